What follows belongs to an exercise in optimizing a design on an open flow for small area and a short achievable clock period; a production flow would make more cautious choices.
Where RTL was checked, it was by simulation tests only, not by an equivalence proof against the original.
Order is by start time. A run may have started before the one above it ended, and the first run may already hold edits.
Some runs may be left out. An edit can pass the tests and still lose a function that they never use.
Function not checked in runs 2, 3, 5 and 8: the RTL went through the layout flow alone.
No activity file was given, so power comes from the tool's default toggle rates.

`design/flow/constraint.sdc`:
```
create_clock -name core_clock -period 5.5 [get_ports {clk}]
set_input_delay 1.1000 -clock core_clock [delete_from_list [all_inputs] [get_ports {clk}]]
set_output_delay 1.1000 -clock core_clock [all_outputs]
set_load 0.01 [all_outputs]
```
`design/flow/config.mk`:
```
export PLATFORM = sky130hd
export DESIGN_NAME = mul_signed_64
export DESIGN_NICKNAME = mul_signed_64
export VERILOG_FILES = /design/flow/design.v
export SDC_FILE = /design/flow/constraint.sdc
export NUM_CORES = 4
export LEC_CHECK = 0
export CAP_MARGIN = 20
export CORE_MARGIN = 2
export CORE_UTILIZATION = 40
export SLEW_MARGIN = 20
```
`design/flow/design.v`:
```
`timescale 100ps/100ps
module booth(
    input[2:0] a,
    input[63:0] b,
    output x,
    output[127:0] y  
);
wire s;
assign s = a[2];  
wire[1:0] ai;
assign ai = s ? ~a : a;
wire[2:0] z;
assign z[0] = ~(ai[0]|ai[1]);  
assign z[1] = ai[0]^ai[1];  
assign z[2] = ai[0]&ai[1];  
reg[127:0] res;
always @(*)
begin
    case(z)
    3'b001:
        res = 128'b0;
    3'b010:
        res = {{64{b[63]}},b};  
    3'b100:
        res = {{63{b[63]}},b,1'b0};  
    default: res = 128'b0;
    endcase
end
assign x = s;
assign y = s ? ~res : res;
endmodule
module adder(
    input[127:0] a,
    input[127:0] b,
    input[127:0] c,
    output[127:0] x,
    output[127:0] y
);
assign y = a ^ b ^ c;
assign x = (a & b) | (a & c) | (b & c);
endmodule
module DFF
#(
    parameter WIDTH = 32
)(
    input clk,
    input rst_n,
    input vld_in,
    input[WIDTH-1:0] a,
    output reg vld_out,
    output reg[WIDTH-1:0] x
);
always @(posedge clk or negedge rst_n)
begin
    if(!rst_n)
    begin
        vld_out <= 0;
    end else
    begin
        vld_out <= vld_in;
        if(vld_in) x <= a;
    end
end
endmodule
module mul_signed_64(
    input clk,
    input rst_n,
    input stb,  
    input[63:0] din1,
    input[63:0] din2,
    output valid_out,
    output[127:0] dout
);
wire[2:0] vld;
wire[63:0] a, b;
DFF #(128) latch0(
    .clk(clk),
    .rst_n(rst_n),
    .vld_in(stb),
    .a({din1, din2}),
    .vld_out(vld[0]),
    .x({a, b})
);
wire[64:0] ai;
assign ai = {a,1'b0};
wire[127:0] p[32:0];
wire[127:0] cin;
genvar i;
generate
for(i = 0; i < 32; i = i + 1)
begin
booth enc(
    .a(ai[i*2+2:i*2]),
    .b(b),
    .x(cin[i*2]),
    .y(p[i])
);
assign cin[i*2+1] = 0;
end
endgenerate
assign cin[127:64] = 0;
wire[127:0] c0[11:0];
wire[127:0] s0[11:0];
genvar j;
generate
for(j = 0; j < 11; j = j + 1)
begin
adder csa_s0(.a(p[j*3]<<(j*6)), .b(p[j*3+1]<<(j*6+2)), .c(j==10?cin:(p[j*3+2]<<(j*6+4))), .x(c0[j]), .y(s0[j]));
end
endgenerate
wire[127:0] c1[8:0];
wire[127:0] s1[8:0];
generate
for(j = 0; j < 4; j = j + 1)
begin
adder csa_s1_0(.a(c0[j*3]<<1), .b(s0[j*3+1]), .c(j==3?0:(c0[j*3+2]<<1)), .x(c1[j*2]), .y(s1[j*2]));
adder csa_s1_1(.a(s0[j*3]), .b(c0[j*3+1]<<1), .c(j==3?0:s0[j*3+2]), .x(c1[j*2+1]), .y(s1[j*2+1]));
end
endgenerate
wire[127:0] c2[5:0];
wire[127:0] s2[5:0];
generate
for(j = 0; j < 3; j = j + 1)
begin
adder csa_s2_0(.a(c1[j*3]<<1), .b(s1[j*3+1]), .c(j==2?0:(c1[j*3+2]<<1)), .x(c2[j*2]), .y(s2[j*2]));
adder csa_s2_1(.a(s1[j*3]), .b(c1[j*3+1]<<1), .c(j==2?0:s1[j*3+2]), .x(c2[j*2+1]), .y(s2[j*2+1]));
end
endgenerate
wire[127:0] c3[5:0];
wire[127:0] s3[5:0];
DFF #(1536) latch1(
    .clk(clk),
    .rst_n(rst_n),
    .vld_in(vld[0]),
    .a({c2[0],c2[1],c2[2],c2[3],c2[4],c2[5],s2[0],s2[1],s2[2],s2[3],s2[4],s2[5]}),
    .vld_out(vld[1]),
    .x({c3[0],c3[1],c3[2],c3[3],c3[4],c3[5],s3[0],s3[1],s3[2],s3[3],s3[4],s3[5]})
);
wire[127:0] c4[3:0];
wire[127:0] s4[3:0];
generate
for(j = 0; j < 2; j = j + 1)
begin
adder csa_s3_0(.a(c3[j*3]<<1), .b(s3[j*3+1]), .c(c3[j*3+2]<<1), .x(c4[j*2]), .y(s4[j*2]));
adder csa_s3_1(.a(s3[j*3]), .b(c3[j*3+1]<<1), .c(s3[j*3+2]), .x(c4[j*2+1]), .y(s4[j*2+1]));
end
endgenerate
wire[127:0] c5[2:0];
wire[127:0] s5[2:0];
adder csa_s4_0(.a(c4[0]<<1), .b(c4[1]<<1), .c(s4[1]), .x(c5[0]), .y(s5[0]));
adder csa_s4_1(.a(c4[2]<<1), .b(c4[3]<<1), .c(s4[3]), .x(c5[1]), .y(s5[1]));
adder csa_s4_2(.a(s4[0]), .b(s4[2]), .c(128'b0), .x(c5[2]), .y(s5[2]));
wire[127:0] c6[1:0];
wire[127:0] s6[1:0];
adder csa_s5_0(.a(s5[0]), .b(s5[1]), .c(c5[2]<<1), .x(c6[0]), .y(s6[0]));
adder csa_s5_1(.a(c5[0]<<1), .b(c5[1]<<1), .c(s5[2]), .x(c6[1]), .y(s6[1]));
wire[127:0] c7[1:0];
wire[127:0] s7[1:0];
adder csa_s6_0(.a(c6[0]<<1), .b(c6[1]<<1), .c(s6[1]), .x(c7[0]), .y(s7[0]));
adder csa_s6_1(.a(c7[0]<<1), .b(s7[0]), .c(s6[0]), .x(c7[1]), .y(s7[1]));
wire[127:0] x,y;
DFF #(256) latch2(
    .clk(clk),
    .rst_n(rst_n),
    .vld_in(vld[1]),
    .a({c7[1]<<1, s7[1]}),
    .vld_out(vld[2]),
    .x({x, y})
);
wire[127:0] product;
add_128 cla(
    .a(x),
    .b(y),
    .sum(product)
);
DFF #(128) latch3(
    .clk(clk),
    .rst_n(rst_n),
    .vld_in(vld[2]),
    .a(product),
    .vld_out(valid_out),
    .x(dout)
);
endmodule
`timescale 100ps/100ps
module carry4(
    input[3:0] p,
    input[3:0] g,
    input cin,
    output bp,
    output bg,
    output[2:0] cout
);
assign bp = &p;
assign bg = g[3]|(p[3]&g[2])|(p[3]&p[2]&g[1])|(p[3]&p[2]&p[1]&g[0]);
assign cout[0] = g[0]|(p[0]&cin);
assign cout[1] = g[1]|(p[1]&g[0])|(p[1]&p[0]&cin);
assign cout[2] = g[2]|(p[2]&g[1])|(p[2]&p[1]&g[0])|(p[2]&p[1]&p[0]&cin);
endmodule
module add_128(
    input[127:0] a,
    input[127:0] b,
    output[127:0] sum
);
wire cin;
assign cin = 0;
wire[127:0] c;
wire[127:0] p,g;
assign p = a|b;
assign g = a&b;
wire[31:0] bp,bg;
genvar i;
generate
for(i = 0; i < 32; i = i + 1)
begin
carry4 cgen_s0(
    .p(p[i*4+3:i*4]),
    .g(g[i*4+3:i*4]),
    .cin(c[i*4]),
    .bp(bp[i]),
    .bg(bg[i]),
    .cout(c[i*4+3:i*4+1])
);
end
endgenerate
wire[7:0] bbp,bbg;
generate
for(i = 0; i < 8; i = i + 1)
begin
carry4 cgen_s1(
    .p(bp[i*4+3:i*4]),
    .g(bg[i*4+3:i*4]),
    .cin(c[i*16]),
    .bp(bbp[i]),
    .bg(bbg[i]),
    .cout({c[i*16+12],c[i*16+8],c[i*16+4]})
);
end
endgenerate
wire[1:0] bbbp,bbbg;
generate
for(i = 0; i < 2; i = i + 1)
begin
carry4 cgen_s2(
    .p(bbp[i*4+3:i*4]),
    .g(bbg[i*4+3:i*4]),
    .cin(c[i*64]),
    .bp(bbbp[i]),
    .bg(bbbg[i]),
    .cout({c[i*64+48],c[i*64+32],c[i*64+16]})
);
end
endgenerate
assign c[0] = cin;
assign c[64] = bbbg[0]|(bbbp[0]&cin);
wire[127:0] y;
assign y = (~a&~b&c)|(~a&b&~c)|(a&~b&~c)|(a&b&c);
assign sum = y;
endmodule
```
`design/flow/run.sh`:
```
#!/bin/bash
# synth_recipe.tcl (not shown) runs the flow's synth.tcl, then flattens the netlist and writes it again
# the make line also repeats each setting of config.mk as NAME=value (left out here)
make -C /OpenROAD-flow-scripts/flow DESIGN_CONFIG=/design/flow/config.mk WORK_HOME=/design/flow/orfs CLKGATE_MAP_FILE= SYNTH_SCRIPT=/design/flow/synth_recipe.tcl finish
```
==> results by group, run 1 <==
Outcome
  – Status: timing/DRC/antenna clean

Route
  – Routed Antenna Nets: 0
  – Vias per inst: between 5 and 6
  – Vias: 121036
  – Post-Route WL: 612000 um
  – WL/cell: about 30 um
  – Drc violations: 0
  – 1st-iter DRT viols: about 17000
  – DRT Pass-1 Iters: 8

Critical path
  – Worst path required time: approximately 6.2 ns
  – WP data arrival: ~6.1 ns
  – WS Path Type: reg2reg
  – Startpoint Class: flip-flop
  – Max Fanout on Critical Path: 3
  – CP Capture Type: flip-flop

Clock tree
  – CTS tree: done
  – Skew-Pair Late Insertion Delay: 1.00 ns
  – Clk buf depth: 4
  – Clk sink count: roughly 1600
  – H-tree levels: 4
  – CTS root buffer: clkbuf_16
  – Post-CTS Hold Buffers: 0
  – Clock transition at path regs: ~0.070 ns
  – CTS Buf Count: just under 200

Logic synthesis
  – Mapped Cells: about 15000
  – Synth unique cells: 63
  – Ys Warns: 5
  – Area of the mapped netlist: about 160000 um^2
  – Number of synthesized flops with an enable pin: between 1500 and 2000
  – Dominant synthesized flop cell: edfxtp_1
  – Async SR Flop Fraction: 0.258%
  – Mean Syn Cell Area: between 10 and 15 um^2
  – Seq cells post-synth: 1553
  – Syn_nets: 18585
  – Register area share after synthesis: about 29%

Timing
  – Final worst slack: approximately 0.14 ns
  – Final Hold Fails: 0
  – Worst slew margin: 16.8%
  – Worst slew pin tran: around 1.2 ns
  – Tcrit/Tclk final: 97.5%
  – Clock Skew: a little under 0.09 ns
  – FMAX: between 0.15 and 0.2 GHz
  – Final-report setup violation count: 0
  – Final Max Tran Viols: 0
  – Crit path time final: between 5 and 6 ns

Die
  – Core Region: around 410000 um^2
  – Io pins: between 200 and 300
  – Site Rows: around 230
  – Initial Util: around two fifths
  – Die height: roughly 640 um
  – DIE WIDTH: between 600 and 700 um
  – DIE AREA: approximately 410000 um^2

Final layout
  – Final core occ: about 44%
  – Area Growth Syn to Fin: 10.4%
  – Finished Layout Cells: 20638
  – Nets: 18204
  – Final instance area: 180000 um^2
  – Share of post-route cells with drive strength above 1: 6.21%

Global route
  – Initial antenna violation count: 27
  – Pin count of the biggest net entering global routing: 97
  – First-pass GRT wire length: around 890000 um
  – Global route total overflow: 0
  – Vias in the first global route: about 130k
  – GRT Util Overall: between 20% and 30%

Place
  – Post-Place Setup Slack: -0.267 ns
  – Area after DPL: around 170000 um^2
  – Final HPWL DP: around 410000 um
  – RD Place Congestion: 0.948
  – Placed insts: just over 20000
  – # port buffers: between 200 and 300

Run
  – Max_cap viols: 0

Hold path
  – Min-delay worst type: in2async
## worst max-delay path, stage by stage (launching register included)
cell and delay (ns):
edfxtp_1 0.37, ha_1 0.21, ha_1 0.19, maj3_2 0.33, o221a_1 0.27, a221oi_4 0.29, o311ai_4 0.21, a221oi_2 0.33
buf_4 0.22, o31ai_4 0.22, buf_4 0.22, a31oi_4 0.33, buf_12 0.17, o21bai_2 0.21, a21o_1 0.26, maj3_1 0.36
maj3_2 0.33, maj3_1 0.37, xnor2_1 0.13
## cell usage after synthesis (64+ instances only)
library cell | number | area, um^2
edfxtp_1 | 1549 | 46500
nand2_1 | 64 | 240
ha_1 | 760 | 9510
inv_1 | 2546 | 9560
a22oi_1 | 2057 | 15400
fa_1 | 2278 | 45600
clkbuf_1 | 866 | 3250
xnor2_1 | 1598 | 14000
xor2_1 | 682 | 5970
buf_1 | 514 | 1930
nor2_1 | 1953 | 7330
o21ai_0 | 80 | 400
## metal layers
metal  part of all wire, %  up-vias  global-route usage (%)
met5                 0.090        -                    1.03
met4                   6.8       26                    15.6
met3                    14     2378                    10.9
met2                    42     9222                    43.4
met1                    37    60376                    37.4
li1                      -    49034                       -
## registers in the layout, indices dropped and copies added, names as in the netlist
register,cells
latch1.vld_out,1
latch2.vld_out,1
latch3.x,128
latch1.x,1040
latch0.vld_out,1
latch3.vld_out,1
latch0.x,128
latch2.x,253
## through the flow
stage	hold slack (ns)	TNS, ns
floorplan	0.346	-3321.84
global placement	0.362	-1.45
detailed placement	0.365	-1.05
CTS	0.342	0
global route	0.365	-0.0135
finish	0.375	0
## cells by family after synthesis
group / count (synthesis) / synth area share [%]
compound gates: 2409 / 10.9
xor+xnor: 2280 / 12.2
fa+ha+maj: 3112 / 34.2
simple gates: 2135 / 5.06
buf+inv: 3927 / 9.03
flops: 1553 / 28.5
## path summary, 6_finish.rpt
check,from,end,slack (ns),cells after the start
max,latch2.x[2],latch3.x[79],0.14,18
min,rst_n,latch3.vld_out,0.38,1
max reg2reg,latch2.x[2],latch3.x[79],0.14,18
min reg2reg,latch1.vld_out,latch2.vld_out,0.38,0
max in group asynchronous,rst_n,latch1.vld_out,4.89,1
min in group core_clock,latch1.vld_out,latch2.vld_out,0.38,0
## placed cells by master (no fill, tap or decap), drive strengths merged, types with 10 or more instances in the layout
master / netlist / routed
nand2: 64 / 64
clkbuf: 866 / 231
o31ai: 54 / 54
nor2b: 10 / 10
a21o: 13 / 13
xnor2: 1598 / 1598
edfxtp: 1549 / 1549
nor2: 1953 / 1953
buf: 514 / 542
clkinvlp: 0 / 11
and2: 12 / 12
inv: 2547 / 2559
a221oi: 18 / 18
clkinv: 0 / 80
bufinv: 0 / 20
o22ai: 27 / 27
a22oi: 2057 / 2057
xor2: 682 / 682
maj3: 74 / 74
a21oi: 58 / 58
ha: 760 / 760
o211ai: 12 / 12
diode: 0 / 19
a211oi: 15 / 15
nor3: 35 / 35
clkdlybuf4s50: 0 / 259
fa: 2278 / 2278
a31oi: 23 / 23
nand3: 12 / 12
o21ai: 80 / 80
## layout make-up
| class | instances | area [um^2] |
|---|---|---|
| Antenna cell | 19 | 47.5 |
| Clock buffer | 231 | 5060 |
| Clock inverter | 123 | 1280 |
| Fill cell | 37885 | 226000 |
| Inverter | 2547 | 9560 |
| Multi-Input combinational cell | 9936 | 102000 |
| Sequential cell | 1553 | 46600 |
| Tap cell | 5428 | 6790 |
| Timing Repair Buffer | 801 | 8680 |
## timing repair
| action | in CTS | in global routing |
|---|---|---|
| pin swaps | 1 | 5 |
| gates resized for setup | 2 | 10 |
| cloned | 0 | 0 |
| buffers inserted | 0 | 4 |
| setup endpoints to repair | 7 | 7 |
Power of run 1 is not shown: default switching activity piles up to over one toggle a cycle in this logic, so the estimate is an artifact.
==> run 2: too many edits to list; what changed since run 1 <==
design/flow/design.v: 259 -> 4855 lines; modules unchanged: 0
  mul_signed_64: edited, 120 -> 4075 lines, shown in part
  add_128: edited, 60 -> 780 lines, not shown
  removed: booth, adder, DFF, carry4
  code outside the modules changed too, not shown
==> module mul_signed_64, changes in run 2, first 73 of 4187 lines <==
@@ -3,118 +3,4073 @@
     input rst_n,
-    input stb,  
-    input[63:0] din1,
-    input[63:0] din2,
+    input stb,
+    input [63:0] din1,
+    input [63:0] din2,
     output valid_out,
-    output[127:0] dout
+    output [127:0] dout
 );
-wire[2:0] vld;
-wire[63:0] a, b;
-DFF #(128) latch0(
-    .clk(clk),
-    .rst_n(rst_n),
-    .vld_in(stb),
-    .a({din1, din2}),
-    .vld_out(vld[0]),
-    .x({a, b})
-);
-wire[64:0] ai;
-assign ai = {a,1'b0};
-wire[127:0] p[32:0];
-wire[127:0] cin;
-genvar i;
-generate
-for(i = 0; i < 32; i = i + 1)
-begin
-booth enc(
-    .a(ai[i*2+2:i*2]),
-    .b(b),
-    .x(cin[i*2]),
-    .y(p[i])
-);
-assign cin[i*2+1] = 0;
-end
-endgenerate
-assign cin[127:64] = 0;
-wire[127:0] c0[11:0];
-wire[127:0] s0[11:0];
-genvar j;
-generate
-for(j = 0; j < 11; j = j + 1)
-begin
-adder csa_s0(.a(p[j*3]<<(j*6)), .b(p[j*3+1]<<(j*6+2)), .c(j==10?cin:(p[j*3+2]<<(j*6+4))), .x(c0[j]), .y(s0[j]));
-end
-endgenerate
-wire[127:0] c1[8:0];
-wire[127:0] s1[8:0];
-generate
-for(j = 0; j < 4; j = j + 1)
-begin
-adder csa_s1_0(.a(c0[j*3]<<1), .b(s0[j*3+1]), .c(j==3?0:(c0[j*3+2]<<1)), .x(c1[j*2]), .y(s1[j*2]));
-adder csa_s1_1(.a(s0[j*3]), .b(c0[j*3+1]<<1), .c(j==3?0:s0[j*3+2]), .x(c1[j*2+1]), .y(s1[j*2+1]));
-end
-endgenerate
-wire[127:0] c2[5:0];
-wire[127:0] s2[5:0];
-generate
-for(j = 0; j < 3; j = j + 1)
-begin
-adder csa_s2_0(.a(c1[j*3]<<1), .b(s1[j*3+1]), .c(j==2?0:(c1[j*3+2]<<1)), .x(c2[j*2]), .y(s2[j*2]));
-adder csa_s2_1(.a(s1[j*3]), .b(c1[j*3+1]<<1), .c(j==2?0:s1[j*3+2]), .x(c2[j*2+1]), .y(s2[j*2+1]));
+reg [3:0] vld;
+always @(posedge clk or negedge rst_n)
+    if (!rst_n) vld <= 0;
+    else vld <= {vld[2:0], stb};
+assign valid_out = vld[3];
+wire [31:0] e_one_d, e_two_d, e_neg_d;
+wire [64:0] a_ext = {din1, 1'b0};
+genvar gi;
--- a/design/flow/config.mk
+++ b/design/flow/config.mk
@@ -7,2 +7,3 @@
 export LEC_CHECK = 0
+export ABC_AREA = 1
 export CAP_MARGIN = 20
@@ -10,2 +11,3 @@
 export CORE_UTILIZATION = 40
+export SETUP_SLACK_MARGIN = 2.7
 export SLEW_MARGIN = 20
==> results by group, run 2 <==
Outcome
  – Status: did not finish
  – Failed at: 5_1_grt
  – Err: [ERROR GRT-0116] Global routing finished with congestion. Check the congestion regions in the DRC Viewer.

Logic synthesis
  – Synth unique cells: 46
  – Synth cell count leaders: inv_1 (2183), xor2_1 (2107), o22ai_1 (2017), fa_1 (1869), dfxtp_1 (1043)
  – Mapped Cells: approximately 12000
  – Most frequent cell after synthesis: inv_1
  – Async SR Flop Fraction: less than 1%
  – Register area share after synthesis: a little under a fifth
  – Dominant synthesized flop cell: dfxtp_1
  – Ys Warns: 1
  – Post-synth top area share: between 30% and 40%
  – Area of the mapped netlist: 111000 um^2
  – Syn_nets: 14118
  – Seq cells post-synth: 1047
  – Cell taking the most area after synthesis: fa_1
  – Mean Syn Cell Area: 9.31 um^2
  – Ranking of synthesized cells by area: fa_1 (34%), dfxtp_1 (19%), xor2_1 (17%)
  – Number of synthesized flops with an enable pin: 0

Place
  – RD Place Congestion: roughly 1.0
  – # port buffers: about 260
  – Final HPWL DP: between 300000 and 400000 um
  – Placed insts: 15171
  – Post-Place Setup Slack: between 1 and 1.5 ns

Clock tree
  – Post-CTS Hold Buffers: 0
  – CTS Buf Count: between 100 and 150
  – H-tree levels: 4
  – Clk buf depth: 4
  – Clk sink count: approximately 1000
  – CTS root buffer: clkbuf_16

Die
  – Initial Util: between 40% and 50%
  – Die height: approximately 530 um
  – Site Rows: 193
  – Io pins: between 200 and 300
  – DIE WIDTH: 530 um

Global route
  – Pin count of the biggest net entering global routing: 51
[run 2: cell count changes after synthesis, moves of 1043 or more]
cell and delta:
nor2_1 -1738, edfxtp_1 -1549, a22oi_1 -2057, o22ai_1 +1990, xnor2_1 -1584, xor2_1 +1425, dfxtp_1 +1043
[run 2: how the worst min path moves through the flow]
stage / from / endpoint / slack [ns]
floorplan: r4[0] / rcs[0] / 0.31
global placement: r4[517] / rcs[216] / 0.31
detailed placement: r4[4] / rcs[4] / 0.32
CTS: r4[2] / rcs[2] / 0.33
[run 2: kinds of logic after synthesis]
family | synth area share (%)
and+or+nand+nor | 3.93
DFF | 18.9
xor gates and xnor gates | 16.8
AOI/OAI and AO/OA | 12.5
buffers and inverters | 11.6
adders and majority gates | 36.0
muxes | 0.325
[run 2: what timing repair did]
| action | 4_1_cts |
|---|---|
| buffers inserted | 715 |
| pin swaps | 630 |
| resized for setup | 3497 |
| endpoints found under the setup margin | 715 |
| cloned | 458 |
[run 2: metrics by stage]
step / instance area, um^2 / util (%)
after floorplan: 122000 / -
after global placement: 122000 / 44.1
after detailed placement: 122000 / 44.1
after CTS: 158000 / 57.4
--- run 3: outline of the changes from run 2 ---
design/flow/design.v: 4855 -> 5493 lines; modules unchanged: 0
  mul_signed_64: edited, 4075 -> 4071 lines, shown in part
  add_128: edited, 780 -> 1422 lines, not shown
==> module mul_signed_64, changes in run 3, first 44 of 2022 lines <==
@@ -9,20 +9,16 @@
 );
-reg [3:0] vld;
+reg [2:0] vld;
 always @(posedge clk or negedge rst_n)
     if (!rst_n) vld <= 0;
-    else vld <= {vld[2:0], stb};
-assign valid_out = vld[3];
-wire [31:0] e_one_d, e_two_d, e_neg_d;
-wire [64:0] a_ext = {din1, 1'b0};
+    else vld <= {vld[1:0], stb};
+assign valid_out = vld[2];
+wire [63:0] ma = din1, mb = din2;
+wire [31:0] e_one, e_two, e_neg;
+wire [64:0] a_ext = {ma, 1'b0};
 genvar gi;
 generate for (gi = 0; gi < 32; gi = gi + 1) begin : enc
-  assign e_one_d[gi] = a_ext[2*gi+1] ^ a_ext[2*gi];
-  assign e_two_d[gi] = (a_ext[2*gi+2] & ~a_ext[2*gi+1] & ~a_ext[2*gi]) | (~a_ext[2*gi+2] & a_ext[2*gi+1] & a_ext[2*gi]);
-  assign e_neg_d[gi] = a_ext[2*gi+2];
+  assign e_one[gi] = a_ext[2*gi+1] ^ a_ext[2*gi];
+  assign e_two[gi] = (a_ext[2*gi+2] & ~a_ext[2*gi+1] & ~a_ext[2*gi]) | (~a_ext[2*gi+2] & a_ext[2*gi+1] & a_ext[2*gi]);
+  assign e_neg[gi] = a_ext[2*gi+2];
 end endgenerate
-reg [31:0] e_one, e_two, e_neg;
-reg [63:0] mb;
-always @(posedge clk) begin
-  e_one <= e_one_d; e_two <= e_two_d; e_neg <= e_neg_d; mb <= din2;
-end
 wire [64:0] bx = {mb[63], mb};
@@ -2929,706 +2925,706 @@
 wire c2868 = pp31[63] | c2270;
-wire s2869 = s37 ^ c36 ^ c2272;
-wire c2870 = (s37 & c36) | (s37 & c2272) | (c36 & c2272);
-wire s2871 = s2281 ^ c1390 ^ c1392;
-wire c2872 = (s2281 & c1390) | (s2281 & c1392) | (c1390 & c1392);
-wire s2873 = s2283 ^ c1394 ^ c2282;
-wire c2874 = (s2283 & c1394) | (s2283 & c2282) | (c1394 & c2282);
-wire s2875 = s2285 ^ c1396 ^ c2284;
-wire c2876 = (s2285 & c1396) | (s2285 & c2284) | (c1396 & c2284);
-wire s2877 = s2287 ^ c1400 ^ c2286;
-wire c2878 = (s2287 & c1400) | (s2287 & c2286) | (c1400 & c2286);
-wire s2879 = s2289 ^ c1404 ^ c2288;
-wire c2880 = (s2289 & c1404) | (s2289 & c2288) | (c1404 & c2288);
--- a/design/flow/config.mk
+++ b/design/flow/config.mk
@@ -10,4 +10,4 @@
 export CORE_MARGIN = 2
-export CORE_UTILIZATION = 40
-export SETUP_SLACK_MARGIN = 2.7
+export CORE_UTILIZATION = 30
+export SETUP_SLACK_MARGIN = 2.5
 export SLEW_MARGIN = 20
==> results by group, run 3 <==
Outcome
  – Status: did not finish
  – Failed at: 5_1_grt
  – Err: [ERROR GRT-0232] Routing congestion too high. Check the congestion heatmap in the GUI.

Logic synthesis
  – Mean Syn Cell Area: approximately 9.0 um^2
  – Ys Warns: 1
  – Mapped Cells: approximately 13000
  – Dominant synthesized flop cell: dfxtp_1
  – Mux contribution to synthesized area: less than 1%
  – Adder-Cell Fraction of Synth Area: 34.4%
  – Post-synth top area share: between 30% and 40%
  – Synth unique cells: between 40 and 50
  – Syn_nets: between 15000 and 20000
  – Ranking of synthesized cells by area: fa_1 (32%), dfxtp_1 (19%), xor2_1 (16%)
  – Most frequent cell after synthesis: inv_1
  – Number of synthesized flops with an enable pin: 0
  – Seq cells post-synth: 1111
  – Area of the mapped netlist: 116000 um^2
  – Synth Area in Compound Gates: 12.0%
  – Async SR Flop Fraction: less than 1%
  – Cell taking the most area after synthesis: fa_1
  – Synth cell count leaders: inv_1 (2282), xor2_1 (2104), o22ai_1 (2016), fa_1 (1869), nand2_1 (1414)
  – XOR/XNOR Fraction of Synth Area: 16.0%
  – Synth Area in Simple Gates: ~7.0%
  – Largest family of logic cells by synthesized area: adder cells
  – Register area share after synthesis: about a fifth

Clock tree
  – H-tree levels: 4
  – CTS Buf Count: around 150
  – Clk sink count: roughly 1100
  – Clk buf depth: 4
  – CTS root buffer: clkbuf_16

Die
  – Initial Util: between 30% and 40%
  – Site Rows: 228
  – DIE WIDTH: around 630 um
  – Io pins: between 200 and 300
  – Die height: 626 um

Place
  – Post-Place Setup Slack: approximately 0.36 ns
  – RD Place Congestion: between 0.9 and 1
  – Placed insts: approximately 18000
  – # port buffers: approximately 260
  – Final HPWL DP: 404000 um

Global route
  – Pin count of the biggest net entering global routing: 52
==> run 3: changes by cell type after synthesis, moves of 22 or more <==
| cell | previous run | this run |
|---|---|---|
| nor2_1 | 215 | 290 |
| inv_1 | 2183 | 2282 |
| o21ai_2 | 0 | 22 |
| clkbuf_1 | 812 | 379 |
| a21oi_1 | 119 | 95 |
| inv_2 | 156 | 96 |
| nand4_1 | 5 | 32 |
| dfxtp_1 | 1043 | 1108 |
| buf_2 | 137 | 352 |
| nand2_1 | 645 | 1414 |
| buf_1 | 49 | 267 |
| mux2_2 | 32 | 0 |
==> run 3: metrics by stage <==
stage / hold WS (ns) / area [um^2]
CTS: 0.323 / 160000
detailed placement: 0.312 / 130000
global placement: 0.312 / 130000
floorplan: 0.310 / 121000
==> run 3: cell families after synthesis <==
| kind of cell | Yosys count |
|---|---|
| multiplexers | 2 |
| XOR/XNOR | 2116 |
| buffers and inverters | 3386 |
| flip-flops | 1111 |
| AO/OA/AOI/OAI | 2242 |
| adder cells (fa/ha/maj) | 2068 |
| AND/OR/NAND/NOR | 1974 |
==> run 3: how the worst max path moves through the flow <==
stage | from | end | slack (ns) | depth (start not counted)
after floorplan | din1[43] | r3[444] | 1.86 | 12
after global placement | din1[14] | r3[120] | 0.39 | 10
after detailed placement | din1[14] | r3[33] | 0.36 | 10
after CTS | din1[47] | r3[512] | 2.13 | 14
==> run 3: what timing repair did <==
| action | in CTS |
|---|---|
| buffers inserted | 635 |
| hold buffers | 0 |
| pin swaps | 432 |
| setup endpoints to repair | 762 |
| resized for setup | 2375 |
| gates cloned | 386 |
==> run 4: too many edits to list; what changed since run 3 <==
design/flow/design.v: 5493 -> 5493 lines; modules unchanged: 1
  mul_signed_64: edited, 4071 -> 4071 lines, shown in part
==> module mul_signed_64, changes in run 4, first 36 of 2416 lines <==
@@ -2327,1026 +2327,1026 @@
 wire c2270 = (sx31 & pp31[62]) | (sx31 & c1374) | (pp31[62] & c1374);
-wire s2271 = s35 ^ e_neg[2] ^ c1376;
-wire c2272 = (s35 & e_neg[2]) | (s35 & c1376) | (e_neg[2] & c1376);
-wire s2273 = s1383 ^ c44 ^ c46;
-wire c2274 = (s1383 & c44) | (s1383 & c46) | (c44 & c46);
-wire s2275 = s1385 ^ c48 ^ c1384;
-wire c2276 = (s1385 & c48) | (s1385 & c1384) | (c48 & c1384);
-wire s2277 = s1387 ^ c52 ^ c1386;
-wire c2278 = (s1387 & c52) | (s1387 & c1386) | (c52 & c1386);
-wire s2279 = s1389 ^ s1391 ^ c1388;
-wire c2280 = (s1389 & s1391) | (s1389 & c1388) | (s1391 & c1388);
-wire s2281 = s1393 ^ c58 ^ c60;
-wire c2282 = (s1393 & c58) | (s1393 & c60) | (c58 & c60);
-wire s2283 = s1395 ^ c62 ^ c64;
-wire c2284 = (s1395 & c62) | (s1395 & c64) | (c62 & c64);
-wire s2285 = s1397 ^ s1399 ^ c70;
-wire c2286 = (s1397 & s1399) | (s1397 & c70) | (s1399 & c70);
-wire s2287 = s1401 ^ s1403 ^ c1398;
-wire c2288 = (s1401 & s1403) | (s1401 & c1398) | (s1403 & c1398);
-wire s2289 = s1405 ^ s1407 ^ c1402;
-wire c2290 = (s1405 & s1407) | (s1405 & c1402) | (s1407 & c1402);
-wire s2291 = s1409 ^ s1411 ^ c84;
-wire c2292 = (s1409 & s1411) | (s1409 & c84) | (s1411 & c84);
-wire s2293 = c86 ^ c1406 ^ c1408;
-wire c2294 = (c86 & c1406) | (c86 & c1408) | (c1406 & c1408);
-wire s2295 = s1413 ^ s1415 ^ c92;
-wire c2296 = (s1413 & s1415) | (s1413 & c92) | (s1415 & c92);
-wire s2297 = s1417 ^ s1419 ^ c98;
-wire c2298 = (s1417 & s1419) | (s1417 & c98) | (s1419 & c98);
-wire s2299 = s1421 ^ s1423 ^ s1425;
-wire c2300 = (s1421 & s1423) | (s1421 & s1425) | (s1423 & s1425);
-wire s2301 = s1427 ^ s1429 ^ c110;
-wire c2302 = (s1427 & s1429) | (s1427 & c110) | (s1429 & c110);
-wire s2303 = c112 ^ c1422 ^ c1424;
-wire c2304 = (c112 & c1422) | (c112 & c1424) | (c1422 & c1424);
removed: design/flow/run.sh
==> design/flow/flow/run.sh (new file) <==
#!/bin/bash
set -euo pipefail
here=$(pwd)
orfs=$(grep -o 'WORK_HOME=[^ ]*' standard.sh | head -1 | cut -d= -f2 | tr -d "'")
res=$orfs/results/$FLOW_PLATFORM/mul_signed_64/base
bash standard.sh "$res/1_2_yosys.v" > "$here/synth.log" 2>&1
python3 flow/fa_polarity.py "$res/1_2_yosys.v" "$res/1_2_yosys.pol.v" > "$here/fa_polarity.log" 2>&1
mv "$res/1_2_yosys.pol.v" "$res/1_2_yosys.v"
bash standard.sh > "$here/layout.log" 2>&1
==> design/flow/flow/fa_polarity.py (new file) <==
#!/usr/bin/env python3
"""Remove inverters around full adders in a Yosys netlist.

A full adder is self-dual: FA(~a,~b,~c) = (~sum, ~carry). Yosys's extract_fa
leaves many inverters between full adders where ABC picked the other polarity.
This picks, for every full adder, whether to build it in true or complemented
form so that as few nets as possible need an inverter, then rewrites the netlist.
Registers and ports are untouched.

usage: fa_polarity.py IN.v OUT.v
"""
import re, sys
from collections import defaultdict

src = open(sys.argv[1]).read()
m = re.search(r'\bmodule\b.*?;\n', src, re.S)
mod_end = src.rindex('endmodule')
body = src[m.end():mod_end]

NET = r'(?:\\\S+ |[A-Za-z_][\w$]*(?:\[\d+\])?|\d+\'[bhd][0-9a-fA-FxXzZ]+)'
cell_re = re.compile(r'^\s*(sky130_fd_sc_hd__\w+)\s+(\S+(?: )?)\s*\((.*?)\);\n', re.S | re.M)
pin_re = re.compile(r'\.(\w+)\(\s*(' + NET + r')\s*\)')

# split body into cell statements and everything else
items = []   # ('text', str) or ('cell', type, name, [(pin, net)])
pos = 0
for cm in cell_re.finditer(body):
    if cm.start() > pos:
        items.append(('text', body[pos:cm.start()]))
    pins = pin_re.findall(cm.group(3))
    items.append(('cell', cm.group(1), cm.group(2), pins))
    pos = cm.end()
items.append(('text', body[pos:]))

ports = set()
for pm in re.finditer(r'^\s*(?:input|output)\s+(?:\[(\d+):(\d+)\]\s+)?(\S+);', body, re.M):
    name = pm.group(3)
    if pm.group(1):
        hi, lo = int(pm.group(1)), int(pm.group(2))
        for i in range(min(hi, lo), max(hi, lo) + 1):
            ports.add(f'{name}[{i}]')
    ports.add(name)
# assigns would hide loads: refuse to run on them
if re.search(r'^\s*assign\b', body, re.M):
    print('netlist has assign statements; leaving it unchanged', file=sys.stderr)
    open(sys.argv[2], 'w').write(src)
    sys.exit(0)

OUTPINS = {'X', 'Y', 'Q', 'Q_N', 'SUM', 'COUT', 'HI', 'LO'}
def is_inv(t): return re.match(r'sky130_fd_sc_hd__(inv|clkinv)_\d+$', t) is not None
def is_fa(t): return re.match(r'sky130_fd_sc_hd__(fa|xor2|xnor2)_\d+$', t) is not None
def is_x(t): return re.match(r'sky130_fd_sc_hd__(xor2|xnor2)_\d+$', t) is not None
XSWAP = {'xor2': 'xnor2', 'xnor2': 'xor2'}
def key(n): return n.strip()

inv_of = {}      # inverter output net -> input net
removable = []   # indexes of inverter items
for idx, it in enumerate(items):
    if it[0] == 'cell' and is_inv(it[1]):
        d = dict(it[3])
        y, a = key(d['Y']), key(d['A'])
        if y in ports:
            continue
        inv_of[y] = a
        removable.append(idx)

def lit(n):
    n = key(n); p = 0
    while n in inv_of:
        n = inv_of[n]; p ^= 1
    return n, p

fas = [idx for idx, it in enumerate(items) if it[0] == 'cell' and is_fa(it[1])]
fa_out = {}  # net -> fa index
for idx in fas:
    d = dict(items[idx][3])
    if is_x(items[idx][1]):
        fa_out[key(d.get('Y', d.get('X')))] = idx
    else:
        fa_out[key(d['SUM'])] = idx
        fa_out[key(d['COUT'])] = idx

# loads: list of (base, parity, owner_fa or None)
loads = defaultdict(list)  # base -> list of [parity, owner]
ltype = {}
removable_set = set(removable)
for idx, it in enumerate(items):
    if it[0] != 'cell' or idx in removable_set:
        continue
    for pin, net in it[3]:
        if pin in OUTPINS:
            continue
        b, p = lit(net)
        loads[b].append((p, idx if is_fa(it[1]) and not is_x(it[1]) else None))
        ltype[(b, len(loads[b])-1)] = it[1]
# port outputs driven by removable inverters? ports are loads too
for pnet in ports:
    pass  # outputs driven by inverters were excluded above; outputs driven directly need no change

flip = defaultdict(int)
def need_inv(b):
    # does base net b need an inverter given the flips?
    fb = flip[fa_out[b]] if b in fa_out else 0
    for p, owner in loads[b]:
        fo = flip[owner] if owner is not None else 0
        if p ^ fb ^ fo:
            return 1
    return 0

def nets_of(idx):
    d = dict(items[idx][3])
    s = set()
    if is_x(items[idx][1]):
        s.add(key(d.get('Y', d.get('X'))))
        return s
    for pin in ('A', 'B', 'CIN'):
        s.add(lit(d[pin])[0])
    s.add(key(d['SUM'])); s.add(key(d['COUT']))
    return s

fa_nets = {idx: nets_of(idx) for idx in fas}
before = sum(need_inv(b) for b in list(loads))
improved = True
rounds = 0
while improved and rounds < 50:
    improved = False; rounds += 1
    for idx in fas:
        ns = fa_nets[idx]
        c0 = sum(need_inv(b) for b in ns)
        flip[idx] ^= 1
        c1 = sum(need_inv(b) for b in ns)
        if c1 < c0:
            improved = True
        else:
            flip[idx] ^= 1
# simulated annealing on top of the greedy result
import random, math
rng = random.Random(1)
cur = sum(need_inv(b) for b in list(loads))
best = cur; best_flip = dict(flip)
T = 1.0
nmoves = 400000
for k in range(nmoves):
    T = 1.5 * (1 - k / nmoves) + 0.02
    idx = fas[rng.randrange(len(fas))]
    ns = fa_nets[idx]
    c0 = sum(need_inv(b) for b in ns)
    flip[idx] ^= 1
    c1 = sum(need_inv(b) for b in ns)
    d = c1 - c0
    if d <= 0 or rng.random() < math.exp(-d / T):
        cur += d
        if cur < best:
            best = cur; best_flip = dict(flip)
    else:
        flip[idx] ^= 1
flip.clear(); flip.update(best_flip)
after = sum(need_inv(b) for b in list(loads))
print(f'inverters: {len(removable)} removable, nets needing one {before} -> {after}, '
      f'{sum(flip.values())} of {len(fas)} full adders flipped', file=sys.stderr)

# rewrite
invnet = {}
new_cells = []
def get_net(b, want):
    # net carrying value (base b) ^ want, where base already accounts for flips
    if not want:
        return b
    if b not in invnet:
        n = f'fapol_n{len(invnet)}'
        invnet[b] = n
        new_cells.append(n)
    return invnet[b]

out = []
for idx, it in enumerate(items):
    if it[0] == 'text':
        out.append(it[1]); continue
    if idx in removable_set:
        continue
    t, name, pins = it[1], it[2], it[3]
    fo = flip[idx] if is_fa(t) and not is_x(t) else 0
    if is_x(t) and flip[idx]:
        mm = re.match(r'sky130_fd_sc_hd__(xor2|xnor2)_(\d+)$', t)
        t = f'sky130_fd_sc_hd__{XSWAP[mm.group(1)]}_{mm.group(2)}'
        pins = [({'X': 'Y', 'Y': 'X'}[p] if p in ('X', 'Y') else p, n) for p, n in pins]
    conns = []
    for pin, net in pins:
        if pin in OUTPINS:
            conns.append((pin, net.strip() if not net.startswith('\\') else net))
            continue
        b, p = lit(net)
        fb = flip[fa_out[b]] if b in fa_out else 0
        n = get_net(b, p ^ fb ^ fo)
        conns.append((pin, n))
    def fmt(n):
        return n if not n.startswith('\\') else (n if n.endswith(' ') else n + ' ')
    out.append(f'  {t} {name.strip()}{" " if name.strip().startswith(chr(92)) else ""} (\n' +
               ',\n'.join(f'    .{p}({fmt(n)})' for p, n in conns) + '\n  );\n')
decls = ''.join(f'  wire {n};\n' for n in invnet.values())
cells = ''.join(f'  sky130_fd_sc_hd__inv_1 fapol_i{i} (\n    .A({b if not b.startswith(chr(92)) else b + " "}),\n    .Y({n})\n  );\n'
                for i, (b, n) in enumerate(invnet.items()))
res = src[:m.end()] + decls + ''.join(out) + cells + src[mod_end:]
open(sys.argv[2], 'w').write(res)
print(f'wrote {len(invnet)} inverters', file=sys.stderr)
if len(sys.argv) > 3:
    from collections import Counter
    drv = {}
    for idx, it in enumerate(items):
        if it[0] == 'cell':
            for pin, net in it[3]:
                if pin in OUTPINS: drv[key(net)] = it[1].replace('sky130_fd_sc_hd__', '')
    c = Counter(); cl = Counter()
    for b in invnet:
        c[drv.get(b, 'port')] += 1
        fb = flip[fa_out[b]] if b in fa_out else 0
        for j, (p, owner) in enumerate(loads[b]):
            fo = flip[owner] if owner is not None else 0
            if p ^ fb ^ fo:
                cl[drv.get(b, 'port') + '->' + ltype[(b, j)].replace('sky130_fd_sc_hd__', '')] += 1
    print(c.most_common(10), cl, file=sys.stderr)
==> design/flow/standard.sh (new file) <==
#!/bin/bash
# synth_recipe.tcl (not shown) runs the flow's synth.tcl, then flattens the netlist and writes it again
# the make line also repeats each setting of config.mk as NAME=value (left out here)
make -C /OpenROAD-flow-scripts/flow DESIGN_CONFIG=/design/flow/config.mk WORK_HOME=/design/flow/orfs CLKGATE_MAP_FILE= SYNTH_SCRIPT=/design/flow/synth_recipe.tcl "${@:-finish}"
--- a/design/flow/config.mk
+++ b/design/flow/config.mk
@@ -10,4 +10,4 @@
 export CORE_MARGIN = 2
-export CORE_UTILIZATION = 30
-export SETUP_SLACK_MARGIN = 2.5
+export CORE_UTILIZATION = 40
+export SETUP_SLACK_MARGIN = 2.3
 export SLEW_MARGIN = 20
==> results by group, run 4 <==
Critical path
  – Crit-path most repeated cell: fa_1
  – Critical-path top delay cell: buf_4
  – WS Path Type: in2reg
  – Worst-path cell chain: buf_2, buf_4, nand2_4, nand2_8, buf_12, o22ai_1, xnor2_1, fa_1, fa_1
  – Startpoint Class: primary input
  – Worst path required time: 6.20 ns
  – CP Capture Type: flip-flop
  – Reg-to-reg setup timing slack: ~2.2 ns
  – Max Fanout on Critical Path: 35
  – CP max stage delay: 0.54 ns
  – WP data arrival: about 4.1 ns

Final layout
  – Share of post-route cells with drive strength above 1: 9.61%
  – Commonest non-fill, non-tap cell in the layout: o22ai_1
  – Fill cells: approximately 27000
  – Nets: 13831
  – Most frequent cells in the layout: o22ai_1 (1998), fa_1 (1837), dfxtp_1 (1400)
  – Final core occ: a little under half
  – Biggest regs: r2: 1024 flops, r7: 254 flops, dout_r: 128 flops
  – Max reg flops: 1024
  – Most flops, register: r2
  – Area Growth Syn to Fin: 14.2%

Die
  – Core Region: around 290000 um^2
  – DIE AREA: around 300000 um^2
  – Initial Util: 40.1%
  – Io pins: between 200 and 300
  – Site Rows: 198
  – Die height: roughly 540 um
  – DIE WIDTH: between 500 and 600 um

Route
  – Post-Route WL: 597000 um
  – Routed Antenna Nets: 0
  – Vias: between 100k and 150k
  – 1st-iter DRT viols: ~17000
  – Drc violations: 0
  – Vias per inst: 6.58
  – WL/cell: between 30 and 40 um
  – DRT Pass-1 Iters: 15

Global route
  – Initial antenna violation count: 68
  – Vias in the first global route: around 110k
  – First-pass GRT wire length: ~800000 um
  – Pin count of the biggest net entering global routing: 65
  – Global route total overflow: 0
  – GRT Util Overall: between 30% and 40%

Timing
  – Final Hold Fails: 0
  – Crit path time final: around 3.4 ns
  – Tcrit/Tclk final: between 60% and 70%
  – Setup_tns: 0 ns
  – Final Max Tran Viols: 0
  – Clock Skew: between 0.07 and 0.08 ns
  – Final-report setup violation count: 0
  – Worst slew margin: 13.2%
  – Worst slew pin tran: roughly 1.3 ns
  – Fin Hold WS: 0.324 ns
  – FMAX: between 0.2 and 0.3 GHz
  – RSZ-0062 raised after global routing: true

Clock tree
  – Clock transition at path regs: 0.06 ns
  – H-tree levels: 4
  – CTS Buf Count: about 170
  – Clk buf depth: 4
  – CTS tree: done
  – CTS root buffer: clkbuf_16
  – Post-CTS Hold Buffers: 0
  – Skew-Pair Late Insertion Delay: ~0.9 ns
  – Clk sink count: 1409

Logic synthesis
  – Ys Warns: 1
  – Mapped Cells: roughly 12000
  – Area of the mapped netlist: about 120000 um^2
  – Mean Syn Cell Area: around 9.9 um^2
  – Syn_nets: about 14000

Place
  – # port buffers: roughly 260
  – RD Place Congestion: roughly 1.0
  – Final HPWL DP: between 300000 and 400000 um

Run
  – Max_cap viols: 0

Hold path
  – Min-delay worst type: reg2reg

Outcome
  – Status: timing/DRC/antenna clean
-- run 4: routing by layer --
metal  global-route usage [%]  wire (um)  share of wire (%)  up-vias
li1                         -          -                  -    38310
met1                     43.2     194000                 33    50127
met2                     54.1     233000                 39    10883
met3                     22.5     108000                 18     3909
met4                     28.1      60800                 10       95
met5                     1.17       1460               0.24        -
-- run 4: worst max-delay path, delay by kind of cell --
kind,cells,cell delay (ns)
AO/OA/AOI/OAI,1,0.16
XOR/XNOR,1,0.37
adder cells (fa/ha/maj),2,1.01
buffers and inverters,3,0.93
AND/OR/NAND/NOR,2,0.41
-- run 4: metrics by stage --
step / area [um^2] / std cells / worst slack [ns]
4_1_cts: 131000 / 15626 / 2.24
3_5_place_dp: 124000 / 15270 / 0.978
2_1_floorplan: 118000 / 11759 / 2.25
3_3_place_gp: 124000 / 15269 / 0.980
5_1_grt: 133000 / 15675 / 2.20
6_report: 133000 / 15701 / 2.10
-- run 4: final timing paths --
| path | start | end | cells after the start |
|---|---|---|---|
| max | din1[27] | r2[500] | 9 |
| min | r2[1] | r7[1] | 0 |
| max reg2reg | r2[237] | r7[77] | 5 |
| min reg2reg | r2[1] | r7[1] | 0 |
| max in group asynchronous | rst_n | vld[0] | 1 |
| min in group asynchronous | rst_n | vld[2] | 1 |
-- run 4: layout make-up --
| type | count | area (um^2) | area share (%) |
|---|---|---|---|
| Sequential cell | 1409 | 28200 | 21.2 |
| Inverter | 948 | 3720 | 2.80 |
| Clock buffer | 247 | 5050 | 3.80 |
| Antenna cell | 37 | 92.6 | 0.0697 |
| Tap cell | 3900 | 4880 | 3.67 |
| Multi-Input combinational cell | 8404 | 81600 | 61.4 |
| Timing Repair Buffer | 696 | 8570 | 6.45 |
| Clock inverter | 60 | 758 | 0.570 |
-- run 4: what timing repair did --
action | 4_1_cts | 5_1_grt
endpoints found under the setup margin | 847 | 662
cloned | 14 | 25
hold endpoints to repair | 0 | 0
pin swaps | 18 | 20
resized for setup | 140 | 239
setup buffers | 35 | 13
Power of run 4 is not shown: the default activity estimate is doubtful for this run.
==> run 5: too many edits to list; what changed since run 4 <==
design/flow/design.v: 5493 -> 5491 lines; modules unchanged: 0
  mul_signed_64: edited, 4071 -> 4070 lines, shown in part
  add_128: edited, 1422 -> 1421 lines
==> module mul_signed_64, changes in run 5, first 28 of 8040 lines <==
@@ -14,45 +14,44 @@
 assign valid_out = vld[2];
-wire [63:0] ma = din1, mb = din2;
+wire [64:0] a_ext = {din1, 1'b0};
 wire [31:0] e_one, e_two, e_neg;
-wire [64:0] a_ext = {ma, 1'b0};
 genvar gi;
 generate for (gi = 0; gi < 32; gi = gi + 1) begin : enc
-  assign e_one[gi] = a_ext[2*gi+1] ^ a_ext[2*gi];
-  assign e_two[gi] = (a_ext[2*gi+2] & ~a_ext[2*gi+1] & ~a_ext[2*gi]) | (~a_ext[2*gi+2] & a_ext[2*gi+1] & a_ext[2*gi]);
-  assign e_neg[gi] = a_ext[2*gi+2];
+    assign e_one[gi] = a_ext[2*gi+1] ^ a_ext[2*gi];
+    assign e_two[gi] = (a_ext[2*gi+2] & ~a_ext[2*gi+1] & ~a_ext[2*gi]) | (~a_ext[2*gi+2] & a_ext[2*gi+1] & a_ext[2*gi]);
+    assign e_neg[gi] = a_ext[2*gi+2];
 end endgenerate
-wire [64:0] bx = {mb[63], mb};
-wire [65:0] bs = {mb[63], mb, 1'b0};
-wire [64:0] pp0 = (({65{e_one[0]}} & bx) | ({65{e_two[0]}} & bs[64:0])) ^ {65{e_neg[0]}};
-wire [64:0] pp1 = (({65{e_one[1]}} & bx) | ({65{e_two[1]}} & bs[64:0])) ^ {65{e_neg[1]}};
-wire [64:0] pp2 = (({65{e_one[2]}} & bx) | ({65{e_two[2]}} & bs[64:0])) ^ {65{e_neg[2]}};
-wire [64:0] pp3 = (({65{e_one[3]}} & bx) | ({65{e_two[3]}} & bs[64:0])) ^ {65{e_neg[3]}};
-wire [64:0] pp4 = (({65{e_one[4]}} & bx) | ({65{e_two[4]}} & bs[64:0])) ^ {65{e_neg[4]}};
-wire [64:0] pp5 = (({65{e_one[5]}} & bx) | ({65{e_two[5]}} & bs[64:0])) ^ {65{e_neg[5]}};
-wire [64:0] pp6 = (({65{e_one[6]}} & bx) | ({65{e_two[6]}} & bs[64:0])) ^ {65{e_neg[6]}};
-wire [64:0] pp7 = (({65{e_one[7]}} & bx) | ({65{e_two[7]}} & bs[64:0])) ^ {65{e_neg[7]}};
-wire [64:0] pp8 = (({65{e_one[8]}} & bx) | ({65{e_two[8]}} & bs[64:0])) ^ {65{e_neg[8]}};
-wire [64:0] pp9 = (({65{e_one[9]}} & bx) | ({65{e_two[9]}} & bs[64:0])) ^ {65{e_neg[9]}};
-wire [64:0] pp10 = (({65{e_one[10]}} & bx) | ({65{e_two[10]}} & bs[64:0])) ^ {65{e_neg[10]}};
==> module add_128, changes in run 5 <==
@@ -1,3 +1,2 @@
 module add_128(
-    input clk,
     input [127:0] a,
--- a/design/flow/flow/run.sh
+++ b/design/flow/flow/run.sh
@@ -2,2 +2,4 @@
 set -euo pipefail
+# port buffers: a plain buffer instead of the delay cell buffer_ports picks by default
+export BUFFER_PORTS_ARGS="-buffer_cell sky130_fd_sc_hd__buf_2"
 here=$(pwd)
--- a/design/flow/config.mk
+++ b/design/flow/config.mk
@@ -10,4 +10,4 @@
 export CORE_MARGIN = 2
-export CORE_UTILIZATION = 40
-export SETUP_SLACK_MARGIN = 2.3
+export CORE_UTILIZATION = 45
+export SETUP_SLACK_MARGIN = 2.4
 export SLEW_MARGIN = 20
==> results by group, run 5 <==
Logic synthesis
  – Area of the mapped netlist: 111000 um^2
  – Ys Warns: 1
  – Syn_nets: around 14000
  – Mean Syn Cell Area: between 9 and 10 um^2
  – Mapped Cells: ~11000

Outcome
  – Err: [ERROR GRT-0232] Routing congestion too high. Check the congestion heatmap in the GUI.
  – Status: did not finish
  – Failed at: 5_1_grt

Global route
  – Pin count of the biggest net entering global routing: 65

Die
  – DIE WIDTH: roughly 500 um
  – Die height: 500 um
  – Io pins: 260
  – Site Rows: approximately 180
  – Initial Util: 45.1%

Clock tree
  – CTS Buf Count: between 100 and 150
  – CTS root buffer: clkbuf_16
  – Clk buf depth: 3
  – H-tree levels: 4

Place
  – RD Place Congestion: 1.04
  – # port buffers: about 260
  – Final HPWL DP: around 370000 um
-- run 5: worst max-delay path by stage --
stage / from / to / slack (ns) / depth (start not counted)
3_5_place_dp: din1[19] / r1[222] / 0.56 / 9
3_3_place_gp: din1[19] / r1[222] / 0.57 / 9
4_1_cts: din1[21] / r1[87] / 2.28 / 13
2_1_floorplan: din1[5] / r1[364] / 1.77 / 9
-- run 5: repair_timing --
action	in CTS
hold endpoints to repair	3
gates cloned	197
hold buffers	1
buffers inserted	350
endpoints found under the setup margin	729
gates resized for setup	1035
pin swaps	422
-- run 5: stage by stage --
step / worst slack [ns] / cell area (um^2) / cells / utilization (%) / hold WS [ns]
floorplan: 1.77 / 115000 / 11471 / - / 0.310
global placement: 0.566 / 119000 / 14351 / 48.6 / 0.312
detailed placement: 0.558 / 119000 / 14351 / 48.6 / 0.312
CTS: 2.28 / 138000 / 15141 / 56.1 / 0.313
==> run 6: changes to the inputs <==
==> design/flow/design.v: back to that of run 4 <==
==> results by group, run 6 <==
Logic synthesis
  – Mapped Cells: 11759
  – Syn_nets: about 14000
  – Ys Warns: 1
  – Mean Syn Cell Area: 9.90 um^2
  – Area of the mapped netlist: 116000 um^2

Critical path
  – Critical Path Start: r2[254]
  – Worst path required time: about 6.3 ns
  – CP Capture Type: flip-flop
  – WS Path Type: reg2reg
  – Max Fanout on Critical Path: 1
  – WP data arrival: 4.08 ns
  – RR Startpoint: r2[254]
  – Startpoint Class: flip-flop

Die
  – Io pins: 260
  – Site Rows: ~190
  – DIE WIDTH: a little over 500 um
  – Core Region: approximately 260000 um^2
  – Die height: between 500 and 600 um
  – Initial Util: 45.3%
  – DIE AREA: 263000 um^2

Final layout
  – Final core occ: between 50% and 60%
  – Biggest regs: r2: 1024 flops, r7: 254 flops, dout_r: 128 flops
  – Final instance area: between 100000 and 150000 um^2
  – Max reg flops: roughly 1000
  – Most frequent cells in the layout: o22ai_1 (1883), fa_1 (1693), nand2_1 (1374)
  – Share of post-route cells with drive strength above 1: ~14%
  – Nets: 13842
  – Commonest non-fill, non-tap cell in the layout: o22ai_1
  – Most flops, register: r2
  – Area Growth Syn to Fin: 13.0%

Global route
  – Vias in the first global route: between 100k and 150k
  – Met2 Use GR: approximately three fifths
  – GRT Util Overall: between 40% and 50%
  – First-pass GRT wire length: 784000 um
  – Global route total overflow: 0
  – Pin count of the biggest net entering global routing: 65
  – M3 GR Usage: 23.1%
  – Initial antenna violation count: 63
  – GRT met1 Usage: about half
  – Gr busiest metal: met2

Clock tree
  – Skew-Pair Late Insertion Delay: 0.90 ns
  – H-tree levels: 4
  – Clk buf depth: 4
  – Clk sink count: between 1000 and 1500
  – CTS Buf Count: approximately 170
  – Clock transition at path regs: approximately 0.060 ns
  – CTS root buffer: clkbuf_16
  – CTS tree: done

Route
  – Vias per inst: about 6.7
  – DRT Pass-1 Iters: 9
  – WL/cell: ~38 um
  – Vias: between 100k and 150k
  – Post-Route WL: 579000 um
  – Routed Antenna Nets: 0
  – 1st-iter DRT viols: between 15000 and 20000
  – Drc violations: 0

Timing
  – Final Max Tran Viols: 0
  – Worst slew pin tran: ~1.3 ns
  – Final Hold Fails: 0
  – Worst slew margin: 11.5%
  – RSZ-0062 raised after global routing: true
  – Crit path time final: about 3.3 ns
  – Tcrit/Tclk final: roughly 60%
  – FMAX: around 0.3 GHz
  – Clock Skew: 0.0588 ns
  – Setup_tns: 0 ns
  – Final-report setup violation count: 0
  – Fin Hold WS: approximately 0.31 ns

Hold path
  – Hold Crit Start: stb
  – Min-delay worst type: in2reg

Run
  – Max_cap viols: 0

Place
  – # port buffers: 259
  – RD Place Congestion: between 1 and 1.5
  – Final HPWL DP: 379000 um
  – Area after DPL: 123000 um^2

Outcome
  – Status: timing/DRC/antenna clean
run 6: final timing paths:
check / slack [ns] / depth (start not counted) / endpoint
worst max register to register: 2.18 / 5 / r7[81]
worst max-delay path: 2.18 / 5 / r7[81]
min in group asynchronous: 0.52 / 2 / vld[1]
worst min-delay path: 0.31 / 1 / vld[0]
worst min register to register: 0.32 / 0 / r7[0]
max in group asynchronous: 4.87 / 2 / vld[0]
run 6: layout make-up:
type                            instances  area [um^2]
Antenna cell                           61          153
Clock inverter                         83          955
Inverter                              948         3640
Multi-Input combinational cell       8405        82700
Clock buffer                          215         4770
Timing Repair Buffer                  706         6780
Sequential cell                      1409        28300
Tap cell                             3384         4230
Fill cell                           23192       125000
run 6: metal layers:
layer | up-vias | part of all wire, %
met2 | 10350 | 39
li1 | 38308 | -
met4 | 68 | 9.2
met1 | 49742 | 34
met3 | 3246 | 18
met5 | - | 0.17
run 6: what timing repair did:
item / CTS / global route
hold endpoints to repair: 3 / 0
hold buffers: 1 / 0
resized for setup: 162 / 154
gates cloned: 8 / 13
pin swaps: 28 / 27
setup endpoints to repair: 921 / 442
setup buffers: 44 / 22
run 6: metrics by stage:
step | worst slack [ns] | cells
finish | 2.18 | 15211
global route | 2.15 | 15186
CTS | 2.30 | 15115
detailed placement | 0.776 | 14764
global placement | 0.802 | 14764
floorplan | 2.28 | 11759
run 6: critical path: stages (launching register included):
cell and delay (ns):
dfxtp_1 0.43, fa_1 0.48, fa_1 0.52, fa_1 0.53, fa_2 0.45, fa_2 0.79
Power of run 6 is not shown: default switching activity piles up to over one toggle a cycle in this logic, so the estimate is an artifact.
==> run 7: changes to the inputs <==
--- a/design/flow/config.mk
+++ b/design/flow/config.mk
@@ -11,3 +11,3 @@
 export CORE_UTILIZATION = 45
-export SETUP_SLACK_MARGIN = 2.4
+export SETUP_SLACK_MARGIN = 2.8
 export SLEW_MARGIN = 20
==> results by group, run 7 <==
Die
  – Initial Util: between 40% and 50%
  – Die height: 513 um
  – Site Rows: ~190
  – DIE WIDTH: roughly 510 um
  – Io pins: 260

Outcome
  – Failed at: 5_1_grt
  – Status: did not finish
  – Err: [ERROR GRT-0232] Routing congestion too high. Check the congestion heatmap in the GUI.

Clock tree
  – H-tree levels: 4
  – Clk buf depth: 3
  – CTS root buffer: clkbuf_16
  – CTS Buf Count: about 160

Logic synthesis
  – Mapped Cells: between 10000 and 15000
  – Syn_nets: ~14000
  – Area of the mapped netlist: about 120000 um^2
  – Mean Syn Cell Area: around 10 um^2
  – Ys Warns: 1

Place
  – Final HPWL DP: ~380000 um
  – RD Place Congestion: slightly above 1
  – # port buffers: 259
  – Placed insts: roughly 15000
  – Area after DPL: between 100000 and 150000 um^2

Global route
  – Pin count of the biggest net entering global routing: 65
==> run 7: timing repair <==
| item | in CTS |
|---|---|
| hold buffers | 1 |
| gates cloned | 126 |
| endpoints found under the hold margin | 3 |
| pin swaps | 333 |
| resized for setup | 1121 |
| setup buffers | 241 |
| endpoints found under the setup margin | 1184 |
==> run 7: how the worst max path moves through the flow <==
stage / endpoint / startpoint / slack [ns] / depth (start not counted)
after floorplan: r2[871] / din1[45] / 2.28 / 9
after global placement: r2[111] / din1[23] / 0.65 / 10
after detailed placement: r2[156] / din1[3] / 0.91 / 8
after CTS: r7[192] / r2[834] / 2.21 / 5
==> run 7: metrics by stage <==
| step | worst slack (ns) | utilization, % |
|---|---|---|
| floorplan | 2.28 | - |
| global placement | 0.650 | 48.9 |
| detailed placement | 0.908 | 48.9 |
| CTS | 2.21 | 55.1 |
==> run 8: changes to the inputs <==
--- a/design/flow/design.v
+++ b/design/flow/design.v
@@ -9,16 +9,20 @@
 );
-reg [2:0] vld;
+reg [4:0] vld;
 always @(posedge clk or negedge rst_n)
     if (!rst_n) vld <= 0;
-    else vld <= {vld[1:0], stb};
-assign valid_out = vld[2];
-wire [63:0] ma = din1, mb = din2;
-wire [31:0] e_one, e_two, e_neg;
-wire [64:0] a_ext = {ma, 1'b0};
+    else vld <= {vld[3:0], stb};
+assign valid_out = vld[4];
+wire [31:0] e_one_d, e_two_d, e_neg_d;
+wire [64:0] a_ext = {din1, 1'b0};
 genvar gi;
 generate for (gi = 0; gi < 32; gi = gi + 1) begin : enc
-  assign e_one[gi] = a_ext[2*gi+1] ^ a_ext[2*gi];
-  assign e_two[gi] = (a_ext[2*gi+2] & ~a_ext[2*gi+1] & ~a_ext[2*gi]) | (~a_ext[2*gi+2] & a_ext[2*gi+1] & a_ext[2*gi]);
-  assign e_neg[gi] = a_ext[2*gi+2];
+  assign e_one_d[gi] = a_ext[2*gi+1] ^ a_ext[2*gi];
+  assign e_two_d[gi] = (a_ext[2*gi+2] & ~a_ext[2*gi+1] & ~a_ext[2*gi]) | (~a_ext[2*gi+2] & a_ext[2*gi+1] & a_ext[2*gi]);
+  assign e_neg_d[gi] = a_ext[2*gi+2];
 end endgenerate
+reg [31:0] e_one, e_two, e_neg;
+reg [63:0] mb;
+always @(posedge clk) begin
+  e_one <= e_one_d; e_two <= e_two_d; e_neg <= e_neg_d; mb <= din2;
+end
 wire [64:0] bx = {mb[63], mb};
@@ -3769,298 +3773,300 @@
 wire c3712 = (s2859 & c2858) | (s2859 & c3526) | (c2858 & c3526);
-wire s3713 = r2[14] ^ r2[15] ^ c3532;
-wire c3714 = (r2[14] & r2[15]) | (r2[14] & c3532) | (r2[15] & c3532);
-wire s3715 = s3559 ^ c3310 ^ c3312;
-wire c3716 = (s3559 & c3310) | (s3559 & c3312) | (c3310 & c3312);
-wire s3717 = s3561 ^ c3314 ^ c3560;
-wire c3718 = (s3561 & c3314) | (s3561 & c3560) | (c3314 & c3560);
-wire s3719 = s3563 ^ c3316 ^ c3562;
-wire c3720 = (s3563 & c3316) | (s3563 & c3562) | (c3316 & c3562);
-wire s3721 = s3565 ^ c3318 ^ c3564;
-wire c3722 = (s3565 & c3318) | (s3565 & c3564) | (c3318 & c3564);
-wire s3723 = s3567 ^ c3320 ^ c3566;
-wire c3724 = (s3567 & c3320) | (s3567 & c3566) | (c3320 & c3566);
-wire s3725 = s3569 ^ c3322 ^ c3568;
-wire c3726 = (s3569 & c3322) | (s3569 & c3568) | (c3322 & c3568);
-wire s3727 = s3571 ^ c3324 ^ c3570;
-wire c3728 = (s3571 & c3324) | (s3571 & c3570) | (c3324 & c3570);
-wire s3729 = s3573 ^ c3328 ^ c3572;
-wire c3730 = (s3573 & c3328) | (s3573 & c3572) | (c3328 & c3572);
-wire s3731 = s3575 ^ c3332 ^ c3574;
-wire c3732 = (s3575 & c3332) | (s3575 & c3574) | (c3332 & c3574);
-wire s3733 = s3577 ^ c3336 ^ c3576;
-wire c3734 = (s3577 & c3336) | (s3577 & c3576) | (c3336 & c3576);
-wire s3735 = s3579 ^ c3340 ^ c3578;
-wire c3736 = (s3579 & c3340) | (s3579 & c3578) | (c3340 & c3578);
-wire s3737 = s3581 ^ c3344 ^ c3580;
-wire c3738 = (s3581 & c3344) | (s3581 & c3580) | (c3344 & c3580);
-wire s3739 = s3583 ^ c3348 ^ c3582;
-wire c3740 = (s3583 & c3348) | (s3583 & c3582) | (c3348 & c3582);
-wire s3741 = s3585 ^ c3352 ^ c3584;
-wire c3742 = (s3585 & c3352) | (s3585 & c3584) | (c3352 & c3584);
-wire s3743 = s3587 ^ c3356 ^ c3586;
-wire c3744 = (s3587 & c3356) | (s3587 & c3586) | (c3356 & c3586);
-wire s3745 = s3589 ^ c3360 ^ c3588;
-wire c3746 = (s3589 & c3360) | (s3589 & c3588) | (c3360 & c3588);
-wire s3747 = s3591 ^ c3364 ^ c3590;
-wire c3748 = (s3591 & c3364) | (s3591 & c3590) | (c3364 & c3590);
-wire s3749 = s3593 ^ c3368 ^ c3592;
-wire c3750 = (s3593 & c3368) | (s3593 & c3592) | (c3368 & c3592);
-wire s3751 = s3595 ^ s3597 ^ c3594;
-wire c3752 = (s3595 & s3597) | (s3595 & c3594) | (s3597 & c3594);
-wire s3753 = s3599 ^ s3601 ^ c3596;
-wire c3754 = (s3599 & s3601) | (s3599 & c3596) | (s3601 & c3596);
-wire s3755 = s3603 ^ s3605 ^ c3600;
-wire c3756 = (s3603 & s3605) | (s3603 & c3600) | (s3605 & c3600);
-wire s3757 = s3607 ^ s3609 ^ c3604;
-wire c3758 = (s3607 & s3609) | (s3607 & c3604) | (s3609 & c3604);
-wire s3759 = s3611 ^ s3613 ^ c3608;
-wire c3760 = (s3611 & s3613) | (s3611 & c3608) | (s3613 & c3608);
-wire s3761 = s3615 ^ s3617 ^ c3612;
-wire c3762 = (s3615 & s3617) | (s3615 & c3612) | (s3617 & c3612);
-wire s3763 = s3619 ^ s3621 ^ c3616;
-wire c3764 = (s3619 & s3621) | (s3619 & c3616) | (s3621 & c3616);
-wire s3765 = s3623 ^ s3625 ^ c3620;
-wire c3766 = (s3623 & s3625) | (s3623 & c3620) | (s3625 & c3620);
-wire s3767 = s3627 ^ s3629 ^ c3624;
-wire c3768 = (s3627 & s3629) | (s3627 & c3624) | (s3629 & c3624);
-wire s3769 = s3631 ^ c3408 ^ c3628;
-wire c3770 = (s3631 & c3408) | (s3631 & c3628) | (c3408 & c3628);
-wire s3771 = s3633 ^ s3635 ^ c3632;
-wire c3772 = (s3633 & s3635) | (s3633 & c3632) | (s3635 & c3632);
-wire s3773 = s3637 ^ c3416 ^ c3634;
-wire c3774 = (s3637 & c3416) | (s3637 & c3634) | (c3416 & c3634);
-wire s3775 = s3639 ^ c3420 ^ c3638;
-wire c3776 = (s3639 & c3420) | (s3639 & c3638) | (c3420 & c3638);
-wire s3777 = s3641 ^ c3422 ^ c3424;
-wire c3778 = (s3641 & c3422) | (s3641 & c3424) | (c3422 & c3424);
-wire s3779 = s3643 ^ c3428 ^ c3642;
-wire c3780 = (s3643 & c3428) | (s3643 & c3642) | (c3428 & c3642);
-wire s3781 = s3645 ^ c3430 ^ c3432;
-wire c3782 = (s3645 & c3430) | (s3645 & c3432) | (c3430 & c3432);
-wire s3783 = s3647 ^ c3436 ^ c3646;
-wire c3784 = (s3647 & c3436) | (s3647 & c3646) | (c3436 & c3646);
-wire s3785 = s3649 ^ c3438 ^ c3440;
-wire c3786 = (s3649 & c3438) | (s3649 & c3440) | (c3438 & c3440);
-wire s3787 = s3651 ^ c3442 ^ c3650;
-wire c3788 = (s3651 & c3442) | (s3651 & c3650) | (c3442 & c3650);
-wire s3789 = s3653 ^ c3444 ^ c3446;
-wire c3790 = (s3653 & c3444) | (s3653 & c3446) | (c3444 & c3446);
-wire s3791 = s3655 ^ c3448 ^ c3654;
-wire c3792 = (s3655 & c3448) | (s3655 & c3654) | (c3448 & c3654);
-wire s3793 = s3657 ^ c3450 ^ c3452;
-wire c3794 = (s3657 & c3450) | (s3657 & c3452) | (c3450 & c3452);
-wire s3795 = s3659 ^ c3454 ^ c3658;
-wire c3796 = (s3659 & c3454) | (s3659 & c3658) | (c3454 & c3658);
-wire s3797 = s3661 ^ c3456 ^ c3458;
-wire c3798 = (s3661 & c3456) | (s3661 & c3458) | (c3456 & c3458);
-wire s3799 = s3663 ^ c3460 ^ c3662;
-wire c3800 = (s3663 & c3460) | (s3663 & c3662) | (c3460 & c3662);
-wire s3801 = s3667 ^ c3464 ^ c3466;
-wire c3802 = (s3667 & c3464) | (s3667 & c3466) | (c3464 & c3466);
-wire s3803 = s3671 ^ c3470 ^ c3472;
-wire c3804 = (s3671 & c3470) | (s3671 & c3472) | (c3470 & c3472);
-wire s3805 = s3677 ^ c3480 ^ c3676;
-wire c3806 = (s3677 & c3480) | (s3677 & c3676) | (c3480 & c3676);
-wire s3807 = s3681 ^ c3484 ^ c3680;
-wire c3808 = (s3681 & c3484) | (s3681 & c3680) | (c3484 & c3680);
-wire s3809 = s3685 ^ c3488 ^ c3684;
-wire c3810 = (s3685 & c3488) | (s3685 & c3684) | (c3488 & c3684);
-wire s3811 = s3689 ^ c3492 ^ c3688;
-wire c3812 = (s3689 & c3492) | (s3689 & c3688) | (c3492 & c3688);
-wire s3813 = s3693 ^ c3496 ^ c3692;
-wire c3814 = (s3693 & c3496) | (s3693 & c3692) | (c3496 & c3692);
-wire s3815 = s3501 ^ c3500 ^ c3696;
-wire c3816 = (s3501 & c3500) | (s3501 & c3696) | (c3500 & c3696);
-wire s3817 = s3505 ^ c3504 ^ c3698;
-wire c3818 = (s3505 & c3504) | (s3505 & c3698) | (c3504 & c3698);
-wire s3819 = s3511 ^ c3510 ^ c3700;
-wire c3820 = (s3511 & c3510) | (s3511 & c3700) | (c3510 & c3700);
-wire s3821 = s3515 ^ c3514 ^ c3702;
-wire c3822 = (s3515 & c3514) | (s3515 & c3702) | (c3514 & c3702);
-wire s3823 = s3519 ^ c3518 ^ c3704;
-wire c3824 = (s3519 & c3518) | (s3519 & c3704) | (c3518 & c3704);
-wire s3825 = s3249 ^ c3248 ^ c3706;
-wire c3826 = (s3249 & c3248) | (s3249 & c3706) | (c3248 & c3706);
-wire s3827 = r7[10] ^ r7[11] ^ r7[12];
-wire c3828 = (r7[10] & r7[11]) | (r7[10] & r7[12]) | (r7[11] & r7[12]);
-wire s3829 = r7[13] ^ r7[14];
-wire c3830 = r7[13] & r7[14];
-wire s3831 = r7[15] ^ r7[16];
-wire c3832 = r7[15] & r7[16];
-wire s3833 = r7[17] ^ r7[18];
-wire c3834 = r7[17] & r7[18];
-wire s3835 = r7[19] ^ r7[20];
-wire c3836 = r7[19] & r7[20];
-wire s3837 = r7[21] ^ r7[22];
-wire c3838 = r7[21] & r7[22];
-wire s3839 = r7[23] ^ r7[24];
-wire c3840 = r7[23] & r7[24];
-wire s3841 = r7[25] ^ r7[26];
-wire c3842 = r7[25] & r7[26];
-wire s3843 = r7[27] ^ r7[28];
-wire c3844 = r7[27] & r7[28];
-wire s3845 = r7[29] ^ r7[30];
-wire c3846 = r7[29] & r7[30];
-wire s3847 = r7[31] ^ r7[32];
-wire c3848 = r7[31] & r7[32];
-wire s3849 = r7[33] ^ r7[34];
-wire c3850 = r7[33] & r7[34];
-wire s3851 = r7[35] ^ r7[36];
-wire c3852 = r7[35] & r7[36];
-wire s3853 = r7[37] ^ r7[38];
-wire c3854 = r7[37] & r7[38];
-wire s3855 = r7[39] ^ r7[40];
-wire c3856 = r7[39] & r7[40];
-wire s3857 = r7[41] ^ r7[42];
-wire c3858 = r7[41] & r7[42];
-wire s3859 = r7[43] ^ r7[44];
-wire c3860 = r7[43] & r7[44];
-wire s3861 = r7[45] ^ r7[46];
-wire c3862 = r7[45] & r7[46];
-wire s3863 = r7[47] ^ r7[48];
-wire c3864 = r7[47] & r7[48];
-wire s3865 = r7[49] ^ r7[50];
-wire c3866 = r7[49] & r7[50];
-wire s3867 = r7[51] ^ r7[52];
-wire c3868 = r7[51] & r7[52];
-wire s3869 = r7[53] ^ r7[54];
-wire c3870 = r7[53] & r7[54];
-wire s3871 = r7[55] ^ r7[56];
-wire c3872 = r7[55] & r7[56];
-wire s3873 = r7[57] ^ r7[58];
-wire c3874 = r7[57] & r7[58];
-wire s3875 = r7[59] ^ r7[60];
-wire c3876 = r7[59] & r7[60];
-wire s3877 = r7[61] ^ r7[62];
-wire c3878 = r7[61] & r7[62];
-wire s3879 = r7[63] ^ r7[64];
-wire c3880 = r7[63] & r7[64];
-wire s3881 = r7[65] ^ r7[66];
-wire c3882 = r7[65] & r7[66];
-wire s3883 = r7[67] ^ r7[68];
-wire c3884 = r7[67] & r7[68];
-wire s3885 = r7[69] ^ r7[70];
-wire c3886 = r7[69] & r7[70];
-wire s3887 = r7[71] ^ r7[72];
-wire c3888 = r7[71] & r7[72];
-wire s3889 = r7[73] ^ r7[74];
-wire c3890 = r7[73] & r7[74];
-wire s3891 = r7[75] ^ r7[76];
-wire c3892 = r7[75] & r7[76];
-wire s3893 = r7[77] ^ r7[78];
-wire c3894 = r7[77] & r7[78];
-wire s3895 = r7[79] ^ r7[80];
-wire c3896 = r7[79] & r7[80];
-wire s3897 = r7[81] ^ r7[82];
-wire c3898 = r7[81] & r7[82];
-wire s3899 = r7[83] ^ r7[84];
-wire c3900 = r7[83] & r7[84];
-wire s3901 = r7[85] ^ r7[86];
-wire c3902 = r7[85] & r7[86];
-wire s3903 = r7[87] ^ r7[88];
-wire c3904 = r7[87] & r7[88];
-wire s3905 = r7[89] ^ r7[90];
-wire c3906 = r7[89] & r7[90];
-wire s3907 = r7[91] ^ r7[92];
-wire c3908 = r7[91] & r7[92];
-wire s3909 = r7[93] ^ r7[94];
-wire c3910 = r7[93] & r7[94];
-wire s3911 = r7[95] ^ r7[96];
-wire c3912 = r7[95] & r7[96];
-wire s3913 = r7[97] ^ r7[98];
-wire c3914 = r7[97] & r7[98];
-wire s3915 = r7[99] ^ r7[100];
-wire c3916 = r7[99] & r7[100];
-wire s3917 = r7[101] ^ r7[102];
-wire c3918 = r7[101] & r7[102];
-wire s3919 = r7[103] ^ r7[104];
-wire c3920 = r7[103] & r7[104];
-wire s3921 = r7[105] ^ r7[106];
-wire c3922 = r7[105] & r7[106];
-wire s3923 = r7[107] ^ r7[108];
-wire c3924 = r7[107] & r7[108];
-wire s3925 = r7[109] ^ r7[110];
-wire c3926 = r7[109] & r7[110];
-wire s3927 = r7[111] ^ r7[112];
-wire c3928 = r7[111] & r7[112];
-wire s3929 = r7[113] ^ r7[114] ^ r7[115];
-wire c3930 = (r7[113] & r7[114]) | (r7[113] & r7[115]) | (r7[114] & r7[115]);
-wire s3931 = r7[116] ^ r7[117] ^ r7[118];
-wire c3932 = (r7[116] & r7[117]) | (r7[116] & r7[118]) | (r7[117] & r7[118]);
-wire s3933 = r7[119] ^ r7[120] ^ r7[121];
-wire c3934 = (r7[119] & r7[120]) | (r7[119] & r7[121]) | (r7[120] & r7[121]);
-wire s3935 = r7[122] ^ r7[123] ^ r7[124];
-wire c3936 = (r7[122] & r7[123]) | (r7[122] & r7[124]) | (r7[123] & r7[124]);
-wire s3937 = r7[125] ^ r7[126] ^ r7[127];
-wire c3938 = (r7[125] & r7[126]) | (r7[125] & r7[127]) | (r7[126] & r7[127]);
-wire s3939 = r7[128] ^ r7[129] ^ r7[130];
-wire c3940 = (r7[128] & r7[129]) | (r7[128] & r7[130]) | (r7[129] & r7[130]);
-wire s3941 = r7[131] ^ r7[132] ^ r7[133];
-wire c3942 = (r7[131] & r7[132]) | (r7[131] & r7[133]) | (r7[132] & r7[133]);
-wire s3943 = r7[134] ^ r7[135] ^ r7[136];
-wire c3944 = (r7[134] & r7[135]) | (r7[134] & r7[136]) | (r7[135] & r7[136]);
-wire s3945 = r7[137] ^ r7[138] ^ r7[139];
-wire c3946 = (r7[137] & r7[138]) | (r7[137] & r7[139]) | (r7[138] & r7[139]);
-wire s3947 = r7[140] ^ r7[141];
-wire c3948 = r7[140] & r7[141];
-wire s3949 = r7[142] ^ r7[143] ^ r7[144];
-wire c3950 = (r7[142] & r7[143]) | (r7[142] & r7[144]) | (r7[143] & r7[144]);
-wire s3951 = r7[145] ^ r7[146];
-wire c3952 = r7[145] & r7[146];
-wire s3953 = r7[147] ^ r7[148] ^ r7[149];
-wire c3954 = (r7[147] & r7[148]) | (r7[147] & r7[149]) | (r7[148] & r7[149]);
-wire s3955 = r7[150] ^ r7[151];
-wire c3956 = r7[150] & r7[151];
-wire s3957 = r7[152] ^ r7[153] ^ r7[154];
-wire c3958 = (r7[152] & r7[153]) | (r7[152] & r7[154]) | (r7[153] & r7[154]);
-wire s3959 = r7[155] ^ r7[156];
-wire c3960 = r7[155] & r7[156];
-wire s3961 = r7[157] ^ r7[158] ^ r7[159];
-wire c3962 = (r7[157] & r7[158]) | (r7[157] & r7[159]) | (r7[158] & r7[159]);
-wire s3963 = r7[160] ^ r7[161];
-wire c3964 = r7[160] & r7[161];
-wire s3965 = r7[162] ^ r7[163] ^ r7[164];
-wire c3966 = (r7[162] & r7[163]) | (r7[162] & r7[164]) | (r7[163] & r7[164]);
-wire s3967 = r7[165] ^ r7[166];
-wire c3968 = r7[165] & r7[166];
-wire s3969 = r7[167] ^ r7[168] ^ r7[169];
-wire c3970 = (r7[167] & r7[168]) | (r7[167] & r7[169]) | (r7[168] & r7[169]);
-wire s3971 = r7[170] ^ r7[171];
-wire c3972 = r7[170] & r7[171];
-wire s3973 = r7[172] ^ r7[173] ^ r7[174];
-wire c3974 = (r7[172] & r7[173]) | (r7[172] & r7[174]) | (r7[173] & r7[174]);
-wire s3975 = r7[175] ^ r7[176];
-wire c3976 = r7[175] & r7[176];
-wire s3977 = r7[177] ^ r7[178] ^ r7[179];
-wire c3978 = (r7[177] & r7[178]) | (r7[177] & r7[179]) | (r7[178] & r7[179]);
-wire s3979 = r7[180] ^ r7[181];
-wire c3980 = r7[180] & r7[181];
-wire s3981 = r7[182] ^ r7[183] ^ r7[184];
-wire c3982 = (r7[182] & r7[183]) | (r7[182] & r7[184]) | (r7[183] & r7[184]);
-wire s3983 = r7[185] ^ r7[186];
-wire c3984 = r7[185] & r7[186];
-wire s3985 = r7[187] ^ r7[188] ^ r7[189];
-wire c3986 = (r7[187] & r7[188]) | (r7[187] & r7[189]) | (r7[188] & r7[189]);
-wire s3987 = r7[190] ^ r7[191];
-wire c3988 = r7[190] & r7[191];
-wire s3989 = r7[193] ^ r7[194] ^ r7[195];
-wire c3990 = (r7[193] & r7[194]) | (r7[193] & r7[195]) | (r7[194] & r7[195]);
-wire s3991 = r7[197] ^ r7[198] ^ r7[199];
-wire c3992 = (r7[197] & r7[198]) | (r7[197] & r7[199]) | (r7[198] & r7[199]);
-wire s3993 = r7[201] ^ r7[202] ^ r7[203];
-wire c3994 = (r7[201] & r7[202]) | (r7[201] & r7[203]) | (r7[202] & r7[203]);
-wire s3995 = r7[205] ^ r7[206] ^ r7[207];
-wire c3996 = (r7[205] & r7[206]) | (r7[205] & r7[207]) | (r7[206] & r7[207]);
-wire s3997 = r7[209] ^ r7[210] ^ r7[211];
-wire c3998 = (r7[209] & r7[210]) | (r7[209] & r7[211]) | (r7[210] & r7[211]);
-wire s3999 = r7[213] ^ r7[214] ^ r7[215];
-wire c4000 = (r7[213] & r7[214]) | (r7[213] & r7[215]) | (r7[214] & r7[215]);
-wire s4001 = r7[217] ^ r7[218] ^ r7[219];
-wire c4002 = (r7[217] & r7[218]) | (r7[217] & r7[219]) | (r7[218] & r7[219]);
+wire s3713 = r6[9] ^ r6[10] ^ r6[11];
+wire c3714 = (r6[9] & r6[10]) | (r6[9] & r6[11]) | (r6[10] & r6[11]);
+wire s3715 = r6[76] ^ r6[77] ^ r6[78];
+wire c3716 = (r6[76] & r6[77]) | (r6[76] & r6[78]) | (r6[77] & r6[78]);
+wire s3717 = r6[80] ^ r6[81] ^ r6[82];
+wire c3718 = (r6[80] & r6[81]) | (r6[80] & r6[82]) | (r6[81] & r6[82]);
+wire s3719 = r6[83] ^ r6[84] ^ r6[85];
+wire c3720 = (r6[83] & r6[84]) | (r6[83] & r6[85]) | (r6[84] & r6[85]);
+wire s3721 = r6[86] ^ r6[87] ^ r6[88];
+wire c3722 = (r6[86] & r6[87]) | (r6[86] & r6[88]) | (r6[87] & r6[88]);
+wire s3723 = r6[89] ^ r6[90] ^ r6[91];
+wire c3724 = (r6[89] & r6[90]) | (r6[89] & r6[91]) | (r6[90] & r6[91]);
+wire s3725 = r6[92] ^ r6[93] ^ r6[94];
+wire c3726 = (r6[92] & r6[93]) | (r6[92] & r6[94]) | (r6[93] & r6[94]);
+wire s3727 = r6[95] ^ r6[96] ^ r6[97];
+wire c3728 = (r6[95] & r6[96]) | (r6[95] & r6[97]) | (r6[96] & r6[97]);
+wire s3729 = r6[98] ^ r6[99] ^ r6[100];
+wire c3730 = (r6[98] & r6[99]) | (r6[98] & r6[100]) | (r6[99] & r6[100]);
+wire s3731 = r6[101] ^ r6[102] ^ r6[103];
+wire c3732 = (r6[101] & r6[102]) | (r6[101] & r6[103]) | (r6[102] & r6[103]);
+wire s3733 = r6[104] ^ r6[105] ^ r6[106];
+wire c3734 = (r6[104] & r6[105]) | (r6[104] & r6[106]) | (r6[105] & r6[106]);
+wire s3735 = r6[107] ^ r6[108] ^ r6[109];
+wire c3736 = (r6[107] & r6[108]) | (r6[107] & r6[109]) | (r6[108] & r6[109]);
+wire s3737 = r6[110] ^ r6[111] ^ r6[112];
+wire c3738 = (r6[110] & r6[111]) | (r6[110] & r6[112]) | (r6[111] & r6[112]);
+wire s3739 = r6[113] ^ r6[114] ^ r6[115];
+wire c3740 = (r6[113] & r6[114]) | (r6[113] & r6[115]) | (r6[114] & r6[115]);
+wire s3741 = r6[116] ^ r6[117] ^ r6[118];
+wire c3742 = (r6[116] & r6[117]) | (r6[116] & r6[118]) | (r6[117] & r6[118]);
+wire s3743 = r6[119] ^ r6[120] ^ r6[121];
+wire c3744 = (r6[119] & r6[120]) | (r6[119] & r6[121]) | (r6[120] & r6[121]);
+wire s3745 = r6[122] ^ r6[123] ^ r6[124];
+wire c3746 = (r6[122] & r6[123]) | (r6[122] & r6[124]) | (r6[123] & r6[124]);
+wire s3747 = r6[125] ^ r6[126] ^ r6[127];
+wire c3748 = (r6[125] & r6[126]) | (r6[125] & r6[127]) | (r6[126] & r6[127]);
+wire s3749 = r6[128] ^ r6[129] ^ r6[130];
+wire c3750 = (r6[128] & r6[129]) | (r6[128] & r6[130]) | (r6[129] & r6[130]);
+wire s3751 = r6[131] ^ r6[132] ^ r6[133];
+wire c3752 = (r6[131] & r6[132]) | (r6[131] & r6[133]) | (r6[132] & r6[133]);
+wire s3753 = r6[134] ^ r6[135] ^ r6[136];
+wire c3754 = (r6[134] & r6[135]) | (r6[134] & r6[136]) | (r6[135] & r6[136]);
+wire s3755 = r6[138] ^ r6[139] ^ r6[140];
+wire c3756 = (r6[138] & r6[139]) | (r6[138] & r6[140]) | (r6[139] & r6[140]);
+wire s3757 = r6[142] ^ r6[143] ^ r6[144];
+wire c3758 = (r6[142] & r6[143]) | (r6[142] & r6[144]) | (r6[143] & r6[144]);
+wire s3759 = r6[146] ^ r6[147] ^ r6[148];
+wire c3760 = (r6[146] & r6[147]) | (r6[146] & r6[148]) | (r6[147] & r6[148]);
+wire s3761 = r6[150] ^ r6[151] ^ r6[152];
+wire c3762 = (r6[150] & r6[151]) | (r6[150] & r6[152]) | (r6[151] & r6[152]);
+wire s3763 = r6[154] ^ r6[155] ^ r6[156];
+wire c3764 = (r6[154] & r6[155]) | (r6[154] & r6[156]) | (r6[155] & r6[156]);
+wire s3765 = r6[158] ^ r6[159] ^ r6[160];
+wire c3766 = (r6[158] & r6[159]) | (r6[158] & r6[160]) | (r6[159] & r6[160]);
+wire s3767 = r6[162] ^ r6[163] ^ r6[164];
+wire c3768 = (r6[162] & r6[163]) | (r6[162] & r6[164]) | (r6[163] & r6[164]);
+wire s3769 = r6[166] ^ r6[167] ^ r6[168];
+wire c3770 = (r6[166] & r6[167]) | (r6[166] & r6[168]) | (r6[167] & r6[168]);
+wire s3771 = r6[170] ^ r6[171] ^ r6[172];
+wire c3772 = (r6[170] & r6[171]) | (r6[170] & r6[172]) | (r6[171] & r6[172]);
+wire s3773 = r6[173] ^ r6[174] ^ r6[175];
+wire c3774 = (r6[173] & r6[174]) | (r6[173] & r6[175]) | (r6[174] & r6[175]);
+wire s3775 = r6[177] ^ r6[178] ^ r6[179];
+wire c3776 = (r6[177] & r6[178]) | (r6[177] & r6[179]) | (r6[178] & r6[179]);
+wire s3777 = r6[180] ^ r6[181] ^ r6[182];
+wire c3778 = (r6[180] & r6[181]) | (r6[180] & r6[182]) | (r6[181] & r6[182]);
+wire s3779 = r6[184] ^ r6[185] ^ r6[186];
+wire c3780 = (r6[184] & r6[185]) | (r6[184] & r6[186]) | (r6[185] & r6[186]);
+wire s3781 = r6[187] ^ r6[188] ^ r6[189];
+wire c3782 = (r6[187] & r6[188]) | (r6[187] & r6[189]) | (r6[188] & r6[189]);
+wire s3783 = r6[191] ^ r6[192] ^ r6[193];
+wire c3784 = (r6[191] & r6[192]) | (r6[191] & r6[193]) | (r6[192] & r6[193]);
+wire s3785 = r6[194] ^ r6[195] ^ r6[196];
+wire c3786 = (r6[194] & r6[195]) | (r6[194] & r6[196]) | (r6[195] & r6[196]);
+wire s3787 = r6[198] ^ r6[199] ^ r6[200];
+wire c3788 = (r6[198] & r6[199]) | (r6[198] & r6[200]) | (r6[199] & r6[200]);
+wire s3789 = r6[201] ^ r6[202] ^ r6[203];
+wire c3790 = (r6[201] & r6[202]) | (r6[201] & r6[203]) | (r6[202] & r6[203]);
+wire s3791 = r6[205] ^ r6[206] ^ r6[207];
+wire c3792 = (r6[205] & r6[206]) | (r6[205] & r6[207]) | (r6[206] & r6[207]);
+wire s3793 = r6[208] ^ r6[209] ^ r6[210];
+wire c3794 = (r6[208] & r6[209]) | (r6[208] & r6[210]) | (r6[209] & r6[210]);
+wire s3795 = r6[212] ^ r6[213] ^ r6[214];
+wire c3796 = (r6[212] & r6[213]) | (r6[212] & r6[214]) | (r6[213] & r6[214]);
+wire s3797 = r6[215] ^ r6[216] ^ r6[217];
+wire c3798 = (r6[215] & r6[216]) | (r6[215] & r6[217]) | (r6[216] & r6[217]);
+wire s3799 = r6[219] ^ r6[220] ^ r6[221];
+wire c3800 = (r6[219] & r6[220]) | (r6[219] & r6[221]) | (r6[220] & r6[221]);
+wire s3801 = r6[224] ^ r6[225] ^ r6[226];
+wire c3802 = (r6[224] & r6[225]) | (r6[224] & r6[226]) | (r6[225] & r6[226]);
+wire s3803 = r6[230] ^ r6[231] ^ r6[232];
+wire c3804 = (r6[230] & r6[231]) | (r6[230] & r6[232]) | (r6[231] & r6[232]);
+wire s3805 = r6[238] ^ r6[239] ^ r6[240];
+wire c3806 = (r6[238] & r6[239]) | (r6[238] & r6[240]) | (r6[239] & r6[240]);
+wire s3807 = r6[243] ^ r6[244] ^ r6[245];
+wire c3808 = (r6[243] & r6[244]) | (r6[243] & r6[245]) | (r6[244] & r6[245]);
+wire s3809 = r6[248] ^ r6[249] ^ r6[250];
+wire c3810 = (r6[248] & r6[249]) | (r6[248] & r6[250]) | (r6[249] & r6[250]);
+wire s3811 = r6[253] ^ r6[254] ^ r6[255];
+wire c3812 = (r6[253] & r6[254]) | (r6[253] & r6[255]) | (r6[254] & r6[255]);
+wire s3813 = r6[258] ^ r6[259] ^ r6[260];
+wire c3814 = (r6[258] & r6[259]) | (r6[258] & r6[260]) | (r6[259] & r6[260]);
+wire s3815 = r6[263] ^ r6[264] ^ r6[265];
+wire c3816 = (r6[263] & r6[264]) | (r6[263] & r6[265]) | (r6[264] & r6[265]);
+wire s3817 = r6[268] ^ r6[269] ^ r6[270];
+wire c3818 = (r6[268] & r6[269]) | (r6[268] & r6[270]) | (r6[269] & r6[270]);
+wire s3819 = r6[274] ^ r6[275] ^ r6[276];
+wire c3820 = (r6[274] & r6[275]) | (r6[274] & r6[276]) | (r6[275] & r6[276]);
+wire s3821 = r6[278] ^ r6[279] ^ r6[280];
+wire c3822 = (r6[278] & r6[279]) | (r6[278] & r6[280]) | (r6[279] & r6[280]);
+wire s3823 = r6[282] ^ r6[283] ^ r6[284];
+wire c3824 = (r6[282] & r6[283]) | (r6[282] & r6[284]) | (r6[283] & r6[284]);
+wire s3825 = r6[286] ^ r6[287] ^ r6[288];
+wire c3826 = (r6[286] & r6[287]) | (r6[286] & r6[288]) | (r6[287] & r6[288]);
+wire s3827 = r6[12] ^ r6[13] ^ c3714;
+wire c3828 = (r6[12] & r6[13]) | (r6[12] & c3714) | (r6[13] & c3714);
+wire s3829 = r6[14] ^ r6[15];
+wire c3830 = r6[14] & r6[15];
+wire s3831 = r6[16] ^ r6[17];
+wire c3832 = r6[16] & r6[17];
+wire s3833 = r6[18] ^ r6[19];
+wire c3834 = r6[18] & r6[19];
+wire s3835 = r6[20] ^ r6[21];
+wire c3836 = r6[20] & r6[21];
+wire s3837 = r6[22] ^ r6[23];
+wire c3838 = r6[22] & r6[23];
+wire s3839 = r6[24] ^ r6[25];
+wire c3840 = r6[24] & r6[25];
+wire s3841 = r6[26] ^ r6[27];
+wire c3842 = r6[26] & r6[27];
+wire s3843 = r6[28] ^ r6[29];
+wire c3844 = r6[28] & r6[29];
+wire s3845 = r6[30] ^ r6[31];
+wire c3846 = r6[30] & r6[31];
+wire s3847 = r6[32] ^ r6[33];
+wire c3848 = r6[32] & r6[33];
+wire s3849 = r6[34] ^ r6[35];
+wire c3850 = r6[34] & r6[35];
+wire s3851 = r6[36] ^ r6[37];
+wire c3852 = r6[36] & r6[37];
+wire s3853 = r6[38] ^ r6[39];
+wire c3854 = r6[38] & r6[39];
+wire s3855 = r6[40] ^ r6[41];
+wire c3856 = r6[40] & r6[41];
+wire s3857 = r6[42] ^ r6[43];
+wire c3858 = r6[42] & r6[43];
+wire s3859 = r6[44] ^ r6[45];
+wire c3860 = r6[44] & r6[45];
+wire s3861 = r6[46] ^ r6[47];
+wire c3862 = r6[46] & r6[47];
+wire s3863 = r6[48] ^ r6[49];
+wire c3864 = r6[48] & r6[49];
+wire s3865 = r6[50] ^ r6[51];
+wire c3866 = r6[50] & r6[51];
+wire s3867 = r6[52] ^ r6[53];
+wire c3868 = r6[52] & r6[53];
+wire s3869 = r6[54] ^ r6[55];
+wire c3870 = r6[54] & r6[55];
+wire s3871 = r6[56] ^ r6[57];
+wire c3872 = r6[56] & r6[57];
+wire s3873 = r6[58] ^ r6[59];
+wire c3874 = r6[58] & r6[59];
+wire s3875 = r6[60] ^ r6[61];
+wire c3876 = r6[60] & r6[61];
+wire s3877 = r6[62] ^ r6[63];
+wire c3878 = r6[62] & r6[63];
+wire s3879 = r6[64] ^ r6[65];
+wire c3880 = r6[64] & r6[65];
+wire s3881 = r6[66] ^ r6[67];
+wire c3882 = r6[66] & r6[67];
+wire s3883 = r6[68] ^ r6[69];
+wire c3884 = r6[68] & r6[69];
+wire s3885 = r6[70] ^ r6[71];
+wire c3886 = r6[70] & r6[71];
+wire s3887 = r6[72] ^ r6[73];
+wire c3888 = r6[72] & r6[73];
+wire s3889 = r6[74] ^ r6[75];
+wire c3890 = r6[74] & r6[75];
+wire s3891 = s3715 ^ r6[79];
+wire c3892 = s3715 & r6[79];
+wire s3893 = s3717 ^ c3716;
+wire c3894 = s3717 & c3716;
+wire s3895 = s3719 ^ c3718;
+wire c3896 = s3719 & c3718;
+wire s3897 = s3721 ^ c3720;
+wire c3898 = s3721 & c3720;
+wire s3899 = s3723 ^ c3722;
+wire c3900 = s3723 & c3722;
+wire s3901 = s3725 ^ c3724;
+wire c3902 = s3725 & c3724;
+wire s3903 = s3727 ^ c3726;
+wire c3904 = s3727 & c3726;
+wire s3905 = s3729 ^ c3728;
+wire c3906 = s3729 & c3728;
+wire s3907 = s3731 ^ c3730;
+wire c3908 = s3731 & c3730;
+wire s3909 = s3733 ^ c3732;
+wire c3910 = s3733 & c3732;
+wire s3911 = s3735 ^ c3734;
+wire c3912 = s3735 & c3734;
+wire s3913 = s3737 ^ c3736;
+wire c3914 = s3737 & c3736;
+wire s3915 = s3739 ^ c3738;
+wire c3916 = s3739 & c3738;
+wire s3917 = s3741 ^ c3740;
+wire c3918 = s3741 & c3740;
+wire s3919 = s3743 ^ c3742;
+wire c3920 = s3743 & c3742;
+wire s3921 = s3745 ^ c3744;
+wire c3922 = s3745 & c3744;
+wire s3923 = s3747 ^ c3746;
+wire c3924 = s3747 & c3746;
+wire s3925 = s3749 ^ c3748;
+wire c3926 = s3749 & c3748;
+wire s3927 = s3751 ^ c3750;
+wire c3928 = s3751 & c3750;
+wire s3929 = s3753 ^ r6[137] ^ c3752;
+wire c3930 = (s3753 & r6[137]) | (s3753 & c3752) | (r6[137] & c3752);
+wire s3931 = s3755 ^ r6[141] ^ c3754;
+wire c3932 = (s3755 & r6[141]) | (s3755 & c3754) | (r6[141] & c3754);
+wire s3933 = s3757 ^ r6[145] ^ c3756;
+wire c3934 = (s3757 & r6[145]) | (s3757 & c3756) | (r6[145] & c3756);
+wire s3935 = s3759 ^ r6[149] ^ c3758;
+wire c3936 = (s3759 & r6[149]) | (s3759 & c3758) | (r6[149] & c3758);
+wire s3937 = s3761 ^ r6[153] ^ c3760;
+wire c3938 = (s3761 & r6[153]) | (s3761 & c3760) | (r6[153] & c3760);
+wire s3939 = s3763 ^ r6[157] ^ c3762;
+wire c3940 = (s3763 & r6[157]) | (s3763 & c3762) | (r6[157] & c3762);
+wire s3941 = s3765 ^ r6[161] ^ c3764;
+wire c3942 = (s3765 & r6[161]) | (s3765 & c3764) | (r6[161] & c3764);
+wire s3943 = s3767 ^ r6[165] ^ c3766;
+wire c3944 = (s3767 & r6[165]) | (s3767 & c3766) | (r6[165] & c3766);
+wire s3945 = s3769 ^ r6[169] ^ c3768;
+wire c3946 = (s3769 & r6[169]) | (s3769 & c3768) | (r6[169] & c3768);
+wire s3947 = s3771 ^ c3770;
+wire c3948 = s3771 & c3770;
+wire s3949 = s3773 ^ r6[176] ^ c3772;
+wire c3950 = (s3773 & r6[176]) | (s3773 & c3772) | (r6[176] & c3772);
+wire s3951 = s3775 ^ c3774;
+wire c3952 = s3775 & c3774;
+wire s3953 = s3777 ^ r6[183] ^ c3776;
+wire c3954 = (s3777 & r6[183]) | (s3777 & c3776) | (r6[183] & c3776);
+wire s3955 = s3779 ^ c3778;
+wire c3956 = s3779 & c3778;
+wire s3957 = s3781 ^ r6[190] ^ c3780;
+wire c3958 = (s3781 & r6[190]) | (s3781 & c3780) | (r6[190] & c3780);
+wire s3959 = s3783 ^ c3782;
+wire c3960 = s3783 & c3782;
+wire s3961 = s3785 ^ r6[197] ^ c3784;
+wire c3962 = (s3785 & r6[197]) | (s3785 & c3784) | (r6[197] & c3784);
+wire s3963 = s3787 ^ c3786;
+wire c3964 = s3787 & c3786;
+wire s3965 = s3789 ^ r6[204] ^ c3788;
+wire c3966 = (s3789 & r6[204]) | (s3789 & c3788) | (r6[204] & c3788);
+wire s3967 = s3791 ^ c3790;
+wire c3968 = s3791 & c3790;
+wire s3969 = s3793 ^ r6[211] ^ c3792;
+wire c3970 = (s3793 & r6[211]) | (s3793 & c3792) | (r6[211] & c3792);
+wire s3971 = s3795 ^ c3794;
+wire c3972 = s3795 & c3794;
+wire s3973 = s3797 ^ r6[218] ^ c3796;
+wire c3974 = (s3797 & r6[218]) | (s3797 & c3796) | (r6[218] & c3796);
+wire s3975 = s3799 ^ c3798;
+wire c3976 = s3799 & c3798;
+wire s3977 = r6[222] ^ r6[223] ^ c3800;
+wire c3978 = (r6[222] & r6[223]) | (r6[222] & c3800) | (r6[223] & c3800);
+wire s3979 = s3801 ^ r6[227];
+wire c3980 = s3801 & r6[227];
+wire s3981 = r6[228] ^ r6[229] ^ c3802;
+wire c3982 = (r6[228] & r6[229]) | (r6[228] & c3802) | (r6[229] & c3802);
+wire s3983 = s3803 ^ r6[233];
+wire c3984 = s3803 & r6[233];
+wire s3985 = r6[234] ^ r6[235] ^ c3804;
+wire c3986 = (r6[234] & r6[235]) | (r6[234] & c3804) | (r6[235] & c3804);
+wire s3987 = r6[236] ^ r6[237];
+wire c3988 = r6[236] & r6[237];
+wire s3989 = r6[241] ^ r6[242] ^ c3806;
+wire c3990 = (r6[241] & r6[242]) | (r6[241] & c3806) | (r6[242] & c3806);
+wire s3991 = r6[246] ^ r6[247] ^ c3808;
+wire c3992 = (r6[246] & r6[247]) | (r6[246] & c3808) | (r6[247] & c3808);
+wire s3993 = r6[251] ^ r6[252] ^ c3810;
+wire c3994 = (r6[251] & r6[252]) | (r6[251] & c3810) | (r6[252] & c3810);
+wire s3995 = r6[256] ^ r6[257] ^ c3812;
+wire c3996 = (r6[256] & r6[257]) | (r6[256] & c3812) | (r6[257] & c3812);
+wire s3997 = r6[261] ^ r6[262] ^ c3814;
+wire c3998 = (r6[261] & r6[262]) | (r6[261] & c3814) | (r6[262] & c3814);
+wire s3999 = r6[266] ^ r6[267] ^ c3816;
+wire c4000 = (r6[266] & r6[267]) | (r6[266] & c3816) | (r6[267] & c3816);
+wire s4001 = r6[271] ^ r6[272] ^ c3818;
+wire c4002 = (r6[271] & r6[272]) | (r6[271] & c3818) | (r6[272] & c3818);
 reg [1023:0] r2;
 always @(posedge clk) r2 <= {sx32, c2270, pp31[63], s2269, c1372, s1373, c2268, c1370, s1371, c2266, s2267, c2264, s2265, c2262, c1364, s2263, c2260, c1362, c1360, s2261, c2258, c1358, s2259, c2256, c1354, s2257, c2254, c1350, c1348, s2255, c2252, c2250, c1346, c1344, s2253, c2248, c2246, s2251, s2249, c2244, c2242, c1338, s2247, s2245, c2240, c2238, s2243, s2241, c2236, c2234, s2239, s2237, c2232, c2230, c1320, s2235, s2233, c2228, c2226, c1314, s2231, s2229, c2224, c2222, c2220, c1308, c1306, s2227, s2225, c2218, c2216, s2223, s2221, s2219, c2214, c2212, c1294, c1292, s2217, s2215, c2210, c2208, c2206, c1286, c1284, s2213, s2211, c2204, c2202, c2200, s2209, s2207, s2205, c2198, c2196, c2194, s2203, s2201, s2199, c2192, c2190, c2188, c1262, s2197, s2195, s2193, c2186, c2184, c2182, c1254, c1252, s2191, s2189, s2187, c2180, c2178, c2176, c1244, s2185, s2183, s2181, c2174, c2172, c2170, c1234, s2179, s2177, s2175, c2168, c2166, c2164, c1224, c1222, s2173, s2171, s2169, c2162, c2160, c2158, c2156, c1214, c1212, s2167, s2165, s2163, c2154, c2152, c2150, c2148, s2161, s2159, s2157, s2155, c2146, c2144, c2142, c2140, c1194, s2153, s2151, s2149, s2147, c2138, c2136, c2134, c2132, s2145, s2143, s2141, s2139, c2130, c2128, c2126, c2124, s2137, s2135, s2133, s2131, c2122, c2120, c2118, c2116, c1158, s2129, s2127, s2125, s2123, c2114, c2112, c2110, c2108, c1146, s2121, s2119, s2117, s2115, c2106, c2104, c2102, c2100, c2098, c1134, c1132, s2113, s2111, s2109, s2107, c2096, c2094, c2092, c2090, s2105, s2103, s2101, s2099, s2097, c2088, c2086, c2084, c2082, c1108, c1106, s2095, s2093, s2091, s2089, c2080, c2078, c2076, c2074, c2072, c1094, c1092, s2087, s2085, s2083, s2081, c2070, c2068, c2066, c2064, c2062, s2079, s2077, s2075, s2073, s2071, c2060, c2058, c2056, c2054, c2052, s2069, s2067, s2065, s2063, s2061, c2050, c2048, c2046, c2044, c2042, c1052, s2059, s2057, s2055, s2053, s2051, c2040, c2038, c2036, c2034, c2032, c1038, c1036, s2049, s2047, s2045, s2043, s2041, c2030, c2028, c2026, c2024, c2022, c1022, s2039, s2037, s2035, s2033, s2031, c2020, c2018, c2016, c2014, c2012, c1006, s2029, s2027, s2025, s2023, s2021, c2010, c2008, c2006, c2004, c2002, c990, c988, s2019, s2017, s2015, s2013, s2011, c2000, c1998, c1996, c1994, c1992, c1990, c974, c972, s2009, s2007, s2005, s2003, s2001, c1988, c1986, c1984, c1982, c1980, c1978, s1999, s1997, s1995, s1993, s1991, s1989, c1976, c1974, c1972, c1970, c1968, c1966, c942, s1987, s1985, s1983, s1981, s1979, s1977, c1964, c1962, c1960, c1958, c1956, c1954, s1975, s1973, s1971, s1969, s1967, s1965, c1952, c1950, c1948, c1946, c1944, c1942, s1963, s1961, s1959, s1957, s1955, s1953, c1940, c1938, c1936, c1934, c1932, c1930, c888, s1951, s1949, s1947, s1945, s1943, s1941, c1928, c1926, c1924, c1922, c1920, c1918, c870, s1939, s1937, s1935, s1933, s1931, s1929, c1916, c1914, c1912, c1910, c1908, c1906, c1904, c852, c850, s1927, s1925, s1923, s1921, s1919, s1917, c1902, c1900, c1898, c1896, c1894, c1892, s1915, s1913, s1911, s1909, s1907, s1905, s1903, c1890, c1888, c1886, c1884, c1882, c1880, c814, c812, s1901, s1899, s1897, s1895, s1893, s1891, c1878, c1876, c1874, c1872, c1870, c1868, c1866, c794, c792, s1889, s1887, s1885, s1883, s1881, s1879, c1864, c1862, c1860, c1858, c1856, c1854, c1852, s1877, s1875, s1873, s1871, s1869, s1867, s1865, c1850, c1848, c1846, c1844, c1842, c1840, c1838, c754, s1863, s1861, s1859, s1857, s1855, s1853, s1851, c1836, c1834, c1832, c1830, c1828, c1826, c1824, c734, s1849, s1847, s1845, s1843, s1841, s1839, s1837, c1822, c1820, c1818, c1816, c1814, c1812, c1810, c714, s1835, s1833, s1831, s1829, s1827, s1825, s1823, c1808, c1806, c1804, c1802, c1800, c1798, c1796, c694, c692, s1821, s1819, s1817, s1815, s1813, s1811, s1809, c1794, c1792, c1790, c1788, c1786, c1784, c1782, s1807, s1805, s1803, s1801, s1799, s1797, s1795, c1780, c1778, c1776, c1774, c1772, c1770, c1768, s1793, s1791, s1789, s1787, s1785, s1783, s1781, c1766, c1764, c1762, c1760, c1758, c1756, c632, s1779, s1777, s1775, s1773, s1771, s1769, s1767, c1754, c1752, c1750, c1748, c1746, c1744, c612, c610, s1765, s1763, s1761, s1759, s1757, s1755, c1742, c1740, c1738, c1736, c1734, c1732, c1730, c592, c590, s1753, s1751, s1749, s1747, s1745, s1743, c1728, c1726, c1724, c1722, c1720, c1718, s1741, s1739, s1737, s1735, s1733, s1731, s1729, c1716, c1714, c1712, c1710, c1708, c1706, c554, s1727, s1725, s1723, s1721, s1719, s1717, c1704, c1702, c1700, c1698, c1696, c1694, c536, s1715, s1713, s1711, s1709, s1707, s1705, c1692, c1690, c1688, c1686, c1684, c1682, c518, c516, s1703, s1701, s1699, s1697, s1695, s1693, c1680, c1678, c1676, c1674, c1672, c1670, s1691, s1689, s1687, s1685, s1683, s1681, c1668, c1666, c1664, c1662, c1660, c1658, s1679, s1677, s1675, s1673, s1671, s1669, c1656, c1654, c1652, c1650, c1648, c466, s1667, s1665, s1663, s1661, s1659, s1657, c1646, c1644, c1642, c1640, c1638, c448, c446, s1655, s1653, s1651, s1649, s1647, c1636, c1634, c1632, c1630, c1628, c1626, c432, c430, s1645, s1643, s1641, s1639, s1637, c1624, c1622, c1620, c1618, c1616, s1635, s1633, s1631, s1629, s1627, s1625, c1614, c1612, c1610, c1608, c1606, c400, s1623, s1621, s1619, s1617, s1615, c1604, c1602, c1600, c1598, c1596, c384, s1613, s1611, s1609, s1607, s1605, c1594, c1592, c1590, c1588, c1586, c370, c368, s1603, s1601, s1599, s1597, s1595, c1584, c1582, c1580, c1578, c1576, s1593, s1591, s1589, s1587, s1585, c1574, c1572, c1570, c1568, c1566, s1583, s1581, s1579, s1577, s1575, c1564, c1562, c1560, c1558, c326, s1573, s1571, s1569, s1567, s1565, c1556, c1554, c1552, c1550, c312, c310, s1563, s1561, s1559, s1557, c1548, c1546, c1544, c1542, c1540, c298, c296, s1555, s1553, s1551, s1549, c1538, c1536, c1534, c1532, s1547, s1545, s1543, s1541, s1539, c1530, c1528, c1526, c1524, c272, s1537, s1535, s1533, s1531, c1522, c1520, c1518, c1516, c260, s1529, s1527, s1525, s1523, c1514, c1512, c1510, c1508, c248, c246, s1521, s1519, s1517, s1515, c1506, c1504, c1502, c1500, s1513, s1511, s1509, s1507, c1498, c1496, c1494, c1492, s1505, s1503, s1501, s1499, c1490, c1488, c1486, c214, s1497, s1495, s1493, s1491, c1484, c1482, c1480, c202, c200, s1489, s1487, s1485, c1478, c1476, c1474, c1472, c192, c190, s1483, s1481, s1479, c1470, c1468, c1466, s1477, s1475, s1473, s1471, c1464, c1462, c1460, c172, s1469, s1467, s1465, c1458, c1456, c1454, c162, s1463, s1461, s1459, c1452, c1450, c1448, c154, c152, s1457, s1455, s1453, c1446, c1444, c1442, s1451, s1449, s1447, c1440, c1438, c1436, s1445, s1443, s1441, c1434, c1432, c128, s1439, s1437, s1435, c1430, c1428, c120, c118, s1433, s1431, c1426, c1424, c1422, c112, c110, s1429, s1427, c1420, c1418, s1425, s1423, s1421, c1416, c1414, c98, s1419, s1417, c1412, c1410, c92, s1415, s1413, c1408, c1406, c86, c84, s1411, s1409, c1404, c1402, s1407, s1405, c1400, c1398, s1403, s1401, c1396, c70, s1399, s1397, c1394, c64, c62, s1395, c1392, c1390, c60, c58, s1393, c1388, s1391, s1389, c1386, c52, s1387, c1384, c48, s1385, c1382, c46, c44, s1383, c1380, s1381, c1378, s1379, c38, s1377, c36, s37, c1376, e_neg[2], s35, s1375, s33, pp0[1], e_neg[0], pp0[0]};
-reg [253:0] r7;
-always @(posedge clk) r7 <= {c2868, r2[1023], s2867, c3264, r2[1020], s3263, c3530, s2865, s3529, c3528, s3261, s3527, c3712, s3259, s3711, c3710, s3525, s3709, c3708, s3523, s3707, c3826, s3521, s3825, c3824, s3705, s3823, c3822, s3703, s3821, c3820, s3701, s3819, s3699, c3818, c3506, s3507, s3817, c3816, c3502, s3697, s3815, c3814, c3694, s3695, s3813, c3812, c3690, s3691, s3811, c3810, c3686, s3687, s3809, c3808, c3682, s3683, s3807, c3806, c3678, s3679, s3805, c3674, s3675, c3804, c3672, s3673, c3670, s3803, c3802, c3668, s3669, c3666, s3801, c3800, c3664, s3665, c3798, s3799, c3796, c3660, s3797, c3794, s3795, c3792, c3656, s3793, c3790, s3791, c3788, c3652, s3789, c3786, s3787, c3784, c3648, s3785, c3782, s3783, c3780, c3644, s3781, c3778, s3779, c3776, c3640, s3777, c3774, s3775, c3772, c3636, s3773, c3770, s3771, c3768, c3630, s3769, c3766, c3626, s3767, c3764, c3622, s3765, c3762, c3618, s3763, c3760, c3614, s3761, c3758, c3610, s3759, c3756, c3606, s3757, c3754, c3602, s3755, c3752, c3598, s3753, c3750, s3751, c3748, s3749, c3746, s3747, c3744, s3745, c3742, s3743, c3740, s3741, c3738, s3739, c3736, s3737, c3734, s3735, c3732, s3733, c3730, s3731, c3728, s3729, c3726, s3727, c3724, s3725, c3722, s3723, c3720, s3721, c3718, s3719, c3716, s3717, c3558, s3715, c3556, s3557, c3554, s3555, c3552, s3553, c3550, s3551, c3548, s3549, c3546, s3547, c3544, s3545, c3542, s3543, c3540, s3541, c3538, s3539, c3536, s3537, c3534, s3535, c3284, s3533, c3282, s3283, c3280, s3281, c3278, s3279, c3276, s3277, c3274, s3275, c3272, s3273, c3270, s3271, c3268, s3269, c2882, s3267, c2880, s2881, c2878, s2879, c2876, s2877, c2874, s2875, c2872, s2873, c2280, s2871, c2278, s2279, c2276, s2277, c2274, s2275, c3714, r2[19], s2273, s3713, s3531, s3265, s2869, s2271, r2[4], r2[3], r2[2], r2[1], r2[0]};
-wire [127:0] fx = {1'b1, r7[252], r7[251], r7[249], r7[248], r7[246], r7[245], r7[243], r7[242], r7[240], r7[239], r7[237], r7[236], r7[234], r7[233], r7[231], r7[230], r7[228], r7[227], r7[225], r7[224], r7[222], r7[221], r7[220], s4001, r7[216], s3999, r7[212], s3997, r7[208], s3995, r7[204], s3993, r7[200], s3991, r7[196], s3989, r7[192], s3987, s3985, s3983, s3981, s3979, s3977, s3975, s3973, s3971, s3969, s3967, s3965, s3963, s3961, s3959, s3957, s3955, s3953, s3951, s3949, s3947, s3945, s3943, s3941, s3939, s3937, s3935, s3933, s3931, s3929, s3927, s3925, s3923, s3921, s3919, s3917, s3915, s3913, s3911, s3909, s3907, s3905, s3903, s3901, s3899, s3897, s3895, s3893, s3891, s3889, s3887, s3885, s3883, s3881, s3879, s3877, s3875, s3873, s3871, s3869, s3867, s3865, s3863, s3861, s3859, s3857, s3855, s3853, s3851, s3849, s3847, s3845, s3843, s3841, s3839, s3837, s3835, s3833, s3831, s3829, s3827, r7[9], r7[8], r7[7], r7[6], r7[5], r7[4], r7[3], r7[2], r7[0]};
-wire [127:0] fy = {1'b0, r7[253], 1'b0, r7[250], 1'b0, r7[247], 1'b0, r7[244], 1'b0, r7[241], 1'b0, r7[238], 1'b0, r7[235], 1'b0, r7[232], 1'b0, r7[229], 1'b0, r7[226], 1'b0, r7[223], 1'b0, c4002, 1'b0, c4000, 1'b0, c3998, 1'b0, c3996, 1'b0, c3994, 1'b0, c3992, 1'b0, c3990, 1'b0, c3988, c3986, c3984, c3982, c3980, c3978, c3976, c3974, c3972, c3970, c3968, c3966, c3964, c3962, c3960, c3958, c3956, c3954, c3952, c3950, c3948, c3946, c3944, c3942, c3940, c3938, c3936, c3934, c3932, c3930, c3928, c3926, c3924, c3922, c3920, c3918, c3916, c3914, c3912, c3910, c3908, c3906, c3904, c3902, c3900, c3898, c3896, c3894, c3892, c3890, c3888, c3886, c3884, c3882, c3880, c3878, c3876, c3874, c3872, c3870, c3868, c3866, c3864, c3862, c3860, c3858, c3856, c3854, c3852, c3850, c3848, c3846, c3844, c3842, c3840, c3838, c3836, c3834, c3832, c3830, c3828, 1'b0, 1'b0, 1'b0, 1'b0, 1'b0, 1'b0, 1'b0, 1'b0, 1'b0, r7[1]};
+reg [310:0] r6;
+always @(posedge clk) r6 <= {c2868, r2[1023], s2867, c3264, r2[1020], s3263, c3530, s2865, s3529, c3528, s3261, s3527, c3712, s3259, s3711, c3710, s3525, s3709, c3708, s3523, s3707, s3521, c3706, c3248, s3249, s3705, c3704, c3518, s3519, s3703, c3702, c3514, s3515, s3701, c3700, c3510, s3511, s3699, c3506, s3507, c3698, c3504, s3505, c3502, s3697, c3696, c3500, s3501, c3694, s3695, c3692, c3496, s3693, c3690, s3691, c3688, c3492, s3689, c3686, s3687, c3684, c3488, s3685, c3682, s3683, c3680, c3484, s3681, c3678, s3679, c3676, c3480, s3677, c3674, s3675, c3672, s3673, c3670, c3472, c3470, s3671, c3668, s3669, c3666, c3466, c3464, s3667, c3664, s3665, c3662, c3460, s3663, c3660, c3458, c3456, s3661, c3658, c3454, s3659, c3656, c3452, c3450, s3657, c3654, c3448, s3655, c3652, c3446, c3444, s3653, c3650, c3442, s3651, c3648, c3440, c3438, s3649, c3646, c3436, s3647, c3644, c3432, c3430, s3645, c3642, c3428, s3643, c3640, c3424, c3422, s3641, c3638, c3420, s3639, c3636, c3634, c3416, s3637, c3632, s3635, s3633, c3630, c3628, c3408, s3631, c3626, c3624, s3629, s3627, c3622, c3620, s3625, s3623, c3618, c3616, s3621, s3619, c3614, c3612, s3617, s3615, c3610, c3608, s3613, s3611, c3606, c3604, s3609, s3607, c3602, c3600, s3605, s3603, c3598, c3596, s3601, s3599, c3594, s3597, s3595, c3592, c3368, s3593, c3590, c3364, s3591, c3588, c3360, s3589, c3586, c3356, s3587, c3584, c3352, s3585, c3582, c3348, s3583, c3580, c3344, s3581, c3578, c3340, s3579, c3576, c3336, s3577, c3574, c3332, s3575, c3572, c3328, s3573, c3570, c3324, s3571, c3568, c3322, s3569, c3566, c3320, s3567, c3564, c3318, s3565, c3562, c3316, s3563, c3560, c3314, s3561, c3558, c3312, c3310, s3559, c3556, s3557, c3554, s3555, c3552, s3553, c3550, s3551, c3548, s3549, c3546, s3547, c3544, s3545, c3542, s3543, c3540, s3541, c3538, s3539, c3536, s3537, c3534, s3535, c3284, s3533, c3282, s3283, c3280, s3281, c3278, s3279, c3276, s3277, c3274, s3275, c3272, s3273, c3270, s3271, c3268, s3269, c2882, s3267, c2880, s2881, c2878, s2879, c2876, s2877, c2874, s2875, c2872, s2873, c2280, s2871, c2278, s2279, c2276, s2277, c2274, s2275, r2[19], s2273, c3532, r2[15], r2[14], s3531, s3265, s2869, s2271, r2[4], r2[3], r2[2], r2[1], r2[0]};
+reg [226:0] rcs;
+always @(posedge clk) rcs <= {r6[310], r6[309], r6[308], r6[307], r6[306], r6[305], r6[304], r6[303], r6[302], r6[301], r6[300], r6[299], r6[298], r6[297], r6[296], r6[295], r6[294], r6[293], r6[292], r6[291], r6[290], c3826, r6[289], s3825, c3824, r6[285], s3823, c3822, r6[281], s3821, c3820, r6[277], s3819, c4002, r6[273], s4001, c4000, s3817, s3999, c3998, s3815, s3997, c3996, s3813, s3995, c3994, s3811, s3993, c3992, s3809, s3991, c3990, s3807, s3989, c3988, s3805, c3986, s3987, c3984, s3985, c3982, s3983, c3980, s3981, c3978, s3979, c3976, s3977, c3974, s3975, c3972, s3973, c3970, s3971, c3968, s3969, c3966, s3967, c3964, s3965, c3962, s3963, c3960, s3961, c3958, s3959, c3956, s3957, c3954, s3955, c3952, s3953, c3950, s3951, c3948, s3949, c3946, s3947, c3944, s3945, c3942, s3943, c3940, s3941, c3938, s3939, c3936, s3937, c3934, s3935, c3932, s3933, c3930, s3931, c3928, s3929, c3926, s3927, c3924, s3925, c3922, s3923, c3920, s3921, c3918, s3919, c3916, s3917, c3914, s3915, c3912, s3913, c3910, s3911, c3908, s3909, c3906, s3907, c3904, s3905, c3902, s3903, c3900, s3901, c3898, s3899, c3896, s3897, c3894, s3895, c3892, s3893, c3890, s3891, c3888, s3889, c3886, s3887, c3884, s3885, c3882, s3883, c3880, s3881, c3878, s3879, c3876, s3877, c3874, s3875, c3872, s3873, c3870, s3871, c3868, s3869, c3866, s3867, c3864, s3865, c3862, s3863, c3860, s3861, c3858, s3859, c3856, s3857, c3854, s3855, c3852, s3853, c3850, s3851, c3848, s3849, c3846, s3847, c3844, s3845, c3842, s3843, c3840, s3841, c3838, s3839, c3836, s3837, c3834, s3835, c3832, s3833, c3830, s3831, c3828, s3829, s3827, s3713, r6[8], r6[7], r6[6], r6[5], r6[4], r6[3], r6[2], r6[1], r6[0]};
+wire [127:0] fx = {1'b1, rcs[225], rcs[224], rcs[222], rcs[221], rcs[219], rcs[218], rcs[216], rcs[215], rcs[213], rcs[212], rcs[210], rcs[209], rcs[207], rcs[206], rcs[204], rcs[203], rcs[201], rcs[200], rcs[198], rcs[197], rcs[195], rcs[194], rcs[192], rcs[191], rcs[189], rcs[188], rcs[186], rcs[185], rcs[183], rcs[182], rcs[180], rcs[179], rcs[177], rcs[176], rcs[174], rcs[173], rcs[171], rcs[169], rcs[167], rcs[165], rcs[163], rcs[161], rcs[159], rcs[157], rcs[155], rcs[153], rcs[151], rcs[149], rcs[147], rcs[145], rcs[143], rcs[141], rcs[139], rcs[137], rcs[135], rcs[133], rcs[131], rcs[129], rcs[127], rcs[125], rcs[123], rcs[121], rcs[119], rcs[117], rcs[115], rcs[113], rcs[111], rcs[109], rcs[107], rcs[105], rcs[103], rcs[101], rcs[99], rcs[97], rcs[95], rcs[93], rcs[91], rcs[89], rcs[87], rcs[85], rcs[83], rcs[81], rcs[79], rcs[77], rcs[75], rcs[73], rcs[71], rcs[69], rcs[67], rcs[65], rcs[63], rcs[61], rcs[59], rcs[57], rcs[55], rcs[53], rcs[51], rcs[49], rcs[47], rcs[45], rcs[43], rcs[41], rcs[39], rcs[37], rcs[35], rcs[33], rcs[31], rcs[29], rcs[27], rcs[25], rcs[23], rcs[21], rcs[19], rcs[17], rcs[15], rcs[13], rcs[11], rcs[10], rcs[9], rcs[8], rcs[7], rcs[6], rcs[5], rcs[4], rcs[3], rcs[2], rcs[0]};
+wire [127:0] fy = {1'b0, rcs[226], 1'b0, rcs[223], 1'b0, rcs[220], 1'b0, rcs[217], 1'b0, rcs[214], 1'b0, rcs[211], 1'b0, rcs[208], 1'b0, rcs[205], 1'b0, rcs[202], 1'b0, rcs[199], 1'b0, rcs[196], 1'b0, rcs[193], 1'b0, rcs[190], 1'b0, rcs[187], 1'b0, rcs[184], 1'b0, rcs[181], 1'b0, rcs[178], 1'b0, rcs[175], 1'b0, rcs[172], rcs[170], rcs[168], rcs[166], rcs[164], rcs[162], rcs[160], rcs[158], rcs[156], rcs[154], rcs[152], rcs[150], rcs[148], rcs[146], rcs[144], rcs[142], rcs[140], rcs[138], rcs[136], rcs[134], rcs[132], rcs[130], rcs[128], rcs[126], rcs[124], rcs[122], rcs[120], rcs[118], rcs[116], rcs[114], rcs[112], rcs[110], rcs[108], rcs[106], rcs[104], rcs[102], rcs[100], rcs[98], rcs[96], rcs[94], rcs[92], rcs[90], rcs[88], rcs[86], rcs[84], rcs[82], rcs[80], rcs[78], rcs[76], rcs[74], rcs[72], rcs[70], rcs[68], rcs[66], rcs[64], rcs[62], rcs[60], rcs[58], rcs[56], rcs[54], rcs[52], rcs[50], rcs[48], rcs[46], rcs[44], rcs[42], rcs[40], rcs[38], rcs[36], rcs[34], rcs[32], rcs[30], rcs[28], rcs[26], rcs[24], rcs[22], rcs[20], rcs[18], rcs[16], rcs[14], rcs[12], 1'b0, 1'b0, 1'b0, 1'b0, 1'b0, 1'b0, 1'b0, 1'b0, 1'b0, rcs[1]};
 wire [127:0] fsum;
--- a/design/flow/config.mk
+++ b/design/flow/config.mk
@@ -10,4 +10,5 @@
 export CORE_MARGIN = 2
-export CORE_UTILIZATION = 45
-export SETUP_SLACK_MARGIN = 2.8
+export CORE_UTILIZATION = 40
+export CTS_BUF_LIST = sky130_fd_sc_hd__clkbuf_4 sky130_fd_sc_hd__clkbuf_8
+export SETUP_SLACK_MARGIN = 2.6
 export SLEW_MARGIN = 20
==> results by group, run 8 <==
Die
  – Io pins: 260
  – Core Region: roughly 310000 um^2
  – Die height: 564 um
  – DIE WIDTH: between 500 and 600 um
  – Site Rows: a little over 200
  – Initial Util: 40.2%
  – DIE AREA: between 300000 and 400000 um^2

Place
  – RD Place Congestion: between 1 and 1.5
  – Final HPWL DP: about 380000 um
  – # port buffers: ~260
  – Placed insts: ~16000

Critical path
  – Worst path required time: 6.46 ns
  – WS Path Type: reg2reg
  – WP data arrival: 4.01 ns
  – Startpoint Class: flip-flop
  – Critical-path top delay cell: fa_1
  – Max Fanout on Critical Path: 44
  – CP max stage delay: 0.50 ns
  – Worst-path cell chain: inv_2, buf_8, buf_6, o22ai_1, xor2_2, mux2_2, inv_1, fa_1
  – CP Capture Type: flip-flop

Route
  – 1st-iter DRT viols: 15625
  – Routed Antenna Nets: 0
  – Vias: roughly 100k
  – Drc violations: 0
  – DRT Pass-1 Iters: 9
  – Post-Route WL: just under 600000 um
  – WL/cell: 34.9 um
  – Vias per inst: between 6 and 7

Global route
  – Gr busiest metal: met2
  – M3 GR Usage: between 10% and 20%
  – Vias in the first global route: about 100k
  – GRT met1 Usage: a little over two fifths
  – Global route total overflow: 0
  – GRT Util Overall: around 36%
  – Met2 Use GR: 50.2%
  – Initial antenna violation count: 63
  – First-pass GRT wire length: between 700000 and 800000 um
  – Pin count of the biggest net entering global routing: 65

Run
  – Max_cap viols: 0

Final layout
  – Nets: 14306
  – Commonest non-fill, non-tap cell in the layout: o22ai_1
  – Max reg flops: between 1000 and 1500
  – Finished Layout Cells: 16537
  – Area Growth Syn to Fin: 11.1%
  – Most frequent cells in the layout: o22ai_1 (2016), fa_1 (1868), dfxtp_1 (1814)
  – Share of post-route cells with drive strength above 1: 12.5%
  – Biggest regs: r2: 1024 flops, r6: 311 flops, rcs: 227 flops
  – Most flops, register: r2

Timing
  – RSZ-0062 raised after global routing: false
  – Fin Hold WS: between 0.06 and 0.07 ns
  – Tcrit/Tclk final: a little under three fifths
  – Worst slew pin tran: 1.19 ns
  – Final Hold Fails: 0
  – Final-report setup violation count: 0
  – Crit path time final: 3.05 ns
  – Clock Skew: 0.105 ns
  – Final Max Tran Viols: 0
  – FMAX: ~0.33 GHz
  – Worst slew margin: 21.0%
  – Setup_tns: 0 ns

Clock tree
  – Skew-Pair Late Insertion Delay: between 1 and 1.5 ns
  – Clk buf depth: 4
  – CTS root buffer: clkbuf_8
  – Clock transition at path regs: ~0.060 ns
  – CTS Buf Count: ~340
  – H-tree levels: 5
  – CTS tree: done
  – Clk sink count: 1855

Logic synthesis
  – Syn_nets: around 14000
  – Mapped Cells: around 12000
  – Area of the mapped netlist: roughly 130000 um^2
  – Mean Syn Cell Area: about 10 um^2
  – Ys Warns: 1

Hold path
  – Min-delay worst type: in2reg

Outcome
  – Status: timing/DRC/antenna clean
[run 8: cell type report]
class / count / area, um^2
inverter: 1000 / 4110
fill: 29497 / 173000
sequential: 1855 / 37300
clock buffer: 503 / 6470
clock inverter: 89 / 1080
timing repair buffer: 563 / 4520
tap: 4140 / 5180
antenna: 37 / 92.6
multi-input combinational: 8350 / 80800
[run 8: timing repair]
action / CTS / global route
gates resized for setup: 153 / 100
setup endpoints to repair: 831 / 275
hold endpoints to repair: 7 / 0
setup buffers: 6 / 6
pin swaps: 1 / 2
hold buffers: 3 / 0
[run 8: critical path, delay by kind of cell, from the launching register on]
family / cells / cell delay [ns]
muxes: 1 / 0.45
buffers and inverters: 4 / 1.02
AOI/OAI and AO/OA: 1 / 0.15
adders and majority gates: 1 / 0.50
DFF: 1 / 0.32
xor gates and xnor gates: 1 / 0.46
[run 8: through the flow]
| step | cell area, um^2 | utilization [%] | worst slack [ns] |
|---|---|---|---|
| global placement | 131000 | 41.9 | 1.84 |
| floorplan | 126000 | - | 3.04 |
| global route | 139000 | 44.7 | 2.60 |
| detailed placement | 131000 | 41.9 | 1.78 |
| finish | 140000 | 44.7 | 2.45 |
| CTS | 139000 | 44.6 | 2.60 |
[run 8: worst paths after layout]
check                      startpoint  endpoint  slack, ns  depth (start not counted)
setup reg to reg             e_two[9]    r2[68]       2.45                          8
max in group asynchronous       rst_n    vld[4]       5.00                          2
min in group asynchronous       rst_n    vld[0]       0.37                          2
hold reg to reg               r6[300]  rcs[216]       0.30                          0
hold / removal               din2[32]    mb[32]       0.07                          1
setup / recovery             e_two[9]    r2[68]       2.45                          8
[run 8: metal layers]
layer | share of wire, % | routed length, um | vias up
met1 | 34 | 198000 | 50066
met2 | 40 | 229000 | 9809
met4 | 8.9 | 51200 | 86
met3 | 17 | 98600 | 3116
li1 | - | - | 39701
met5 | 0.15 | 885 | -
Power of run 8 is not shown: the default activity estimate is doubtful for this run.
==> run 9: changes to the inputs <==
--- a/design/flow/design.v
+++ b/design/flow/design.v
@@ -4063,2 +4063,202 @@
 wire c4002 = (r6[271] & r6[272]) | (r6[271] & c3818) | (r6[272] & c3818);
+wire bp0 = r6[0] ^ r6[1];
+wire bg0 = r6[0] & r6[1];
+wire bp10 = s3829 ^ c3828;
+wire bg10 = s3829 & c3828;
+wire bp11 = s3831 ^ c3830;
+wire bg11 = s3831 & c3830;
+wire bp12 = s3833 ^ c3832;
+wire bg12 = s3833 & c3832;
+wire bp13 = s3835 ^ c3834;
+wire bg13 = s3835 & c3834;
+wire bp14 = s3837 ^ c3836;
+wire bg14 = s3837 & c3836;
+wire bp15 = s3839 ^ c3838;
+wire bg15 = s3839 & c3838;
+wire bp16 = s3841 ^ c3840;
+wire bg16 = s3841 & c3840;
+wire bp17 = s3843 ^ c3842;
+wire bg17 = s3843 & c3842;
+wire bp18 = s3845 ^ c3844;
+wire bg18 = s3845 & c3844;
+wire bp19 = s3847 ^ c3846;
+wire bg19 = s3847 & c3846;
+wire bp20 = s3849 ^ c3848;
+wire bg20 = s3849 & c3848;
+wire bp21 = s3851 ^ c3850;
+wire bg21 = s3851 & c3850;
+wire bp22 = s3853 ^ c3852;
+wire bg22 = s3853 & c3852;
+wire bp23 = s3855 ^ c3854;
+wire bg23 = s3855 & c3854;
+wire bp24 = s3857 ^ c3856;
+wire bg24 = s3857 & c3856;
+wire bp25 = s3859 ^ c3858;
+wire bg25 = s3859 & c3858;
+wire bp26 = s3861 ^ c3860;
+wire bg26 = s3861 & c3860;
+wire bp27 = s3863 ^ c3862;
+wire bg27 = s3863 & c3862;
+wire bp28 = s3865 ^ c3864;
+wire bg28 = s3865 & c3864;
+wire bp29 = s3867 ^ c3866;
+wire bg29 = s3867 & c3866;
+wire bp30 = s3869 ^ c3868;
+wire bg30 = s3869 & c3868;
+wire bp31 = s3871 ^ c3870;
+wire bg31 = s3871 & c3870;
+wire bp32 = s3873 ^ c3872;
+wire bg32 = s3873 & c3872;
+wire bp33 = s3875 ^ c3874;
+wire bg33 = s3875 & c3874;
+wire bp34 = s3877 ^ c3876;
+wire bg34 = s3877 & c3876;
+wire bp35 = s3879 ^ c3878;
+wire bg35 = s3879 & c3878;
+wire bp36 = s3881 ^ c3880;
+wire bg36 = s3881 & c3880;
+wire bp37 = s3883 ^ c3882;
+wire bg37 = s3883 & c3882;
+wire bp38 = s3885 ^ c3884;
+wire bg38 = s3885 & c3884;
+wire bp39 = s3887 ^ c3886;
+wire bg39 = s3887 & c3886;
+wire bp40 = s3889 ^ c3888;
+wire bg40 = s3889 & c3888;
+wire bp41 = s3891 ^ c3890;
+wire bg41 = s3891 & c3890;
+wire bp42 = s3893 ^ c3892;
+wire bg42 = s3893 & c3892;
+wire bp43 = s3895 ^ c3894;
+wire bg43 = s3895 & c3894;
+wire bp44 = s3897 ^ c3896;
+wire bg44 = s3897 & c3896;
+wire bp45 = s3899 ^ c3898;
+wire bg45 = s3899 & c3898;
+wire bp46 = s3901 ^ c3900;
+wire bg46 = s3901 & c3900;
+wire bp47 = s3903 ^ c3902;
+wire bg47 = s3903 & c3902;
+wire bp48 = s3905 ^ c3904;
+wire bg48 = s3905 & c3904;
+wire bp49 = s3907 ^ c3906;
+wire bg49 = s3907 & c3906;
+wire bp50 = s3909 ^ c3908;
+wire bg50 = s3909 & c3908;
+wire bp51 = s3911 ^ c3910;
+wire bg51 = s3911 & c3910;
+wire bp52 = s3913 ^ c3912;
+wire bg52 = s3913 & c3912;
+wire bp53 = s3915 ^ c3914;
+wire bg53 = s3915 & c3914;
+wire bp54 = s3917 ^ c3916;
+wire bg54 = s3917 & c3916;
+wire bp55 = s3919 ^ c3918;
+wire bg55 = s3919 & c3918;
+wire bp56 = s3921 ^ c3920;
+wire bg56 = s3921 & c3920;
+wire bp57 = s3923 ^ c3922;
+wire bg57 = s3923 & c3922;
+wire bp58 = s3925 ^ c3924;
+wire bg58 = s3925 & c3924;
+wire bp59 = s3927 ^ c3926;
+wire bg59 = s3927 & c3926;
+wire bp60 = s3929 ^ c3928;
+wire bg60 = s3929 & c3928;
+wire bp61 = s3931 ^ c3930;
+wire bg61 = s3931 & c3930;
+wire bp62 = s3933 ^ c3932;
+wire bg62 = s3933 & c3932;
+wire bp63 = s3935 ^ c3934;
+wire bg63 = s3935 & c3934;
+wire bp64 = s3937 ^ c3936;
+wire bg64 = s3937 & c3936;
+wire bp65 = s3939 ^ c3938;
+wire bg65 = s3939 & c3938;
+wire bp66 = s3941 ^ c3940;
+wire bg66 = s3941 & c3940;
+wire bp67 = s3943 ^ c3942;
+wire bg67 = s3943 & c3942;
+wire bp68 = s3945 ^ c3944;
+wire bg68 = s3945 & c3944;
+wire bp69 = s3947 ^ c3946;
+wire bg69 = s3947 & c3946;
+wire bp70 = s3949 ^ c3948;
+wire bg70 = s3949 & c3948;
+wire bp71 = s3951 ^ c3950;
+wire bg71 = s3951 & c3950;
+wire bp72 = s3953 ^ c3952;
+wire bg72 = s3953 & c3952;
+wire bp73 = s3955 ^ c3954;
+wire bg73 = s3955 & c3954;
+wire bp74 = s3957 ^ c3956;
+wire bg74 = s3957 & c3956;
+wire bp75 = s3959 ^ c3958;
+wire bg75 = s3959 & c3958;
+wire bp76 = s3961 ^ c3960;
+wire bg76 = s3961 & c3960;
+wire bp77 = s3963 ^ c3962;
+wire bg77 = s3963 & c3962;
+wire bp78 = s3965 ^ c3964;
+wire bg78 = s3965 & c3964;
+wire bp79 = s3967 ^ c3966;
+wire bg79 = s3967 & c3966;
+wire bp80 = s3969 ^ c3968;
+wire bg80 = s3969 & c3968;
+wire bp81 = s3971 ^ c3970;
+wire bg81 = s3971 & c3970;
+wire bp82 = s3973 ^ c3972;
+wire bg82 = s3973 & c3972;
+wire bp83 = s3975 ^ c3974;
+wire bg83 = s3975 & c3974;
+wire bp84 = s3977 ^ c3976;
+wire bg84 = s3977 & c3976;
+wire bp85 = s3979 ^ c3978;
+wire bg85 = s3979 & c3978;
+wire bp86 = s3981 ^ c3980;
+wire bg86 = s3981 & c3980;
+wire bp87 = s3983 ^ c3982;
+wire bg87 = s3983 & c3982;
+wire bp88 = s3985 ^ c3984;
+wire bg88 = s3985 & c3984;
+wire bp89 = s3987 ^ c3986;
+wire bg89 = s3987 & c3986;
+wire bp90 = s3805 ^ c3988;
+wire bg90 = s3805 & c3988;
+wire bp92 = s3807 ^ c3990;
+wire bg92 = s3807 & c3990;
+wire bp94 = s3809 ^ c3992;
+wire bg94 = s3809 & c3992;
+wire bp96 = s3811 ^ c3994;
+wire bg96 = s3811 & c3994;
+wire bp98 = s3813 ^ c3996;
+wire bg98 = s3813 & c3996;
+wire bp100 = s3815 ^ c3998;
+wire bg100 = s3815 & c3998;
+wire bp102 = s3817 ^ c4000;
+wire bg102 = s3817 & c4000;
+wire bp104 = r6[273] ^ c4002;
+wire bg104 = r6[273] & c4002;
+wire bp106 = r6[277] ^ c3820;
+wire bg106 = r6[277] & c3820;
+wire bp108 = r6[281] ^ c3822;
+wire bg108 = r6[281] & c3822;
+wire bp110 = r6[285] ^ c3824;
+wire bg110 = r6[285] & c3824;
+wire bp112 = r6[289] ^ c3826;
+wire bg112 = r6[289] & c3826;
+wire bp114 = r6[291] ^ r6[292];
+wire bg114 = r6[291] & r6[292];
+wire bp116 = r6[294] ^ r6[295];
+wire bg116 = r6[294] & r6[295];
+wire bp118 = r6[297] ^ r6[298];
+wire bg118 = r6[297] & r6[298];
+wire bp120 = r6[300] ^ r6[301];
+wire bg120 = r6[300] & r6[301];
+wire bp122 = r6[303] ^ r6[304];
+wire bg122 = r6[303] & r6[304];
+wire bp124 = r6[306] ^ r6[307];
+wire bg124 = r6[306] & r6[307];
+wire bp126 = r6[309] ^ r6[310];
+wire bg126 = r6[309] & r6[310];
 reg [1023:0] r2;
@@ -4068,3 +4268,3 @@
 reg [226:0] rcs;
-always @(posedge clk) rcs <= {r6[310], r6[309], r6[308], r6[307], r6[306], r6[305], r6[304], r6[303], r6[302], r6[301], r6[300], r6[299], r6[298], r6[297], r6[296], r6[295], r6[294], r6[293], r6[292], r6[291], r6[290], c3826, r6[289], s3825, c3824, r6[285], s3823, c3822, r6[281], s3821, c3820, r6[277], s3819, c4002, r6[273], s4001, c4000, s3817, s3999, c3998, s3815, s3997, c3996, s3813, s3995, c3994, s3811, s3993, c3992, s3809, s3991, c3990, s3807, s3989, c3988, s3805, c3986, s3987, c3984, s3985, c3982, s3983, c3980, s3981, c3978, s3979, c3976, s3977, c3974, s3975, c3972, s3973, c3970, s3971, c3968, s3969, c3966, s3967, c3964, s3965, c3962, s3963, c3960, s3961, c3958, s3959, c3956, s3957, c3954, s3955, c3952, s3953, c3950, s3951, c3948, s3949, c3946, s3947, c3944, s3945, c3942, s3943, c3940, s3941, c3938, s3939, c3936, s3937, c3934, s3935, c3932, s3933, c3930, s3931, c3928, s3929, c3926, s3927, c3924, s3925, c3922, s3923, c3920, s3921, c3918, s3919, c3916, s3917, c3914, s3915, c3912, s3913, c3910, s3911, c3908, s3909, c3906, s3907, c3904, s3905, c3902, s3903, c3900, s3901, c3898, s3899, c3896, s3897, c3894, s3895, c3892, s3893, c3890, s3891, c3888, s3889, c3886, s3887, c3884, s3885, c3882, s3883, c3880, s3881, c3878, s3879, c3876, s3877, c3874, s3875, c3872, s3873, c3870, s3871, c3868, s3869, c3866, s3867, c3864, s3865, c3862, s3863, c3860, s3861, c3858, s3859, c3856, s3857, c3854, s3855, c3852, s3853, c3850, s3851, c3848, s3849, c3846, s3847, c3844, s3845, c3842, s3843, c3840, s3841, c3838, s3839, c3836, s3837, c3834, s3835, c3832, s3833, c3830, s3831, c3828, s3829, s3827, s3713, r6[8], r6[7], r6[6], r6[5], r6[4], r6[3], r6[2], r6[1], r6[0]};
+always @(posedge clk) rcs <= {bg126, bp126, r6[308], bg124, bp124, r6[305], bg122, bp122, r6[302], bg120, bp120, r6[299], bg118, bp118, r6[296], bg116, bp116, r6[293], bg114, bp114, r6[290], bg112, bp112, s3825, bg110, bp110, s3823, bg108, bp108, s3821, bg106, bp106, s3819, bg104, bp104, s4001, bg102, bp102, s3999, bg100, bp100, s3997, bg98, bp98, s3995, bg96, bp96, s3993, bg94, bp94, s3991, bg92, bp92, s3989, bg90, bp90, bg89, bp89, bg88, bp88, bg87, bp87, bg86, bp86, bg85, bp85, bg84, bp84, bg83, bp83, bg82, bp82, bg81, bp81, bg80, bp80, bg79, bp79, bg78, bp78, bg77, bp77, bg76, bp76, bg75, bp75, bg74, bp74, bg73, bp73, bg72, bp72, bg71, bp71, bg70, bp70, bg69, bp69, bg68, bp68, bg67, bp67, bg66, bp66, bg65, bp65, bg64, bp64, bg63, bp63, bg62, bp62, bg61, bp61, bg60, bp60, bg59, bp59, bg58, bp58, bg57, bp57, bg56, bp56, bg55, bp55, bg54, bp54, bg53, bp53, bg52, bp52, bg51, bp51, bg50, bp50, bg49, bp49, bg48, bp48, bg47, bp47, bg46, bp46, bg45, bp45, bg44, bp44, bg43, bp43, bg42, bp42, bg41, bp41, bg40, bp40, bg39, bp39, bg38, bp38, bg37, bp37, bg36, bp36, bg35, bp35, bg34, bp34, bg33, bp33, bg32, bp32, bg31, bp31, bg30, bp30, bg29, bp29, bg28, bp28, bg27, bp27, bg26, bp26, bg25, bp25, bg24, bp24, bg23, bp23, bg22, bp22, bg21, bp21, bg20, bp20, bg19, bp19, bg18, bp18, bg17, bp17, bg16, bp16, bg15, bp15, bg14, bp14, bg13, bp13, bg12, bp12, bg11, bp11, bg10, bp10, s3827, s3713, r6[8], r6[7], r6[6], r6[5], r6[4], r6[3], r6[2], bg0, bp0};
 wire [127:0] fx = {1'b1, rcs[225], rcs[224], rcs[222], rcs[221], rcs[219], rcs[218], rcs[216], rcs[215], rcs[213], rcs[212], rcs[210], rcs[209], rcs[207], rcs[206], rcs[204], rcs[203], rcs[201], rcs[200], rcs[198], rcs[197], rcs[195], rcs[194], rcs[192], rcs[191], rcs[189], rcs[188], rcs[186], rcs[185], rcs[183], rcs[182], rcs[180], rcs[179], rcs[177], rcs[176], rcs[174], rcs[173], rcs[171], rcs[169], rcs[167], rcs[165], rcs[163], rcs[161], rcs[159], rcs[157], rcs[155], rcs[153], rcs[151], rcs[149], rcs[147], rcs[145], rcs[143], rcs[141], rcs[139], rcs[137], rcs[135], rcs[133], rcs[131], rcs[129], rcs[127], rcs[125], rcs[123], rcs[121], rcs[119], rcs[117], rcs[115], rcs[113], rcs[111], rcs[109], rcs[107], rcs[105], rcs[103], rcs[101], rcs[99], rcs[97], rcs[95], rcs[93], rcs[91], rcs[89], rcs[87], rcs[85], rcs[83], rcs[81], rcs[79], rcs[77], rcs[75], rcs[73], rcs[71], rcs[69], rcs[67], rcs[65], rcs[63], rcs[61], rcs[59], rcs[57], rcs[55], rcs[53], rcs[51], rcs[49], rcs[47], rcs[45], rcs[43], rcs[41], rcs[39], rcs[37], rcs[35], rcs[33], rcs[31], rcs[29], rcs[27], rcs[25], rcs[23], rcs[21], rcs[19], rcs[17], rcs[15], rcs[13], rcs[11], rcs[10], rcs[9], rcs[8], rcs[7], rcs[6], rcs[5], rcs[4], rcs[3], rcs[2], rcs[0]};
@@ -4072,3 +4272,3 @@
 wire [127:0] fsum;
-add_128 u_add(.clk(clk), .a(fx), .b(fy), .sum(fsum));
+add_128 u_add(.p(fx), .g(fy), .sum(fsum));
 reg [127:0] dout_r;
@@ -4078,9 +4278,8 @@
 module add_128(
-    input clk,
-    input [127:0] a,
-    input [127:0] b,
+    input [127:0] p,   
+    input [127:0] g,   
     output [127:0] sum
 );
-wire [127:0] p0 = a ^ b;
-wire [127:0] g0 = a & b;
+wire [127:0] p0 = p;
+wire [127:0] g0 = g;
 wire pg4003_g = g0[1] | (p0[1] & g0[0]);
--- a/design/flow/config.mk
+++ b/design/flow/config.mk
@@ -11,4 +11,3 @@
 export CORE_UTILIZATION = 40
-export CTS_BUF_LIST = sky130_fd_sc_hd__clkbuf_4 sky130_fd_sc_hd__clkbuf_8
-export SETUP_SLACK_MARGIN = 2.6
+export SETUP_SLACK_MARGIN = 2.75
 export SLEW_MARGIN = 20
==> results by group, run 9 <==
Timing
  – Fin Hold WS: roughly 0.26 ns
  – Crit path time final: about 2.9 ns
  – Final Hold Fails: 0
  – RSZ-0062 raised after global routing: true
  – Setup_tns: 0 ns
  – Final worst slack: around 2.6 ns
  – Worst slew margin: a little under a fifth
  – Worst slew pin tran: about 1.2 ns
  – Final-report setup violation count: 0
  – Clock Skew: roughly 0.099 ns
  – Tcrit/Tclk final: roughly 53%
  – Final Max Tran Viols: 0
  – FMAX: about 0.35 GHz

Route
  – Routed Antenna Nets: 0
  – WL/cell: around 35 um
  – DRT Pass-1 Iters: 11
  – 1st-iter DRT viols: about 15000
  – Drc violations: 0
  – Vias per inst: 6.23
  – Post-Route WL: 578000 um
  – Vias: around 100k

Logic synthesis
  – Area of the mapped netlist: 125000 um^2
  – Ys Warns: 1
  – Mapped Cells: roughly 12000
  – Mean Syn Cell Area: 10.3 um^2
  – Syn_nets: between 10000 and 15000

Place
  – # port buffers: between 200 and 300
  – Final HPWL DP: roughly 390000 um
  – Area after DPL: 131000 um^2
  – Post-Place Setup Slack: roughly 1.9 ns
  – Placed insts: between 15000 and 20000
  – RD Place Congestion: between 1 and 1.5

Final layout
  – Max reg flops: approximately 1000
  – Area Growth Syn to Fin: 11.9%
  – Finished Layout Cells: ~16000
  – Most flops, register: r2
  – Commonest non-fill, non-tap cell in the layout: o22ai_1
  – Nets: approximately 14000
  – Final instance area: 140000 um^2
  – Final core occ: roughly 45%
  – Most frequent cells in the layout: o22ai_1 (2016), fa_1 (1857), dfxtp_1 (1795)
  – Biggest regs: r2: 1024 flops, r6: 311 flops, rcs: 227 flops
  – Share of post-route cells with drive strength above 1: 10.8%

Clock tree
  – Clk buf depth: 4
  – H-tree levels: 4
  – Skew-Pair Late Insertion Delay: 0.96 ns
  – Clock transition at path regs: about 0.070 ns
  – CTS Buf Count: roughly 220
  – Clk sink count: around 1900
  – CTS root buffer: clkbuf_16
  – CTS tree: done

Die
  – Site Rows: between 200 and 250
  – Die height: 564 um
  – Core Region: 312000 um^2
  – Initial Util: 40.2%
  – DIE AREA: ~320000 um^2
  – DIE WIDTH: 564 um
  – Io pins: 260

Critical path
  – WS Path Type: reg2reg
  – RR Startpoint: e_two[7]
  – Critical R2R Capture: r2[648]
  – CP Capture Type: flip-flop
  – Startpoint Class: flip-flop
  – Critical Path Start: e_two[7]
  – Max Fanout on Critical Path: 13
  – WP data arrival: around 3.7 ns
  – Reg-to-reg setup timing slack: around 2.6 ns
  – Reg2reg path depth: 6
  – Worst setup endpoint: r2[648]
  – Worst path required time: approximately 6.3 ns

Power
  – P_leak: roughly 57 nW
  – Peak supply drop: around 1.1 mV
  – PD cells: approximately 760 nW/um^2
  – Tot Pwr: 107 mW

Global route
  – First-pass GRT wire length: 794000 um
  – GRT Util Overall: 35.7%
  – Initial antenna violation count: 72
  – Vias in the first global route: a little over 100k
  – Pin count of the biggest net entering global routing: 65
  – Global route total overflow: 0

Hold path
  – Min-delay worst type: in2reg

Outcome
  – Status: timing/DRC/antenna clean

Run
  – Max_cap viols: 0
run 9: how the worst min path moves through the flow:
stage,startpoint,endpoint,slack (ns),cells past startpoint
after floorplan,rcs[0],dout_r[0],0.31,0
after global placement,r6[290],rcs[206],0.31,0
after detailed placement,r2[15],r6[10],0.31,0
after CTS,din2[46],mb[46],0.24,1
after global routing,din2[46],mb[46],0.26,1
final,din2[8],mb[8],0.26,1
run 9: power breakdown:
group	switching (mW)	total, mW	internal [mW]
clock	6.34	15.7	9.37
combinational	39.3	64.8	25.4
sequential	4.83	26.1	21.2
run 9: per-layer routing:
metal | vias to the layer above | track usage, % | share of wire (%) | routed length [um]
met5 | - | 1.85 | 0.19 | 1100
met4 | 88 | 22.7 | 8.4 | 48300
met3 | 2931 | 18.4 | 17 | 96000
met2 | 9513 | 50.8 | 40 | 232000
met1 | 49857 | 42.0 | 35 | 201000
li1 | 39351 | - | - | -
run 9: worst max-delay path, stage by stage, from the launching register on:
cell and delay [ns]:
dfxtp_2 0.44, inv_4 0.26, buf_4 0.44, o22ai_1 0.19, xor2_1 0.20, fa_2 0.76, fa_1 0.47
run 9: area by class of cell:
class | instances | area, um^2
multi-input combinational | 8333 | 80700
clock buffer | 287 | 6060
inverter | 977 | 4220
sequential | 1855 | 37300
timing repair buffer | 581 | 5080
fill | 29400 | 172000
tap | 4140 | 5180
clock inverter | 105 | 1520
antenna | 42 | 105
run 9: what timing repair did:
item                                   CTS  global route
setup buffers                           12            13
setup endpoints to repair              890           322
hold buffers                             1             0
pin swaps                                0             2
cloned                                   0             2
gates resized for setup                274           192
endpoints found under the hold margin    5             0
==> run 10: changes to the inputs <==
--- a/design/flow/design.v
+++ b/design/flow/design.v
@@ -22,7 +22,9 @@
 end endgenerate
-reg [31:0] e_one, e_two, e_neg;
-reg [63:0] mb;
+reg [31:0] e_one_n, e_two_n, e_neg;
+reg [63:0] mb_n;
 always @(posedge clk) begin
-  e_one <= e_one_d; e_two <= e_two_d; e_neg <= e_neg_d; mb <= din2;
+  e_one_n <= ~e_one_d; e_two_n <= ~e_two_d; e_neg <= e_neg_d; mb_n <= ~din2;
 end
+wire [31:0] e_one = ~e_one_n, e_two = ~e_two_n;
+wire [63:0] mb = ~mb_n;
 wire [64:0] bx = {mb[63], mb};
@@ -3591,364 +3593,364 @@
 wire c3530 = (r2[1013] & r2[1014]) | (r2[1013] & c3262) | (r2[1014] & c3262);
-wire s3531 = r2[12] ^ r2[13] ^ c3266;
-wire c3532 = (r2[12] & r2[13]) | (r2[12] & c3266) | (r2[13] & c3266);
-wire s3533 = s3285 ^ c2900 ^ c2902;
-wire c3534 = (s3285 & c2900) | (s3285 & c2902) | (c2900 & c2902);
-wire s3535 = s3287 ^ c2904 ^ c3286;
-wire c3536 = (s3287 & c2904) | (s3287 & c3286) | (c2904 & c3286);
-wire s3537 = s3289 ^ c2906 ^ c3288;
-wire c3538 = (s3289 & c2906) | (s3289 & c3288) | (c2906 & c3288);
-wire s3539 = s3291 ^ c2908 ^ c3290;
-wire c3540 = (s3291 & c2908) | (s3291 & c3290) | (c2908 & c3290);
-wire s3541 = s3293 ^ c2910 ^ c3292;
-wire c3542 = (s3293 & c2910) | (s3293 & c3292) | (c2910 & c3292);
-wire s3543 = s3295 ^ c2914 ^ c3294;
-wire c3544 = (s3295 & c2914) | (s3295 & c3294) | (c2914 & c3294);
-wire s3545 = s3297 ^ c2918 ^ c3296;
-wire c3546 = (s3297 & c2918) | (s3297 & c3296) | (c2918 & c3296);
-wire s3547 = s3299 ^ c2922 ^ c3298;
-wire c3548 = (s3299 & c2922) | (s3299 & c3298) | (c2922 & c3298);
-wire s3549 = s3301 ^ c2926 ^ c3300;
-wire c3550 = (s3301 & c2926) | (s3301 & c3300) | (c2926 & c3300);
-wire s3551 = s3303 ^ c2930 ^ c3302;
-wire c3552 = (s3303 & c2930) | (s3303 & c3302) | (c2930 & c3302);
-wire s3553 = s3305 ^ c2934 ^ c3304;
-wire c3554 = (s3305 & c2934) | (s3305 & c3304) | (c2934 & c3304);
-wire s3555 = s3307 ^ c2938 ^ c3306;
-wire c3556 = (s3307 & c2938) | (s3307 & c3306) | (c2938 & c3306);
-wire s3557 = s3309 ^ s3311 ^ c3308;
-wire c3558 = (s3309 & s3311) | (s3309 & c3308) | (s3311 & c3308);
-wire s3559 = s3313 ^ c2944 ^ c2946;
-wire c3560 = (s3313 & c2944) | (s3313 & c2946) | (c2944 & c2946);
-wire s3561 = s3315 ^ c2948 ^ c2950;
-wire c3562 = (s3315 & c2948) | (s3315 & c2950) | (c2948 & c2950);
-wire s3563 = s3317 ^ c2952 ^ c2954;
-wire c3564 = (s3317 & c2952) | (s3317 & c2954) | (c2952 & c2954);
-wire s3565 = s3319 ^ c2956 ^ c2958;
-wire c3566 = (s3319 & c2956) | (s3319 & c2958) | (c2956 & c2958);
-wire s3567 = s3321 ^ c2960 ^ c2962;
-wire c3568 = (s3321 & c2960) | (s3321 & c2962) | (c2960 & c2962);
-wire s3569 = s3323 ^ c2964 ^ c2966;
-wire c3570 = (s3323 & c2964) | (s3323 & c2966) | (c2964 & c2966);
-wire s3571 = s3325 ^ s3327 ^ c2972;
-wire c3572 = (s3325 & s3327) | (s3325 & c2972) | (s3327 & c2972);
-wire s3573 = s3329 ^ s3331 ^ c3326;
-wire c3574 = (s3329 & s3331) | (s3329 & c3326) | (s3331 & c3326);
-wire s3575 = s3333 ^ s3335 ^ c3330;
-wire c3576 = (s3333 & s3335) | (s3333 & c3330) | (s3335 & c3330);
-wire s3577 = s3337 ^ s3339 ^ c3334;
-wire c3578 = (s3337 & s3339) | (s3337 & c3334) | (s3339 & c3334);
-wire s3579 = s3341 ^ s3343 ^ c3338;
-wire c3580 = (s3341 & s3343) | (s3341 & c3338) | (s3343 & c3338);
-wire s3581 = s3345 ^ s3347 ^ c3342;
-wire c3582 = (s3345 & s3347) | (s3345 & c3342) | (s3347 & c3342);
-wire s3583 = s3349 ^ s3351 ^ c3346;
-wire c3584 = (s3349 & s3351) | (s3349 & c3346) | (s3351 & c3346);
-wire s3585 = s3353 ^ s3355 ^ c3350;
-wire c3586 = (s3353 & s3355) | (s3353 & c3350) | (s3355 & c3350);
-wire s3587 = s3357 ^ s3359 ^ c3354;
-wire c3588 = (s3357 & s3359) | (s3357 & c3354) | (s3359 & c3354);
-wire s3589 = s3361 ^ s3363 ^ c3358;
-wire c3590 = (s3361 & s3363) | (s3361 & c3358) | (s3363 & c3358);
-wire s3591 = s3365 ^ s3367 ^ c3362;
-wire c3592 = (s3365 & s3367) | (s3365 & c3362) | (s3367 & c3362);
-wire s3593 = s3369 ^ s3371 ^ c3366;
-wire c3594 = (s3369 & s3371) | (s3369 & c3366) | (s3371 & c3366);
-wire s3595 = s3373 ^ s3375 ^ c3028;
-wire c3596 = (s3373 & s3375) | (s3373 & c3028) | (s3375 & c3028);
-wire s3597 = c3030 ^ c3370 ^ c3372;
-wire c3598 = (c3030 & c3370) | (c3030 & c3372) | (c3370 & c3372);
-wire s3599 = s3377 ^ s3379 ^ c3036;
-wire c3600 = (s3377 & s3379) | (s3377 & c3036) | (s3379 & c3036);
-wire s3601 = c3374 ^ c3376;
-wire c3602 = c3374 & c3376;
-wire s3603 = s3381 ^ s3383 ^ c3042;
-wire c3604 = (s3381 & s3383) | (s3381 & c3042) | (s3383 & c3042);
-wire s3605 = c3378 ^ c3380;
-wire c3606 = c3378 & c3380;
-wire s3607 = s3385 ^ s3387 ^ c3048;
-wire c3608 = (s3385 & s3387) | (s3385 & c3048) | (s3387 & c3048);
-wire s3609 = c3382 ^ c3384;
-wire c3610 = c3382 & c3384;
-wire s3611 = s3389 ^ s3391 ^ c3054;
-wire c3612 = (s3389 & s3391) | (s3389 & c3054) | (s3391 & c3054);
-wire s3613 = c3386 ^ c3388;
-wire c3614 = c3386 & c3388;
-wire s3615 = s3393 ^ s3395 ^ c3060;
-wire c3616 = (s3393 & s3395) | (s3393 & c3060) | (s3395 & c3060);
-wire s3617 = c3390 ^ c3392;
-wire c3618 = c3390 & c3392;
-wire s3619 = s3397 ^ s3399 ^ c3066;
-wire c3620 = (s3397 & s3399) | (s3397 & c3066) | (s3399 & c3066);
-wire s3621 = c3394 ^ c3396;
-wire c3622 = c3394 & c3396;
-wire s3623 = s3401 ^ s3403 ^ c3072;
-wire c3624 = (s3401 & s3403) | (s3401 & c3072) | (s3403 & c3072);
-wire s3625 = c3398 ^ c3400;
-wire c3626 = c3398 & c3400;
-wire s3627 = s3405 ^ s3407 ^ c3076;
-wire c3628 = (s3405 & s3407) | (s3405 & c3076) | (s3407 & c3076);
-wire s3629 = c3078 ^ c3402 ^ c3404;
-wire c3630 = (c3078 & c3402) | (c3078 & c3404) | (c3402 & c3404);
-wire s3631 = s3409 ^ s3411 ^ c3406;
-wire c3632 = (s3409 & s3411) | (s3409 & c3406) | (s3411 & c3406);
-wire s3633 = s3413 ^ s3415 ^ c3088;
-wire c3634 = (s3413 & s3415) | (s3413 & c3088) | (s3415 & c3088);
-wire s3635 = c3090 ^ c3410 ^ c3412;
-wire c3636 = (c3090 & c3410) | (c3090 & c3412) | (c3410 & c3412);
-wire s3637 = s3417 ^ s3419 ^ c3414;
-wire c3638 = (s3417 & s3419) | (s3417 & c3414) | (s3419 & c3414);
-wire s3639 = s3421 ^ s3423 ^ c3418;
-wire c3640 = (s3421 & s3423) | (s3421 & c3418) | (s3423 & c3418);
-wire s3641 = s3425 ^ s3427 ^ c3108;
-wire c3642 = (s3425 & s3427) | (s3425 & c3108) | (s3427 & c3108);
-wire s3643 = s3429 ^ s3431 ^ c3426;
-wire c3644 = (s3429 & s3431) | (s3429 & c3426) | (s3431 & c3426);
-wire s3645 = s3433 ^ s3435 ^ c3120;
-wire c3646 = (s3433 & s3435) | (s3433 & c3120) | (s3435 & c3120);
-wire s3647 = s3437 ^ s3439 ^ c3434;
-wire c3648 = (s3437 & s3439) | (s3437 & c3434) | (s3439 & c3434);
-wire s3649 = s3441 ^ c3126 ^ c3128;
-wire c3650 = (s3441 & c3126) | (s3441 & c3128) | (c3126 & c3128);
-wire s3651 = s3443 ^ s3445 ^ c3134;
-wire c3652 = (s3443 & s3445) | (s3443 & c3134) | (s3445 & c3134);
-wire s3653 = s3447 ^ c3136 ^ c3138;
-wire c3654 = (s3447 & c3136) | (s3447 & c3138) | (c3136 & c3138);
-wire s3655 = s3449 ^ s3451 ^ c3144;
-wire c3656 = (s3449 & s3451) | (s3449 & c3144) | (s3451 & c3144);
-wire s3657 = s3453 ^ c3146 ^ c3148;
-wire c3658 = (s3453 & c3146) | (s3453 & c3148) | (c3146 & c3148);
-wire s3659 = s3455 ^ s3457 ^ c3154;
-wire c3660 = (s3455 & s3457) | (s3455 & c3154) | (s3457 & c3154);
-wire s3661 = s3459 ^ c3156 ^ c3158;
-wire c3662 = (s3459 & c3156) | (s3459 & c3158) | (c3156 & c3158);
-wire s3663 = s3461 ^ c3160 ^ c3162;
-wire c3664 = (s3461 & c3160) | (s3461 & c3162) | (c3160 & c3162);
-wire s3665 = s3463 ^ s3465 ^ c3462;
-wire c3666 = (s3463 & s3465) | (s3463 & c3462) | (s3465 & c3462);
-wire s3667 = s3467 ^ c3170 ^ c3172;
-wire c3668 = (s3467 & c3170) | (s3467 & c3172) | (c3170 & c3172);
-wire s3669 = s3469 ^ s3471 ^ c3468;
-wire c3670 = (s3469 & s3471) | (s3469 & c3468) | (s3471 & c3468);
-wire s3671 = s3473 ^ c3178 ^ c3180;
-wire c3672 = (s3473 & c3178) | (s3473 & c3180) | (c3178 & c3180);
-wire s3673 = s3475 ^ c3184 ^ c3474;
-wire c3674 = (s3475 & c3184) | (s3475 & c3474) | (c3184 & c3474);
-wire s3675 = s3477 ^ s3479 ^ c3476;
-wire c3676 = (s3477 & s3479) | (s3477 & c3476) | (s3479 & c3476);
-wire s3677 = s3481 ^ c3192 ^ c3478;
-wire c3678 = (s3481 & c3192) | (s3481 & c3478) | (c3192 & c3478);
-wire s3679 = s3483 ^ c3196 ^ c3482;
-wire c3680 = (s3483 & c3196) | (s3483 & c3482) | (c3196 & c3482);
-wire s3681 = s3485 ^ c3198 ^ c3200;
-wire c3682 = (s3485 & c3198) | (s3485 & c3200) | (c3198 & c3200);
-wire s3683 = s3487 ^ c3204 ^ c3486;
-wire c3684 = (s3487 & c3204) | (s3487 & c3486) | (c3204 & c3486);
-wire s3685 = s3489 ^ c3206 ^ c3208;
-wire c3686 = (s3489 & c3206) | (s3489 & c3208) | (c3206 & c3208);
-wire s3687 = s3491 ^ c3210 ^ c3490;
-wire c3688 = (s3491 & c3210) | (s3491 & c3490) | (c3210 & c3490);
-wire s3689 = s3493 ^ c3212 ^ c3214;
-wire c3690 = (s3493 & c3212) | (s3493 & c3214) | (c3212 & c3214);
-wire s3691 = s3495 ^ c3216 ^ c3494;
-wire c3692 = (s3495 & c3216) | (s3495 & c3494) | (c3216 & c3494);
-wire s3693 = s3497 ^ c3218 ^ c3220;
-wire c3694 = (s3497 & c3218) | (s3497 & c3220) | (c3218 & c3220);
-wire s3695 = s3499 ^ c3222 ^ c3498;
-wire c3696 = (s3499 & c3222) | (s3499 & c3498) | (c3222 & c3498);
-wire s3697 = s3503 ^ c3226 ^ c3228;
-wire c3698 = (s3503 & c3226) | (s3503 & c3228) | (c3226 & c3228);
-wire s3699 = s3509 ^ c3234 ^ c3508;
-wire c3700 = (s3509 & c3234) | (s3509 & c3508) | (c3234 & c3508);
-wire s3701 = s3513 ^ c3238 ^ c3512;
-wire c3702 = (s3513 & c3238) | (s3513 & c3512) | (c3238 & c3512);
-wire s3703 = s3517 ^ c3242 ^ c3516;
-wire c3704 = (s3517 & c3242) | (s3517 & c3516) | (c3242 & c3516);
-wire s3705 = s3247 ^ c3246 ^ c3520;
-wire c3706 = (s3247 & c3246) | (s3247 & c3520) | (c3246 & c3520);
-wire s3707 = s3253 ^ c3252 ^ c3522;
-wire c3708 = (s3253 & c3252) | (s3253 & c3522) | (c3252 & c3522);
-wire s3709 = s3257 ^ c3256 ^ c3524;
-wire c3710 = (s3257 & c3256) | (s3257 & c3524) | (c3256 & c3524);
-wire s3711 = s2859 ^ c2858 ^ c3526;
-wire c3712 = (s2859 & c2858) | (s2859 & c3526) | (c2858 & c3526);
-wire s3713 = r6[9] ^ r6[10] ^ r6[11];
-wire c3714 = (r6[9] & r6[10]) | (r6[9] & r6[11]) | (r6[10] & r6[11]);
-wire s3715 = r6[76] ^ r6[77] ^ r6[78];
-wire c3716 = (r6[76] & r6[77]) | (r6[76] & r6[78]) | (r6[77] & r6[78]);
-wire s3717 = r6[80] ^ r6[81] ^ r6[82];
-wire c3718 = (r6[80] & r6[81]) | (r6[80] & r6[82]) | (r6[81] & r6[82]);
-wire s3719 = r6[83] ^ r6[84] ^ r6[85];
-wire c3720 = (r6[83] & r6[84]) | (r6[83] & r6[85]) | (r6[84] & r6[85]);
-wire s3721 = r6[86] ^ r6[87] ^ r6[88];
-wire c3722 = (r6[86] & r6[87]) | (r6[86] & r6[88]) | (r6[87] & r6[88]);
-wire s3723 = r6[89] ^ r6[90] ^ r6[91];
-wire c3724 = (r6[89] & r6[90]) | (r6[89] & r6[91]) | (r6[90] & r6[91]);
-wire s3725 = r6[92] ^ r6[93] ^ r6[94];
-wire c3726 = (r6[92] & r6[93]) | (r6[92] & r6[94]) | (r6[93] & r6[94]);
-wire s3727 = r6[95] ^ r6[96] ^ r6[97];
-wire c3728 = (r6[95] & r6[96]) | (r6[95] & r6[97]) | (r6[96] & r6[97]);
-wire s3729 = r6[98] ^ r6[99] ^ r6[100];
-wire c3730 = (r6[98] & r6[99]) | (r6[98] & r6[100]) | (r6[99] & r6[100]);
-wire s3731 = r6[101] ^ r6[102] ^ r6[103];
-wire c3732 = (r6[101] & r6[102]) | (r6[101] & r6[103]) | (r6[102] & r6[103]);
-wire s3733 = r6[104] ^ r6[105] ^ r6[106];
-wire c3734 = (r6[104] & r6[105]) | (r6[104] & r6[106]) | (r6[105] & r6[106]);
-wire s3735 = r6[107] ^ r6[108] ^ r6[109];
-wire c3736 = (r6[107] & r6[108]) | (r6[107] & r6[109]) | (r6[108] & r6[109]);
-wire s3737 = r6[110] ^ r6[111] ^ r6[112];
-wire c3738 = (r6[110] & r6[111]) | (r6[110] & r6[112]) | (r6[111] & r6[112]);
-wire s3739 = r6[113] ^ r6[114] ^ r6[115];
-wire c3740 = (r6[113] & r6[114]) | (r6[113] & r6[115]) | (r6[114] & r6[115]);
-wire s3741 = r6[116] ^ r6[117] ^ r6[118];
-wire c3742 = (r6[116] & r6[117]) | (r6[116] & r6[118]) | (r6[117] & r6[118]);
-wire s3743 = r6[119] ^ r6[120] ^ r6[121];
-wire c3744 = (r6[119] & r6[120]) | (r6[119] & r6[121]) | (r6[120] & r6[121]);
-wire s3745 = r6[122] ^ r6[123] ^ r6[124];
-wire c3746 = (r6[122] & r6[123]) | (r6[122] & r6[124]) | (r6[123] & r6[124]);
-wire s3747 = r6[125] ^ r6[126] ^ r6[127];
-wire c3748 = (r6[125] & r6[126]) | (r6[125] & r6[127]) | (r6[126] & r6[127]);
-wire s3749 = r6[128] ^ r6[129] ^ r6[130];
-wire c3750 = (r6[128] & r6[129]) | (r6[128] & r6[130]) | (r6[129] & r6[130]);
-wire s3751 = r6[131] ^ r6[132] ^ r6[133];
-wire c3752 = (r6[131] & r6[132]) | (r6[131] & r6[133]) | (r6[132] & r6[133]);
-wire s3753 = r6[134] ^ r6[135] ^ r6[136];
-wire c3754 = (r6[134] & r6[135]) | (r6[134] & r6[136]) | (r6[135] & r6[136]);
-wire s3755 = r6[138] ^ r6[139] ^ r6[140];
-wire c3756 = (r6[138] & r6[139]) | (r6[138] & r6[140]) | (r6[139] & r6[140]);
-wire s3757 = r6[142] ^ r6[143] ^ r6[144];
-wire c3758 = (r6[142] & r6[143]) | (r6[142] & r6[144]) | (r6[143] & r6[144]);
-wire s3759 = r6[146] ^ r6[147] ^ r6[148];
-wire c3760 = (r6[146] & r6[147]) | (r6[146] & r6[148]) | (r6[147] & r6[148]);
-wire s3761 = r6[150] ^ r6[151] ^ r6[152];
-wire c3762 = (r6[150] & r6[151]) | (r6[150] & r6[152]) | (r6[151] & r6[152]);
-wire s3763 = r6[154] ^ r6[155] ^ r6[156];
-wire c3764 = (r6[154] & r6[155]) | (r6[154] & r6[156]) | (r6[155] & r6[156]);
-wire s3765 = r6[158] ^ r6[159] ^ r6[160];
-wire c3766 = (r6[158] & r6[159]) | (r6[158] & r6[160]) | (r6[159] & r6[160]);
-wire s3767 = r6[162] ^ r6[163] ^ r6[164];
-wire c3768 = (r6[162] & r6[163]) | (r6[162] & r6[164]) | (r6[163] & r6[164]);
-wire s3769 = r6[166] ^ r6[167] ^ r6[168];
-wire c3770 = (r6[166] & r6[167]) | (r6[166] & r6[168]) | (r6[167] & r6[168]);
-wire s3771 = r6[170] ^ r6[171] ^ r6[172];
-wire c3772 = (r6[170] & r6[171]) | (r6[170] & r6[172]) | (r6[171] & r6[172]);
-wire s3773 = r6[173] ^ r6[174] ^ r6[175];
-wire c3774 = (r6[173] & r6[174]) | (r6[173] & r6[175]) | (r6[174] & r6[175]);
-wire s3775 = r6[177] ^ r6[178] ^ r6[179];
-wire c3776 = (r6[177] & r6[178]) | (r6[177] & r6[179]) | (r6[178] & r6[179]);
-wire s3777 = r6[180] ^ r6[181] ^ r6[182];
-wire c3778 = (r6[180] & r6[181]) | (r6[180] & r6[182]) | (r6[181] & r6[182]);
-wire s3779 = r6[184] ^ r6[185] ^ r6[186];
-wire c3780 = (r6[184] & r6[185]) | (r6[184] & r6[186]) | (r6[185] & r6[186]);
-wire s3781 = r6[187] ^ r6[188] ^ r6[189];
-wire c3782 = (r6[187] & r6[188]) | (r6[187] & r6[189]) | (r6[188] & r6[189]);
-wire s3783 = r6[191] ^ r6[192] ^ r6[193];
-wire c3784 = (r6[191] & r6[192]) | (r6[191] & r6[193]) | (r6[192] & r6[193]);
-wire s3785 = r6[194] ^ r6[195] ^ r6[196];
-wire c3786 = (r6[194] & r6[195]) | (r6[194] & r6[196]) | (r6[195] & r6[196]);
-wire s3787 = r6[198] ^ r6[199] ^ r6[200];
-wire c3788 = (r6[198] & r6[199]) | (r6[198] & r6[200]) | (r6[199] & r6[200]);
-wire s3789 = r6[201] ^ r6[202] ^ r6[203];
-wire c3790 = (r6[201] & r6[202]) | (r6[201] & r6[203]) | (r6[202] & r6[203]);
-wire s3791 = r6[205] ^ r6[206] ^ r6[207];
-wire c3792 = (r6[205] & r6[206]) | (r6[205] & r6[207]) | (r6[206] & r6[207]);
-wire s3793 = r6[208] ^ r6[209] ^ r6[210];
-wire c3794 = (r6[208] & r6[209]) | (r6[208] & r6[210]) | (r6[209] & r6[210]);
-wire s3795 = r6[212] ^ r6[213] ^ r6[214];
-wire c3796 = (r6[212] & r6[213]) | (r6[212] & r6[214]) | (r6[213] & r6[214]);
-wire s3797 = r6[215] ^ r6[216] ^ r6[217];
-wire c3798 = (r6[215] & r6[216]) | (r6[215] & r6[217]) | (r6[216] & r6[217]);
-wire s3799 = r6[219] ^ r6[220] ^ r6[221];
-wire c3800 = (r6[219] & r6[220]) | (r6[219] & r6[221]) | (r6[220] & r6[221]);
-wire s3801 = r6[224] ^ r6[225] ^ r6[226];
-wire c3802 = (r6[224] & r6[225]) | (r6[224] & r6[226]) | (r6[225] & r6[226]);
-wire s3803 = r6[230] ^ r6[231] ^ r6[232];
-wire c3804 = (r6[230] & r6[231]) | (r6[230] & r6[232]) | (r6[231] & r6[232]);
-wire s3805 = r6[238] ^ r6[239] ^ r6[240];
-wire c3806 = (r6[238] & r6[239]) | (r6[238] & r6[240]) | (r6[239] & r6[240]);
-wire s3807 = r6[243] ^ r6[244] ^ r6[245];
-wire c3808 = (r6[243] & r6[244]) | (r6[243] & r6[245]) | (r6[244] & r6[245]);
-wire s3809 = r6[248] ^ r6[249] ^ r6[250];
-wire c3810 = (r6[248] & r6[249]) | (r6[248] & r6[250]) | (r6[249] & r6[250]);
-wire s3811 = r6[253] ^ r6[254] ^ r6[255];
-wire c3812 = (r6[253] & r6[254]) | (r6[253] & r6[255]) | (r6[254] & r6[255]);
-wire s3813 = r6[258] ^ r6[259] ^ r6[260];
-wire c3814 = (r6[258] & r6[259]) | (r6[258] & r6[260]) | (r6[259] & r6[260]);
-wire s3815 = r6[263] ^ r6[264] ^ r6[265];
-wire c3816 = (r6[263] & r6[264]) | (r6[263] & r6[265]) | (r6[264] & r6[265]);
-wire s3817 = r6[268] ^ r6[269] ^ r6[270];
-wire c3818 = (r6[268] & r6[269]) | (r6[268] & r6[270]) | (r6[269] & r6[270]);
-wire s3819 = r6[274] ^ r6[275] ^ r6[276];
-wire c3820 = (r6[274] & r6[275]) | (r6[274] & r6[276]) | (r6[275] & r6[276]);
-wire s3821 = r6[278] ^ r6[279] ^ r6[280];
-wire c3822 = (r6[278] & r6[279]) | (r6[278] & r6[280]) | (r6[279] & r6[280]);
-wire s3823 = r6[282] ^ r6[283] ^ r6[284];
-wire c3824 = (r6[282] & r6[283]) | (r6[282] & r6[284]) | (r6[283] & r6[284]);
-wire s3825 = r6[286] ^ r6[287] ^ r6[288];
-wire c3826 = (r6[286] & r6[287]) | (r6[286] & r6[288]) | (r6[287] & r6[288]);
-wire s3827 = r6[12] ^ r6[13] ^ c3714;
-wire c3828 = (r6[12] & r6[13]) | (r6[12] & c3714) | (r6[13] & c3714);
-wire s3829 = r6[14] ^ r6[15];
-wire c3830 = r6[14] & r6[15];
-wire s3831 = r6[16] ^ r6[17];
-wire c3832 = r6[16] & r6[17];
-wire s3833 = r6[18] ^ r6[19];
-wire c3834 = r6[18] & r6[19];
-wire s3835 = r6[20] ^ r6[21];
-wire c3836 = r6[20] & r6[21];
-wire s3837 = r6[22] ^ r6[23];
-wire c3838 = r6[22] & r6[23];
-wire s3839 = r6[24] ^ r6[25];
-wire c3840 = r6[24] & r6[25];
-wire s3841 = r6[26] ^ r6[27];
-wire c3842 = r6[26] & r6[27];
-wire s3843 = r6[28] ^ r6[29];
-wire c3844 = r6[28] & r6[29];
-wire s3845 = r6[30] ^ r6[31];
-wire c3846 = r6[30] & r6[31];
-wire s3847 = r6[32] ^ r6[33];
-wire c3848 = r6[32] & r6[33];
-wire s3849 = r6[34] ^ r6[35];
-wire c3850 = r6[34] & r6[35];
-wire s3851 = r6[36] ^ r6[37];
-wire c3852 = r6[36] & r6[37];
-wire s3853 = r6[38] ^ r6[39];
-wire c3854 = r6[38] & r6[39];
-wire s3855 = r6[40] ^ r6[41];
-wire c3856 = r6[40] & r6[41];
-wire s3857 = r6[42] ^ r6[43];
-wire c3858 = r6[42] & r6[43];
-wire s3859 = r6[44] ^ r6[45];
-wire c3860 = r6[44] & r6[45];
-wire s3861 = r6[46] ^ r6[47];
-wire c3862 = r6[46] & r6[47];
-wire s3863 = r6[48] ^ r6[49];
-wire c3864 = r6[48] & r6[49];
-wire s3865 = r6[50] ^ r6[51];
-wire c3866 = r6[50] & r6[51];
-wire s3867 = r6[52] ^ r6[53];
-wire c3868 = r6[52] & r6[53];
-wire s3869 = r6[54] ^ r6[55];
-wire c3870 = r6[54] & r6[55];
-wire s3871 = r6[56] ^ r6[57];
-wire c3872 = r6[56] & r6[57];
-wire s3873 = r6[58] ^ r6[59];
-wire c3874 = r6[58] & r6[59];
-wire s3875 = r6[60] ^ r6[61];
-wire c3876 = r6[60] & r6[61];
-wire s3877 = r6[62] ^ r6[63];
-wire c3878 = r6[62] & r6[63];
-wire s3879 = r6[64] ^ r6[65];
-wire c3880 = r6[64] & r6[65];
-wire s3881 = r6[66] ^ r6[67];
-wire c3882 = r6[66] & r6[67];
-wire s3883 = r6[68] ^ r6[69];
-wire c3884 = r6[68] & r6[69];
-wire s3885 = r6[70] ^ r6[71];
-wire c3886 = r6[70] & r6[71];
-wire s3887 = r6[72] ^ r6[73];
-wire c3888 = r6[72] & r6[73];
-wire s3889 = r6[74] ^ r6[75];
-wire c3890 = r6[74] & r6[75];
-wire s3891 = s3715 ^ r6[79];
-wire c3892 = s3715 & r6[79];
+wire s3531 = r5[8] ^ r5[9] ^ r5[10];
+wire c3532 = (r5[8] & r5[9]) | (r5[8] & r5[10]) | (r5[9] & r5[10]);
+wire s3533 = r5[51] ^ r5[52] ^ r5[53];
+wire c3534 = (r5[51] & r5[52]) | (r5[51] & r5[53]) | (r5[52] & r5[53]);
+wire s3535 = r5[55] ^ r5[56] ^ r5[57];
+wire c3536 = (r5[55] & r5[56]) | (r5[55] & r5[57]) | (r5[56] & r5[57]);
+wire s3537 = r5[58] ^ r5[59] ^ r5[60];
+wire c3538 = (r5[58] & r5[59]) | (r5[58] & r5[60]) | (r5[59] & r5[60]);
+wire s3539 = r5[61] ^ r5[62] ^ r5[63];
+wire c3540 = (r5[61] & r5[62]) | (r5[61] & r5[63]) | (r5[62] & r5[63]);
+wire s3541 = r5[64] ^ r5[65] ^ r5[66];
+wire c3542 = (r5[64] & r5[65]) | (r5[64] & r5[66]) | (r5[65] & r5[66]);
+wire s3543 = r5[67] ^ r5[68] ^ r5[69];
+wire c3544 = (r5[67] & r5[68]) | (r5[67] & r5[69]) | (r5[68] & r5[69]);
+wire s3545 = r5[70] ^ r5[71] ^ r5[72];
+wire c3546 = (r5[70] & r5[71]) | (r5[70] & r5[72]) | (r5[71] & r5[72]);
+wire s3547 = r5[73] ^ r5[74] ^ r5[75];
+wire c3548 = (r5[73] & r5[74]) | (r5[73] & r5[75]) | (r5[74] & r5[75]);
+wire s3549 = r5[76] ^ r5[77] ^ r5[78];
+wire c3550 = (r5[76] & r5[77]) | (r5[76] & r5[78]) | (r5[77] & r5[78]);
+wire s3551 = r5[79] ^ r5[80] ^ r5[81];
+wire c3552 = (r5[79] & r5[80]) | (r5[79] & r5[81]) | (r5[80] & r5[81]);
+wire s3553 = r5[82] ^ r5[83] ^ r5[84];
+wire c3554 = (r5[82] & r5[83]) | (r5[82] & r5[84]) | (r5[83] & r5[84]);
+wire s3555 = r5[85] ^ r5[86] ^ r5[87];
+wire c3556 = (r5[85] & r5[86]) | (r5[85] & r5[87]) | (r5[86] & r5[87]);
+wire s3557 = r5[88] ^ r5[89] ^ r5[90];
+wire c3558 = (r5[88] & r5[89]) | (r5[88] & r5[90]) | (r5[89] & r5[90]);
+wire s3559 = r5[91] ^ r5[92] ^ r5[93];
+wire c3560 = (r5[91] & r5[92]) | (r5[91] & r5[93]) | (r5[92] & r5[93]);
+wire s3561 = r5[96] ^ r5[97] ^ r5[98];
+wire c3562 = (r5[96] & r5[97]) | (r5[96] & r5[98]) | (r5[97] & r5[98]);
+wire s3563 = r5[100] ^ r5[101] ^ r5[102];
+wire c3564 = (r5[100] & r5[101]) | (r5[100] & r5[102]) | (r5[101] & r5[102]);
+wire s3565 = r5[104] ^ r5[105] ^ r5[106];
+wire c3566 = (r5[104] & r5[105]) | (r5[104] & r5[106]) | (r5[105] & r5[106]);
+wire s3567 = r5[108] ^ r5[109] ^ r5[110];
+wire c3568 = (r5[108] & r5[109]) | (r5[108] & r5[110]) | (r5[109] & r5[110]);
+wire s3569 = r5[112] ^ r5[113] ^ r5[114];
+wire c3570 = (r5[112] & r5[113]) | (r5[112] & r5[114]) | (r5[113] & r5[114]);
+wire s3571 = r5[116] ^ r5[117] ^ r5[118];
+wire c3572 = (r5[116] & r5[117]) | (r5[116] & r5[118]) | (r5[117] & r5[118]);
+wire s3573 = r5[120] ^ r5[121] ^ r5[122];
+wire c3574 = (r5[120] & r5[121]) | (r5[120] & r5[122]) | (r5[121] & r5[122]);
+wire s3575 = r5[124] ^ r5[125] ^ r5[126];
+wire c3576 = (r5[124] & r5[125]) | (r5[124] & r5[126]) | (r5[125] & r5[126]);
+wire s3577 = r5[128] ^ r5[129] ^ r5[130];
+wire c3578 = (r5[128] & r5[129]) | (r5[128] & r5[130]) | (r5[129] & r5[130]);
+wire s3579 = r5[132] ^ r5[133] ^ r5[134];
+wire c3580 = (r5[132] & r5[133]) | (r5[132] & r5[134]) | (r5[133] & r5[134]);
+wire s3581 = r5[136] ^ r5[137] ^ r5[138];
+wire c3582 = (r5[136] & r5[137]) | (r5[136] & r5[138]) | (r5[137] & r5[138]);
+wire s3583 = r5[140] ^ r5[141] ^ r5[142];
+wire c3584 = (r5[140] & r5[141]) | (r5[140] & r5[142]) | (r5[141] & r5[142]);
+wire s3585 = r5[144] ^ r5[145] ^ r5[146];
+wire c3586 = (r5[144] & r5[145]) | (r5[144] & r5[146]) | (r5[145] & r5[146]);
+wire s3587 = r5[148] ^ r5[149] ^ r5[150];
+wire c3588 = (r5[148] & r5[149]) | (r5[148] & r5[150]) | (r5[149] & r5[150]);
+wire s3589 = r5[152] ^ r5[153] ^ r5[154];
+wire c3590 = (r5[152] & r5[153]) | (r5[152] & r5[154]) | (r5[153] & r5[154]);
+wire s3591 = r5[156] ^ r5[157] ^ r5[158];
+wire c3592 = (r5[156] & r5[157]) | (r5[156] & r5[158]) | (r5[157] & r5[158]);
+wire s3593 = r5[160] ^ r5[161] ^ r5[162];
+wire c3594 = (r5[160] & r5[161]) | (r5[160] & r5[162]) | (r5[161] & r5[162]);
+wire s3595 = r5[164] ^ r5[165] ^ r5[166];
+wire c3596 = (r5[164] & r5[165]) | (r5[164] & r5[166]) | (r5[165] & r5[166]);
+wire s3597 = r5[167] ^ r5[168] ^ r5[169];
+wire c3598 = (r5[167] & r5[168]) | (r5[167] & r5[169]) | (r5[168] & r5[169]);
+wire s3599 = r5[170] ^ r5[171] ^ r5[172];
+wire c3600 = (r5[170] & r5[171]) | (r5[170] & r5[172]) | (r5[171] & r5[172]);
+wire s3601 = r5[173] ^ r5[174];
+wire c3602 = r5[173] & r5[174];
+wire s3603 = r5[175] ^ r5[176] ^ r5[177];
+wire c3604 = (r5[175] & r5[176]) | (r5[175] & r5[177]) | (r5[176] & r5[177]);
+wire s3605 = r5[178] ^ r5[179];
+wire c3606 = r5[178] & r5[179];
+wire s3607 = r5[180] ^ r5[181] ^ r5[182];
+wire c3608 = (r5[180] & r5[181]) | (r5[180] & r5[182]) | (r5[181] & r5[182]);
+wire s3609 = r5[183] ^ r5[184];
+wire c3610 = r5[183] & r5[184];
+wire s3611 = r5[185] ^ r5[186] ^ r5[187];
+wire c3612 = (r5[185] & r5[186]) | (r5[185] & r5[187]) | (r5[186] & r5[187]);
+wire s3613 = r5[188] ^ r5[189];
+wire c3614 = r5[188] & r5[189];
+wire s3615 = r5[190] ^ r5[191] ^ r5[192];
+wire c3616 = (r5[190] & r5[191]) | (r5[190] & r5[192]) | (r5[191] & r5[192]);
+wire s3617 = r5[193] ^ r5[194];
+wire c3618 = r5[193] & r5[194];
+wire s3619 = r5[195] ^ r5[196] ^ r5[197];
+wire c3620 = (r5[195] & r5[196]) | (r5[195] & r5[197]) | (r5[196] & r5[197]);
+wire s3621 = r5[198] ^ r5[199];
+wire c3622 = r5[198] & r5[199];
+wire s3623 = r5[200] ^ r5[201] ^ r5[202];
+wire c3624 = (r5[200] & r5[201]) | (r5[200] & r5[202]) | (r5[201] & r5[202]);
+wire s3625 = r5[203] ^ r5[204];
+wire c3626 = r5[203] & r5[204];
+wire s3627 = r5[205] ^ r5[206] ^ r5[207];
+wire c3628 = (r5[205] & r5[206]) | (r5[205] & r5[207]) | (r5[206] & r5[207]);
+wire s3629 = r5[208] ^ r5[209] ^ r5[210];
+wire c3630 = (r5[208] & r5[209]) | (r5[208] & r5[210]) | (r5[209] & r5[210]);
+wire s3631 = r5[211] ^ r5[212] ^ r5[213];
+wire c3632 = (r5[211] & r5[212]) | (r5[211] & r5[213]) | (r5[212] & r5[213]);
+wire s3633 = r5[215] ^ r5[216] ^ r5[217];
+wire c3634 = (r5[215] & r5[216]) | (r5[215] & r5[217]) | (r5[216] & r5[217]);
+wire s3635 = r5[218] ^ r5[219] ^ r5[220];
+wire c3636 = (r5[218] & r5[219]) | (r5[218] & r5[220]) | (r5[219] & r5[220]);
+wire s3637 = r5[221] ^ r5[222] ^ r5[223];
+wire c3638 = (r5[221] & r5[222]) | (r5[221] & r5[223]) | (r5[222] & r5[223]);
+wire s3639 = r5[225] ^ r5[226] ^ r5[227];
+wire c3640 = (r5[225] & r5[226]) | (r5[225] & r5[227]) | (r5[226] & r5[227]);
+wire s3641 = r5[229] ^ r5[230] ^ r5[231];
+wire c3642 = (r5[229] & r5[230]) | (r5[229] & r5[231]) | (r5[230] & r5[231]);
+wire s3643 = r5[234] ^ r5[235] ^ r5[236];
+wire c3644 = (r5[234] & r5[235]) | (r5[234] & r5[236]) | (r5[235] & r5[236]);
+wire s3645 = r5[238] ^ r5[239] ^ r5[240];
+wire c3646 = (r5[238] & r5[239]) | (r5[238] & r5[240]) | (r5[239] & r5[240]);
+wire s3647 = r5[243] ^ r5[244] ^ r5[245];
+wire c3648 = (r5[243] & r5[244]) | (r5[243] & r5[245]) | (r5[244] & r5[245]);
+wire s3649 = r5[247] ^ r5[248] ^ r5[249];
+wire c3650 = (r5[247] & r5[248]) | (r5[247] & r5[249]) | (r5[248] & r5[249]);
+wire s3651 = r5[252] ^ r5[253] ^ r5[254];
+wire c3652 = (r5[252] & r5[253]) | (r5[252] & r5[254]) | (r5[253] & r5[254]);
+wire s3653 = r5[256] ^ r5[257] ^ r5[258];
+wire c3654 = (r5[256] & r5[257]) | (r5[256] & r5[258]) | (r5[257] & r5[258]);
+wire s3655 = r5[261] ^ r5[262] ^ r5[263];
+wire c3656 = (r5[261] & r5[262]) | (r5[261] & r5[263]) | (r5[262] & r5[263]);
+wire s3657 = r5[265] ^ r5[266] ^ r5[267];
+wire c3658 = (r5[265] & r5[266]) | (r5[265] & r5[267]) | (r5[266] & r5[267]);
+wire s3659 = r5[270] ^ r5[271] ^ r5[272];
+wire c3660 = (r5[270] & r5[271]) | (r5[270] & r5[272]) | (r5[271] & r5[272]);
+wire s3661 = r5[274] ^ r5[275] ^ r5[276];
+wire c3662 = (r5[274] & r5[275]) | (r5[274] & r5[276]) | (r5[275] & r5[276]);
+wire s3663 = r5[279] ^ r5[280] ^ r5[281];
+wire c3664 = (r5[279] & r5[280]) | (r5[279] & r5[281]) | (r5[280] & r5[281]);
+wire s3665 = r5[283] ^ r5[284] ^ r5[285];
+wire c3666 = (r5[283] & r5[284]) | (r5[283] & r5[285]) | (r5[284] & r5[285]);
+wire s3667 = r5[286] ^ r5[287] ^ r5[288];
+wire c3668 = (r5[286] & r5[287]) | (r5[286] & r5[288]) | (r5[287] & r5[288]);
+wire s3669 = r5[291] ^ r5[292] ^ r5[293];
+wire c3670 = (r5[291] & r5[292]) | (r5[291] & r5[293]) | (r5[292] & r5[293]);
+wire s3671 = r5[294] ^ r5[295] ^ r5[296];
+wire c3672 = (r5[294] & r5[295]) | (r5[294] & r5[296]) | (r5[295] & r5[296]);
+wire s3673 = r5[299] ^ r5[300] ^ r5[301];
+wire c3674 = (r5[299] & r5[300]) | (r5[299] & r5[301]) | (r5[300] & r5[301]);
+wire s3675 = r5[302] ^ r5[303] ^ r5[304];
+wire c3676 = (r5[302] & r5[303]) | (r5[302] & r5[304]) | (r5[303] & r5[304]);
+wire s3677 = r5[305] ^ r5[306] ^ r5[307];
+wire c3678 = (r5[305] & r5[306]) | (r5[305] & r5[307]) | (r5[306] & r5[307]);
+wire s3679 = r5[309] ^ r5[310] ^ r5[311];
+wire c3680 = (r5[309] & r5[310]) | (r5[309] & r5[311]) | (r5[310] & r5[311]);
+wire s3681 = r5[312] ^ r5[313] ^ r5[314];
+wire c3682 = (r5[312] & r5[313]) | (r5[312] & r5[314]) | (r5[313] & r5[314]);
+wire s3683 = r5[316] ^ r5[317] ^ r5[318];
+wire c3684 = (r5[316] & r5[317]) | (r5[316] & r5[318]) | (r5[317] & r5[318]);
+wire s3685 = r5[319] ^ r5[320] ^ r5[321];
+wire c3686 = (r5[319] & r5[320]) | (r5[319] & r5[321]) | (r5[320] & r5[321]);
+wire s3687 = r5[323] ^ r5[324] ^ r5[325];
+wire c3688 = (r5[323] & r5[324]) | (r5[323] & r5[325]) | (r5[324] & r5[325]);
+wire s3689 = r5[326] ^ r5[327] ^ r5[328];
+wire c3690 = (r5[326] & r5[327]) | (r5[326] & r5[328]) | (r5[327] & r5[328]);
+wire s3691 = r5[330] ^ r5[331] ^ r5[332];
+wire c3692 = (r5[330] & r5[331]) | (r5[330] & r5[332]) | (r5[331] & r5[332]);
+wire s3693 = r5[333] ^ r5[334] ^ r5[335];
+wire c3694 = (r5[333] & r5[334]) | (r5[333] & r5[335]) | (r5[334] & r5[335]);
+wire s3695 = r5[337] ^ r5[338] ^ r5[339];
+wire c3696 = (r5[337] & r5[338]) | (r5[337] & r5[339]) | (r5[338] & r5[339]);
+wire s3697 = r5[342] ^ r5[343] ^ r5[344];
+wire c3698 = (r5[342] & r5[343]) | (r5[342] & r5[344]) | (r5[343] & r5[344]);
+wire s3699 = r5[350] ^ r5[351] ^ r5[352];
+wire c3700 = (r5[350] & r5[351]) | (r5[350] & r5[352]) | (r5[351] & r5[352]);
+wire s3701 = r5[355] ^ r5[356] ^ r5[357];
+wire c3702 = (r5[355] & r5[356]) | (r5[355] & r5[357]) | (r5[356] & r5[357]);
+wire s3703 = r5[360] ^ r5[361] ^ r5[362];
+wire c3704 = (r5[360] & r5[361]) | (r5[360] & r5[362]) | (r5[361] & r5[362]);
+wire s3705 = r5[365] ^ r5[366] ^ r5[367];
+wire c3706 = (r5[365] & r5[366]) | (r5[365] & r5[367]) | (r5[366] & r5[367]);
+wire s3707 = r5[371] ^ r5[372] ^ r5[373];
+wire c3708 = (r5[371] & r5[372]) | (r5[371] & r5[373]) | (r5[372] & r5[373]);
+wire s3709 = r5[375] ^ r5[376] ^ r5[377];
+wire c3710 = (r5[375] & r5[376]) | (r5[375] & r5[377]) | (r5[376] & r5[377]);
+wire s3711 = r5[379] ^ r5[380] ^ r5[381];
+wire c3712 = (r5[379] & r5[380]) | (r5[379] & r5[381]) | (r5[380] & r5[381]);
+wire s3713 = r5[11] ^ r5[12] ^ c3532;
+wire c3714 = (r5[11] & r5[12]) | (r5[11] & c3532) | (r5[12] & c3532);
+wire s3715 = s3559 ^ r5[94] ^ r5[95];
+wire c3716 = (s3559 & r5[94]) | (s3559 & r5[95]) | (r5[94] & r5[95]);
+wire s3717 = s3561 ^ r5[99] ^ c3560;
+wire c3718 = (s3561 & r5[99]) | (s3561 & c3560) | (r5[99] & c3560);
+wire s3719 = s3563 ^ r5[103] ^ c3562;
+wire c3720 = (s3563 & r5[103]) | (s3563 & c3562) | (r5[103] & c3562);
+wire s3721 = s3565 ^ r5[107] ^ c3564;
+wire c3722 = (s3565 & r5[107]) | (s3565 & c3564) | (r5[107] & c3564);
+wire s3723 = s3567 ^ r5[111] ^ c3566;
+wire c3724 = (s3567 & r5[111]) | (s3567 & c3566) | (r5[111] & c3566);
+wire s3725 = s3569 ^ r5[115] ^ c3568;
+wire c3726 = (s3569 & r5[115]) | (s3569 & c3568) | (r5[115] & c3568);
+wire s3727 = s3571 ^ r5[119] ^ c3570;
+wire c3728 = (s3571 & r5[119]) | (s3571 & c3570) | (r5[119] & c3570);
+wire s3729 = s3573 ^ r5[123] ^ c3572;
+wire c3730 = (s3573 & r5[123]) | (s3573 & c3572) | (r5[123] & c3572);
+wire s3731 = s3575 ^ r5[127] ^ c3574;
+wire c3732 = (s3575 & r5[127]) | (s3575 & c3574) | (r5[127] & c3574);
+wire s3733 = s3577 ^ r5[131] ^ c3576;
+wire c3734 = (s3577 & r5[131]) | (s3577 & c3576) | (r5[131] & c3576);
+wire s3735 = s3579 ^ r5[135] ^ c3578;
+wire c3736 = (s3579 & r5[135]) | (s3579 & c3578) | (r5[135] & c3578);
+wire s3737 = s3581 ^ r5[139] ^ c3580;
+wire c3738 = (s3581 & r5[139]) | (s3581 & c3580) | (r5[139] & c3580);
+wire s3739 = s3583 ^ r5[143] ^ c3582;
+wire c3740 = (s3583 & r5[143]) | (s3583 & c3582) | (r5[143] & c3582);
+wire s3741 = s3585 ^ r5[147] ^ c3584;
+wire c3742 = (s3585 & r5[147]) | (s3585 & c3584) | (r5[147] & c3584);
+wire s3743 = s3587 ^ r5[151] ^ c3586;
+wire c3744 = (s3587 & r5[151]) | (s3587 & c3586) | (r5[151] & c3586);
+wire s3745 = s3589 ^ r5[155] ^ c3588;
+wire c3746 = (s3589 & r5[155]) | (s3589 & c3588) | (r5[155] & c3588);
+wire s3747 = s3591 ^ r5[159] ^ c3590;
+wire c3748 = (s3591 & r5[159]) | (s3591 & c3590) | (r5[159] & c3590);
+wire s3749 = s3593 ^ r5[163] ^ c3592;
+wire c3750 = (s3593 & r5[163]) | (s3593 & c3592) | (r5[163] & c3592);
+wire s3751 = s3595 ^ s3597 ^ c3594;
+wire c3752 = (s3595 & s3597) | (s3595 & c3594) | (s3597 & c3594);
+wire s3753 = s3599 ^ s3601 ^ c3596;
+wire c3754 = (s3599 & s3601) | (s3599 & c3596) | (s3601 & c3596);
+wire s3755 = s3603 ^ s3605 ^ c3600;
+wire c3756 = (s3603 & s3605) | (s3603 & c3600) | (s3605 & c3600);
+wire s3757 = s3607 ^ s3609 ^ c3604;
+wire c3758 = (s3607 & s3609) | (s3607 & c3604) | (s3609 & c3604);
+wire s3759 = s3611 ^ s3613 ^ c3608;
+wire c3760 = (s3611 & s3613) | (s3611 & c3608) | (s3613 & c3608);
+wire s3761 = s3615 ^ s3617 ^ c3612;
+wire c3762 = (s3615 & s3617) | (s3615 & c3612) | (s3617 & c3612);
+wire s3763 = s3619 ^ s3621 ^ c3616;
+wire c3764 = (s3619 & s3621) | (s3619 & c3616) | (s3621 & c3616);
+wire s3765 = s3623 ^ s3625 ^ c3620;
+wire c3766 = (s3623 & s3625) | (s3623 & c3620) | (s3625 & c3620);
+wire s3767 = s3627 ^ s3629 ^ c3624;
+wire c3768 = (s3627 & s3629) | (s3627 & c3624) | (s3629 & c3624);
+wire s3769 = s3631 ^ r5[214] ^ c3628;
+wire c3770 = (s3631 & r5[214]) | (s3631 & c3628) | (r5[214] & c3628);
+wire s3771 = s3633 ^ s3635 ^ c3632;
+wire c3772 = (s3633 & s3635) | (s3633 & c3632) | (s3635 & c3632);
+wire s3773 = s3637 ^ r5[224] ^ c3634;
+wire c3774 = (s3637 & r5[224]) | (s3637 & c3634) | (r5[224] & c3634);
+wire s3775 = s3639 ^ r5[228] ^ c3638;
+wire c3776 = (s3639 & r5[228]) | (s3639 & c3638) | (r5[228] & c3638);
+wire s3777 = s3641 ^ r5[232] ^ r5[233];
+wire c3778 = (s3641 & r5[232]) | (s3641 & r5[233]) | (r5[232] & r5[233]);
+wire s3779 = s3643 ^ r5[237] ^ c3642;
+wire c3780 = (s3643 & r5[237]) | (s3643 & c3642) | (r5[237] & c3642);
+wire s3781 = s3645 ^ r5[241] ^ r5[242];
+wire c3782 = (s3645 & r5[241]) | (s3645 & r5[242]) | (r5[241] & r5[242]);
+wire s3783 = s3647 ^ r5[246] ^ c3646;
+wire c3784 = (s3647 & r5[246]) | (s3647 & c3646) | (r5[246] & c3646);
+wire s3785 = s3649 ^ r5[250] ^ r5[251];
+wire c3786 = (s3649 & r5[250]) | (s3649 & r5[251]) | (r5[250] & r5[251]);
+wire s3787 = s3651 ^ r5[255] ^ c3650;
+wire c3788 = (s3651 & r5[255]) | (s3651 & c3650) | (r5[255] & c3650);
+wire s3789 = s3653 ^ r5[259] ^ r5[260];
+wire c3790 = (s3653 & r5[259]) | (s3653 & r5[260]) | (r5[259] & r5[260]);
+wire s3791 = s3655 ^ r5[264] ^ c3654;
+wire c3792 = (s3655 & r5[264]) | (s3655 & c3654) | (r5[264] & c3654);
+wire s3793 = s3657 ^ r5[268] ^ r5[269];
+wire c3794 = (s3657 & r5[268]) | (s3657 & r5[269]) | (r5[268] & r5[269]);
+wire s3795 = s3659 ^ r5[273] ^ c3658;
+wire c3796 = (s3659 & r5[273]) | (s3659 & c3658) | (r5[273] & c3658);
+wire s3797 = s3661 ^ r5[277] ^ r5[278];
+wire c3798 = (s3661 & r5[277]) | (s3661 & r5[278]) | (r5[277] & r5[278]);
+wire s3799 = s3663 ^ r5[282] ^ c3662;
+wire c3800 = (s3663 & r5[282]) | (s3663 & c3662) | (r5[282] & c3662);
+wire s3801 = s3667 ^ r5[289] ^ r5[290];
+wire c3802 = (s3667 & r5[289]) | (s3667 & r5[290]) | (r5[289] & r5[290]);
+wire s3803 = s3671 ^ r5[297] ^ r5[298];
+wire c3804 = (s3671 & r5[297]) | (s3671 & r5[298]) | (r5[297] & r5[298]);
+wire s3805 = s3677 ^ r5[308] ^ c3676;
+wire c3806 = (s3677 & r5[308]) | (s3677 & c3676) | (r5[308] & c3676);
+wire s3807 = s3681 ^ r5[315] ^ c3680;
+wire c3808 = (s3681 & r5[315]) | (s3681 & c3680) | (r5[315] & c3680);
+wire s3809 = s3685 ^ r5[322] ^ c3684;
+wire c3810 = (s3685 & r5[322]) | (s3685 & c3684) | (r5[322] & c3684);
+wire s3811 = s3689 ^ r5[329] ^ c3688;
+wire c3812 = (s3689 & r5[329]) | (s3689 & c3688) | (r5[329] & c3688);
+wire s3813 = s3693 ^ r5[336] ^ c3692;
+wire c3814 = (s3693 & r5[336]) | (s3693 & c3692) | (r5[336] & c3692);
+wire s3815 = r5[340] ^ r5[341] ^ c3696;
+wire c3816 = (r5[340] & r5[341]) | (r5[340] & c3696) | (r5[341] & c3696);
+wire s3817 = r5[346] ^ r5[347] ^ c3698;
+wire c3818 = (r5[346] & r5[347]) | (r5[346] & c3698) | (r5[347] & c3698);
+wire s3819 = r5[353] ^ r5[354] ^ c3700;
+wire c3820 = (r5[353] & r5[354]) | (r5[353] & c3700) | (r5[354] & c3700);
+wire s3821 = r5[358] ^ r5[359] ^ c3702;
+wire c3822 = (r5[358] & r5[359]) | (r5[358] & c3702) | (r5[359] & c3702);
+wire s3823 = r5[363] ^ r5[364] ^ c3704;
+wire c3824 = (r5[363] & r5[364]) | (r5[363] & c3704) | (r5[364] & c3704);
+wire s3825 = r5[368] ^ r5[369] ^ c3706;
+wire c3826 = (r5[368] & r5[369]) | (r5[368] & c3706) | (r5[369] & c3706);
+wire s3827 = r5[13] ^ r5[14] ^ c3714;
+wire c3828 = (r5[13] & r5[14]) | (r5[13] & c3714) | (r5[14] & c3714);
+wire s3829 = r5[15] ^ r5[16];
+wire c3830 = r5[15] & r5[16];
+wire s3831 = r5[17] ^ r5[18];
+wire c3832 = r5[17] & r5[18];
+wire s3833 = r5[19] ^ r5[20];
+wire c3834 = r5[19] & r5[20];
+wire s3835 = r5[21] ^ r5[22];
+wire c3836 = r5[21] & r5[22];
+wire s3837 = r5[23] ^ r5[24];
+wire c3838 = r5[23] & r5[24];
+wire s3839 = r5[25] ^ r5[26];
+wire c3840 = r5[25] & r5[26];
+wire s3841 = r5[27] ^ r5[28];
+wire c3842 = r5[27] & r5[28];
+wire s3843 = r5[29] ^ r5[30];
+wire c3844 = r5[29] & r5[30];
+wire s3845 = r5[31] ^ r5[32];
+wire c3846 = r5[31] & r5[32];
+wire s3847 = r5[33] ^ r5[34];
+wire c3848 = r5[33] & r5[34];
+wire s3849 = r5[35] ^ r5[36];
+wire c3850 = r5[35] & r5[36];
+wire s3851 = r5[37] ^ r5[38];
+wire c3852 = r5[37] & r5[38];
+wire s3853 = r5[39] ^ r5[40];
+wire c3854 = r5[39] & r5[40];
+wire s3855 = r5[41] ^ r5[42];
+wire c3856 = r5[41] & r5[42];
+wire s3857 = r5[43] ^ r5[44];
+wire c3858 = r5[43] & r5[44];
+wire s3859 = r5[45] ^ r5[46];
+wire c3860 = r5[45] & r5[46];
+wire s3861 = r5[47] ^ r5[48];
+wire c3862 = r5[47] & r5[48];
+wire s3863 = r5[49] ^ r5[50];
+wire c3864 = r5[49] & r5[50];
+wire s3865 = s3533 ^ r5[54];
+wire c3866 = s3533 & r5[54];
+wire s3867 = s3535 ^ c3534;
+wire c3868 = s3535 & c3534;
+wire s3869 = s3537 ^ c3536;
+wire c3870 = s3537 & c3536;
+wire s3871 = s3539 ^ c3538;
+wire c3872 = s3539 & c3538;
+wire s3873 = s3541 ^ c3540;
+wire c3874 = s3541 & c3540;
+wire s3875 = s3543 ^ c3542;
+wire c3876 = s3543 & c3542;
+wire s3877 = s3545 ^ c3544;
+wire c3878 = s3545 & c3544;
+wire s3879 = s3547 ^ c3546;
+wire c3880 = s3547 & c3546;
+wire s3881 = s3549 ^ c3548;
+wire c3882 = s3549 & c3548;
+wire s3883 = s3551 ^ c3550;
+wire c3884 = s3551 & c3550;
+wire s3885 = s3553 ^ c3552;
+wire c3886 = s3553 & c3552;
+wire s3887 = s3555 ^ c3554;
+wire c3888 = s3555 & c3554;
+wire s3889 = s3557 ^ c3556;
+wire c3890 = s3557 & c3556;
+wire s3891 = s3715 ^ c3558;
+wire c3892 = s3715 & c3558;
 wire s3893 = s3717 ^ c3716;
@@ -3989,78 +3991,78 @@
 wire c3928 = s3751 & c3750;
-wire s3929 = s3753 ^ r6[137] ^ c3752;
-wire c3930 = (s3753 & r6[137]) | (s3753 & c3752) | (r6[137] & c3752);
-wire s3931 = s3755 ^ r6[141] ^ c3754;
-wire c3932 = (s3755 & r6[141]) | (s3755 & c3754) | (r6[141] & c3754);
-wire s3933 = s3757 ^ r6[145] ^ c3756;
-wire c3934 = (s3757 & r6[145]) | (s3757 & c3756) | (r6[145] & c3756);
-wire s3935 = s3759 ^ r6[149] ^ c3758;
-wire c3936 = (s3759 & r6[149]) | (s3759 & c3758) | (r6[149] & c3758);
-wire s3937 = s3761 ^ r6[153] ^ c3760;
-wire c3938 = (s3761 & r6[153]) | (s3761 & c3760) | (r6[153] & c3760);
-wire s3939 = s3763 ^ r6[157] ^ c3762;
-wire c3940 = (s3763 & r6[157]) | (s3763 & c3762) | (r6[157] & c3762);
-wire s3941 = s3765 ^ r6[161] ^ c3764;
-wire c3942 = (s3765 & r6[161]) | (s3765 & c3764) | (r6[161] & c3764);
-wire s3943 = s3767 ^ r6[165] ^ c3766;
-wire c3944 = (s3767 & r6[165]) | (s3767 & c3766) | (r6[165] & c3766);
-wire s3945 = s3769 ^ r6[169] ^ c3768;
-wire c3946 = (s3769 & r6[169]) | (s3769 & c3768) | (r6[169] & c3768);
+wire s3929 = s3753 ^ c3598 ^ c3752;
+wire c3930 = (s3753 & c3598) | (s3753 & c3752) | (c3598 & c3752);
+wire s3931 = s3755 ^ c3602 ^ c3754;
+wire c3932 = (s3755 & c3602) | (s3755 & c3754) | (c3602 & c3754);
+wire s3933 = s3757 ^ c3606 ^ c3756;
+wire c3934 = (s3757 & c3606) | (s3757 & c3756) | (c3606 & c3756);
+wire s3935 = s3759 ^ c3610 ^ c3758;
+wire c3936 = (s3759 & c3610) | (s3759 & c3758) | (c3610 & c3758);
+wire s3937 = s3761 ^ c3614 ^ c3760;
+wire c3938 = (s3761 & c3614) | (s3761 & c3760) | (c3614 & c3760);
+wire s3939 = s3763 ^ c3618 ^ c3762;
+wire c3940 = (s3763 & c3618) | (s3763 & c3762) | (c3618 & c3762);
+wire s3941 = s3765 ^ c3622 ^ c3764;
+wire c3942 = (s3765 & c3622) | (s3765 & c3764) | (c3622 & c3764);
+wire s3943 = s3767 ^ c3626 ^ c3766;
+wire c3944 = (s3767 & c3626) | (s3767 & c3766) | (c3626 & c3766);
+wire s3945 = s3769 ^ c3630 ^ c3768;
+wire c3946 = (s3769 & c3630) | (s3769 & c3768) | (c3630 & c3768);
 wire s3947 = s3771 ^ c3770;
 wire c3948 = s3771 & c3770;
-wire s3949 = s3773 ^ r6[176] ^ c3772;
-wire c3950 = (s3773 & r6[176]) | (s3773 & c3772) | (r6[176] & c3772);
+wire s3949 = s3773 ^ c3636 ^ c3772;
+wire c3950 = (s3773 & c3636) | (s3773 & c3772) | (c3636 & c3772);
 wire s3951 = s3775 ^ c3774;
 wire c3952 = s3775 & c3774;
-wire s3953 = s3777 ^ r6[183] ^ c3776;
-wire c3954 = (s3777 & r6[183]) | (s3777 & c3776) | (r6[183] & c3776);
+wire s3953 = s3777 ^ c3640 ^ c3776;
+wire c3954 = (s3777 & c3640) | (s3777 & c3776) | (c3640 & c3776);
 wire s3955 = s3779 ^ c3778;
 wire c3956 = s3779 & c3778;
-wire s3957 = s3781 ^ r6[190] ^ c3780;
-wire c3958 = (s3781 & r6[190]) | (s3781 & c3780) | (r6[190] & c3780);
+wire s3957 = s3781 ^ c3644 ^ c3780;
+wire c3958 = (s3781 & c3644) | (s3781 & c3780) | (c3644 & c3780);
 wire s3959 = s3783 ^ c3782;
 wire c3960 = s3783 & c3782;
-wire s3961 = s3785 ^ r6[197] ^ c3784;
-wire c3962 = (s3785 & r6[197]) | (s3785 & c3784) | (r6[197] & c3784);
+wire s3961 = s3785 ^ c3648 ^ c3784;
+wire c3962 = (s3785 & c3648) | (s3785 & c3784) | (c3648 & c3784);
 wire s3963 = s3787 ^ c3786;
 wire c3964 = s3787 & c3786;
-wire s3965 = s3789 ^ r6[204] ^ c3788;
-wire c3966 = (s3789 & r6[204]) | (s3789 & c3788) | (r6[204] & c3788);
+wire s3965 = s3789 ^ c3652 ^ c3788;
+wire c3966 = (s3789 & c3652) | (s3789 & c3788) | (c3652 & c3788);
 wire s3967 = s3791 ^ c3790;
 wire c3968 = s3791 & c3790;
-wire s3969 = s3793 ^ r6[211] ^ c3792;
-wire c3970 = (s3793 & r6[211]) | (s3793 & c3792) | (r6[211] & c3792);
+wire s3969 = s3793 ^ c3656 ^ c3792;
+wire c3970 = (s3793 & c3656) | (s3793 & c3792) | (c3656 & c3792);
 wire s3971 = s3795 ^ c3794;
 wire c3972 = s3795 & c3794;
-wire s3973 = s3797 ^ r6[218] ^ c3796;
-wire c3974 = (s3797 & r6[218]) | (s3797 & c3796) | (r6[218] & c3796);
+wire s3973 = s3797 ^ c3660 ^ c3796;
+wire c3974 = (s3797 & c3660) | (s3797 & c3796) | (c3660 & c3796);
 wire s3975 = s3799 ^ c3798;
 wire c3976 = s3799 & c3798;
-wire s3977 = r6[222] ^ r6[223] ^ c3800;
-wire c3978 = (r6[222] & r6[223]) | (r6[222] & c3800) | (r6[223] & c3800);
-wire s3979 = s3801 ^ r6[227];
-wire c3980 = s3801 & r6[227];
-wire s3981 = r6[228] ^ r6[229] ^ c3802;
-wire c3982 = (r6[228] & r6[229]) | (r6[228] & c3802) | (r6[229] & c3802);
-wire s3983 = s3803 ^ r6[233];
-wire c3984 = s3803 & r6[233];
-wire s3985 = r6[234] ^ r6[235] ^ c3804;
-wire c3986 = (r6[234] & r6[235]) | (r6[234] & c3804) | (r6[235] & c3804);
-wire s3987 = r6[236] ^ r6[237];
-wire c3988 = r6[236] & r6[237];
-wire s3989 = r6[241] ^ r6[242] ^ c3806;
-wire c3990 = (r6[241] & r6[242]) | (r6[241] & c3806) | (r6[242] & c3806);
-wire s3991 = r6[246] ^ r6[247] ^ c3808;
-wire c3992 = (r6[246] & r6[247]) | (r6[246] & c3808) | (r6[247] & c3808);
-wire s3993 = r6[251] ^ r6[252] ^ c3810;
-wire c3994 = (r6[251] & r6[252]) | (r6[251] & c3810) | (r6[252] & c3810);
-wire s3995 = r6[256] ^ r6[257] ^ c3812;
-wire c3996 = (r6[256] & r6[257]) | (r6[256] & c3812) | (r6[257] & c3812);
-wire s3997 = r6[261] ^ r6[262] ^ c3814;
-wire c3998 = (r6[261] & r6[262]) | (r6[261] & c3814) | (r6[262] & c3814);
-wire s3999 = r6[266] ^ r6[267] ^ c3816;
-wire c4000 = (r6[266] & r6[267]) | (r6[266] & c3816) | (r6[267] & c3816);
-wire s4001 = r6[271] ^ r6[272] ^ c3818;
-wire c4002 = (r6[271] & r6[272]) | (r6[271] & c3818) | (r6[272] & c3818);
-wire bp0 = r6[0] ^ r6[1];
-wire bg0 = r6[0] & r6[1];
+wire s3977 = s3665 ^ c3664 ^ c3800;
+wire c3978 = (s3665 & c3664) | (s3665 & c3800) | (c3664 & c3800);
+wire s3979 = s3801 ^ c3666;
+wire c3980 = s3801 & c3666;
+wire s3981 = s3669 ^ c3668 ^ c3802;
+wire c3982 = (s3669 & c3668) | (s3669 & c3802) | (c3668 & c3802);
+wire s3983 = s3803 ^ c3670;
+wire c3984 = s3803 & c3670;
+wire s3985 = s3673 ^ c3672 ^ c3804;
+wire c3986 = (s3673 & c3672) | (s3673 & c3804) | (c3672 & c3804);
+wire s3987 = s3675 ^ c3674;
+wire c3988 = s3675 & c3674;
+wire s3989 = s3679 ^ c3678 ^ c3806;
+wire c3990 = (s3679 & c3678) | (s3679 & c3806) | (c3678 & c3806);
+wire s3991 = s3683 ^ c3682 ^ c3808;
+wire c3992 = (s3683 & c3682) | (s3683 & c3808) | (c3682 & c3808);
+wire s3993 = s3687 ^ c3686 ^ c3810;
+wire c3994 = (s3687 & c3686) | (s3687 & c3810) | (c3686 & c3810);
+wire s3995 = s3691 ^ c3690 ^ c3812;
+wire c3996 = (s3691 & c3690) | (s3691 & c3812) | (c3690 & c3812);
+wire s3997 = s3695 ^ c3694 ^ c3814;
+wire c3998 = (s3695 & c3694) | (s3695 & c3814) | (c3694 & c3814);
+wire s3999 = s3697 ^ r5[345] ^ c3816;
+wire c4000 = (s3697 & r5[345]) | (s3697 & c3816) | (r5[345] & c3816);
+wire s4001 = r5[348] ^ r5[349] ^ c3818;
+wire c4002 = (r5[348] & r5[349]) | (r5[348] & c3818) | (r5[349] & c3818);
+wire bp0 = r5[0] ^ r5[1];
+wire bg0 = r5[0] & r5[1];
 wire bp10 = s3829 ^ c3828;
@@ -4239,32 +4241,32 @@
 wire bg102 = s3817 & c4000;
-wire bp104 = r6[273] ^ c4002;
-wire bg104 = r6[273] & c4002;
-wire bp106 = r6[277] ^ c3820;
-wire bg106 = r6[277] & c3820;
-wire bp108 = r6[281] ^ c3822;
-wire bg108 = r6[281] & c3822;
-wire bp110 = r6[285] ^ c3824;
-wire bg110 = r6[285] & c3824;
-wire bp112 = r6[289] ^ c3826;
-wire bg112 = r6[289] & c3826;
-wire bp114 = r6[291] ^ r6[292];
-wire bg114 = r6[291] & r6[292];
-wire bp116 = r6[294] ^ r6[295];
-wire bg116 = r6[294] & r6[295];
-wire bp118 = r6[297] ^ r6[298];
-wire bg118 = r6[297] & r6[298];
-wire bp120 = r6[300] ^ r6[301];
-wire bg120 = r6[300] & r6[301];
-wire bp122 = r6[303] ^ r6[304];
-wire bg122 = r6[303] & r6[304];
-wire bp124 = r6[306] ^ r6[307];
-wire bg124 = r6[306] & r6[307];
-wire bp126 = r6[309] ^ r6[310];
-wire bg126 = r6[309] & r6[310];
+wire bp104 = s3699 ^ c4002;
+wire bg104 = s3699 & c4002;
+wire bp106 = s3701 ^ c3820;
+wire bg106 = s3701 & c3820;
+wire bp108 = s3703 ^ c3822;
+wire bg108 = s3703 & c3822;
+wire bp110 = s3705 ^ c3824;
+wire bg110 = s3705 & c3824;
+wire bp112 = r5[370] ^ c3826;
+wire bg112 = r5[370] & c3826;
+wire bp114 = r5[374] ^ c3708;
+wire bg114 = r5[374] & c3708;
+wire bp116 = r5[378] ^ c3710;
+wire bg116 = r5[378] & c3710;
+wire bp118 = r5[382] ^ c3712;
+wire bg118 = r5[382] & c3712;
+wire bp120 = r5[384] ^ r5[385];
+wire bg120 = r5[384] & r5[385];
+wire bp122 = r5[387] ^ r5[388];
+wire bg122 = r5[387] & r5[388];
+wire bp124 = r5[390] ^ r5[391];
+wire bg124 = r5[390] & r5[391];
+wire bp126 = r5[393] ^ r5[394];
+wire bg126 = r5[393] & r5[394];
 reg [1023:0] r2;
 always @(posedge clk) r2 <= {sx32, c2270, pp31[63], s2269, c1372, s1373, c2268, c1370, s1371, c2266, s2267, c2264, s2265, c2262, c1364, s2263, c2260, c1362, c1360, s2261, c2258, c1358, s2259, c2256, c1354, s2257, c2254, c1350, c1348, s2255, c2252, c2250, c1346, c1344, s2253, c2248, c2246, s2251, s2249, c2244, c2242, c1338, s2247, s2245, c2240, c2238, s2243, s2241, c2236, c2234, s2239, s2237, c2232, c2230, c1320, s2235, s2233, c2228, c2226, c1314, s2231, s2229, c2224, c2222, c2220, c1308, c1306, s2227, s2225, c2218, c2216, s2223, s2221, s2219, c2214, c2212, c1294, c1292, s2217, s2215, c2210, c2208, c2206, c1286, c1284, s2213, s2211, c2204, c2202, c2200, s2209, s2207, s2205, c2198, c2196, c2194, s2203, s2201, s2199, c2192, c2190, c2188, c1262, s2197, s2195, s2193, c2186, c2184, c2182, c1254, c1252, s2191, s2189, s2187, c2180, c2178, c2176, c1244, s2185, s2183, s2181, c2174, c2172, c2170, c1234, s2179, s2177, s2175, c2168, c2166, c2164, c1224, c1222, s2173, s2171, s2169, c2162, c2160, c2158, c2156, c1214, c1212, s2167, s2165, s2163, c2154, c2152, c2150, c2148, s2161, s2159, s2157, s2155, c2146, c2144, c2142, c2140, c1194, s2153, s2151, s2149, s2147, c2138, c2136, c2134, c2132, s2145, s2143, s2141, s2139, c2130, c2128, c2126, c2124, s2137, s2135, s2133, s2131, c2122, c2120, c2118, c2116, c1158, s2129, s2127, s2125, s2123, c2114, c2112, c2110, c2108, c1146, s2121, s2119, s2117, s2115, c2106, c2104, c2102, c2100, c2098, c1134, c1132, s2113, s2111, s2109, s2107, c2096, c2094, c2092, c2090, s2105, s2103, s2101, s2099, s2097, c2088, c2086, c2084, c2082, c1108, c1106, s2095, s2093, s2091, s2089, c2080, c2078, c2076, c2074, c2072, c1094, c1092, s2087, s2085, s2083, s2081, c2070, c2068, c2066, c2064, c2062, s2079, s2077, s2075, s2073, s2071, c2060, c2058, c2056, c2054, c2052, s2069, s2067, s2065, s2063, s2061, c2050, c2048, c2046, c2044, c2042, c1052, s2059, s2057, s2055, s2053, s2051, c2040, c2038, c2036, c2034, c2032, c1038, c1036, s2049, s2047, s2045, s2043, s2041, c2030, c2028, c2026, c2024, c2022, c1022, s2039, s2037, s2035, s2033, s2031, c2020, c2018, c2016, c2014, c2012, c1006, s2029, s2027, s2025, s2023, s2021, c2010, c2008, c2006, c2004, c2002, c990, c988, s2019, s2017, s2015, s2013, s2011, c2000, c1998, c1996, c1994, c1992, c1990, c974, c972, s2009, s2007, s2005, s2003, s2001, c1988, c1986, c1984, c1982, c1980, c1978, s1999, s1997, s1995, s1993, s1991, s1989, c1976, c1974, c1972, c1970, c1968, c1966, c942, s1987, s1985, s1983, s1981, s1979, s1977, c1964, c1962, c1960, c1958, c1956, c1954, s1975, s1973, s1971, s1969, s1967, s1965, c1952, c1950, c1948, c1946, c1944, c1942, s1963, s1961, s1959, s1957, s1955, s1953, c1940, c1938, c1936, c1934, c1932, c1930, c888, s1951, s1949, s1947, s1945, s1943, s1941, c1928, c1926, c1924, c1922, c1920, c1918, c870, s1939, s1937, s1935, s1933, s1931, s1929, c1916, c1914, c1912, c1910, c1908, c1906, c1904, c852, c850, s1927, s1925, s1923, s1921, s1919, s1917, c1902, c1900, c1898, c1896, c1894, c1892, s1915, s1913, s1911, s1909, s1907, s1905, s1903, c1890, c1888, c1886, c1884, c1882, c1880, c814, c812, s1901, s1899, s1897, s1895, s1893, s1891, c1878, c1876, c1874, c1872, c1870, c1868, c1866, c794, c792, s1889, s1887, s1885, s1883, s1881, s1879, c1864, c1862, c1860, c1858, c1856, c1854, c1852, s1877, s1875, s1873, s1871, s1869, s1867, s1865, c1850, c1848, c1846, c1844, c1842, c1840, c1838, c754, s1863, s1861, s1859, s1857, s1855, s1853, s1851, c1836, c1834, c1832, c1830, c1828, c1826, c1824, c734, s1849, s1847, s1845, s1843, s1841, s1839, s1837, c1822, c1820, c1818, c1816, c1814, c1812, c1810, c714, s1835, s1833, s1831, s1829, s1827, s1825, s1823, c1808, c1806, c1804, c1802, c1800, c1798, c1796, c694, c692, s1821, s1819, s1817, s1815, s1813, s1811, s1809, c1794, c1792, c1790, c1788, c1786, c1784, c1782, s1807, s1805, s1803, s1801, s1799, s1797, s1795, c1780, c1778, c1776, c1774, c1772, c1770, c1768, s1793, s1791, s1789, s1787, s1785, s1783, s1781, c1766, c1764, c1762, c1760, c1758, c1756, c632, s1779, s1777, s1775, s1773, s1771, s1769, s1767, c1754, c1752, c1750, c1748, c1746, c1744, c612, c610, s1765, s1763, s1761, s1759, s1757, s1755, c1742, c1740, c1738, c1736, c1734, c1732, c1730, c592, c590, s1753, s1751, s1749, s1747, s1745, s1743, c1728, c1726, c1724, c1722, c1720, c1718, s1741, s1739, s1737, s1735, s1733, s1731, s1729, c1716, c1714, c1712, c1710, c1708, c1706, c554, s1727, s1725, s1723, s1721, s1719, s1717, c1704, c1702, c1700, c1698, c1696, c1694, c536, s1715, s1713, s1711, s1709, s1707, s1705, c1692, c1690, c1688, c1686, c1684, c1682, c518, c516, s1703, s1701, s1699, s1697, s1695, s1693, c1680, c1678, c1676, c1674, c1672, c1670, s1691, s1689, s1687, s1685, s1683, s1681, c1668, c1666, c1664, c1662, c1660, c1658, s1679, s1677, s1675, s1673, s1671, s1669, c1656, c1654, c1652, c1650, c1648, c466, s1667, s1665, s1663, s1661, s1659, s1657, c1646, c1644, c1642, c1640, c1638, c448, c446, s1655, s1653, s1651, s1649, s1647, c1636, c1634, c1632, c1630, c1628, c1626, c432, c430, s1645, s1643, s1641, s1639, s1637, c1624, c1622, c1620, c1618, c1616, s1635, s1633, s1631, s1629, s1627, s1625, c1614, c1612, c1610, c1608, c1606, c400, s1623, s1621, s1619, s1617, s1615, c1604, c1602, c1600, c1598, c1596, c384, s1613, s1611, s1609, s1607, s1605, c1594, c1592, c1590, c1588, c1586, c370, c368, s1603, s1601, s1599, s1597, s1595, c1584, c1582, c1580, c1578, c1576, s1593, s1591, s1589, s1587, s1585, c1574, c1572, c1570, c1568, c1566, s1583, s1581, s1579, s1577, s1575, c1564, c1562, c1560, c1558, c326, s1573, s1571, s1569, s1567, s1565, c1556, c1554, c1552, c1550, c312, c310, s1563, s1561, s1559, s1557, c1548, c1546, c1544, c1542, c1540, c298, c296, s1555, s1553, s1551, s1549, c1538, c1536, c1534, c1532, s1547, s1545, s1543, s1541, s1539, c1530, c1528, c1526, c1524, c272, s1537, s1535, s1533, s1531, c1522, c1520, c1518, c1516, c260, s1529, s1527, s1525, s1523, c1514, c1512, c1510, c1508, c248, c246, s1521, s1519, s1517, s1515, c1506, c1504, c1502, c1500, s1513, s1511, s1509, s1507, c1498, c1496, c1494, c1492, s1505, s1503, s1501, s1499, c1490, c1488, c1486, c214, s1497, s1495, s1493, s1491, c1484, c1482, c1480, c202, c200, s1489, s1487, s1485, c1478, c1476, c1474, c1472, c192, c190, s1483, s1481, s1479, c1470, c1468, c1466, s1477, s1475, s1473, s1471, c1464, c1462, c1460, c172, s1469, s1467, s1465, c1458, c1456, c1454, c162, s1463, s1461, s1459, c1452, c1450, c1448, c154, c152, s1457, s1455, s1453, c1446, c1444, c1442, s1451, s1449, s1447, c1440, c1438, c1436, s1445, s1443, s1441, c1434, c1432, c128, s1439, s1437, s1435, c1430, c1428, c120, c118, s1433, s1431, c1426, c1424, c1422, c112, c110, s1429, s1427, c1420, c1418, s1425, s1423, s1421, c1416, c1414, c98, s1419, s1417, c1412, c1410, c92, s1415, s1413, c1408, c1406, c86, c84, s1411, s1409, c1404, c1402, s1407, s1405, c1400, c1398, s1403, s1401, c1396, c70, s1399, s1397, c1394, c64, c62, s1395, c1392, c1390, c60, c58, s1393, c1388, s1391, s1389, c1386, c52, s1387, c1384, c48, s1385, c1382, c46, c44, s1383, c1380, s1381, c1378, s1379, c38, s1377, c36, s37, c1376, e_neg[2], s35, s1375, s33, pp0[1], e_neg[0], pp0[0]};
-reg [310:0] r6;
-always @(posedge clk) r6 <= {c2868, r2[1023], s2867, c3264, r2[1020], s3263, c3530, s2865, s3529, c3528, s3261, s3527, c3712, s3259, s3711, c3710, s3525, s3709, c3708, s3523, s3707, s3521, c3706, c3248, s3249, s3705, c3704, c3518, s3519, s3703, c3702, c3514, s3515, s3701, c3700, c3510, s3511, s3699, c3506, s3507, c3698, c3504, s3505, c3502, s3697, c3696, c3500, s3501, c3694, s3695, c3692, c3496, s3693, c3690, s3691, c3688, c3492, s3689, c3686, s3687, c3684, c3488, s3685, c3682, s3683, c3680, c3484, s3681, c3678, s3679, c3676, c3480, s3677, c3674, s3675, c3672, s3673, c3670, c3472, c3470, s3671, c3668, s3669, c3666, c3466, c3464, s3667, c3664, s3665, c3662, c3460, s3663, c3660, c3458, c3456, s3661, c3658, c3454, s3659, c3656, c3452, c3450, s3657, c3654, c3448, s3655, c3652, c3446, c3444, s3653, c3650, c3442, s3651, c3648, c3440, c3438, s3649, c3646, c3436, s3647, c3644, c3432, c3430, s3645, c3642, c3428, s3643, c3640, c3424, c3422, s3641, c3638, c3420, s3639, c3636, c3634, c3416, s3637, c3632, s3635, s3633, c3630, c3628, c3408, s3631, c3626, c3624, s3629, s3627, c3622, c3620, s3625, s3623, c3618, c3616, s3621, s3619, c3614, c3612, s3617, s3615, c3610, c3608, s3613, s3611, c3606, c3604, s3609, s3607, c3602, c3600, s3605, s3603, c3598, c3596, s3601, s3599, c3594, s3597, s3595, c3592, c3368, s3593, c3590, c3364, s3591, c3588, c3360, s3589, c3586, c3356, s3587, c3584, c3352, s3585, c3582, c3348, s3583, c3580, c3344, s3581, c3578, c3340, s3579, c3576, c3336, s3577, c3574, c3332, s3575, c3572, c3328, s3573, c3570, c3324, s3571, c3568, c3322, s3569, c3566, c3320, s3567, c3564, c3318, s3565, c3562, c3316, s3563, c3560, c3314, s3561, c3558, c3312, c3310, s3559, c3556, s3557, c3554, s3555, c3552, s3553, c3550, s3551, c3548, s3549, c3546, s3547, c3544, s3545, c3542, s3543, c3540, s3541, c3538, s3539, c3536, s3537, c3534, s3535, c3284, s3533, c3282, s3283, c3280, s3281, c3278, s3279, c3276, s3277, c3274, s3275, c3272, s3273, c3270, s3271, c3268, s3269, c2882, s3267, c2880, s2881, c2878, s2879, c2876, s2877, c2874, s2875, c2872, s2873, c2280, s2871, c2278, s2279, c2276, s2277, c2274, s2275, r2[19], s2273, c3532, r2[15], r2[14], s3531, s3265, s2869, s2271, r2[4], r2[3], r2[2], r2[1], r2[0]};
+reg [394:0] r5;
+always @(posedge clk) r5 <= {c2868, r2[1023], s2867, c3264, r2[1020], s3263, c3530, s2865, s3529, c3528, s3261, s3527, s3259, c3526, c2858, s2859, s3525, c3524, c3256, s3257, s3523, c3522, c3252, s3253, s3521, c3248, s3249, c3520, c3246, s3247, c3518, s3519, c3516, c3242, s3517, c3514, s3515, c3512, c3238, s3513, c3510, s3511, c3508, c3234, s3509, c3506, s3507, c3504, s3505, c3502, c3228, c3226, s3503, c3500, s3501, c3498, c3222, s3499, c3496, c3220, c3218, s3497, c3494, c3216, s3495, c3492, c3214, c3212, s3493, c3490, c3210, s3491, c3488, c3208, c3206, s3489, c3486, c3204, s3487, c3484, c3200, c3198, s3485, c3482, c3196, s3483, c3480, c3478, c3192, s3481, c3476, s3479, s3477, c3474, c3184, s3475, c3472, c3470, c3180, c3178, s3473, c3468, s3471, s3469, c3466, c3464, c3172, c3170, s3467, c3462, s3465, s3463, c3460, c3162, c3160, s3461, c3458, c3456, c3158, c3156, s3459, c3454, c3154, s3457, s3455, c3452, c3450, c3148, c3146, s3453, c3448, c3144, s3451, s3449, c3446, c3444, c3138, c3136, s3447, c3442, c3134, s3445, s3443, c3440, c3438, c3128, c3126, s3441, c3436, c3434, s3439, s3437, c3432, c3430, c3120, s3435, s3433, c3428, c3426, s3431, s3429, c3424, c3422, c3108, s3427, s3425, c3420, c3418, s3423, s3421, c3416, c3414, s3419, s3417, c3412, c3410, c3090, c3088, s3415, s3413, c3408, c3406, s3411, s3409, c3404, c3402, c3078, c3076, s3407, s3405, c3400, c3398, c3072, s3403, s3401, c3396, c3394, c3066, s3399, s3397, c3392, c3390, c3060, s3395, s3393, c3388, c3386, c3054, s3391, s3389, c3384, c3382, c3048, s3387, s3385, c3380, c3378, c3042, s3383, s3381, c3376, c3374, c3036, s3379, s3377, c3372, c3370, c3030, c3028, s3375, s3373, c3368, c3366, s3371, s3369, c3364, c3362, s3367, s3365, c3360, c3358, s3363, s3361, c3356, c3354, s3359, s3357, c3352, c3350, s3355, s3353, c3348, c3346, s3351, s3349, c3344, c3342, s3347, s3345, c3340, c3338, s3343, s3341, c3336, c3334, s3339, s3337, c3332, c3330, s3335, s3333, c3328, c3326, s3331, s3329, c3324, c2972, s3327, s3325, c3322, c2966, c2964, s3323, c3320, c2962, c2960, s3321, c3318, c2958, c2956, s3319, c3316, c2954, c2952, s3317, c3314, c2950, c2948, s3315, c3312, c3310, c2946, c2944, s3313, c3308, s3311, s3309, c3306, c2938, s3307, c3304, c2934, s3305, c3302, c2930, s3303, c3300, c2926, s3301, c3298, c2922, s3299, c3296, c2918, s3297, c3294, c2914, s3295, c3292, c2910, s3293, c3290, c2908, s3291, c3288, c2906, s3289, c3286, c2904, s3287, c3284, c2902, c2900, s3285, c3282, s3283, c3280, s3281, c3278, s3279, c3276, s3277, c3274, s3275, c3272, s3273, c3270, s3271, c3268, s3269, c2882, s3267, c2880, s2881, c2878, s2879, c2876, s2877, c2874, s2875, c2872, s2873, c2280, s2871, c2278, s2279, c2276, s2277, c2274, s2275, r2[19], s2273, r2[15], r2[14], c3266, r2[13], r2[12], s3265, s2869, s2271, r2[4], r2[3], r2[2], r2[1], r2[0]};
 reg [226:0] rcs;
-always @(posedge clk) rcs <= {bg126, bp126, r6[308], bg124, bp124, r6[305], bg122, bp122, r6[302], bg120, bp120, r6[299], bg118, bp118, r6[296], bg116, bp116, r6[293], bg114, bp114, r6[290], bg112, bp112, s3825, bg110, bp110, s3823, bg108, bp108, s3821, bg106, bp106, s3819, bg104, bp104, s4001, bg102, bp102, s3999, bg100, bp100, s3997, bg98, bp98, s3995, bg96, bp96, s3993, bg94, bp94, s3991, bg92, bp92, s3989, bg90, bp90, bg89, bp89, bg88, bp88, bg87, bp87, bg86, bp86, bg85, bp85, bg84, bp84, bg83, bp83, bg82, bp82, bg81, bp81, bg80, bp80, bg79, bp79, bg78, bp78, bg77, bp77, bg76, bp76, bg75, bp75, bg74, bp74, bg73, bp73, bg72, bp72, bg71, bp71, bg70, bp70, bg69, bp69, bg68, bp68, bg67, bp67, bg66, bp66, bg65, bp65, bg64, bp64, bg63, bp63, bg62, bp62, bg61, bp61, bg60, bp60, bg59, bp59, bg58, bp58, bg57, bp57, bg56, bp56, bg55, bp55, bg54, bp54, bg53, bp53, bg52, bp52, bg51, bp51, bg50, bp50, bg49, bp49, bg48, bp48, bg47, bp47, bg46, bp46, bg45, bp45, bg44, bp44, bg43, bp43, bg42, bp42, bg41, bp41, bg40, bp40, bg39, bp39, bg38, bp38, bg37, bp37, bg36, bp36, bg35, bp35, bg34, bp34, bg33, bp33, bg32, bp32, bg31, bp31, bg30, bp30, bg29, bp29, bg28, bp28, bg27, bp27, bg26, bp26, bg25, bp25, bg24, bp24, bg23, bp23, bg22, bp22, bg21, bp21, bg20, bp20, bg19, bp19, bg18, bp18, bg17, bp17, bg16, bp16, bg15, bp15, bg14, bp14, bg13, bp13, bg12, bp12, bg11, bp11, bg10, bp10, s3827, s3713, r6[8], r6[7], r6[6], r6[5], r6[4], r6[3], r6[2], bg0, bp0};
+always @(posedge clk) rcs <= {bg126, bp126, r5[392], bg124, bp124, r5[389], bg122, bp122, r5[386], bg120, bp120, r5[383], bg118, bp118, s3711, bg116, bp116, s3709, bg114, bp114, s3707, bg112, bp112, s3825, bg110, bp110, s3823, bg108, bp108, s3821, bg106, bp106, s3819, bg104, bp104, s4001, bg102, bp102, s3999, bg100, bp100, s3997, bg98, bp98, s3995, bg96, bp96, s3993, bg94, bp94, s3991, bg92, bp92, s3989, bg90, bp90, bg89, bp89, bg88, bp88, bg87, bp87, bg86, bp86, bg85, bp85, bg84, bp84, bg83, bp83, bg82, bp82, bg81, bp81, bg80, bp80, bg79, bp79, bg78, bp78, bg77, bp77, bg76, bp76, bg75, bp75, bg74, bp74, bg73, bp73, bg72, bp72, bg71, bp71, bg70, bp70, bg69, bp69, bg68, bp68, bg67, bp67, bg66, bp66, bg65, bp65, bg64, bp64, bg63, bp63, bg62, bp62, bg61, bp61, bg60, bp60, bg59, bp59, bg58, bp58, bg57, bp57, bg56, bp56, bg55, bp55, bg54, bp54, bg53, bp53, bg52, bp52, bg51, bp51, bg50, bp50, bg49, bp49, bg48, bp48, bg47, bp47, bg46, bp46, bg45, bp45, bg44, bp44, bg43, bp43, bg42, bp42, bg41, bp41, bg40, bp40, bg39, bp39, bg38, bp38, bg37, bp37, bg36, bp36, bg35, bp35, bg34, bp34, bg33, bp33, bg32, bp32, bg31, bp31, bg30, bp30, bg29, bp29, bg28, bp28, bg27, bp27, bg26, bp26, bg25, bp25, bg24, bp24, bg23, bp23, bg22, bp22, bg21, bp21, bg20, bp20, bg19, bp19, bg18, bp18, bg17, bp17, bg16, bp16, bg15, bp15, bg14, bp14, bg13, bp13, bg12, bp12, bg11, bp11, bg10, bp10, s3827, s3713, s3531, r5[7], r5[6], r5[5], r5[4], r5[3], r5[2], bg0, bp0};
 wire [127:0] fx = {1'b1, rcs[225], rcs[224], rcs[222], rcs[221], rcs[219], rcs[218], rcs[216], rcs[215], rcs[213], rcs[212], rcs[210], rcs[209], rcs[207], rcs[206], rcs[204], rcs[203], rcs[201], rcs[200], rcs[198], rcs[197], rcs[195], rcs[194], rcs[192], rcs[191], rcs[189], rcs[188], rcs[186], rcs[185], rcs[183], rcs[182], rcs[180], rcs[179], rcs[177], rcs[176], rcs[174], rcs[173], rcs[171], rcs[169], rcs[167], rcs[165], rcs[163], rcs[161], rcs[159], rcs[157], rcs[155], rcs[153], rcs[151], rcs[149], rcs[147], rcs[145], rcs[143], rcs[141], rcs[139], rcs[137], rcs[135], rcs[133], rcs[131], rcs[129], rcs[127], rcs[125], rcs[123], rcs[121], rcs[119], rcs[117], rcs[115], rcs[113], rcs[111], rcs[109], rcs[107], rcs[105], rcs[103], rcs[101], rcs[99], rcs[97], rcs[95], rcs[93], rcs[91], rcs[89], rcs[87], rcs[85], rcs[83], rcs[81], rcs[79], rcs[77], rcs[75], rcs[73], rcs[71], rcs[69], rcs[67], rcs[65], rcs[63], rcs[61], rcs[59], rcs[57], rcs[55], rcs[53], rcs[51], rcs[49], rcs[47], rcs[45], rcs[43], rcs[41], rcs[39], rcs[37], rcs[35], rcs[33], rcs[31], rcs[29], rcs[27], rcs[25], rcs[23], rcs[21], rcs[19], rcs[17], rcs[15], rcs[13], rcs[11], rcs[10], rcs[9], rcs[8], rcs[7], rcs[6], rcs[5], rcs[4], rcs[3], rcs[2], rcs[0]};
--- a/design/flow/config.mk
+++ b/design/flow/config.mk
@@ -11,3 +11,5 @@
 export CORE_UTILIZATION = 40
-export SETUP_SLACK_MARGIN = 2.75
+export CTS_CLUSTER_DIAMETER = 100
+export CTS_CLUSTER_SIZE = 20
+export SETUP_SLACK_MARGIN = 3.05
 export SLEW_MARGIN = 20
==> results by group, run 10 <==
Die
  – Die height: between 500 and 600 um
  – Site Rows: 206
  – Core Region: 315000 um^2
  – DIE WIDTH: 568 um
  – Initial Util: 40.3%
  – Io pins: between 200 and 300
  – DIE AREA: between 300000 and 400000 um^2

Place
  – # port buffers: around 260
  – RD Place Congestion: slightly above 1
  – Placed insts: between 15000 and 20000
  – Final HPWL DP: roughly 370000 um

Critical path
  – Max Fanout on Critical Path: 1
  – Critical Path Start: r5[265]
  – WP data arrival: 3.36 ns
  – WS Path Type: reg2reg
  – CP Capture Type: flip-flop
  – RR Startpoint: r5[265]
  – Reg-to-reg setup timing slack: approximately 2.9 ns
  – Worst path required time: about 6.3 ns
  – Startpoint Class: flip-flop

Route
  – DRT met1 WL: between 200000 and 250000 um
  – Routed wl met2: 247000 um
  – Drc violations: 0
  – Post-Route WL: ~650000 um
  – DRT Pass-1 Iters: 14
  – Routed Antenna Nets: 0
  – Vias per inst: roughly 6.6
  – WL/cell: approximately 40 um
  – Vias: 109812
  – Top routing layer used: met5
  – 1st-iter DRT viols: between 20000 and 25000
  – WL met3: approximately 120000 um

Logic synthesis
  – Area of the mapped netlist: 127000 um^2
  – Mean Syn Cell Area: ~10 um^2
  – Mapped Cells: between 10000 and 15000
  – Ys Warns: 1
  – Syn_nets: ~14000

Run
  – Max_cap viols: 0

Clock tree
  – Skew-Pair Late Insertion Delay: between 0.9 and 1 ns
  – Clock transition at path regs: around 0.10 ns
  – CTS Buf Count: ~120
  – CTS tree: done
  – CTS root buffer: clkbuf_16
  – H-tree levels: 3
  – Clk sink count: 1939
  – Clk buf depth: 3

Hold path
  – Min-delay worst type: in2reg
  – Hold Crit Start: din2[4]

Final layout
  – Most flops, register: r2
  – Fill cells: between 20000 and 30000
  – Biggest regs: r2: 1024 flops, r5: 395 flops, rcs: 227 flops
  – Nets: 14438
  – Area Growth Syn to Fin: 13.4%
  – Share of post-route cells with drive strength above 1: approximately 12%
  – Most frequent cells in the layout: o22ai_1 (1998), fa_1 (1853), dfxtp_1 (1728)
  – Max reg flops: roughly 1000
  – Commonest non-fill, non-tap cell in the layout: o22ai_1
  – Final core occ: between 40% and 50%
  – Finished Layout Cells: about 17000

Timing
  – Worst slew pin tran: a little over 0.9 ns
  – Clock Skew: approximately 0.087 ns
  – Crit path time final: 2.60 ns
  – Final Hold Fails: 0
  – Final-report setup violation count: 0
  – FMAX: between 0.3 and 0.4 GHz
  – Final Max Tran Viols: 0
  – RSZ-0062 raised after global routing: true
  – Tcrit/Tclk final: 47.2%
  – Setup_tns: 0 ns
  – Worst slew margin: between 30% and 40%

Power
  – PD cells: 660 nW/um^2
  – Tot Pwr: ~95 mW
  – Peak supply drop: between 0.6 and 0.7 mV
  – P_leak: 58.9 nW

Global route
  – GRT Util Overall: roughly 39%
  – First-pass GRT wire length: around 860000 um
  – Global route total overflow: 0
  – Vias in the first global route: between 100k and 150k
  – Initial antenna violation count: 103
  – Pin count of the biggest net entering global routing: 66

Outcome
  – Status: timing/DRC/antenna clean
-- run 10: cell types whose count changed in the layout (fill, tap and decap cells not counted), moves of 67 or more --
cell / before / now
dfxtp_1: 1795 / 1728
buf_4: 152 / 259
dfxtp_4: 22 / 123
clkbuf_16: 224 / 140
buf_12: 58 / 183
-- run 10: metal layers --
layer	global-route usage, %	vias to the layer above
li1	-	40014
met1	43.5	52931
met2	52.4	12313
met3	23.4	4426
met4	27.9	128
met5	5.67	-
-- run 10: per-stage QoR --
| stage | worst slack, ns | area, um^2 | hold WS, ns |
|---|---|---|---|
| floorplan | 3.06 | 127000 | 0.310 |
| global placement | 2.12 | 132000 | 0.311 |
| detailed placement | 2.13 | 132000 | 0.312 |
| CTS | 2.96 | 141000 | 0.297 |
| global route | 2.97 | 144000 | 0.288 |
| finish | 2.90 | 144000 | 0.292 |
-- run 10: final cells by class --
class | instances | area, um^2 | area share [%]
flip-flops and latches | 1939 | 39400 | 27.4
clock buffers | 138 | 3080 | 2.14
well taps | 4160 | 5200 | 3.61
inverters | 883 | 3420 | 2.37
repair buffers | 935 | 11200 | 7.78
clock inverters | 34 | 527 | 0.366
diodes | 91 | 228 | 0.158
multi-input cells | 8362 | 81000 | 56.2
-- run 10: repair_timing --
item | in CTS | in global routing
pin swaps | 3 | 63
hold endpoints to repair | 5 | 0
resized for setup | 372 | 261
setup buffers | 278 | 91
gates cloned | 8 | 24
hold buffers | 1 | 0
setup endpoints to repair | 978 | 484
-- run 10: path summary, 6_finish.rpt --
path | endpoint | depth (start not counted)
max | rcs[151] | 4
min | mb_n[4] | 2
max reg2reg | rcs[151] | 4
min reg2reg | rcs[7] | 0
max in group asynchronous | vld[0] | 2
min in group asynchronous | vld[4] | 2
-- run 10: critical path: stages, from the launching register on --
cell and delay, ns:
dfxtp_2 0.37, fa_2 0.56, fa_1 0.43, fa_2 0.82, ha_4 0.27
-- run 10: report_power, final --
| part | internal [mW] | switching (mW) | leakage [nW] |
|---|---|---|---|
| clock network | 4.26 | 5.61 | 1.74 |
| registers | 22.0 | 5.23 | 16.4 |
| logic | 22.8 | 35.2 | 40.7 |
==> run 11: changes to the inputs <==
--- a/design/flow/config.mk
+++ b/design/flow/config.mk
@@ -13,3 +13,3 @@
 export CTS_CLUSTER_SIZE = 20
-export SETUP_SLACK_MARGIN = 3.05
+export SETUP_SLACK_MARGIN = 2.9
 export SLEW_MARGIN = 20
==> results by group, run 11 <==
Timing
  – Crit path time final: about 2.7 ns
  – Final Hold Fails: 0
  – Fin Hold WS: approximately 0.3 ns
  – Setup_tns: 0 ns
  – Worst slew pin tran: about 1.1 ns
  – Clock Skew: 0.0836 ns
  – Tcrit/Tclk final: between 40% and 50%
  – Final Max Tran Viols: 0
  – RSZ-0062 raised after global routing: false
  – Final-report setup violation count: 0
  – FMAX: ~0.37 GHz
  – Worst slew margin: about a quarter

Critical path
  – WS Path Type: reg2reg
  – RR Startpoint: e_two_n[4]
  – CP max stage delay: between 0.6 and 0.7 ns
  – Worst-path cell chain: buf_6, o22ai_1, xor2_1, fa_1, fa_1
  – WP data arrival: around 3.5 ns
  – Worst path required time: about 6.3 ns
  – CP Capture Type: flip-flop
  – Startpoint Class: flip-flop
  – Max Fanout on Critical Path: 24
  – Critical-path top delay cell: dfxtp_4
  – Worst path bufs/invs: 1
  – Family with the most delay on the worst path: adder cells
  – Critical R2R Capture: r2[406]
  – Reg2reg path depth: 5
  – Reg-to-reg setup timing slack: 2.81 ns
  – Crit-path most repeated cell: fa_1

Hold path
  – Worst Hold Depth: 2
  – Hold path endpoint: mb_n[49]
  – Min-delay worst type: in2reg
  – Hold Crit Start: din2[49]

Route
  – Top routing layer used: met5
  – Drc violations: 0
  – Post-Route WL: slightly above 600000 um
  – WL met3: 112000 um
  – 1st-iter DRT viols: roughly 18000
  – Vias per inst: 6.48
  – Routed Antenna Nets: 0
  – DRT met1 WL: around 210000 um
  – DRT Pass-1 Iters: 12
  – Routed wl met2: 239000 um
  – WL/cell: approximately 38 um
  – Vias: ~110k

Final layout
  – Final core occ: between 40 and 50%
  – Final instance area: about 140000 um^2
  – Fill cells: ~30000
  – Nets: approximately 14000
  – Commonest non-fill, non-tap cell in the layout: o22ai_1
  – Finished Layout Cells: 16395
  – Most frequent cells in the layout: o22ai_1 (2016), fa_1 (1866), dfxtp_1 (1761)
  – Share of post-route cells with drive strength above 1: a little over a tenth
  – Max reg flops: slightly above 1000
  – Most flops, register: r2
  – Area Growth Syn to Fin: 10.9%
  – Biggest regs: r2: 1024 flops, r5: 395 flops, rcs: 227 flops

Die
  – Initial Util: 40.3%
  – Die height: roughly 570 um
  – Io pins: 260
  – Core Region: 315000 um^2
  – DIE WIDTH: about 570 um
  – Site Rows: 206
  – DIE AREA: between 300000 and 400000 um^2

Logic synthesis
  – Mapped Cells: 12297
  – Syn_nets: 14496
  – Mean Syn Cell Area: ~10 um^2
  – Area of the mapped netlist: between 100000 and 150000 um^2
  – Ys Warns: 1

Place
  – Final HPWL DP: about 370000 um
  – Area after DPL: between 100000 and 150000 um^2
  – # port buffers: 259
  – Placed insts: approximately 16000
  – RD Place Congestion: ~1

Run
  – Max_cap viols: 0

Power
  – Seq pwr share: around 29%
  – Switching pwr: ~45 mW
  – Clock share of power: about a tenth
  – PD cells: between 600 and 700 nW/um^2
  – Peak supply drop: 0.601 mV
  – Comb pwr share: about three fifths
  – P_leak: about 57 nW
  – Switch share: ~48%
  – Int Power: between 40 and 50 mW

Global route
  – GRT Util Overall: between 30% and 40%
  – Vias in the first global route: approximately 100k
  – First-pass GRT wire length: approximately 830000 um
  – Initial antenna violation count: 86
  – Global route total overflow: 0
  – Pin count of the biggest net entering global routing: between 60 and 70

Clock tree
  – H-tree levels: 3
  – Clock transition at path regs: around 0.10 ns
  – CTS Buf Count: approximately 120
  – CTS tree: done
  – CTS root buffer: clkbuf_16
  – Skew-Pair Late Insertion Delay: approximately 0.92 ns
  – Clk sink count: between 1500 and 2000
  – Clk buf depth: 3

Outcome
  – Status: timing/DRC/antenna clean
-- run 11: through the flow --
| stage | total power, mW | worst slack [ns] |
|---|---|---|
| 2_1_floorplan | 55.1 | 3.06 |
| 3_3_place_gp | 79.1 | 2.12 |
| 3_5_place_dp | 80.0 | 2.13 |
| 4_1_cts | 90.5 | 2.79 |
| 5_1_grt | 99.1 | 2.88 |
| 6_report | 93.7 | 2.81 |
-- run 11: area by class of cell --
| class | count | area, um^2 | share of cell area [%] |
|---|---|---|---|
| multi-input combinational | 8362 | 80600 | 57.2 |
| clock inverter | 34 | 527 | 0.374 |
| antenna | 62 | 155 | 0.110 |
| inverter | 883 | 3390 | 2.40 |
| tap | 4160 | 5200 | 3.69 |
| sequential | 1939 | 39300 | 27.9 |
| timing repair buffer | 817 | 8620 | 6.12 |
| clock buffer | 138 | 3080 | 2.19 |
-- run 11: timing repair --
action                                 in CTS  in global routing
pin swaps                                   1                  3
gates resized for setup                   201                117
setup endpoints to repair                 902                452
buffers inserted                          106                175
hold buffers                                1                  0
endpoints found under the hold margin       5                  0
cloned                                      0                  2
-- run 11: power by group through the flow --
stage | clock [mW] | sequential (mW) | combinational, mW
after floorplan | 0 | 25.4 | 29.7
after global placement | 0 | 27.8 | 51.3
after detailed placement | 0 | 27.9 | 52.2
after CTS | 9.87 | 27.3 | 53.3
after global routing | 10.3 | 27.7 | 61.0
final | 9.85 | 27.3 | 56.5
-- run 11: metal layers --
metal  global-route usage, %  vias to the layer above
met3                    21.7                     3805
met2                    51.4                    11174
li1                        -                    39702
met1                    42.7                    51456
met4                    25.3                      122
met5                    5.35                        -
-- run 11: worst max path at each step --
stage                      startpoint  cells after the start  slack (ns)      end
after floorplan               mb_n[2]                      7        3.06  r2[368]
after global routing         mb_n[61]                      5        2.88  r2[998]
after detailed placement      mb_n[4]                      5        2.13  r2[395]
after CTS                 e_one_n[17]                      5        2.79  r2[273]
after global placement        mb_n[4]                      5        2.12  r2[395]
final                      e_two_n[4]                      5        2.81  r2[406]
-- run 11: worst reg2reg max path, delay by kind of cell, from the launching register on --
kind | cells | cell delay (ns)
AO/OA/AOI/OAI | 1 | 0.23
buffers and inverters | 1 | 0.38
adder cells (fa/ha/maj) | 2 | 0.96
XOR/XNOR | 1 | 0.36
flip-flops | 1 | 0.65
==> run 12: changes to the inputs <==
--- a/design/flow/config.mk
+++ b/design/flow/config.mk
@@ -13,3 +13,3 @@
 export CTS_CLUSTER_SIZE = 20
-export SETUP_SLACK_MARGIN = 2.9
+export SETUP_SLACK_MARGIN = 3.2
 export SLEW_MARGIN = 20
==> results by group, run 12 <==
Logic synthesis
  – Mean Syn Cell Area: 10.3 um^2
  – Area of the mapped netlist: 127000 um^2
  – Ys Warns: 1
  – Mapped Cells: 12297
  – Syn_nets: ~14000

Place
  – Area after DPL: approximately 130000 um^2
  – Post-Place Setup Slack: roughly 2.2 ns
  – RD Place Congestion: 1.01
  – # port buffers: ~260
  – Final HPWL DP: between 300000 and 400000 um

Die
  – Site Rows: roughly 210
  – DIE WIDTH: 568 um
  – Initial Util: 40.3%
  – Die height: approximately 570 um
  – Io pins: 260

Clock tree
  – Clk buf depth: 3
  – CTS Buf Count: 113
  – CTS root buffer: clkbuf_16
  – Post-CTS Hold Buffers: 0
  – H-tree levels: 3

Outcome
  – Failed at: 5_1_grt
  – Status: did not finish
  – Err: [ERROR GRT-0232] Routing congestion too high. Check the congestion heatmap in the GUI.

Global route
  – Pin count of the biggest net entering global routing: 48
-- run 12: metrics by stage --
step	std cells	util, %
after CTS	16530	46.3
after detailed placement	15880	41.9
after global placement	15879	41.9
after floorplan	12297	-
-- run 12: what timing repair did --
item                                    4_1_cts
endpoints found under the setup margin     1215
resized for setup                           807
pin swaps                                    60
setup buffers                               426
cloned                                       73
-- run 12: how the worst max path moves through the flow --
stage,start,end,slack (ns)
after floorplan,mb_n[27],r2[435],3.20
after global placement,e_two_n[12],r2[808],2.20
after detailed placement,e_two_n[12],r2[808],2.21
after CTS,vld[4],valid_out,3.04

what the ideal ports hide:
The results above use ideal ports. As a check the final layouts listed here were re-extracted and re-timed, cells and wires unchanged. Step 1 (the two cells are an assumption about what drives the block):
set clk [get_ports {clk}]
set_driving_cell -lib_cell sky130_fd_sc_hd__clkbuf_16 $clk
set_driving_cell -lib_cell sky130_fd_sc_hd__buf_2 [delete_from_list [all_inputs] $clk]
Step 2 also shifts input and output timing later by t, the mid clock arrival at the registers, as if the neighbouring blocks saw the same clock. a / b / c = ideal ports / drivers / drivers and shift; a / b = the first two.
run | t (ns) | setup slack, ns | hold WS [ns] | worst data-port slew with drivers (ns)
run 1 | 1.054 | 0.140 / 0.140 / 0.140 | 0.375 / 0.308 / 0.375 | 0.07
run 4 | 0.963 | 2.096 / 2.017 / 1.054 | 0.324 / 0.321 / 0.324 | 0.29
run 6 | 0.980 | 2.177 / 2.177 / 1.276 | 0.314 / 0.227 / 0.324 | 0.30
run 8 | 1.196 | 2.454 / 2.454 / 2.454 | 0.066 / -0.021 / 0.305 | 0.14
run 9 | 1.002 | 2.608 / 2.608 / 2.608 | 0.264 / 0.209 / 0.323 | 0.19
run 10 | 0.986 | 2.903 / 2.903 / 2.903 | 0.292 / 0.262 / 0.327 | 0.22
run 11 | 0.976 | 2.806 / 2.806 / 2.806 | 0.309 / 0.264 / 0.327 | 0.21
After both steps setup and hold are still met in every run listed. The setup slack of run 4, which loses most, moves by -0.079 ns with the drivers and by -1.042 ns with both steps.
